What follows belongs to an exercise in optimizing a design on an open flow for small area and a short achievable clock period; a production flow would make more cautious choices. Function was checked by simulation only, so behaviour that the tests miss may differ from the original. Order is by start time. A run may have started before the one above it ended, and the first run may already hold edits. Some runs may be left out. An edit can pass the tests and still lose a function that they never use. The flow treats the clock pin as an ideal source. Dropping or thinning the clock tree relies on that and would not hold on a real chip.

===== design/flow/config.mk =====
export PLATFORM = sky130hd
export DESIGN_NAME = dadda_16_pipelined
export DESIGN_NICKNAME = dadda_16_pipelined
export VERILOG_FILES = /design/flow/design.v
export SDC_FILE = /design/flow/constraint.sdc
export NUM_CORES = 4
export LEC_CHECK = 0
export CAP_MARGIN = 20
export CORE_MARGIN = 2
export CORE_UTILIZATION = 40
export SLEW_MARGIN = 20

===== design/flow/constraint.sdc =====
create_clock -name core_clock -period 9.0 [get_ports {clk}]
set_input_delay 1.8000 -clock core_clock [delete_from_list [all_inputs] [get_ports {clk}]]
set_output_delay 1.8000 -clock core_clock [all_outputs]
set_load 0.01 [all_outputs]

===== design/flow/design.v =====
module HA(a, b, Sum, Cout);
input a, b;  
output Sum, Cout;  
assign Sum = a ^ b; 
assign Cout = a & b; 
endmodule
module csa_dadda(A,B,Cin,Y,Cout);
input A,B,Cin;
output Y,Cout;
assign Y = A^B^Cin;
assign Cout = (A&B)|(A&Cin)|(B&Cin);
endmodule
module dadda_8_pipelined(clk, rst, A, B, y);
    input clk;
    input rst;
    input [7:0] A;
    input [7:0] B;
    output wire [15:0] y;
    wire  gen_pp [0:7][7:0];
    wire [0:5]s1,c1;
    wire [0:13]s2,c2;   
    wire [0:9]s3,c3;
    wire [0:11]s4,c4;
    wire [0:13]s5,c5;
reg [0:14] s1_pp_drag_pipe_1;
reg [0:27] s2_pp_drag_pipe_1, s2_pp_drag_pipe_2;
reg [0:6] s3_pp_drag_pipe_1, s3_pp_drag_pipe_2, s3_pp_drag_pipe_3;
reg [0:8] s4_pp_drag_pipe_1, s4_pp_drag_pipe_2, s4_pp_drag_pipe_3, s4_pp_drag_pipe_4;
reg [0:4] s5_pp_drag_pipe_1, s5_pp_drag_pipe_2, s5_pp_drag_pipe_3, s5_pp_drag_pipe_4, s5_pp_drag_pipe_5;
reg [0:5] s1_pipe,c1_pipe;
reg [0:13] s2_pipe,c2_pipe;
reg [0:13] s2_drag_pipe, c2_drag_pipe;
reg [0:9] s3_pipe, c3_pipe;
reg [0:11] s4_pipe, c4_pipe;
genvar i;
genvar j;
for(i = 0; i<8; i=i+1)begin
   for(j = 0; j<8;j = j+1)begin
      assign gen_pp[i][j] = A[j]*B[i];
end
end
    HA h1(.a(s1_pp_drag_pipe_1[14]),.b(s1_pp_drag_pipe_1[13]),.Sum(s1[0]),.Cout(c1[0]));
    HA h2(.a(s1_pp_drag_pipe_1[12]),.b(s1_pp_drag_pipe_1[11]),.Sum(s1[2]),.Cout(c1[2]));
    HA h3(.a(s1_pp_drag_pipe_1[10]),.b(s1_pp_drag_pipe_1[9]),.Sum(s1[4]),.Cout(c1[4]));
    csa_dadda c11(.A(s1_pp_drag_pipe_1[8]),.B(s1_pp_drag_pipe_1[7]),.Cin(s1_pp_drag_pipe_1[6]),.Y(s1[1]),.Cout(c1[1]));
    csa_dadda c12(.A(s1_pp_drag_pipe_1[5]),.B(s1_pp_drag_pipe_1[4]),.Cin(s1_pp_drag_pipe_1[3]),.Y(s1[3]),.Cout(c1[3])); 
    csa_dadda c13(.A(s1_pp_drag_pipe_1[2]),.B(s1_pp_drag_pipe_1[1]),.Cin(s1_pp_drag_pipe_1[0]),.Y(s1[5]),.Cout(c1[5]));
    HA h4(.a(s2_pp_drag_pipe_2[27]),.b(s2_pp_drag_pipe_2[26]),.Sum(s2[0]),.Cout(c2[0]));
    HA h5(.a(s2_pp_drag_pipe_2[25]),.b(s2_pp_drag_pipe_2[24]),.Sum(s2[2]),.Cout(c2[2]));
    csa_dadda c21(.A(s2_pp_drag_pipe_2[23]),.B(s2_pp_drag_pipe_2[22]),.Cin(s2_pp_drag_pipe_2[21]),.Y(s2[1]),.Cout(c2[1]));
    csa_dadda c22(.A(s1_pipe[0]),.B(s2_pp_drag_pipe_2[1]),.Cin(s2_pp_drag_pipe_2[0]),.Y(s2[3]),.Cout(c2[3]));
    csa_dadda c23(.A(s2_pp_drag_pipe_2[20]),.B(s2_pp_drag_pipe_2[19]),.Cin(s2_pp_drag_pipe_2[18]),.Y(s2[4]),.Cout(c2[4]));
    csa_dadda c24(.A(s1_pipe[1]),.B(s1_pipe[2]),.Cin(c1_pipe[0]),.Y(s2[5]),.Cout(c2[5]));
    csa_dadda c25(.A(s2_pp_drag_pipe_2[17]),.B(s2_pp_drag_pipe_2[16]),.Cin(s2_pp_drag_pipe_2[15]),.Y(s2[6]),.Cout(c2[6]));
    csa_dadda c26(.A(s1_pipe[3]),.B(s1_pipe[4]),.Cin(c1_pipe[1]),.Y(s2[7]),.Cout(c2[7]));
    csa_dadda c27(.A(c1_pipe[2]),.B(s2_pp_drag_pipe_2[14]),.Cin(s2_pp_drag_pipe_2[13]),.Y(s2[8]),.Cout(c2[8]));
    csa_dadda c28(.A(s1_pipe[5]),.B(c1_pipe[3]),.Cin(c1_pipe[4]),.Y(s2[9]),.Cout(c2[9]));
    csa_dadda c29(.A(s2_pp_drag_pipe_2[12]),.B(s2_pp_drag_pipe_2[11]),.Cin(s2_pp_drag_pipe_2[10]),.Y(s2[10]),.Cout(c2[10]));
    csa_dadda c210(.A(s2_pp_drag_pipe_2[9]),.B(c1_pipe[5]),.Cin(s2_pp_drag_pipe_2[8]),.Y(s2[11]),.Cout(c2[11]));
    csa_dadda c211(.A(s2_pp_drag_pipe_2[7]),.B(s2_pp_drag_pipe_2[6]),.Cin(s2_pp_drag_pipe_2[5]),.Y(s2[12]),.Cout(c2[12]));
    csa_dadda c212(.A(s2_pp_drag_pipe_2[4]),.B(s2_pp_drag_pipe_2[3]),.Cin(s2_pp_drag_pipe_2[2]),.Y(s2[13]),.Cout(c2[13]));
    HA h6(.a(s3_pp_drag_pipe_3[6]),.b(s3_pp_drag_pipe_3[5]),.Sum(s3[0]),.Cout(c3[0]));
    csa_dadda c31(.A(s2_pipe[0]),.B(s3_pp_drag_pipe_3[4]),.Cin(s3_pp_drag_pipe_3[3]),.Y(s3[1]),.Cout(c3[1]));
    csa_dadda c32(.A(s2_pipe[1]),.B(s2_pipe[2]),.Cin(c2_pipe[0]),.Y(s3[2]),.Cout(c3[2]));
    csa_dadda c33(.A(c2_pipe[1]),.B(c2_pipe[2]),.Cin(s2_pipe[3]),.Y(s3[3]),.Cout(c3[3]));
    csa_dadda c34(.A(c2_pipe[3]),.B(c2_pipe[4]),.Cin(s2_pipe[5]),.Y(s3[4]),.Cout(c3[4]));
    csa_dadda c35(.A(c2_pipe[5]),.B(c2_pipe[6]),.Cin(s2_pipe[7]),.Y(s3[5]),.Cout(c3[5]));
    csa_dadda c36(.A(c2_pipe[7]),.B(c2_pipe[8]),.Cin(s2_pipe[9]),.Y(s3[6]),.Cout(c3[6]));
    csa_dadda c37(.A(c2_pipe[9]),.B(c2_pipe[10]),.Cin(s2_pipe[11]),.Y(s3[7]),.Cout(c3[7]));
    csa_dadda c38(.A(c2_pipe[11]),.B(c2_pipe[12]),.Cin(s2_pipe[13]),.Y(s3[8]),.Cout(c3[8]));
    csa_dadda c39(.A(s3_pp_drag_pipe_3[2]),.B(s3_pp_drag_pipe_3[1]),.Cin(s3_pp_drag_pipe_3[0]),.Y(s3[9]),.Cout(c3[9]));
    HA h7(.a(s4_pp_drag_pipe_4[8]),.b(s4_pp_drag_pipe_4[7]),.Sum(s4[0]),.Cout(c4[0]));
    csa_dadda c41(.A(s3_pipe[0]),.B(s4_pp_drag_pipe_4[6]),.Cin(s4_pp_drag_pipe_4[5]),.Y(s4[1]),.Cout(c4[1]));
    csa_dadda c42(.A(c3_pipe[0]),.B(s3_pipe[1]),.Cin(s4_pp_drag_pipe_4[4]),.Y(s4[2]),.Cout(c4[2]));
    csa_dadda c43(.A(c3_pipe[1]),.B(s3_pipe[2]),.Cin(s4_pp_drag_pipe_4[3]),.Y(s4[3]),.Cout(c4[3]));
    csa_dadda c44(.A(c3_pipe[2]),.B(s3_pipe[3]),.Cin(s2_drag_pipe[4]),.Y(s4[4]),.Cout(c4[4]));
    csa_dadda c45(.A(c3_pipe[3]),.B(s3_pipe[4]),.Cin(s2_drag_pipe[6]),.Y(s4[5]),.Cout(c4[5]));
    csa_dadda c46(.A(c3_pipe[4]),.B(s3_pipe[5]),.Cin(s2_drag_pipe[8]),.Y(s4[6]),.Cout(c4[6]));
    csa_dadda c47(.A(c3_pipe[5]),.B(s3_pipe[6]),.Cin(s2_drag_pipe[10]),.Y(s4[7]),.Cout(c4[7]));
    csa_dadda c48(.A(c3_pipe[6]),.B(s3_pipe[7]),.Cin(s2_drag_pipe[12]),.Y(s4[8]),.Cout(c4[8]));
    csa_dadda c49(.A(c3_pipe[7]),.B(s3_pipe[8]),.Cin(s4_pp_drag_pipe_4[2]),.Y(s4[9]),.Cout(c4[9]));
    csa_dadda c410(.A(c3_pipe[8]),.B(s3_pipe[9]),.Cin(c2_drag_pipe[13]),.Y(s4[10]),.Cout(c4[10]));
    csa_dadda c411(.A(c3_pipe[9]),.B(s4_pp_drag_pipe_4[1]),.Cin(s4_pp_drag_pipe_4[0]),.Y(s4[11]),.Cout(c4[11]));
    HA h8(.a(s5_pp_drag_pipe_5[4]),.b(s5_pp_drag_pipe_5[3]),.Sum(y[1]),.Cout(c5[0]));
    csa_dadda c51(.A(s4_pipe[0]),.B(s5_pp_drag_pipe_5[2]),.Cin(c5[0]),.Y(y[2]),.Cout(c5[1]));
    csa_dadda c52(.A(c4_pipe[0]),.B(s4_pipe[1]),.Cin(c5[1]),.Y(y[3]),.Cout(c5[2]));
    csa_dadda c54(.A(c4_pipe[1]),.B(s4_pipe[2]),.Cin(c5[2]),.Y(y[4]),.Cout(c5[3]));
    csa_dadda c55(.A(c4_pipe[2]),.B(s4_pipe[3]),.Cin(c5[3]),.Y(y[5]),.Cout(c5[4]));
    csa_dadda c56(.A(c4_pipe[3]),.B(s4_pipe[4]),.Cin(c5[4]),.Y(y[6]),.Cout(c5[5]));
    csa_dadda c57(.A(c4_pipe[4]),.B(s4_pipe[5]),.Cin(c5[5]),.Y(y[7]),.Cout(c5[6]));
    csa_dadda c58(.A(c4_pipe[5]),.B(s4_pipe[6]),.Cin(c5[6]),.Y(y[8]),.Cout(c5[7]));
    csa_dadda c59(.A(c4_pipe[6]),.B(s4_pipe[7]),.Cin(c5[7]),.Y(y[9]),.Cout(c5[8]));
    csa_dadda c510(.A(c4_pipe[7]),.B(s4_pipe[8]),.Cin(c5[8]),.Y(y[10]),.Cout(c5[9]));
    csa_dadda c511(.A(c4_pipe[8]),.B(s4_pipe[9]),.Cin(c5[9]),.Y(y[11]),.Cout(c5[10]));
    csa_dadda c512(.A(c4_pipe[9]),.B(s4_pipe[10]),.Cin(c5[10]),.Y(y[12]),.Cout(c5[11]));
    csa_dadda c513(.A(c4_pipe[10]),.B(s4_pipe[11]),.Cin(c5[11]),.Y(y[13]),.Cout(c5[12]));
    csa_dadda c514(.A(c4_pipe[11]),.B(s5_pp_drag_pipe_5[1]),.Cin(c5[12]),.Y(y[14]),.Cout(c5[13]));
    assign y[0] = s5_pp_drag_pipe_5[0];
    assign y[15] = c5[13];
always @(posedge clk) begin
    if (!rst) begin
        s1_pp_drag_pipe_1 <= 15'b0;
        s1_pipe <= 6'b0;
        c1_pipe <= 6'b0;
    end else begin
        s1_pp_drag_pipe_1[14] <= gen_pp[6][0];   
        s1_pp_drag_pipe_1[13] <= gen_pp[5][1];   
        s1_pp_drag_pipe_1[12] <= gen_pp[4][3];   
        s1_pp_drag_pipe_1[11] <= gen_pp[3][4];   
        s1_pp_drag_pipe_1[10] <= gen_pp[4][4];   
        s1_pp_drag_pipe_1[9]  <= gen_pp[3][5];   
        s1_pp_drag_pipe_1[8]  <= gen_pp[7][0];   
        s1_pp_drag_pipe_1[7]  <= gen_pp[6][1];   
        s1_pp_drag_pipe_1[6]  <= gen_pp[5][2];   
        s1_pp_drag_pipe_1[5]  <= gen_pp[7][1];   
        s1_pp_drag_pipe_1[4]  <= gen_pp[6][2];   
        s1_pp_drag_pipe_1[3]  <= gen_pp[5][3];   
        s1_pp_drag_pipe_1[2]  <= gen_pp[7][2];   
        s1_pp_drag_pipe_1[1]  <= gen_pp[6][3];   
        s1_pp_drag_pipe_1[0]  <= gen_pp[5][4];   
        s1_pipe <= s1;
        c1_pipe <= c1;
    end
end
always @(posedge clk) begin
    if (!rst) begin
        s2_pp_drag_pipe_1 <= 28'b0;
        s2_pp_drag_pipe_2 <= 28'b0;
        s2_pipe <= 14'b0;
        c2_pipe <= 14'b0;
    end else begin
        s2_pp_drag_pipe_1[27] <= gen_pp[4][0];
        s2_pp_drag_pipe_1[26] <= gen_pp[3][1];
        s2_pp_drag_pipe_1[25] <= gen_pp[2][3];
        s2_pp_drag_pipe_1[24] <= gen_pp[1][4];
        s2_pp_drag_pipe_1[23] <= gen_pp[5][0];
        s2_pp_drag_pipe_1[22] <= gen_pp[4][1];
        s2_pp_drag_pipe_1[21] <= gen_pp[3][2];
        s2_pp_drag_pipe_1[20] <= gen_pp[2][4];
        s2_pp_drag_pipe_1[19] <= gen_pp[1][5];
        s2_pp_drag_pipe_1[18] <= gen_pp[0][6];
        s2_pp_drag_pipe_1[17] <= gen_pp[2][5];
        s2_pp_drag_pipe_1[16] <= gen_pp[1][6];
        s2_pp_drag_pipe_1[15] <= gen_pp[0][7];
        s2_pp_drag_pipe_1[14] <= gen_pp[2][6];
        s2_pp_drag_pipe_1[13] <= gen_pp[1][7];
        s2_pp_drag_pipe_1[12] <= gen_pp[4][5];
        s2_pp_drag_pipe_1[11] <= gen_pp[3][6];
        s2_pp_drag_pipe_1[10] <= gen_pp[2][7];
        s2_pp_drag_pipe_1[9]  <= gen_pp[7][3];
        s2_pp_drag_pipe_1[8]  <= gen_pp[6][4];
        s2_pp_drag_pipe_1[7]  <= gen_pp[5][5];
        s2_pp_drag_pipe_1[6]  <= gen_pp[4][6];
        s2_pp_drag_pipe_1[5]  <= gen_pp[3][7];
        s2_pp_drag_pipe_1[4]  <= gen_pp[7][4];
        s2_pp_drag_pipe_1[3]  <= gen_pp[6][5];
        s2_pp_drag_pipe_1[2]  <= gen_pp[5][6];
        s2_pp_drag_pipe_1[1]  <= gen_pp[4][2];
        s2_pp_drag_pipe_1[0]  <= gen_pp[3][3];
        s2_pp_drag_pipe_2 <= s2_pp_drag_pipe_1;
        s2_pipe <= s2;
        c2_pipe <= c2;
    end
end
always @(posedge clk) begin
    if (!rst) begin
        s3_pp_drag_pipe_1 <= 7'b0000000;
        s3_pp_drag_pipe_2 <= 7'b0000000;
        s3_pp_drag_pipe_3 <= 7'b0000000;
        s3_pipe <= 10'b0000000000;
        c3_pipe <= 10'b0000000000;
    end else begin
        s3_pp_drag_pipe_1[6] <= gen_pp[3][0];
        s3_pp_drag_pipe_1[5] <= gen_pp[2][1];
        s3_pp_drag_pipe_1[4] <= gen_pp[2][2];
        s3_pp_drag_pipe_1[3] <= gen_pp[1][3];
        s3_pp_drag_pipe_1[2] <= gen_pp[7][5];
        s3_pp_drag_pipe_1[1] <= gen_pp[6][6];
        s3_pp_drag_pipe_1[0] <= gen_pp[5][7];
        s3_pp_drag_pipe_2 <= s3_pp_drag_pipe_1;
        s3_pp_drag_pipe_3 <= s3_pp_drag_pipe_2;
        s3_pipe <= s3;
        c3_pipe <= c3;
    end
end
always @(posedge clk) begin
    if (!rst) begin
        s4_pp_drag_pipe_1 <= 8'b00000000;
        s4_pp_drag_pipe_2 <= 8'b00000000;
        s4_pp_drag_pipe_3 <= 8'b00000000;
        s4_pp_drag_pipe_4 <= 8'b00000000;
        s4_pipe <= 12'b000000000000;
        c4_pipe <= 12'b000000000000;
        s2_drag_pipe <= 14'b0;
        c2_drag_pipe <= 14'b0;
    end else begin
        s4_pp_drag_pipe_1[8] <= gen_pp[2][0];
        s4_pp_drag_pipe_1[7] <= gen_pp[1][1];
        s4_pp_drag_pipe_1[6] <= gen_pp[1][2];
        s4_pp_drag_pipe_1[5] <= gen_pp[0][3];
        s4_pp_drag_pipe_1[4] <= gen_pp[0][4];
        s4_pp_drag_pipe_1[3] <= gen_pp[0][5];
        s4_pp_drag_pipe_1[2] <= gen_pp[4][7];
        s4_pp_drag_pipe_1[1] <= gen_pp[7][6];
        s4_pp_drag_pipe_1[0] <= gen_pp[6][7];
        s4_pp_drag_pipe_2 <= s4_pp_drag_pipe_1;
        s4_pp_drag_pipe_3 <= s4_pp_drag_pipe_2;
        s4_pp_drag_pipe_4 <= s4_pp_drag_pipe_3;
        s4_pipe <= s4;
        c4_pipe <= c4;
        s2_drag_pipe <= s2_pipe;
        c2_drag_pipe <= c2_pipe;
    end
end
always @(posedge clk) begin
    if (!rst) begin
        s5_pp_drag_pipe_1 <= 5'b00000;
        s5_pp_drag_pipe_2 <= 5'b00000;
        s5_pp_drag_pipe_3 <= 5'b00000;
        s5_pp_drag_pipe_4 <= 5'b00000;
        s5_pp_drag_pipe_5 <= 5'b00000;
    end else begin
        s5_pp_drag_pipe_1[4] <= gen_pp[1][0];
        s5_pp_drag_pipe_1[3] <= gen_pp[0][1];
        s5_pp_drag_pipe_1[2] <= gen_pp[0][2];
        s5_pp_drag_pipe_1[1] <= gen_pp[7][7];
        s5_pp_drag_pipe_1[0] <= gen_pp[0][0];
        s5_pp_drag_pipe_2 <= s5_pp_drag_pipe_1;
        s5_pp_drag_pipe_3 <= s5_pp_drag_pipe_2;
        s5_pp_drag_pipe_4 <= s5_pp_drag_pipe_3;
        s5_pp_drag_pipe_5 <= s5_pp_drag_pipe_4;
    end
end
endmodule 
module dadda_16_pipelined(clk, rst, A, B, Y_reg);
    input clk, rst;
    input [15:0] A;
    input [15:0] B;
    output reg [31:0] Y_reg;
    wire [31:0] Y;
    reg [15:0] A_reg, B_reg;
    wire [15:0] y11, y12, y21, y22;
    reg [15:0] y11_pipe_1, y12_pipe_1, y21_pipe_1, y22_pipe_1;
    reg [15:0] y11_pipe_2, y12_pipe_2, y21_pipe_2, y22_pipe_2;
    reg s_1_pipe_1;
    reg s_1_pipe_2;
    wire [15:0] s_1, c_1;
    reg [15:0] s_1_reg, c_1_reg;
    wire [22:0] c_2;
    dadda_8_pipelined d1(.clk(clk), .rst(rst), .A(A[7:0]), .B(B[7:0]), .y(y11));
    dadda_8_pipelined d2(.clk(clk), .rst(rst), .A(A[7:0]), .B(B[15:8]), .y(y12));
    dadda_8_pipelined d3(.clk(clk), .rst(rst), .A(A[15:8]), .B(B[7:0]), .y(y21));
    dadda_8_pipelined d4(.clk(clk), .rst(rst), .A(A[15:8]), .B(B[15:8]), .y(y22));
    always @(posedge clk) begin
        if (!rst) begin
            y11_pipe_1 <= 16'b0;
            y12_pipe_1 <= 16'b0;
            y21_pipe_1 <= 16'b0;
            y22_pipe_1 <= 16'b0;
            s_1_pipe_1 <= 1'b0;
        end else begin
            y11_pipe_1 <= y11;
            y12_pipe_1 <= y12;
            y21_pipe_1 <= y21;
            y22_pipe_1 <= y22;
            s_1_pipe_1 <= s_1[0];
        end
    end
    always @(posedge clk) begin
        if (!rst) begin
            y11_pipe_2 <= 16'b0;
            y12_pipe_2 <= 16'b0;
            y21_pipe_2 <= 16'b0;
            y22_pipe_2 <= 16'b0;
            s_1_pipe_2 <= 1'b0;
        end else begin
            y11_pipe_2 <= y11_pipe_1;
            y12_pipe_2 <= y12_pipe_1;
            y21_pipe_2 <= y21_pipe_1;
            y22_pipe_2 <= y22_pipe_1;
            s_1_pipe_2 <= s_1_pipe_1;
        end
    end
    csa_dadda c_11(.A(y11_pipe_1[8]), .B(y12_pipe_1[0]), .Cin(y21_pipe_1[0]), .Y(s_1[0]), .Cout(c_1[0]));
    csa_dadda c_12(.A(y11_pipe_1[9]), .B(y12_pipe_1[1]), .Cin(y21_pipe_1[1]), .Y(s_1[1]), .Cout(c_1[1]));
    csa_dadda c_13(.A(y11_pipe_1[10]), .B(y12_pipe_1[2]), .Cin(y21_pipe_1[2]), .Y(s_1[2]), .Cout(c_1[2]));
    csa_dadda c_14(.A(y11_pipe_1[11]), .B(y12_pipe_1[3]), .Cin(y21_pipe_1[3]), .Y(s_1[3]), .Cout(c_1[3]));
    csa_dadda c_15(.A(y11_pipe_1[12]), .B(y12_pipe_1[4]), .Cin(y21_pipe_1[4]), .Y(s_1[4]), .Cout(c_1[4]));
    csa_dadda c_16(.A(y11_pipe_1[13]), .B(y12_pipe_1[5]), .Cin(y21_pipe_1[5]), .Y(s_1[5]), .Cout(c_1[5]));
    csa_dadda c_17(.A(y11_pipe_1[14]), .B(y12_pipe_1[6]), .Cin(y21_pipe_1[6]), .Y(s_1[6]), .Cout(c_1[6]));
    csa_dadda c_18(.A(y11_pipe_1[15]), .B(y12_pipe_1[7]), .Cin(y21_pipe_1[7]), .Y(s_1[7]), .Cout(c_1[7]));
    csa_dadda c_19(.A(y22_pipe_1[0]), .B(y12_pipe_1[8]), .Cin(y21_pipe_1[8]), .Y(s_1[8]), .Cout(c_1[8]));
    csa_dadda c_110(.A(y22_pipe_1[1]), .B(y12_pipe_1[9]), .Cin(y21_pipe_1[9]), .Y(s_1[9]), .Cout(c_1[9]));
    csa_dadda c_111(.A(y22_pipe_1[2]), .B(y12_pipe_1[10]), .Cin(y21_pipe_1[10]), .Y(s_1[10]), .Cout(c_1[10]));
    csa_dadda c_112(.A(y22_pipe_1[3]), .B(y12_pipe_1[11]), .Cin(y21_pipe_1[11]), .Y(s_1[11]), .Cout(c_1[11]));
    csa_dadda c_113(.A(y22_pipe_1[4]), .B(y12_pipe_1[12]), .Cin(y21_pipe_1[12]), .Y(s_1[12]), .Cout(c_1[12]));
    csa_dadda c_114(.A(y22_pipe_1[5]), .B(y12_pipe_1[13]), .Cin(y21_pipe_1[13]), .Y(s_1[13]), .Cout(c_1[13]));
    csa_dadda c_115(.A(y22_pipe_1[6]), .B(y12_pipe_1[14]), .Cin(y21_pipe_1[14]), .Y(s_1[14]), .Cout(c_1[14]));
    csa_dadda c_116(.A(y22_pipe_1[7]), .B(y12_pipe_1[15]), .Cin(y21_pipe_1[15]), .Y(s_1[15]), .Cout(c_1[15]));
    always @(posedge clk) begin
        if (!rst) begin
            s_1_reg <= 16'b0;
            c_1_reg <= 16'b0;
        end else begin
            s_1_reg <= s_1;
            c_1_reg <= c_1;
        end
    end
    HA h1(.a(s_1_reg[1]), .b(c_1_reg[0]), .Sum(Y[9]), .Cout(c_2[0]));
    csa_dadda c_22(.A(s_1_reg[2]), .B(c_1_reg[1]), .Cin(c_2[0]), .Y(Y[10]), .Cout(c_2[1]));
    csa_dadda c_23(.A(s_1_reg[3]), .B(c_1_reg[2]), .Cin(c_2[1]), .Y(Y[11]), .Cout(c_2[2]));
    csa_dadda c_24(.A(s_1_reg[4]), .B(c_1_reg[3]), .Cin(c_2[2]), .Y(Y[12]), .Cout(c_2[3]));
    csa_dadda c_25(.A(s_1_reg[5]), .B(c_1_reg[4]), .Cin(c_2[3]), .Y(Y[13]), .Cout(c_2[4]));
    csa_dadda c_26(.A(s_1_reg[6]), .B(c_1_reg[5]), .Cin(c_2[4]), .Y(Y[14]), .Cout(c_2[5]));
    csa_dadda c_27(.A(s_1_reg[7]), .B(c_1_reg[6]), .Cin(c_2[5]), .Y(Y[15]), .Cout(c_2[6]));
    csa_dadda c_28(.A(s_1_reg[8]), .B(c_1_reg[7]), .Cin(c_2[6]), .Y(Y[16]), .Cout(c_2[7]));
    csa_dadda c_29(.A(s_1_reg[9]), .B(c_1_reg[8]), .Cin(c_2[7]), .Y(Y[17]), .Cout(c_2[8]));
    csa_dadda c_210(.A(s_1_reg[10]), .B(c_1_reg[9]), .Cin(c_2[8]), .Y(Y[18]), .Cout(c_2[9]));
    csa_dadda c_211(.A(s_1_reg[11]), .B(c_1_reg[10]), .Cin(c_2[9]), .Y(Y[19]), .Cout(c_2[10]));
    csa_dadda c_212(.A(s_1_reg[12]), .B(c_1_reg[11]), .Cin(c_2[10]), .Y(Y[20]), .Cout(c_2[11]));
    csa_dadda c_213(.A(s_1_reg[13]), .B(c_1_reg[12]), .Cin(c_2[11]), .Y(Y[21]), .Cout(c_2[12]));
    csa_dadda c_214(.A(s_1_reg[14]), .B(c_1_reg[13]), .Cin(c_2[12]), .Y(Y[22]), .Cout(c_2[13]));
    csa_dadda c_215(.A(s_1_reg[15]), .B(c_1_reg[14]), .Cin(c_2[13]), .Y(Y[23]), .Cout(c_2[14]));
    csa_dadda c_216(.A(y22_pipe_2[8]), .B(c_1_reg[15]), .Cin(c_2[14]), .Y(Y[24]), .Cout(c_2[15]));
    HA h2(.a(y22_pipe_2[9]), .b(c_2[15]), .Sum(Y[25]), .Cout(c_2[16]));
    HA h3(.a(y22_pipe_2[10]), .b(c_2[16]), .Sum(Y[26]), .Cout(c_2[17]));
    HA h4(.a(y22_pipe_2[11]), .b(c_2[17]), .Sum(Y[27]), .Cout(c_2[18]));
    HA h5(.a(y22_pipe_2[12]), .b(c_2[18]), .Sum(Y[28]), .Cout(c_2[19]));
    HA h6(.a(y22_pipe_2[13]), .b(c_2[19]), .Sum(Y[29]), .Cout(c_2[20]));
    HA h7(.a(y22_pipe_2[14]), .b(c_2[20]), .Sum(Y[30]), .Cout(c_2[21]));
    HA h8(.a(y22_pipe_2[15]), .b(c_2[21]), .Sum(Y[31]), .Cout(c_2[22]));
    assign Y[8] = s_1_pipe_1;
    assign Y[7:0] = y11_pipe_2[7:0];
    always @(posedge clk) begin
        if (!rst) begin
            Y_reg <= 32'b0;
        end else begin
            Y_reg <= Y;
        end
    end
endmodule

===== design/flow/run.sh =====
#!/bin/bash
# synth_recipe.tcl (not shown) runs the flow's synth.tcl, then flattens the netlist and writes it again
# the make line also repeats each setting of config.mk as NAME=value (left out here)
make -C /OpenROAD-flow-scripts/flow DESIGN_CONFIG=/design/flow/config.mk WORK_HOME=/design/flow/orfs CLKGATE_MAP_FILE= SYNTH_SCRIPT=/design/flow/synth_recipe.tcl finish

==> results of run 1 <==
-- synth_stat cells (all sizes together) --
| library cell | n | area, um^2 |
|---|---|---|
| buf | 52 | 469.2 |
| clkbuf | 104 | 478.0 |
| xor2 | 1 | 8.760 |
| and3 | 256 | 1602 |
| dfxtp | 1116 | 22340 |
| fa | 223 | 4464 |
| inv | 28 | 105.1 |
| ha | 39 | 488.0 |
| nor2b | 12 | 75.07 |
| and2 | 848 | 5305 |
-- stage by stage --
step	utilization	setup slack [ns]
6_report	0.4589	0.3796
5_1_grt	0.4589	0.02585
4_1_cts	0.4582	0.03039
3_5_place_dp	0.4156	-0.08845
3_3_place_gp	0.4156	-0.1556
2_1_floorplan	-	0.3121
-- critical path, cell delays in order (launching register included) --
cell and delay [ns]:
dfxtp_1 0.30, ha_1 0.21, fa_1 0.45, fa_1 0.47
fa_2 0.42, fa_2 0.41, fa_2 0.41, fa_2 0.40
fa_1 0.46, fa_1 0.47, fa_2 0.41, fa_1 0.46
fa_2 0.41, fa_1 0.45, fa_1 0.47, fa_1 0.47
fa_2 0.42, ha_1 0.19, ha_1 0.19, ha_1 0.18
ha_1 0.19, ha_1 0.18, ha_1 0.18, xor2_1 0.15
and2_1 0.15
-- how the worst max path moves through the flow --
| stage | to | startpoint | cells after the start |
|---|---|---|---|
| 2_1_floorplan | Y_reg[31] | c_1_reg[0] | 24 |
| 5_1_grt | Y_reg[31] | c_1_reg[0] | 24 |
| 3_3_place_gp | Y_reg[31] | c_1_reg[0] | 24 |
| 4_1_cts | Y_reg[31] | c_1_reg[0] | 24 |
| 6_report | Y_reg[31] | c_1_reg[0] | 24 |
| 3_5_place_dp | Y_reg[31] | c_1_reg[0] | 24 |
-- what timing repair did --
action / 4_1_cts / 5_1_grt
gates cloned: 0 / 0
endpoints found under the setup margin: 2 / 2
gates resized for setup: 3 / 4
-- final cells by class --
type / count / area (um^2) / area share
flip-flops and latches: 1116 / 22340 / 0.5534
multi-input cells: 1379 / 11960 / 0.2963
well taps: 1165 / 1458 / 0.03611
repair buffers: 71 / 765.7 / 0.01897
diodes: 1 / 2.502 / 0.00006199
inverters: 28 / 105.1 / 0.002603
clock buffers: 162 / 3238 / 0.08021
clock inverters: 38 / 499.2 / 0.01237
-- routing by layer --
layer	vias up	share of wire	global-route usage
met5	-	0	0
met4	0	0.024	0.04513
met3	91	0.036	0.02406
met2	207	0.45	0.1980
met1	8065	0.49	0.1732
li1	8341	-	-
-- logic make-up (layout without fill, tap and decap cells) --
family / after synthesis / count (layout) / share of synthesized area
buf+inv: 184 / 299 / 0.02978
xor+xnor: 1 / 1 / 0.0002479
simple gates: 1116 / 1116 / 0.1976
other cells: 0 / 1 / 0
flops: 1116 / 1116 / 0.6322
fa+ha+maj: 262 / 262 / 0.1401
==> reports/metrics.cfg, run 1 <==
[clocking]
cts_htree_levels=3
numCtsBuffers=108
clk_transition_reported_paths_ns=0.06
cts-root-buf=clkbuf_16
cts_setup_buffers=0
clkLatencyLatePin_ns=0.67
cts_hold_buf=0
clockBufferDepth=3
tritoncts=built
clock_sinks=1116

[floorplan]
die_w_um=301.2
ioPinCount=66
coreArea_mm2=0.08797
rows=109
initial_core_util=0.4017
die_area_mm2=0.09073
die_y_um=301.2

[placed_design]
routabilityCongestion=0.7002
port_buffers=65
dp_hpwl_um=33820
dp.cells=3757
dpl_cell_area_mm2=0.03656

[setup_path]
crit_path_start_kind=flip-flop
cp_max_fo=1
crit_path_end_kind=flip-flop
timing_worst_setup_path_type=reg -> reg
r2r_setup_slack_ns=0.38
r2r_cells=24
r2r_start=c_1_reg[0]
crit_required_ns=9.53
r2r-end=Y_reg[31]
crit_arrival_ns=9.15

[timing]
rsz0062_at_grt=false
worstMarginPinSlew_ns=1.095
setup_tns_ns=0
skew_ns=0.01886
slew_headroom=0.2680
hold_viol=0
report.final.slew_viol_count=0
max_freq_mhz=116.0
finalCritPeriodShare=0.9578
fin_crit_ns=8.620
finalSetupViolations=0
hold-worst-slack_ns=0.4243

[min_path]
holdCritStartpoint=y11_pipe_1[1]
hold-path-endpoint=y11_pipe_2[1]
holdPathStages=1
min_path_type=reg -> reg

[synthesis]
syn-instance-count=2679
ys_seq_area_frac=0.6322
netlist_area_mm2=0.03534
ys_ff_latch=1116
yosysWarnings=2
ys_types=14
syn_avg_cell_area_um2=13.19

[detailed_routing]
drc=0
drt_iter0_drc=861
viasPerCell=4.218
dr.pass1.iters=4
vias=16700
wire_per_inst_um=14.27
ant_nets=0
wl_um=56490

[cells_and_area]
area_growth_pct=14.24
num-fill-cells=7794
fin_nets=3000
mostFrequentLayoutCell=dfxtp_1
stdcell_count=3960
layout-drive-gt1-share=0.06836
final_area_mm2=0.04037
final_cell_mix=1116 x dfxtp_1, 848 x and2_1, 256 x and3_1
largest_reg_flops=32

[global_routing]
grt_pass1_vias=16920
antenna_found_initial=6
grt_pass1_wl_um=90280
grt_max_degree=353
grt_usage=0.1259
grt_overflow=0

[outcome]
status=complete, no violations

[flow_run]
cap_violations=0

Power of run 1 is not shown: the default activity estimate is doubtful for this run.
==> run 2: changes to the inputs <==
==> design/flow/design.v (replaced) <==
module HA(a, b, Sum, Cout);
input a, b;  
output Sum, Cout;  
assign Sum = a ^ b; 
assign Cout = a & b; 
endmodule
module csa_dadda(A,B,Cin,Y,Cout);
input A,B,Cin;
output Y,Cout;
assign Y = A^B^Cin;
assign Cout = (A&B)|(A&Cin)|(B&Cin);
endmodule
module dadda_16_pipelined(clk, rst, A, B, Y_reg);
    input clk, rst;
    input [15:0] A;
    input [15:0] B;
    output reg [31:0] Y_reg;
    reg [15:0] a1, a2, a3, a4, a5, a6;
    reg [15:0] b1, b2, b3, b4, b5, b6;
    always @(posedge clk) begin
        a1 <= A;  a2 <= a1; a3 <= a2; a4 <= a3; a5 <= a4; a6 <= a5;
        b1 <= B;  b2 <= b1; b3 <= b2; b4 <= b3; b5 <= b4; b6 <= b5;
    end
    reg [2:0] hold;
    always @(posedge clk) begin
        if (!rst) hold <= 3'd7;
        else if (hold != 3'd0) hold <= hold - 3'd1;
    end
    wire ok = rst & (hold == 3'd0);
    wire [255:0] pp;
    genvar i, j;
    generate
        for (i = 0; i < 16; i = i + 1) begin : g_i
            for (j = 0; j < 16; j = j + 1) begin : g_j
                assign pp[i*16+j] = a6[j] & b6[i];
            end
        end
    endgenerate
    wire s0, c0, s1, c1, s2, c2, s3, c3, s4, c4, s5, c5;
    wire s6, c6, s7, c7, s8, c8, s9, c9, s10, c10, s11, c11;
    wire s12, c12, s13, c13, s14, c14, s15, c15, s16, c16, s17, c17;
    wire s18, c18, s19, c19, s20, c20, s21, c21, s22, c22, s23, c23;
    wire s24, c24, s25, c25, s26, c26, s27, c27, s28, c28, s29, c29;
    wire s30, c30, s31, c31, s32, c32, s33, c33, s34, c34, s35, c35;
    wire s36, c36, s37, c37, s38, c38, s39, c39, s40, c40, s41, c41;
    wire s42, c42, s43, c43, s44, c44, s45, c45, s46, c46, s47, c47;
    wire s48, c48, s49, c49, s50, c50, s51, c51, s52, c52, s53, c53;
    wire s54, c54, s55, c55, s56, c56, s57, c57, s58, c58, s59, c59;
    wire s60, c60, s61, c61, s62, c62, s63, c63, s64, c64, s65, c65;
    wire s66, c66, s67, c67, s68, c68, s69, c69, s70, c70, s71, c71;
    wire s72, c72, s73, c73, s74, c74, s75, c75, s76, c76, s77, c77;
    wire s78, c78, s79, c79, s80, c80, s81, c81, s82, c82, s83, c83;
    wire s84, c84, s85, c85, s86, c86, s87, c87, s88, c88, s89, c89;
    wire s90, c90, s91, c91, s92, c92, s93, c93, s94, c94, s95, c95;
    wire s96, c96, s97, c97, s98, c98, s99, c99, s100, c100, s101, c101;
    wire s102, c102, s103, c103, s104, c104, s105, c105, s106, c106, s107, c107;
    wire s108, c108, s109, c109, s110, c110, s111, c111, s112, c112, s113, c113;
    wire s114, c114, s115, c115, s116, c116, s117, c117, s118, c118, s119, c119;
    wire s120, c120, s121, c121, s122, c122, s123, c123, s124, c124, s125, c125;
    wire s126, c126, s127, c127, s128, c128, s129, c129, s130, c130, s131, c131;
    wire s132, c132, s133, c133, s134, c134, s135, c135, s136, c136, s137, c137;
    wire s138, c138, s139, c139, s140, c140, s141, c141, s142, c142, s143, c143;
    wire s144, c144, s145, c145, s146, c146, s147, c147, s148, c148, s149, c149;
    wire s150, c150, s151, c151, s152, c152, s153, c153, s154, c154, s155, c155;
    wire s156, c156, s157, c157, s158, c158, s159, c159, s160, c160, s161, c161;
    wire s162, c162, s163, c163, s164, c164, s165, c165, s166, c166, s167, c167;
    wire s168, c168, s169, c169, s170, c170, s171, c171, s172, c172, s173, c173;
    wire s174, c174, s175, c175, s176, c176, s177, c177, s178, c178, s179, c179;
    wire s180, c180, s181, c181, s182, c182, s183, c183, s184, c184, s185, c185;
    wire s186, c186, s187, c187, s188, c188, s189, c189, s190, c190, s191, c191;
    wire s192, c192, s193, c193, s194, c194, s195, c195, s196, c196, s197, c197;
    wire s198, c198, s199, c199, s200, c200, s201, c201, s202, c202, s203, c203;
    wire s204, c204, s205, c205, s206, c206, s207, c207, s208, c208, s209, c209;
    HA ha0 (.a(pp[13]), .b(pp[28]), .Sum(s0), .Cout(c0));
    csa_dadda fa0 (.A(pp[14]), .B(pp[29]), .Cin(pp[44]), .Y(s1), .Cout(c1));
    HA ha1 (.a(pp[59]), .b(pp[74]), .Sum(s2), .Cout(c2));
    csa_dadda fa1 (.A(pp[15]), .B(pp[30]), .Cin(pp[45]), .Y(s3), .Cout(c3));
    csa_dadda fa2 (.A(pp[60]), .B(pp[75]), .Cin(pp[90]), .Y(s4), .Cout(c4));
    HA ha2 (.a(pp[105]), .b(pp[120]), .Sum(s5), .Cout(c5));
    csa_dadda fa3 (.A(pp[31]), .B(pp[46]), .Cin(pp[61]), .Y(s6), .Cout(c6));
    csa_dadda fa4 (.A(pp[76]), .B(pp[91]), .Cin(pp[106]), .Y(s7), .Cout(c7));
    HA ha3 (.a(pp[121]), .b(pp[136]), .Sum(s8), .Cout(c8));
    csa_dadda fa5 (.A(pp[47]), .B(pp[62]), .Cin(pp[77]), .Y(s9), .Cout(c9));
    csa_dadda fa6 (.A(pp[92]), .B(pp[107]), .Cin(pp[122]), .Y(s10), .Cout(c10));
    csa_dadda fa7 (.A(pp[63]), .B(pp[78]), .Cin(pp[93]), .Y(s11), .Cout(c11));
    HA ha4 (.a(pp[9]), .b(pp[24]), .Sum(s12), .Cout(c12));
    csa_dadda fa8 (.A(pp[10]), .B(pp[25]), .Cin(pp[40]), .Y(s13), .Cout(c13));
    HA ha5 (.a(pp[55]), .b(pp[70]), .Sum(s14), .Cout(c14));
    csa_dadda fa9 (.A(pp[11]), .B(pp[26]), .Cin(pp[41]), .Y(s15), .Cout(c15));
    csa_dadda fa10 (.A(pp[56]), .B(pp[71]), .Cin(pp[86]), .Y(s16), .Cout(c16));
    HA ha6 (.a(pp[101]), .b(pp[116]), .Sum(s17), .Cout(c17));
    csa_dadda fa11 (.A(pp[12]), .B(pp[27]), .Cin(pp[42]), .Y(s18), .Cout(c18));
    csa_dadda fa12 (.A(pp[57]), .B(pp[72]), .Cin(pp[87]), .Y(s19), .Cout(c19));
    csa_dadda fa13 (.A(pp[102]), .B(pp[117]), .Cin(pp[132]), .Y(s20), .Cout(c20));
    HA ha7 (.a(pp[147]), .b(pp[162]), .Sum(s21), .Cout(c21));
    csa_dadda fa14 (.A(pp[43]), .B(pp[58]), .Cin(pp[73]), .Y(s22), .Cout(c22));
    csa_dadda fa15 (.A(pp[88]), .B(pp[103]), .Cin(pp[118]), .Y(s23), .Cout(c23));
    csa_dadda fa16 (.A(pp[133]), .B(pp[148]), .Cin(pp[163]), .Y(s24), .Cout(c24));
    csa_dadda fa17 (.A(pp[178]), .B(pp[193]), .Cin(pp[208]), .Y(s25), .Cout(c25));
    csa_dadda fa18 (.A(pp[89]), .B(pp[104]), .Cin(pp[119]), .Y(s26), .Cout(c26));
    csa_dadda fa19 (.A(pp[134]), .B(pp[149]), .Cin(pp[164]), .Y(s27), .Cout(c27));
    csa_dadda fa20 (.A(pp[179]), .B(pp[194]), .Cin(pp[209]), .Y(s28), .Cout(c28));
    csa_dadda fa21 (.A(pp[224]), .B(s1), .Cin(s2), .Y(s29), .Cout(c29));
    csa_dadda fa22 (.A(pp[135]), .B(pp[150]), .Cin(pp[165]), .Y(s30), .Cout(c30));
    csa_dadda fa23 (.A(pp[180]), .B(pp[195]), .Cin(pp[210]), .Y(s31), .Cout(c31));
    csa_dadda fa24 (.A(pp[225]), .B(pp[240]), .Cin(s3), .Y(s32), .Cout(c32));
    csa_dadda fa25 (.A(s4), .B(s5), .Cin(c1), .Y(s33), .Cout(c33));
    csa_dadda fa26 (.A(pp[151]), .B(pp[166]), .Cin(pp[181]), .Y(s34), .Cout(c34));
    csa_dadda fa27 (.A(pp[196]), .B(pp[211]), .Cin(pp[226]), .Y(s35), .Cout(c35));
    csa_dadda fa28 (.A(pp[241]), .B(s6), .Cin(s7), .Y(s36), .Cout(c36));
    csa_dadda fa29 (.A(s8), .B(c3), .Cin(c4), .Y(s37), .Cout(c37));
    csa_dadda fa30 (.A(pp[137]), .B(pp[152]), .Cin(pp[167]), .Y(s38), .Cout(c38));
    csa_dadda fa31 (.A(pp[182]), .B(pp[197]), .Cin(pp[212]), .Y(s39), .Cout(c39));
    csa_dadda fa32 (.A(pp[227]), .B(pp[242]), .Cin(s9), .Y(s40), .Cout(c40));
    csa_dadda fa33 (.A(s10), .B(c6), .Cin(c7), .Y(s41), .Cout(c41));
    csa_dadda fa34 (.A(pp[108]), .B(pp[123]), .Cin(pp[138]), .Y(s42), .Cout(c42));
    csa_dadda fa35 (.A(pp[153]), .B(pp[168]), .Cin(pp[183]), .Y(s43), .Cout(c43));
    csa_dadda fa36 (.A(pp[198]), .B(pp[213]), .Cin(pp[228]), .Y(s44), .Cout(c44));
    csa_dadda fa37 (.A(pp[243]), .B(s11), .Cin(c9), .Y(s45), .Cout(c45));
    csa_dadda fa38 (.A(pp[79]), .B(pp[94]), .Cin(pp[109]), .Y(s46), .Cout(c46));
    csa_dadda fa39 (.A(pp[124]), .B(pp[139]), .Cin(pp[154]), .Y(s47), .Cout(c47));
    csa_dadda fa40 (.A(pp[169]), .B(pp[184]), .Cin(pp[199]), .Y(s48), .Cout(c48));
    csa_dadda fa41 (.A(pp[214]), .B(pp[229]), .Cin(pp[244]), .Y(s49), .Cout(c49));
    csa_dadda fa42 (.A(pp[95]), .B(pp[110]), .Cin(pp[125]), .Y(s50), .Cout(c50));
    csa_dadda fa43 (.A(pp[140]), .B(pp[155]), .Cin(pp[170]), .Y(s51), .Cout(c51));
    csa_dadda fa44 (.A(pp[185]), .B(pp[200]), .Cin(pp[215]), .Y(s52), .Cout(c52));
    csa_dadda fa45 (.A(pp[111]), .B(pp[126]), .Cin(pp[141]), .Y(s53), .Cout(c53));
    csa_dadda fa46 (.A(pp[156]), .B(pp[171]), .Cin(pp[186]), .Y(s54), .Cout(c54));
    csa_dadda fa47 (.A(pp[127]), .B(pp[142]), .Cin(pp[157]), .Y(s55), .Cout(c55));
    HA ha8 (.a(pp[6]), .b(pp[21]), .Sum(s56), .Cout(c56));
    csa_dadda fa48 (.A(pp[7]), .B(pp[22]), .Cin(pp[37]), .Y(s57), .Cout(c57));
    HA ha9 (.a(pp[52]), .b(pp[67]), .Sum(s58), .Cout(c58));
    csa_dadda fa49 (.A(pp[8]), .B(pp[23]), .Cin(pp[38]), .Y(s59), .Cout(c59));
    csa_dadda fa50 (.A(pp[53]), .B(pp[68]), .Cin(pp[83]), .Y(s60), .Cout(c60));
    HA ha10 (.a(pp[98]), .b(pp[113]), .Sum(s61), .Cout(c61));
    csa_dadda fa51 (.A(pp[39]), .B(pp[54]), .Cin(pp[69]), .Y(s62), .Cout(c62));
    csa_dadda fa52 (.A(pp[84]), .B(pp[99]), .Cin(pp[114]), .Y(s63), .Cout(c63));
    csa_dadda fa53 (.A(pp[129]), .B(pp[144]), .Cin(s12), .Y(s64), .Cout(c64));
    csa_dadda fa54 (.A(pp[85]), .B(pp[100]), .Cin(pp[115]), .Y(s65), .Cout(c65));
    csa_dadda fa55 (.A(pp[130]), .B(pp[145]), .Cin(pp[160]), .Y(s66), .Cout(c66));
    csa_dadda fa56 (.A(s13), .B(s14), .Cin(c12), .Y(s67), .Cout(c67));
    csa_dadda fa57 (.A(pp[131]), .B(pp[146]), .Cin(pp[161]), .Y(s68), .Cout(c68));
    csa_dadda fa58 (.A(pp[176]), .B(s15), .Cin(s16), .Y(s69), .Cout(c69));
    csa_dadda fa59 (.A(s17), .B(c13), .Cin(c14), .Y(s70), .Cout(c70));
    csa_dadda fa60 (.A(pp[177]), .B(pp[192]), .Cin(s18), .Y(s71), .Cout(c71));
    csa_dadda fa61 (.A(s19), .B(s20), .Cin(s21), .Y(s72), .Cout(c72));
    csa_dadda fa62 (.A(c15), .B(c16), .Cin(c17), .Y(s73), .Cout(c73));
    csa_dadda fa63 (.A(s0), .B(s22), .Cin(s23), .Y(s74), .Cout(c74));
    csa_dadda fa64 (.A(s24), .B(s25), .Cin(c18), .Y(s75), .Cout(c75));
    csa_dadda fa65 (.A(c19), .B(c20), .Cin(c21), .Y(s76), .Cout(c76));
    csa_dadda fa66 (.A(c0), .B(s26), .Cin(s27), .Y(s77), .Cout(c77));
    csa_dadda fa67 (.A(s28), .B(s29), .Cin(c22), .Y(s78), .Cout(c78));
    csa_dadda fa68 (.A(c23), .B(c24), .Cin(c25), .Y(s79), .Cout(c79));
    csa_dadda fa69 (.A(c2), .B(s30), .Cin(s31), .Y(s80), .Cout(c80));
    csa_dadda fa70 (.A(s32), .B(s33), .Cin(c26), .Y(s81), .Cout(c81));
    csa_dadda fa71 (.A(c27), .B(c28), .Cin(c29), .Y(s82), .Cout(c82));
    csa_dadda fa72 (.A(c5), .B(s34), .Cin(s35), .Y(s83), .Cout(c83));
    csa_dadda fa73 (.A(s36), .B(s37), .Cin(c30), .Y(s84), .Cout(c84));
    csa_dadda fa74 (.A(c31), .B(c32), .Cin(c33), .Y(s85), .Cout(c85));
    csa_dadda fa75 (.A(c8), .B(s38), .Cin(s39), .Y(s86), .Cout(c86));
    csa_dadda fa76 (.A(s40), .B(s41), .Cin(c34), .Y(s87), .Cout(c87));
    csa_dadda fa77 (.A(c35), .B(c36), .Cin(c37), .Y(s88), .Cout(c88));
    csa_dadda fa78 (.A(c10), .B(s42), .Cin(s43), .Y(s89), .Cout(c89));
    csa_dadda fa79 (.A(s44), .B(s45), .Cin(c38), .Y(s90), .Cout(c90));
    csa_dadda fa80 (.A(c39), .B(c40), .Cin(c41), .Y(s91), .Cout(c91));
    csa_dadda fa81 (.A(c11), .B(s46), .Cin(s47), .Y(s92), .Cout(c92));
    csa_dadda fa82 (.A(s48), .B(s49), .Cin(c42), .Y(s93), .Cout(c93));
    csa_dadda fa83 (.A(c43), .B(c44), .Cin(c45), .Y(s94), .Cout(c94));
    csa_dadda fa84 (.A(pp[230]), .B(pp[245]), .Cin(s50), .Y(s95), .Cout(c95));
    csa_dadda fa85 (.A(s51), .B(s52), .Cin(c46), .Y(s96), .Cout(c96));
    csa_dadda fa86 (.A(c47), .B(c48), .Cin(c49), .Y(s97), .Cout(c97));
    csa_dadda fa87 (.A(pp[201]), .B(pp[216]), .Cin(pp[231]), .Y(s98), .Cout(c98));
    csa_dadda fa88 (.A(pp[246]), .B(s53), .Cin(s54), .Y(s99), .Cout(c99));
    csa_dadda fa89 (.A(c50), .B(c51), .Cin(c52), .Y(s100), .Cout(c100));
    csa_dadda fa90 (.A(pp[172]), .B(pp[187]), .Cin(pp[202]), .Y(s101), .Cout(c101));
    csa_dadda fa91 (.A(pp[217]), .B(pp[232]), .Cin(pp[247]), .Y(s102), .Cout(c102));
    csa_dadda fa92 (.A(s55), .B(c53), .Cin(c54), .Y(s103), .Cout(c103));
    csa_dadda fa93 (.A(pp[143]), .B(pp[158]), .Cin(pp[173]), .Y(s104), .Cout(c104));
    csa_dadda fa94 (.A(pp[188]), .B(pp[203]), .Cin(pp[218]), .Y(s105), .Cout(c105));
    csa_dadda fa95 (.A(pp[233]), .B(pp[248]), .Cin(c55), .Y(s106), .Cout(c106));
    csa_dadda fa96 (.A(pp[159]), .B(pp[174]), .Cin(pp[189]), .Y(s107), .Cout(c107));
    csa_dadda fa97 (.A(pp[204]), .B(pp[219]), .Cin(pp[234]), .Y(s108), .Cout(c108));
    csa_dadda fa98 (.A(pp[175]), .B(pp[190]), .Cin(pp[205]), .Y(s109), .Cout(c109));
    HA ha11 (.a(pp[4]), .b(pp[19]), .Sum(s110), .Cout(c110));
    csa_dadda fa99 (.A(pp[5]), .B(pp[20]), .Cin(pp[35]), .Y(s111), .Cout(c111));
    HA ha12 (.a(pp[50]), .b(pp[65]), .Sum(s112), .Cout(c112));
    csa_dadda fa100 (.A(pp[36]), .B(pp[51]), .Cin(pp[66]), .Y(s113), .Cout(c113));
    csa_dadda fa101 (.A(pp[81]), .B(pp[96]), .Cin(s56), .Y(s114), .Cout(c114));
    csa_dadda fa102 (.A(pp[82]), .B(pp[97]), .Cin(pp[112]), .Y(s115), .Cout(c115));
    csa_dadda fa103 (.A(s57), .B(s58), .Cin(c56), .Y(s116), .Cout(c116));
    csa_dadda fa104 (.A(pp[128]), .B(s59), .Cin(s60), .Y(s117), .Cout(c117));
    csa_dadda fa105 (.A(s61), .B(c57), .Cin(c58), .Y(s118), .Cout(c118));
    csa_dadda fa106 (.A(s62), .B(s63), .Cin(s64), .Y(s119), .Cout(c119));
    csa_dadda fa107 (.A(c59), .B(c60), .Cin(c61), .Y(s120), .Cout(c120));
    csa_dadda fa108 (.A(s65), .B(s66), .Cin(s67), .Y(s121), .Cout(c121));
    csa_dadda fa109 (.A(c62), .B(c63), .Cin(c64), .Y(s122), .Cout(c122));
    csa_dadda fa110 (.A(s68), .B(s69), .Cin(s70), .Y(s123), .Cout(c123));
    csa_dadda fa111 (.A(c65), .B(c66), .Cin(c67), .Y(s124), .Cout(c124));
    csa_dadda fa112 (.A(s71), .B(s72), .Cin(s73), .Y(s125), .Cout(c125));
    csa_dadda fa113 (.A(c68), .B(c69), .Cin(c70), .Y(s126), .Cout(c126));
    csa_dadda fa114 (.A(s74), .B(s75), .Cin(s76), .Y(s127), .Cout(c127));
    csa_dadda fa115 (.A(c71), .B(c72), .Cin(c73), .Y(s128), .Cout(c128));
    csa_dadda fa116 (.A(s77), .B(s78), .Cin(s79), .Y(s129), .Cout(c129));
    csa_dadda fa117 (.A(c74), .B(c75), .Cin(c76), .Y(s130), .Cout(c130));
    csa_dadda fa118 (.A(s80), .B(s81), .Cin(s82), .Y(s131), .Cout(c131));
    csa_dadda fa119 (.A(c77), .B(c78), .Cin(c79), .Y(s132), .Cout(c132));
    csa_dadda fa120 (.A(s83), .B(s84), .Cin(s85), .Y(s133), .Cout(c133));
    csa_dadda fa121 (.A(c80), .B(c81), .Cin(c82), .Y(s134), .Cout(c134));
    csa_dadda fa122 (.A(s86), .B(s87), .Cin(s88), .Y(s135), .Cout(c135));
    csa_dadda fa123 (.A(c83), .B(c84), .Cin(c85), .Y(s136), .Cout(c136));
    csa_dadda fa124 (.A(s89), .B(s90), .Cin(s91), .Y(s137), .Cout(c137));
    csa_dadda fa125 (.A(c86), .B(c87), .Cin(c88), .Y(s138), .Cout(c138));
    csa_dadda fa126 (.A(s92), .B(s93), .Cin(s94), .Y(s139), .Cout(c139));
    csa_dadda fa127 (.A(c89), .B(c90), .Cin(c91), .Y(s140), .Cout(c140));
    csa_dadda fa128 (.A(s95), .B(s96), .Cin(s97), .Y(s141), .Cout(c141));
    csa_dadda fa129 (.A(c92), .B(c93), .Cin(c94), .Y(s142), .Cout(c142));
    csa_dadda fa130 (.A(s98), .B(s99), .Cin(s100), .Y(s143), .Cout(c143));
    csa_dadda fa131 (.A(c95), .B(c96), .Cin(c97), .Y(s144), .Cout(c144));
    csa_dadda fa132 (.A(s101), .B(s102), .Cin(s103), .Y(s145), .Cout(c145));
    csa_dadda fa133 (.A(c98), .B(c99), .Cin(c100), .Y(s146), .Cout(c146));
    csa_dadda fa134 (.A(s104), .B(s105), .Cin(s106), .Y(s147), .Cout(c147));
    csa_dadda fa135 (.A(c101), .B(c102), .Cin(c103), .Y(s148), .Cout(c148));
    csa_dadda fa136 (.A(pp[249]), .B(s107), .Cin(s108), .Y(s149), .Cout(c149));
    csa_dadda fa137 (.A(c104), .B(c105), .Cin(c106), .Y(s150), .Cout(c150));
    csa_dadda fa138 (.A(pp[220]), .B(pp[235]), .Cin(pp[250]), .Y(s151), .Cout(c151));
    csa_dadda fa139 (.A(s109), .B(c107), .Cin(c108), .Y(s152), .Cout(c152));
    csa_dadda fa140 (.A(pp[191]), .B(pp[206]), .Cin(pp[221]), .Y(s153), .Cout(c153));
    csa_dadda fa141 (.A(pp[236]), .B(pp[251]), .Cin(c109), .Y(s154), .Cout(c154));
    csa_dadda fa142 (.A(pp[207]), .B(pp[222]), .Cin(pp[237]), .Y(s155), .Cout(c155));
    HA ha13 (.a(pp[3]), .b(pp[18]), .Sum(s156), .Cout(c156));
    csa_dadda fa143 (.A(pp[34]), .B(pp[49]), .Cin(pp[64]), .Y(s157), .Cout(c157));
    csa_dadda fa144 (.A(pp[80]), .B(s111), .Cin(s112), .Y(s158), .Cout(c158));
    csa_dadda fa145 (.A(s113), .B(s114), .Cin(c111), .Y(s159), .Cout(c159));
    csa_dadda fa146 (.A(s115), .B(s116), .Cin(c113), .Y(s160), .Cout(c160));
    csa_dadda fa147 (.A(s117), .B(s118), .Cin(c115), .Y(s161), .Cout(c161));
    csa_dadda fa148 (.A(s119), .B(s120), .Cin(c117), .Y(s162), .Cout(c162));
    csa_dadda fa149 (.A(s121), .B(s122), .Cin(c119), .Y(s163), .Cout(c163));
    csa_dadda fa150 (.A(s123), .B(s124), .Cin(c121), .Y(s164), .Cout(c164));
    csa_dadda fa151 (.A(s125), .B(s126), .Cin(c123), .Y(s165), .Cout(c165));
    csa_dadda fa152 (.A(s127), .B(s128), .Cin(c125), .Y(s166), .Cout(c166));
    csa_dadda fa153 (.A(s129), .B(s130), .Cin(c127), .Y(s167), .Cout(c167));
    csa_dadda fa154 (.A(s131), .B(s132), .Cin(c129), .Y(s168), .Cout(c168));
    csa_dadda fa155 (.A(s133), .B(s134), .Cin(c131), .Y(s169), .Cout(c169));
    csa_dadda fa156 (.A(s135), .B(s136), .Cin(c133), .Y(s170), .Cout(c170));
    csa_dadda fa157 (.A(s137), .B(s138), .Cin(c135), .Y(s171), .Cout(c171));
    csa_dadda fa158 (.A(s139), .B(s140), .Cin(c137), .Y(s172), .Cout(c172));
    csa_dadda fa159 (.A(s141), .B(s142), .Cin(c139), .Y(s173), .Cout(c173));
    csa_dadda fa160 (.A(s143), .B(s144), .Cin(c141), .Y(s174), .Cout(c174));
    csa_dadda fa161 (.A(s145), .B(s146), .Cin(c143), .Y(s175), .Cout(c175));
    csa_dadda fa162 (.A(s147), .B(s148), .Cin(c145), .Y(s176), .Cout(c176));
    csa_dadda fa163 (.A(s149), .B(s150), .Cin(c147), .Y(s177), .Cout(c177));
    csa_dadda fa164 (.A(s151), .B(s152), .Cin(c149), .Y(s178), .Cout(c178));
    csa_dadda fa165 (.A(s153), .B(s154), .Cin(c151), .Y(s179), .Cout(c179));
    csa_dadda fa166 (.A(pp[252]), .B(s155), .Cin(c153), .Y(s180), .Cout(c180));
    csa_dadda fa167 (.A(pp[223]), .B(pp[238]), .Cin(pp[253]), .Y(s181), .Cout(c181));
    reg [87:0] m_q;
    always @(posedge clk) begin
        m_q <= {pp[255], c181, pp[254], pp[239], c180, s181, c155, c179, s180, c154, c178, s179, c152, c177, s178, c150, c176, s177, c148, c175, s176, c146, c174, s175, c144, c173, s174, c142, c172, s173, c140, c171, s172, c138, c170, s171, c136, c169, s170, c134, c168, s169, c132, c167, s168, c130, c166, s167, c128, c165, s166, c126, c164, s165, c124, c163, s164, c122, c162, s163, c120, c161, s162, c118, c160, s161, c116, c159, s160, c114, c158, s159, c112, c157, s158, c110, c156, s157, s110, s156, pp[48], pp[33], pp[32], pp[17], pp[2], pp[16], pp[1], pp[0]};
    end
    HA ha14 (.a(m_q[3]), .b(m_q[4]), .Sum(s182), .Cout(c182));
    csa_dadda fa168 (.A(m_q[6]), .B(m_q[7]), .Cin(m_q[8]), .Y(s183), .Cout(c183));
    csa_dadda fa169 (.A(m_q[9]), .B(m_q[10]), .Cin(m_q[11]), .Y(s184), .Cout(c184));
    csa_dadda fa170 (.A(m_q[12]), .B(m_q[13]), .Cin(m_q[14]), .Y(s185), .Cout(c185));
    csa_dadda fa171 (.A(m_q[15]), .B(m_q[16]), .Cin(m_q[17]), .Y(s186), .Cout(c186));
    csa_dadda fa172 (.A(m_q[18]), .B(m_q[19]), .Cin(m_q[20]), .Y(s187), .Cout(c187));
    csa_dadda fa173 (.A(m_q[21]), .B(m_q[22]), .Cin(m_q[23]), .Y(s188), .Cout(c188));
    csa_dadda fa174 (.A(m_q[24]), .B(m_q[25]), .Cin(m_q[26]), .Y(s189), .Cout(c189));
    csa_dadda fa175 (.A(m_q[27]), .B(m_q[28]), .Cin(m_q[29]), .Y(s190), .Cout(c190));
    csa_dadda fa176 (.A(m_q[30]), .B(m_q[31]), .Cin(m_q[32]), .Y(s191), .Cout(c191));
    csa_dadda fa177 (.A(m_q[33]), .B(m_q[34]), .Cin(m_q[35]), .Y(s192), .Cout(c192));
    csa_dadda fa178 (.A(m_q[36]), .B(m_q[37]), .Cin(m_q[38]), .Y(s193), .Cout(c193));
    csa_dadda fa179 (.A(m_q[39]), .B(m_q[40]), .Cin(m_q[41]), .Y(s194), .Cout(c194));
    csa_dadda fa180 (.A(m_q[42]), .B(m_q[43]), .Cin(m_q[44]), .Y(s195), .Cout(c195));
    csa_dadda fa181 (.A(m_q[45]), .B(m_q[46]), .Cin(m_q[47]), .Y(s196), .Cout(c196));
    csa_dadda fa182 (.A(m_q[48]), .B(m_q[49]), .Cin(m_q[50]), .Y(s197), .Cout(c197));
    csa_dadda fa183 (.A(m_q[51]), .B(m_q[52]), .Cin(m_q[53]), .Y(s198), .Cout(c198));
    csa_dadda fa184 (.A(m_q[54]), .B(m_q[55]), .Cin(m_q[56]), .Y(s199), .Cout(c199));
    csa_dadda fa185 (.A(m_q[57]), .B(m_q[58]), .Cin(m_q[59]), .Y(s200), .Cout(c200));
    csa_dadda fa186 (.A(m_q[60]), .B(m_q[61]), .Cin(m_q[62]), .Y(s201), .Cout(c201));
    csa_dadda fa187 (.A(m_q[63]), .B(m_q[64]), .Cin(m_q[65]), .Y(s202), .Cout(c202));
    csa_dadda fa188 (.A(m_q[66]), .B(m_q[67]), .Cin(m_q[68]), .Y(s203), .Cout(c203));
    csa_dadda fa189 (.A(m_q[69]), .B(m_q[70]), .Cin(m_q[71]), .Y(s204), .Cout(c204));
    csa_dadda fa190 (.A(m_q[72]), .B(m_q[73]), .Cin(m_q[74]), .Y(s205), .Cout(c205));
    csa_dadda fa191 (.A(m_q[75]), .B(m_q[76]), .Cin(m_q[77]), .Y(s206), .Cout(c206));
    csa_dadda fa192 (.A(m_q[78]), .B(m_q[79]), .Cin(m_q[80]), .Y(s207), .Cout(c207));
    csa_dadda fa193 (.A(m_q[81]), .B(m_q[82]), .Cin(m_q[83]), .Y(s208), .Cout(c208));
    csa_dadda fa194 (.A(m_q[84]), .B(m_q[85]), .Cin(m_q[86]), .Y(s209), .Cout(c209));
    wire [31:0] r0 = {1'b0, m_q[87], s209, s208, s207, s206, s205, s204, s203, s202, s201, s200, s199, s198, s197, s196, s195, s194, s193, s192, s191, s190, s189, s188, s187, s186, s185, s184, s183, m_q[5], m_q[1], m_q[0]};
    wire [31:0] r1 = {1'b0, c209, c208, c207, c206, c205, c204, c203, c202, c201, c200, c199, c198, c197, c196, c195, c194, c193, c192, c191, c190, c189, c188, c187, c186, c185, c184, c183, c182, s182, m_q[2], 1'b0};
    wire [31:0] sum = r0 + r1;
    always @(posedge clk) begin
        Y_reg <= ok ? sum : 32'd0;
    end
endmodule
==> reports/metrics.cfg, run 2 <==
[outcome]
status=complete, no violations

[cells_and_area]
layout-drive-gt1-share=0.04825
diodes=0
final_area_mm2=0.01666
mostFrequentLayoutCell=dfxtp_1
num-fill-cells=3266
multi_input_area_mm2=0.007322
regArea_mm2=0.006306
final_cell_mix=315 x dfxtp_1, 196 x fa_1, 187 x inv_1
largest_reg_flops=88
fin_nets=1621
area_growth_pct=14.85
final_util=0.4673

[timing]
worstMarginPinSlew_ns=0.8462
slew_headroom=0.4351
hold_viol=0
finalSetupViolations=0
fin_crit_ns=3.674
skew_ns=0.02290
hold-worst-slack_ns=0.3138
report.final.slew_viol_count=0
max_freq_mhz=272.2
finalCritPeriodShare=0.4082
rsz0062_at_grt=false
setup_tns_ns=0

[setup_path]
crit_path_start_kind=flip-flop
crit_arrival_ns=4.06
crit_path_end_kind=flip-flop
timing_worst_setup_path_type=reg -> reg
cp_max_fo=16
crit_required_ns=9.39

[synthesis]
synth_flop_cell=dfxtp_1
synth_enable_flop_cells=0
syn_avg_cell_area_um2=11.27
synth_commonest_cells=315 x dfxtp_1, 196 x fa_1, 187 x inv_1, 145 x and2_1, 140 x nand2_1
yosysWarnings=1
synthArstFlopShare=0
yosysMostFrequentCell=dfxtp_1
yosysTopAreaCellShare=0.4347
syn-instance-count=1287
ys_seq_area_frac=0.4347
ys_types=54
ys_ff_latch=315
netlist_area_mm2=0.01451
synth_top_area_cell=dfxtp_1
yosys-top-cells-area=dfxtp_1 43%, fa_1 27%, and2_1 6.3%

[clocking]
cts_resized=0
tritoncts=built
clockBufferDepth=3
cts_hold_buf=0
clkLatencyLatePin_ns=0.53
numCtsBuffers=34
cts-root-buf=clkbuf_16
clk_transition_reported_paths_ns=0.07
clock_sinks=315
cts_setup_buffers=0
cts_htree_levels=2

[global_routing]
grt_max_degree=31
grt_pass1_wl_um=47600
grt_usage=0.1596
antenna_found_initial=0
grt_pass1_vias=9168
grt_overflow=0

[detailed_routing]
vias=8438
dr.pass1.iters=19
wl_um=28760
wire_per_inst_um=15.72
ant_nets=0
drc=0
drt_iter0_drc=371
viasPerCell=4.613

[floorplan]
rows=69
die_area_mm2=0.03781
ioPinCount=66
coreArea_mm2=0.03566
die_y_um=194.4
initial_core_util=0.4068
die_w_um=194.4

[placed_design]
routabilityCongestion=0.8479
port_buffers=65
dpl_cell_area_mm2=0.01556
dp_hpwl_um=20930

[flow_run]
cap_violations=0

[min_path]
min_path_type=reg -> reg

run 2: logic make-up (layout without fill, tap and decap cells):
kind of cell | Yosys count | in the layout | synth area share
AOI/OAI and AO/OA | 101 | 101 | 0.04899
xor gates and xnor gates | 19 | 19 | 0.01147
adders and majority gates | 243 | 243 | 0.3110
buffers and inverters | 232 | 313 | 0.06055
DFF | 315 | 315 | 0.4347
muxes | 3 | 3 | 0.002156
and+or+nand+nor | 374 | 374 | 0.1311
run 2: final cells by class:
type / count / area share
Clock buffer: 44 / 0.05452
Clock inverter: 16 / 0.01081
Inverter: 187 / 0.04213
Multi-Input combinational cell: 740 / 0.4395
Sequential cell: 315 / 0.3785
Tap cell: 461 / 0.03462
Timing Repair Buffer: 66 / 0.03995
run 2: final timing paths:
path | from | to | slack (ns) | cells past startpoint
max | a6[15] | m_q[49] | 5.33 | 7
min | a3[9] | a4[9] | 0.31 | 0
max reg2reg | a6[15] | m_q[49] | 5.33 | 7
min reg2reg | a3[9] | a4[9] | 0.31 | 0
run 2: metal layers:
metal	GRT usage	wire length, um	vias up
met4	0.06040	919	0
met3	0.03696	1823	59
met5	0	0	-
met1	0.2136	13230	4092
li1	-	-	4039
met2	0.2526	12790	248
run 2: critical path, stage by stage (launching register included):
cell	delay [ns]
dfxtp_1	0.76
nand2_1	0.19
fa_1	0.56
inv_1	0.05
fa_1	0.47
fa_1	0.58
fa_1	0.46
fa_1	0.47
run 2: per-stage QoR:
step	worst slack (ns)	std cells
final	5.326	1829
after global routing	5.170	1829
after CTS	5.326	1828
after detailed placement	5.269	1768
after global placement	5.320	1768
after floorplan	5.630	1287
Power of run 2 is not shown: the default activity estimate is doubtful for this run.
==> run 3: changes to the inputs <==
==> design/flow/design.v (replaced) <==
module HA(a, b, Sum, Cout);
input a, b;  
output Sum, Cout;  
assign Sum = a ^ b; 
assign Cout = a & b; 
endmodule
module HA_n(na, nb, nSum, nCout);
input na, nb;
output nSum, nCout;
gate_xnor2 x (.a(na), .b(nb), .y(nSum));
gate_or2   o (.a(na), .b(nb), .y(nCout));
endmodule
module gate_xnor2(a, b, y);
input a, b;
output y;
assign y = ~(a ^ b);
endmodule
module gate_or2(a, b, y);
input a, b;
output y;
assign y = a | b;
endmodule
module csa_dadda(A,B,Cin,Y,Cout);
input A,B,Cin;
output Y,Cout;
assign Y = A^B^Cin;
assign Cout = (A&B)|(A&Cin)|(B&Cin);
endmodule
module final_adder(a, b, s);
    input [31:0] a, b;
    output [31:0] s;
    wire [31:0] p = a ^ b;
    wire [31:0] g = a & b;
    wire G0 = g[0] | (p[0] & 1'b1);
    wire G1 = g[2] | (p[2] & g[1]);
    wire P1 = p[2] & p[1];
    wire G2 = g[4] | (p[4] & g[3]);
    wire P2 = p[4] & p[3];
    wire G3 = g[6] | (p[6] & g[5]);
    wire P3 = p[6] & p[5];
    wire G4 = g[8] | (p[8] & g[7]);
    wire P4 = p[8] & p[7];
    wire G5 = g[10] | (p[10] & g[9]);
    wire P5 = p[10] & p[9];
    wire G6 = g[12] | (p[12] & g[11]);
    wire P6 = p[12] & p[11];
    wire G7 = g[14] | (p[14] & g[13]);
    wire P7 = p[14] & p[13];
    wire G8 = g[16] | (p[16] & g[15]);
    wire P8 = p[16] & p[15];
    wire G9 = g[18] | (p[18] & g[17]);
    wire P9 = p[18] & p[17];
    wire G10 = g[20] | (p[20] & g[19]);
    wire P10 = p[20] & p[19];
    wire G11 = g[22] | (p[22] & g[21]);
    wire P11 = p[22] & p[21];
    wire G12 = g[24] | (p[24] & g[23]);
    wire P12 = p[24] & p[23];
    wire G13 = g[26] | (p[26] & g[25]);
    wire P13 = p[26] & p[25];
    wire G14 = g[28] | (p[28] & g[27]);
    wire P14 = p[28] & p[27];
    wire G15 = g[30] | (p[30] & g[29]);
    wire P15 = p[30] & p[29];
    wire G16 = G1 | (P1 & G0);
    wire G17 = G3 | (P3 & G2);
    wire P17 = P3 & P2;
    wire G18 = G5 | (P5 & G4);
    wire P18 = P5 & P4;
    wire G19 = G7 | (P7 & G6);
    wire P19 = P7 & P6;
    wire G20 = G9 | (P9 & G8);
    wire P20 = P9 & P8;
    wire G21 = G11 | (P11 & G10);
    wire P21 = P11 & P10;
    wire G22 = G13 | (P13 & G12);
    wire P22 = P13 & P12;
    wire G23 = G15 | (P15 & G14);
    wire P23 = P15 & P14;
    wire G24 = G17 | (P17 & G16);
    wire G25 = G19 | (P19 & G18);
    wire P25 = P19 & P18;
    wire G26 = G21 | (P21 & G20);
    wire P26 = P21 & P20;
    wire G27 = G23 | (P23 & G22);
    wire P27 = P23 & P22;
    wire G28 = G25 | (P25 & G24);
    wire G29 = G27 | (P27 & G26);
    wire P29 = P27 & P26;
    wire G30 = G29 | (P29 & G28);
    wire G31 = G26 | (P26 & G28);
    wire G32 = G18 | (P18 & G24);
    wire G33 = G20 | (P20 & G28);
    wire G34 = G22 | (P22 & G31);
    wire G35 = G2 | (P2 & G16);
    wire G36 = G4 | (P4 & G24);
    wire G37 = G6 | (P6 & G32);
    wire G38 = G8 | (P8 & G28);
    wire G39 = G10 | (P10 & G33);
    wire G40 = G12 | (P12 & G31);
    wire G41 = G14 | (P14 & G34);
    wire G42 = g[1] | (p[1] & G0);
    wire G43 = g[3] | (p[3] & G16);
    wire G44 = g[5] | (p[5] & G35);
    wire G45 = g[7] | (p[7] & G24);
    wire G46 = g[9] | (p[9] & G36);
    wire G47 = g[11] | (p[11] & G32);
    wire G48 = g[13] | (p[13] & G37);
    wire G49 = g[15] | (p[15] & G28);
    wire G50 = g[17] | (p[17] & G38);
    wire G51 = g[19] | (p[19] & G33);
    wire G52 = g[21] | (p[21] & G39);
    wire G53 = g[23] | (p[23] & G31);
    wire G54 = g[25] | (p[25] & G40);
    wire G55 = g[27] | (p[27] & G34);
    wire G56 = g[29] | (p[29] & G41);
    wire G57 = g[31] | (p[31] & G30);
    assign s[0] = p[0] ^ 1'b1;
    assign s[1] = p[1] ^ G0;
    assign s[2] = p[2] ^ G42;
    assign s[3] = p[3] ^ G16;
    assign s[4] = p[4] ^ G43;
    assign s[5] = p[5] ^ G35;
    assign s[6] = p[6] ^ G44;
    assign s[7] = p[7] ^ G24;
    assign s[8] = p[8] ^ G45;
    assign s[9] = p[9] ^ G36;
    assign s[10] = p[10] ^ G46;
    assign s[11] = p[11] ^ G32;
    assign s[12] = p[12] ^ G47;
    assign s[13] = p[13] ^ G37;
    assign s[14] = p[14] ^ G48;
    assign s[15] = p[15] ^ G28;
    assign s[16] = p[16] ^ G49;
    assign s[17] = p[17] ^ G38;
    assign s[18] = p[18] ^ G50;
    assign s[19] = p[19] ^ G33;
    assign s[20] = p[20] ^ G51;
    assign s[21] = p[21] ^ G39;
    assign s[22] = p[22] ^ G52;
    assign s[23] = p[23] ^ G31;
    assign s[24] = p[24] ^ G53;
    assign s[25] = p[25] ^ G40;
    assign s[26] = p[26] ^ G54;
    assign s[27] = p[27] ^ G34;
    assign s[28] = p[28] ^ G55;
    assign s[29] = p[29] ^ G41;
    assign s[30] = p[30] ^ G56;
    assign s[31] = p[31] ^ G30;
endmodule
module dadda_16_pipelined(clk, rst, A, B, Y_reg);
    input clk, rst;
    input [15:0] A;
    input [15:0] B;
    output reg [31:0] Y_reg;
    reg [15:0] a1, a2, a3, a4, a5, a6;
    reg [15:0] b1, b2, b3, b4, b5, b6;
    always @(posedge clk) begin
        a1 <= A;  a2 <= a1; a3 <= a2; a4 <= a3; a5 <= a4; a6 <= a5;
        b1 <= B;  b2 <= b1; b3 <= b2; b4 <= b3; b5 <= b4; b6 <= b5;
    end
    reg [2:0] hold;
    always @(posedge clk) begin
        if (!rst) hold <= 3'd7;
        else if (hold != 3'd0) hold <= hold - 3'd1;
    end
    wire ok = rst & (hold == 3'd0);
    wire [255:0] npp;
    genvar i, j;
    generate
        for (i = 0; i < 16; i = i + 1) begin : g_i
            for (j = 0; j < 16; j = j + 1) begin : g_j
                assign npp[i*16+j] = ~(a6[j] & b6[i]);
            end
        end
    endgenerate
    wire n0, n1, n2, n3, n4, n5, n6, n7, n8, n9, n10, n11, n12, n13, n14, n15;
    wire n16, n17, n18, n19, n20, n21, n22, n23, n24, n25, n26, n27, n28, n29, n30, n31;
    wire n32, n33, n34, n35, n36, n37, n38, n39, n40, n41, n42, n43, n44, n45, n46, n47;
    wire n48, n49, n50, n51, n52, n53, n54, n55, n56, n57, n58, n59, n60, n61, n62, n63;
    wire n64, n65, n66, n67, n68, n69, n70, n71, n72, n73, n74, n75, n76, n77, n78, n79;
    wire n80, n81, n82, n83, n84, n85, n86, n87, n88, n89, n90, n91, n92, n93, n94, n95;
    wire n96, n97, n98, n99, n100, n101, n102, n103, n104, n105, n106, n107, n108, n109, n110, n111;
    wire n112, n113, n114, n115, n116, n117, n118, n119, n120, n121, n122, n123, n124, n125, n126, n127;
    wire n128, n129, n130, n131, n132, n133, n134, n135, n136, n137, n138, n139, n140, n141, n142, n143;
    wire n144, n145, n146, n147, n148, n149, n150, n151, n152, n153, n154, n155, n156, n157, n158, n159;
    wire n160, n161, n162, n163, n164, n165, n166, n167, n168, n169, n170, n171, n172, n173, n174, n175;
    wire n176, n177, n178, n179, n180, n181, n182, n183, n184, n185, n186, n187, n188, n189, n190, n191;
    wire n192, n193, n194, n195, n196, n197, n198, n199, n200, n201, n202, n203, n204, n205, n206, n207;
    wire n208, n209, n210, n211, n212, n213, n214, n215, n216, n217, n218, n219, n220, n221, n222, n223;
    wire n224, n225, n226, n227, n228, n229, n230, n231, n232, n233, n234, n235, n236, n237, n238, n239;
    wire n240, n241, n242, n243, n244, n245, n246, n247, n248, n249, n250, n251, n252, n253, n254, n255;
    wire n256, n257, n258, n259, n260, n261, n262, n263, n264, n265, n266, n267, n268, n269, n270, n271;
    wire n272, n273, n274, n275, n276, n277, n278, n279, n280, n281, n282, n283, n284, n285, n286, n287;
    wire n288, n289, n290, n291, n292, n293, n294, n295, n296, n297, n298, n299, n300, n301, n302, n303;
    wire n304, n305, n306, n307, n308, n309, n310, n311, n312, n313, n314, n315, n316, n317, n318, n319;
    wire n320, n321, n322, n323, n324, n325, n326, n327, n328, n329, n330, n331, n332, n333, n334, n335;
    wire n336, n337, n338, n339, n340, n341, n342, n343, n344, n345, n346, n347, n348, n349, n350, n351;
    wire n352, n353, n354, n355, n356, n357, n358, n359, n360, n361, n362, n363, n364, n365, n366, n367;
    wire n368, n369, n370, n371, n372, n373, n374, n375, n376, n377, n378, n379, n380, n381, n382, n383;
    wire n384, n385, n386, n387, n388, n389, n390, n391, n392, n393, n394, n395, n396, n397, n398, n399;
    wire n400, n401, n402, n403, n404, n405, n406, n407, n408, n409, n410, n411, n412, n413, n414, n415;
    wire n416, n417, n418, n419;
    HA_n ha0 (.na(npp[13]), .nb(npp[28]), .nSum(n0), .nCout(n1));
    csa_dadda fa0 (.A(npp[14]), .B(npp[29]), .Cin(npp[44]), .Y(n2), .Cout(n3));
    HA_n ha1 (.na(npp[59]), .nb(npp[74]), .nSum(n4), .nCout(n5));
    csa_dadda fa1 (.A(npp[15]), .B(npp[30]), .Cin(npp[45]), .Y(n6), .Cout(n7));
    csa_dadda fa2 (.A(npp[60]), .B(npp[75]), .Cin(npp[90]), .Y(n8), .Cout(n9));
    HA_n ha2 (.na(npp[105]), .nb(npp[120]), .nSum(n10), .nCout(n11));
    csa_dadda fa3 (.A(npp[31]), .B(npp[46]), .Cin(npp[61]), .Y(n12), .Cout(n13));
    csa_dadda fa4 (.A(npp[76]), .B(npp[91]), .Cin(npp[106]), .Y(n14), .Cout(n15));
    HA_n ha3 (.na(npp[121]), .nb(npp[136]), .nSum(n16), .nCout(n17));
    csa_dadda fa5 (.A(npp[47]), .B(npp[62]), .Cin(npp[77]), .Y(n18), .Cout(n19));
    csa_dadda fa6 (.A(npp[92]), .B(npp[107]), .Cin(npp[122]), .Y(n20), .Cout(n21));
    csa_dadda fa7 (.A(npp[63]), .B(npp[78]), .Cin(npp[93]), .Y(n22), .Cout(n23));
    HA_n ha4 (.na(npp[9]), .nb(npp[24]), .nSum(n24), .nCout(n25));
    csa_dadda fa8 (.A(npp[10]), .B(npp[25]), .Cin(npp[40]), .Y(n26), .Cout(n27));
    HA_n ha5 (.na(npp[55]), .nb(npp[70]), .nSum(n28), .nCout(n29));
    csa_dadda fa9 (.A(npp[11]), .B(npp[26]), .Cin(npp[41]), .Y(n30), .Cout(n31));
    csa_dadda fa10 (.A(npp[56]), .B(npp[71]), .Cin(npp[86]), .Y(n32), .Cout(n33));
    HA_n ha6 (.na(npp[101]), .nb(npp[116]), .nSum(n34), .nCout(n35));
    csa_dadda fa11 (.A(npp[12]), .B(npp[27]), .Cin(npp[42]), .Y(n36), .Cout(n37));
    csa_dadda fa12 (.A(npp[57]), .B(npp[72]), .Cin(npp[87]), .Y(n38), .Cout(n39));
    csa_dadda fa13 (.A(npp[102]), .B(npp[117]), .Cin(npp[132]), .Y(n40), .Cout(n41));
    HA_n ha7 (.na(npp[147]), .nb(npp[162]), .nSum(n42), .nCout(n43));
    csa_dadda fa14 (.A(npp[43]), .B(npp[58]), .Cin(npp[73]), .Y(n44), .Cout(n45));
    csa_dadda fa15 (.A(npp[88]), .B(npp[103]), .Cin(npp[118]), .Y(n46), .Cout(n47));
    csa_dadda fa16 (.A(npp[133]), .B(npp[148]), .Cin(npp[163]), .Y(n48), .Cout(n49));
    csa_dadda fa17 (.A(npp[178]), .B(npp[193]), .Cin(npp[208]), .Y(n50), .Cout(n51));
    csa_dadda fa18 (.A(npp[89]), .B(npp[104]), .Cin(npp[119]), .Y(n52), .Cout(n53));
    csa_dadda fa19 (.A(npp[134]), .B(npp[149]), .Cin(npp[164]), .Y(n54), .Cout(n55));
    csa_dadda fa20 (.A(npp[179]), .B(npp[194]), .Cin(npp[209]), .Y(n56), .Cout(n57));
    csa_dadda fa21 (.A(npp[224]), .B(n2), .Cin(n4), .Y(n58), .Cout(n59));
    csa_dadda fa22 (.A(npp[135]), .B(npp[150]), .Cin(npp[165]), .Y(n60), .Cout(n61));
    csa_dadda fa23 (.A(npp[180]), .B(npp[195]), .Cin(npp[210]), .Y(n62), .Cout(n63));
    csa_dadda fa24 (.A(npp[225]), .B(npp[240]), .Cin(n6), .Y(n64), .Cout(n65));
    csa_dadda fa25 (.A(n8), .B(n10), .Cin(n3), .Y(n66), .Cout(n67));
    csa_dadda fa26 (.A(npp[151]), .B(npp[166]), .Cin(npp[181]), .Y(n68), .Cout(n69));
    csa_dadda fa27 (.A(npp[196]), .B(npp[211]), .Cin(npp[226]), .Y(n70), .Cout(n71));
    csa_dadda fa28 (.A(npp[241]), .B(n12), .Cin(n14), .Y(n72), .Cout(n73));
    csa_dadda fa29 (.A(n16), .B(n7), .Cin(n9), .Y(n74), .Cout(n75));
    csa_dadda fa30 (.A(npp[137]), .B(npp[152]), .Cin(npp[167]), .Y(n76), .Cout(n77));
    csa_dadda fa31 (.A(npp[182]), .B(npp[197]), .Cin(npp[212]), .Y(n78), .Cout(n79));
    csa_dadda fa32 (.A(npp[227]), .B(npp[242]), .Cin(n18), .Y(n80), .Cout(n81));
    csa_dadda fa33 (.A(n20), .B(n13), .Cin(n15), .Y(n82), .Cout(n83));
    csa_dadda fa34 (.A(npp[108]), .B(npp[123]), .Cin(npp[138]), .Y(n84), .Cout(n85));
    csa_dadda fa35 (.A(npp[153]), .B(npp[168]), .Cin(npp[183]), .Y(n86), .Cout(n87));
    csa_dadda fa36 (.A(npp[198]), .B(npp[213]), .Cin(npp[228]), .Y(n88), .Cout(n89));
    csa_dadda fa37 (.A(npp[243]), .B(n22), .Cin(n19), .Y(n90), .Cout(n91));
    csa_dadda fa38 (.A(npp[79]), .B(npp[94]), .Cin(npp[109]), .Y(n92), .Cout(n93));
    csa_dadda fa39 (.A(npp[124]), .B(npp[139]), .Cin(npp[154]), .Y(n94), .Cout(n95));
    csa_dadda fa40 (.A(npp[169]), .B(npp[184]), .Cin(npp[199]), .Y(n96), .Cout(n97));
    csa_dadda fa41 (.A(npp[214]), .B(npp[229]), .Cin(npp[244]), .Y(n98), .Cout(n99));
    csa_dadda fa42 (.A(npp[95]), .B(npp[110]), .Cin(npp[125]), .Y(n100), .Cout(n101));
    csa_dadda fa43 (.A(npp[140]), .B(npp[155]), .Cin(npp[170]), .Y(n102), .Cout(n103));
    csa_dadda fa44 (.A(npp[185]), .B(npp[200]), .Cin(npp[215]), .Y(n104), .Cout(n105));
    csa_dadda fa45 (.A(npp[111]), .B(npp[126]), .Cin(npp[141]), .Y(n106), .Cout(n107));
    csa_dadda fa46 (.A(npp[156]), .B(npp[171]), .Cin(npp[186]), .Y(n108), .Cout(n109));
    csa_dadda fa47 (.A(npp[127]), .B(npp[142]), .Cin(npp[157]), .Y(n110), .Cout(n111));
    HA_n ha8 (.na(npp[6]), .nb(npp[21]), .nSum(n112), .nCout(n113));
    csa_dadda fa48 (.A(npp[7]), .B(npp[22]), .Cin(npp[37]), .Y(n114), .Cout(n115));
    HA_n ha9 (.na(npp[52]), .nb(npp[67]), .nSum(n116), .nCout(n117));
    csa_dadda fa49 (.A(npp[8]), .B(npp[23]), .Cin(npp[38]), .Y(n118), .Cout(n119));
    csa_dadda fa50 (.A(npp[53]), .B(npp[68]), .Cin(npp[83]), .Y(n120), .Cout(n121));
    HA_n ha10 (.na(npp[98]), .nb(npp[113]), .nSum(n122), .nCout(n123));
    csa_dadda fa51 (.A(npp[39]), .B(npp[54]), .Cin(npp[69]), .Y(n124), .Cout(n125));
    csa_dadda fa52 (.A(npp[84]), .B(npp[99]), .Cin(npp[114]), .Y(n126), .Cout(n127));
    csa_dadda fa53 (.A(npp[129]), .B(npp[144]), .Cin(n24), .Y(n128), .Cout(n129));
    csa_dadda fa54 (.A(npp[85]), .B(npp[100]), .Cin(npp[115]), .Y(n130), .Cout(n131));
    csa_dadda fa55 (.A(npp[130]), .B(npp[145]), .Cin(npp[160]), .Y(n132), .Cout(n133));
    csa_dadda fa56 (.A(n26), .B(n28), .Cin(n25), .Y(n134), .Cout(n135));
    csa_dadda fa57 (.A(npp[131]), .B(npp[146]), .Cin(npp[161]), .Y(n136), .Cout(n137));
    csa_dadda fa58 (.A(npp[176]), .B(n30), .Cin(n32), .Y(n138), .Cout(n139));
    csa_dadda fa59 (.A(n34), .B(n27), .Cin(n29), .Y(n140), .Cout(n141));
    csa_dadda fa60 (.A(npp[177]), .B(npp[192]), .Cin(n36), .Y(n142), .Cout(n143));
    csa_dadda fa61 (.A(n38), .B(n40), .Cin(n42), .Y(n144), .Cout(n145));
    csa_dadda fa62 (.A(n31), .B(n33), .Cin(n35), .Y(n146), .Cout(n147));
    csa_dadda fa63 (.A(n0), .B(n44), .Cin(n46), .Y(n148), .Cout(n149));
    csa_dadda fa64 (.A(n48), .B(n50), .Cin(n37), .Y(n150), .Cout(n151));
    csa_dadda fa65 (.A(n39), .B(n41), .Cin(n43), .Y(n152), .Cout(n153));
    csa_dadda fa66 (.A(n1), .B(n52), .Cin(n54), .Y(n154), .Cout(n155));
    csa_dadda fa67 (.A(n56), .B(n58), .Cin(n45), .Y(n156), .Cout(n157));
    csa_dadda fa68 (.A(n47), .B(n49), .Cin(n51), .Y(n158), .Cout(n159));
    csa_dadda fa69 (.A(n5), .B(n60), .Cin(n62), .Y(n160), .Cout(n161));
    csa_dadda fa70 (.A(n64), .B(n66), .Cin(n53), .Y(n162), .Cout(n163));
    csa_dadda fa71 (.A(n55), .B(n57), .Cin(n59), .Y(n164), .Cout(n165));
    csa_dadda fa72 (.A(n11), .B(n68), .Cin(n70), .Y(n166), .Cout(n167));
    csa_dadda fa73 (.A(n72), .B(n74), .Cin(n61), .Y(n168), .Cout(n169));
    csa_dadda fa74 (.A(n63), .B(n65), .Cin(n67), .Y(n170), .Cout(n171));
    csa_dadda fa75 (.A(n17), .B(n76), .Cin(n78), .Y(n172), .Cout(n173));
    csa_dadda fa76 (.A(n80), .B(n82), .Cin(n69), .Y(n174), .Cout(n175));
    csa_dadda fa77 (.A(n71), .B(n73), .Cin(n75), .Y(n176), .Cout(n177));
    csa_dadda fa78 (.A(n21), .B(n84), .Cin(n86), .Y(n178), .Cout(n179));
    csa_dadda fa79 (.A(n88), .B(n90), .Cin(n77), .Y(n180), .Cout(n181));
    csa_dadda fa80 (.A(n79), .B(n81), .Cin(n83), .Y(n182), .Cout(n183));
    csa_dadda fa81 (.A(n23), .B(n92), .Cin(n94), .Y(n184), .Cout(n185));
    csa_dadda fa82 (.A(n96), .B(n98), .Cin(n85), .Y(n186), .Cout(n187));
    csa_dadda fa83 (.A(n87), .B(n89), .Cin(n91), .Y(n188), .Cout(n189));
    csa_dadda fa84 (.A(npp[230]), .B(npp[245]), .Cin(n100), .Y(n190), .Cout(n191));
    csa_dadda fa85 (.A(n102), .B(n104), .Cin(n93), .Y(n192), .Cout(n193));
    csa_dadda fa86 (.A(n95), .B(n97), .Cin(n99), .Y(n194), .Cout(n195));
    csa_dadda fa87 (.A(npp[201]), .B(npp[216]), .Cin(npp[231]), .Y(n196), .Cout(n197));
    csa_dadda fa88 (.A(npp[246]), .B(n106), .Cin(n108), .Y(n198), .Cout(n199));
    csa_dadda fa89 (.A(n101), .B(n103), .Cin(n105), .Y(n200), .Cout(n201));
    csa_dadda fa90 (.A(npp[172]), .B(npp[187]), .Cin(npp[202]), .Y(n202), .Cout(n203));
    csa_dadda fa91 (.A(npp[217]), .B(npp[232]), .Cin(npp[247]), .Y(n204), .Cout(n205));
    csa_dadda fa92 (.A(n110), .B(n107), .Cin(n109), .Y(n206), .Cout(n207));
    csa_dadda fa93 (.A(npp[143]), .B(npp[158]), .Cin(npp[173]), .Y(n208), .Cout(n209));
    csa_dadda fa94 (.A(npp[188]), .B(npp[203]), .Cin(npp[218]), .Y(n210), .Cout(n211));
    csa_dadda fa95 (.A(npp[233]), .B(npp[248]), .Cin(n111), .Y(n212), .Cout(n213));
    csa_dadda fa96 (.A(npp[159]), .B(npp[174]), .Cin(npp[189]), .Y(n214), .Cout(n215));
    csa_dadda fa97 (.A(npp[204]), .B(npp[219]), .Cin(npp[234]), .Y(n216), .Cout(n217));
    csa_dadda fa98 (.A(npp[175]), .B(npp[190]), .Cin(npp[205]), .Y(n218), .Cout(n219));
    HA_n ha11 (.na(npp[4]), .nb(npp[19]), .nSum(n220), .nCout(n221));
    csa_dadda fa99 (.A(npp[5]), .B(npp[20]), .Cin(npp[35]), .Y(n222), .Cout(n223));
    HA_n ha12 (.na(npp[50]), .nb(npp[65]), .nSum(n224), .nCout(n225));
    csa_dadda fa100 (.A(npp[36]), .B(npp[51]), .Cin(npp[66]), .Y(n226), .Cout(n227));
    csa_dadda fa101 (.A(npp[81]), .B(npp[96]), .Cin(n112), .Y(n228), .Cout(n229));
    csa_dadda fa102 (.A(npp[82]), .B(npp[97]), .Cin(npp[112]), .Y(n230), .Cout(n231));
    csa_dadda fa103 (.A(n114), .B(n116), .Cin(n113), .Y(n232), .Cout(n233));
    csa_dadda fa104 (.A(npp[128]), .B(n118), .Cin(n120), .Y(n234), .Cout(n235));
    csa_dadda fa105 (.A(n122), .B(n115), .Cin(n117), .Y(n236), .Cout(n237));
    csa_dadda fa106 (.A(n124), .B(n126), .Cin(n128), .Y(n238), .Cout(n239));
    csa_dadda fa107 (.A(n119), .B(n121), .Cin(n123), .Y(n240), .Cout(n241));
    csa_dadda fa108 (.A(n130), .B(n132), .Cin(n134), .Y(n242), .Cout(n243));
    csa_dadda fa109 (.A(n125), .B(n127), .Cin(n129), .Y(n244), .Cout(n245));
    csa_dadda fa110 (.A(n136), .B(n138), .Cin(n140), .Y(n246), .Cout(n247));
    csa_dadda fa111 (.A(n131), .B(n133), .Cin(n135), .Y(n248), .Cout(n249));
    csa_dadda fa112 (.A(n142), .B(n144), .Cin(n146), .Y(n250), .Cout(n251));
    csa_dadda fa113 (.A(n137), .B(n139), .Cin(n141), .Y(n252), .Cout(n253));
    csa_dadda fa114 (.A(n148), .B(n150), .Cin(n152), .Y(n254), .Cout(n255));
    csa_dadda fa115 (.A(n143), .B(n145), .Cin(n147), .Y(n256), .Cout(n257));
    csa_dadda fa116 (.A(n154), .B(n156), .Cin(n158), .Y(n258), .Cout(n259));
    csa_dadda fa117 (.A(n149), .B(n151), .Cin(n153), .Y(n260), .Cout(n261));
    csa_dadda fa118 (.A(n160), .B(n162), .Cin(n164), .Y(n262), .Cout(n263));
    csa_dadda fa119 (.A(n155), .B(n157), .Cin(n159), .Y(n264), .Cout(n265));
    csa_dadda fa120 (.A(n166), .B(n168), .Cin(n170), .Y(n266), .Cout(n267));
    csa_dadda fa121 (.A(n161), .B(n163), .Cin(n165), .Y(n268), .Cout(n269));
    csa_dadda fa122 (.A(n172), .B(n174), .Cin(n176), .Y(n270), .Cout(n271));
    csa_dadda fa123 (.A(n167), .B(n169), .Cin(n171), .Y(n272), .Cout(n273));
    csa_dadda fa124 (.A(n178), .B(n180), .Cin(n182), .Y(n274), .Cout(n275));
    csa_dadda fa125 (.A(n173), .B(n175), .Cin(n177), .Y(n276), .Cout(n277));
    csa_dadda fa126 (.A(n184), .B(n186), .Cin(n188), .Y(n278), .Cout(n279));
    csa_dadda fa127 (.A(n179), .B(n181), .Cin(n183), .Y(n280), .Cout(n281));
    csa_dadda fa128 (.A(n190), .B(n192), .Cin(n194), .Y(n282), .Cout(n283));
    csa_dadda fa129 (.A(n185), .B(n187), .Cin(n189), .Y(n284), .Cout(n285));
    csa_dadda fa130 (.A(n196), .B(n198), .Cin(n200), .Y(n286), .Cout(n287));
    csa_dadda fa131 (.A(n191), .B(n193), .Cin(n195), .Y(n288), .Cout(n289));
    csa_dadda fa132 (.A(n202), .B(n204), .Cin(n206), .Y(n290), .Cout(n291));
    csa_dadda fa133 (.A(n197), .B(n199), .Cin(n201), .Y(n292), .Cout(n293));
    csa_dadda fa134 (.A(n208), .B(n210), .Cin(n212), .Y(n294), .Cout(n295));
    csa_dadda fa135 (.A(n203), .B(n205), .Cin(n207), .Y(n296), .Cout(n297));
    csa_dadda fa136 (.A(npp[249]), .B(n214), .Cin(n216), .Y(n298), .Cout(n299));
    csa_dadda fa137 (.A(n209), .B(n211), .Cin(n213), .Y(n300), .Cout(n301));
    csa_dadda fa138 (.A(npp[220]), .B(npp[235]), .Cin(npp[250]), .Y(n302), .Cout(n303));
    csa_dadda fa139 (.A(n218), .B(n215), .Cin(n217), .Y(n304), .Cout(n305));
    csa_dadda fa140 (.A(npp[191]), .B(npp[206]), .Cin(npp[221]), .Y(n306), .Cout(n307));
    csa_dadda fa141 (.A(npp[236]), .B(npp[251]), .Cin(n219), .Y(n308), .Cout(n309));
    csa_dadda fa142 (.A(npp[207]), .B(npp[222]), .Cin(npp[237]), .Y(n310), .Cout(n311));
    HA_n ha13 (.na(npp[3]), .nb(npp[18]), .nSum(n312), .nCout(n313));
    csa_dadda fa143 (.A(npp[34]), .B(npp[49]), .Cin(npp[64]), .Y(n314), .Cout(n315));
    csa_dadda fa144 (.A(npp[80]), .B(n222), .Cin(n224), .Y(n316), .Cout(n317));
    csa_dadda fa145 (.A(n226), .B(n228), .Cin(n223), .Y(n318), .Cout(n319));
    csa_dadda fa146 (.A(n230), .B(n232), .Cin(n227), .Y(n320), .Cout(n321));
    csa_dadda fa147 (.A(n234), .B(n236), .Cin(n231), .Y(n322), .Cout(n323));
    csa_dadda fa148 (.A(n238), .B(n240), .Cin(n235), .Y(n324), .Cout(n325));
    csa_dadda fa149 (.A(n242), .B(n244), .Cin(n239), .Y(n326), .Cout(n327));
    csa_dadda fa150 (.A(n246), .B(n248), .Cin(n243), .Y(n328), .Cout(n329));
    csa_dadda fa151 (.A(n250), .B(n252), .Cin(n247), .Y(n330), .Cout(n331));
    csa_dadda fa152 (.A(n254), .B(n256), .Cin(n251), .Y(n332), .Cout(n333));
    csa_dadda fa153 (.A(n258), .B(n260), .Cin(n255), .Y(n334), .Cout(n335));
    csa_dadda fa154 (.A(n262), .B(n264), .Cin(n259), .Y(n336), .Cout(n337));
    csa_dadda fa155 (.A(n266), .B(n268), .Cin(n263), .Y(n338), .Cout(n339));
    csa_dadda fa156 (.A(n270), .B(n272), .Cin(n267), .Y(n340), .Cout(n341));
    csa_dadda fa157 (.A(n274), .B(n276), .Cin(n271), .Y(n342), .Cout(n343));
    csa_dadda fa158 (.A(n278), .B(n280), .Cin(n275), .Y(n344), .Cout(n345));
    csa_dadda fa159 (.A(n282), .B(n284), .Cin(n279), .Y(n346), .Cout(n347));
    csa_dadda fa160 (.A(n286), .B(n288), .Cin(n283), .Y(n348), .Cout(n349));
    csa_dadda fa161 (.A(n290), .B(n292), .Cin(n287), .Y(n350), .Cout(n351));
    csa_dadda fa162 (.A(n294), .B(n296), .Cin(n291), .Y(n352), .Cout(n353));
    csa_dadda fa163 (.A(n298), .B(n300), .Cin(n295), .Y(n354), .Cout(n355));
    csa_dadda fa164 (.A(n302), .B(n304), .Cin(n299), .Y(n356), .Cout(n357));
    csa_dadda fa165 (.A(n306), .B(n308), .Cin(n303), .Y(n358), .Cout(n359));
    csa_dadda fa166 (.A(npp[252]), .B(n310), .Cin(n307), .Y(n360), .Cout(n361));
    csa_dadda fa167 (.A(npp[223]), .B(npp[238]), .Cin(npp[253]), .Y(n362), .Cout(n363));
    reg [87:0] m_q;
    always @(posedge clk) begin
        m_q <= {npp[255], n363, npp[254], npp[239], n361, n362, n311, n359, n360, n309, n357, n358, n305, n355, n356, n301, n353, n354, n297, n351, n352, n293, n349, n350, n289, n347, n348, n285, n345, n346, n281, n343, n344, n277, n341, n342, n273, n339, n340, n269, n337, n338, n265, n335, n336, n261, n333, n334, n257, n331, n332, n253, n329, n330, n249, n327, n328, n245, n325, n326, n241, n323, n324, n237, n321, n322, n233, n319, n320, n229, n317, n318, n225, n315, n316, n221, n313, n314, n220, n312, npp[48], npp[33], npp[32], npp[17], npp[2], npp[16], npp[1], npp[0]};
    end
    HA_n ha14 (.na(m_q[3]), .nb(m_q[4]), .nSum(n364), .nCout(n365));
    csa_dadda fa168 (.A(m_q[6]), .B(m_q[7]), .Cin(m_q[8]), .Y(n366), .Cout(n367));
    csa_dadda fa169 (.A(m_q[9]), .B(m_q[10]), .Cin(m_q[11]), .Y(n368), .Cout(n369));
    csa_dadda fa170 (.A(m_q[12]), .B(m_q[13]), .Cin(m_q[14]), .Y(n370), .Cout(n371));
    csa_dadda fa171 (.A(m_q[15]), .B(m_q[16]), .Cin(m_q[17]), .Y(n372), .Cout(n373));
    csa_dadda fa172 (.A(m_q[18]), .B(m_q[19]), .Cin(m_q[20]), .Y(n374), .Cout(n375));
    csa_dadda fa173 (.A(m_q[21]), .B(m_q[22]), .Cin(m_q[23]), .Y(n376), .Cout(n377));
    csa_dadda fa174 (.A(m_q[24]), .B(m_q[25]), .Cin(m_q[26]), .Y(n378), .Cout(n379));
    csa_dadda fa175 (.A(m_q[27]), .B(m_q[28]), .Cin(m_q[29]), .Y(n380), .Cout(n381));
    csa_dadda fa176 (.A(m_q[30]), .B(m_q[31]), .Cin(m_q[32]), .Y(n382), .Cout(n383));
    csa_dadda fa177 (.A(m_q[33]), .B(m_q[34]), .Cin(m_q[35]), .Y(n384), .Cout(n385));
    csa_dadda fa178 (.A(m_q[36]), .B(m_q[37]), .Cin(m_q[38]), .Y(n386), .Cout(n387));
    csa_dadda fa179 (.A(m_q[39]), .B(m_q[40]), .Cin(m_q[41]), .Y(n388), .Cout(n389));
    csa_dadda fa180 (.A(m_q[42]), .B(m_q[43]), .Cin(m_q[44]), .Y(n390), .Cout(n391));
    csa_dadda fa181 (.A(m_q[45]), .B(m_q[46]), .Cin(m_q[47]), .Y(n392), .Cout(n393));
    csa_dadda fa182 (.A(m_q[48]), .B(m_q[49]), .Cin(m_q[50]), .Y(n394), .Cout(n395));
    csa_dadda fa183 (.A(m_q[51]), .B(m_q[52]), .Cin(m_q[53]), .Y(n396), .Cout(n397));
    csa_dadda fa184 (.A(m_q[54]), .B(m_q[55]), .Cin(m_q[56]), .Y(n398), .Cout(n399));
    csa_dadda fa185 (.A(m_q[57]), .B(m_q[58]), .Cin(m_q[59]), .Y(n400), .Cout(n401));
    csa_dadda fa186 (.A(m_q[60]), .B(m_q[61]), .Cin(m_q[62]), .Y(n402), .Cout(n403));
    csa_dadda fa187 (.A(m_q[63]), .B(m_q[64]), .Cin(m_q[65]), .Y(n404), .Cout(n405));
    csa_dadda fa188 (.A(m_q[66]), .B(m_q[67]), .Cin(m_q[68]), .Y(n406), .Cout(n407));
    csa_dadda fa189 (.A(m_q[69]), .B(m_q[70]), .Cin(m_q[71]), .Y(n408), .Cout(n409));
    csa_dadda fa190 (.A(m_q[72]), .B(m_q[73]), .Cin(m_q[74]), .Y(n410), .Cout(n411));
    csa_dadda fa191 (.A(m_q[75]), .B(m_q[76]), .Cin(m_q[77]), .Y(n412), .Cout(n413));
    csa_dadda fa192 (.A(m_q[78]), .B(m_q[79]), .Cin(m_q[80]), .Y(n414), .Cout(n415));
    csa_dadda fa193 (.A(m_q[81]), .B(m_q[82]), .Cin(m_q[83]), .Y(n416), .Cout(n417));
    csa_dadda fa194 (.A(m_q[84]), .B(m_q[85]), .Cin(m_q[86]), .Y(n418), .Cout(n419));
    wire [31:0] nr0 = {1'b1, m_q[87], n418, n416, n414, n412, n410, n408, n406, n404, n402, n400, n398, n396, n394, n392, n390, n388, n386, n384, n382, n380, n378, n376, n374, n372, n370, n368, n366, m_q[5], m_q[1], m_q[0]};
    wire [31:0] nr1 = {1'b1, n419, n417, n415, n413, n411, n409, n407, n405, n403, n401, n399, n397, n395, n393, n391, n389, n387, n385, n383, n381, n379, n377, n375, n373, n371, n369, n367, n365, n364, m_q[2], 1'b1};
    wire [31:0] nsum;
    final_adder fadd (.a(nr0), .b(nr1), .s(nsum));
    always @(posedge clk) begin
        Y_reg <= ok ? ~nsum : 32'd0;
    end
endmodule
==> design/flow/flow/run.sh (new file) <==
#!/bin/bash
set -euo pipefail
cd "$(dirname "${BASH_SOURCE[0]}")/.."
bash standard.sh SETUP_SLACK_MARGIN=5.8 \
  "BUFFER_PORTS_ARGS=-buffer_cell sky130_fd_sc_hd__buf_1" finish > flow_make.log 2>&1
==> design/flow/standard.sh (new file) <==
#!/bin/bash
# synth_recipe.tcl (not shown) runs the flow's synth.tcl, then flattens the netlist and writes it again
# the make line also repeats each setting of config.mk as NAME=value (left out here)
make -C /OpenROAD-flow-scripts/flow DESIGN_CONFIG=/design/flow/config.mk WORK_HOME=/design/flow/orfs CLKGATE_MAP_FILE= SYNTH_SCRIPT=/design/flow/synth_recipe.tcl "${@:-finish}"
--- a/design/flow/config.mk
+++ b/design/flow/config.mk
@@ -10,2 +10,4 @@
 export CORE_UTILIZATION = 40
 export SLEW_MARGIN = 20
+export SYNTH_HIERARCHICAL = 1
+export SYNTH_MINIMUM_KEEP_SIZE = 0
removed: design/flow/run.sh
==> reports/metrics.cfg, run 3 <==
[floorplan]
die_area_mm2=0.03496
die_y_um=187.0
coreArea_mm2=0.03328
ioPinCount=66
die_w_um=187.0
rows=67
initial_core_util=0.4023

[clocking]
tritoncts=built
clockBufferDepth=3
numCtsBuffers=31
cts_hold_buf=0
clk_transition_reported_paths_ns=0.06
cts_htree_levels=1
clkLatencyLatePin_ns=0.58
cts-root-buf=clkbuf_16
clock_sinks=315

[detailed_routing]
wl_um=24170
wire_per_inst_um=15.09
ant_nets=0
vias=7245
dr.pass1.iters=5
viasPerCell=4.522
drt_iter0_drc=324
drc=0

[cells_and_area]
mostFrequentLayoutCell=dfxtp_1
area_growth_pct=15.84
diodes=0
final_cell_mix=281 x dfxtp_1, 264 x nand2_1, 206 x fa_1
layout-drive-gt1-share=0.1586
fin_nets=1407
largest_reg_flops=88
num-fill-cells=2996

[synthesis]
synth_commonest_cells=315 x dfxtp_1, 265 x nand2_1, 210 x fa_1, 33 x ha_1, 32 x buf_2
synth_flop_cell=dfxtp_1
synth_top_family_by_area=adder cells
synth-xor-area-share=0.02093
ys_seq_area_frac=0.4709
syn-instance-count=1062
yosysWarnings=7
synth_enable_flop_cells=0
synth_top_area_cell=dfxtp_1
yosysMostFrequentCell=dfxtp_1
yosysTopAreaCellShare=0.4709
netlist_area_mm2=0.01339
synth_compound_area_frac=0.02065
ys_types=43
syn_avg_cell_area_um2=12.61
synthArstFlopShare=0
yosys-top-cells-area=dfxtp_1 47%, fa_1 31%, nand2_1 7.4%
synth_adder_area_share=0.3448
synth.area.mux_share=0.001121
ys_ff_latch=315
yosys.area_share.simple=0.1098

[setup_path]
cpMostUsedCell=fa_1
crit_path_end_kind=flip-flop
crit_path_start_kind=flip-flop
worstPathCellList=fa_1 > ha_4 > o211ai_1 > a21o_1 > a31o_4 > o311a_4 > o31ai_4 > buf_12 > a31oi_4 > o21ai_2 > fa_1 > nor2_2
crit_required_ns=9.51
slowest_stage=fa_1
cp_max_fo=4
timing_worst_setup_path_type=reg -> reg
r2r_cells=12
critical_path.max_stage_delay_ns=0.52
crit_arrival_ns=3.71
r2r_setup_slack_ns=5.80
r2r-end=Y_reg[27]
r2r_start=m_q[9]

[global_routing]
grt_pass1_vias=7756
grt_usage=0.1407
grt_overflow=0
grt_max_degree=33
grt_pass1_wl_um=39250
antenna_found_initial=0

[timing]
setup_tns_ns=0
skew_ns=0.02803
fin_crit_ns=3.204
worstMarginPinSlew_ns=0.6982
worst_slack_ns=5.796
finalCritPeriodShare=0.3560
finalSetupViolations=0
hold_viol=0
slew_headroom=0.5339
rsz0062_at_grt=true
max_freq_mhz=312.1
report.final.slew_viol_count=0

[min_path]
holdPathStages=0
hold-path-endpoint=a2[0]
holdCritStartpoint=a1[0]
min_path_type=reg -> reg

[flow_run]
cap_violations=0

[placed_design]
preCtsSetupSlack_ns=5.427
routabilityCongestion=0.8203
port_buffers=65
dp_hpwl_um=16660

[outcome]
status=complete, no violations

-- run 3: cell count changes after synthesis, sizes merged, moves of 7 or more --
| cell | change |
|---|---|
| inv | -161 |
| and2 | -145 |
| nand2 | +125 |
| buf | +28 |
| a21oi | -24 |
| fa | +14 |
| ha | -14 |
| nor3 | -14 |
| or2 | +14 |
| o21a | -9 |
| xnor2 | +9 |
| a21o | -8 |
| o21ai | -8 |
| and3 | -7 |
-- run 3: layout make-up --
cell class / instances / area (um^2) / share of cell area
flip-flops and latches: 315 / 6384 / 0.4116
inverters: 26 / 97.59 / 0.006292
clock inverters: 14 / 203.9 / 0.01315
repair buffers: 100 / 516.7 / 0.03331
multi-input cells: 656 / 6838 / 0.4408
well taps: 448 / 560.5 / 0.03614
clock buffers: 43 / 910.9 / 0.05872
-- run 3: kinds of logic (layout without fill, tap and decap cells) --
logic type | after synthesis | in the layout
buffers and inverters | 93 | 183
adders and majority gates | 243 | 243
AOI/OAI and AO/OA | 38 | 38
xor gates and xnor gates | 32 | 32
DFF | 315 | 315
and+or+nand+nor | 339 | 339
other | 1 | 3
muxes | 1 | 1
-- run 3: timing repair --
action | CTS | global route
cloned | 0 | 0
resized for setup | 47 | 30
pin swaps | 14 | 30
endpoints found under the setup margin | 27 | 34
endpoints found under the hold margin | 0 | 0
buffers inserted | 8 | 27
-- run 3: per-module statistics from Yosys (local to each module, per instance), excerpt --
| module | copies in the design | flip-flops and latches | cell area [um^2] | cells inside |
|---|---|---|---|---|
| final_adder | 1 | 0 | 1336 | 152 |
| dadda_16_pipelined | 1 | 315 | 7925 | 685 |
| csa_dadda | 195 | 0 | 20.02 | 1 |
| gate_xnor2 | 15 | 0 | 8.758 | 1 |
| gate_or2 | 15 | 0 | 6.256 | 1 |
-- run 3: worst max path at each step --
stage / from / end / slack [ns] / cells past startpoint
floorplan: a6[15] / m_q[46] / 5.80 / 8
global placement: a6[14] / m_q[40] / 5.47 / 6
detailed placement: b6[3] / m_q[52] / 5.43 / 6
CTS: m_q[11] / Y_reg[27] / 5.67 / 12
global route: m_q[8] / Y_reg[27] / 5.69 / 12
finish: m_q[9] / Y_reg[27] / 5.80 / 12
-- run 3: per-layer routing --
layer  global-route usage  vias up  part of all wire
met5                    0        -                 0
met4              0.05342        0             0.038
met3              0.02702       53             0.056
met2               0.2403      235              0.49
met1               0.1774     3587              0.41
li1                     -     3370                 -
-- run 3: per-stage QoR --
step	std cells	util	hold WS [ns]	area, um^2
after floorplan	1064	-	0.3096	13450
after global placement	1510	0.4170	0.3104	13880
after detailed placement	1510	0.4170	0.3121	13880
after CTS	1575	0.4566	0.3108	15190
after global routing	1602	0.4661	0.3234	15510
final	1602	0.4661	0.3018	15510
-- run 3: critical path, delay by kind of cell (launching register included) --
kind / cells / cell delay, ns
AND/OR/NAND/NOR: 1 / 0.08
flip-flops: 1 / 0.32
adder cells (fa/ha/maj): 3 / 1.25
AO/OA/AOI/OAI: 7 / 1.33
buffers and inverters: 1 / 0.16
Power of run 3 is not shown: the default activity estimate is doubtful for this run.
==> run 4: changes to the inputs <==
--- a/design/flow/design.v
+++ b/design/flow/design.v
@@ -27,9 +27,10 @@
 assign Cout = (A&B)|(A&Cin)|(B&Cin);
 endmodule
-module final_adder(a, b, s);
-    input [31:0] a, b;
-    output [31:0] s;
-    wire [31:0] p = a ^ b;
-    wire [31:0] g = a & b;
+module adder_lo(a, b, s, co);
+    input [13:0] a, b;
+    output [13:0] s;
+    output co;
+    wire [13:0] p = a ^ b;
+    wire [13:0] g = a & b;
     wire G0 = g[0] | (p[0] & 1'b1);
     wire G1 = g[2] | (p[2] & g[1]);
@@ -45,107 +46,103 @@
     wire G6 = g[12] | (p[12] & g[11]);
     wire P6 = p[12] & p[11];
+    wire G7 = G1 | (P1 & G0);
+    wire G8 = G3 | (P3 & G2);
+    wire P8 = P3 & P2;
+    wire G9 = G5 | (P5 & G4);
+    wire P9 = P5 & P4;
+    wire G10 = G8 | (P8 & G7);
+    wire G11 = G9 | (P9 & G10);
+    wire G12 = G2 | (P2 & G7);
+    wire G13 = G4 | (P4 & G10);
+    wire G14 = G6 | (P6 & G11);
+    wire G15 = g[1] | (p[1] & G0);
+    wire G16 = g[3] | (p[3] & G7);
+    wire G17 = g[5] | (p[5] & G12);
+    wire G18 = g[7] | (p[7] & G10);
+    wire G19 = g[9] | (p[9] & G13);
+    wire G20 = g[11] | (p[11] & G11);
+    wire G21 = g[13] | (p[13] & G14);
+    assign s[0] = p[0] ^ 1'b1;
+    assign s[1] = p[1] ^ G0;
+    assign s[2] = p[2] ^ G15;
+    assign s[3] = p[3] ^ G7;
+    assign s[4] = p[4] ^ G16;
+    assign s[5] = p[5] ^ G12;
+    assign s[6] = p[6] ^ G17;
+    assign s[7] = p[7] ^ G10;
+    assign s[8] = p[8] ^ G18;
+    assign s[9] = p[9] ^ G13;
+    assign s[10] = p[10] ^ G19;
+    assign s[11] = p[11] ^ G11;
+    assign s[12] = p[12] ^ G20;
+    assign s[13] = p[13] ^ G14;
+    assign co = G21;
+endmodule
+module adder_hi(a, b, ci, s);
+    input [17:0] a, b;
+    input ci;
+    output [17:0] s;
+    wire [17:0] p = a ^ b;
+    wire [17:0] g = a & b;
+    wire G0 = g[0] | (p[0] & ci);
+    wire G1 = g[2] | (p[2] & g[1]);
+    wire P1 = p[2] & p[1];
+    wire G2 = g[4] | (p[4] & g[3]);
+    wire P2 = p[4] & p[3];
+    wire G3 = g[6] | (p[6] & g[5]);
+    wire P3 = p[6] & p[5];
+    wire G4 = g[8] | (p[8] & g[7]);
+    wire P4 = p[8] & p[7];
+    wire G5 = g[10] | (p[10] & g[9]);
+    wire P5 = p[10] & p[9];
+    wire G6 = g[12] | (p[12] & g[11]);
+    wire P6 = p[12] & p[11];
     wire G7 = g[14] | (p[14] & g[13]);
     wire P7 = p[14] & p[13];
     wire G8 = g[16] | (p[16] & g[15]);
     wire P8 = p[16] & p[15];
-    wire G9 = g[18] | (p[18] & g[17]);
-    wire P9 = p[18] & p[17];
-    wire G10 = g[20] | (p[20] & g[19]);
-    wire P10 = p[20] & p[19];
-    wire G11 = g[22] | (p[22] & g[21]);
-    wire P11 = p[22] & p[21];
-    wire G12 = g[24] | (p[24] & g[23]);
-    wire P12 = p[24] & p[23];
-    wire G13 = g[26] | (p[26] & g[25]);
-    wire P13 = p[26] & p[25];
-    wire G14 = g[28] | (p[28] & g[27]);
-    wire P14 = p[28] & p[27];
-    wire G15 = g[30] | (p[30] & g[29]);
-    wire P15 = p[30] & p[29];
-    wire G16 = G1 | (P1 & G0);
-    wire G17 = G3 | (P3 & G2);
-    wire P17 = P3 & P2;
-    wire G18 = G5 | (P5 & G4);
-    wire P18 = P5 & P4;
-    wire G19 = G7 | (P7 & G6);
-    wire P19 = P7 & P6;
-    wire G20 = G9 | (P9 & G8);
-    wire P20 = P9 & P8;
-    wire G21 = G11 | (P11 & G10);
-    wire P21 = P11 & P10;
-    wire G22 = G13 | (P13 & G12);
-    wire P22 = P13 & P12;
-    wire G23 = G15 | (P15 & G14);
-    wire P23 = P15 & P14;
-    wire G24 = G17 | (P17 & G16);
-    wire G25 = G19 | (P19 & G18);
-    wire P25 = P19 & P18;
-    wire G26 = G21 | (P21 & G20);
-    wire P26 = P21 & P20;
-    wire G27 = G23 | (P23 & G22);
-    wire P27 = P23 & P22;
-    wire G28 = G25 | (P25 & G24);
-    wire G29 = G27 | (P27 & G26);
-    wire P29 = P27 & P26;
-    wire G30 = G29 | (P29 & G28);
-    wire G31 = G26 | (P26 & G28);
-    wire G32 = G18 | (P18 & G24);
-    wire G33 = G20 | (P20 & G28);
-    wire G34 = G22 | (P22 & G31);
-    wire G35 = G2 | (P2 & G16);
-    wire G36 = G4 | (P4 & G24);
-    wire G37 = G6 | (P6 & G32);
-    wire G38 = G8 | (P8 & G28);
-    wire G39 = G10 | (P10 & G33);
-    wire G40 = G12 | (P12 & G31);
-    wire G41 = G14 | (P14 & G34);
-    wire G42 = g[1] | (p[1] & G0);
-    wire G43 = g[3] | (p[3] & G16);
-    wire G44 = g[5] | (p[5] & G35);
-    wire G45 = g[7] | (p[7] & G24);
-    wire G46 = g[9] | (p[9] & G36);
-    wire G47 = g[11] | (p[11] & G32);
-    wire G48 = g[13] | (p[13] & G37);
-    wire G49 = g[15] | (p[15] & G28);
-    wire G50 = g[17] | (p[17] & G38);
-    wire G51 = g[19] | (p[19] & G33);
-    wire G52 = g[21] | (p[21] & G39);
-    wire G53 = g[23] | (p[23] & G31);
-    wire G54 = g[25] | (p[25] & G40);
-    wire G55 = g[27] | (p[27] & G34);
-    wire G56 = g[29] | (p[29] & G41);
-    wire G57 = g[31] | (p[31] & G30);
-    assign s[0] = p[0] ^ 1'b1;
+    wire G9 = G1 | (P1 & G0);
+    wire G10 = G3 | (P3 & G2);
+    wire P10 = P3 & P2;
+    wire G11 = G5 | (P5 & G4);
+    wire P11 = P5 & P4;
+    wire G12 = G7 | (P7 & G6);
+    wire P12 = P7 & P6;
+    wire G13 = G10 | (P10 & G9);
+    wire G14 = G12 | (P12 & G11);
+    wire P14 = P12 & P11;
+    wire G15 = G14 | (P14 & G13);
+    wire G16 = G11 | (P11 & G13);
+    wire G17 = G2 | (P2 & G9);
+    wire G18 = G4 | (P4 & G13);
+    wire G19 = G6 | (P6 & G16);
+    wire G20 = G8 | (P8 & G15);
+    wire G21 = g[1] | (p[1] & G0);
+    wire G22 = g[3] | (p[3] & G9);
+    wire G23 = g[5] | (p[5] & G17);
+    wire G24 = g[7] | (p[7] & G13);
+    wire G25 = g[9] | (p[9] & G18);
+    wire G26 = g[11] | (p[11] & G16);
+    wire G27 = g[13] | (p[13] & G19);
+    wire G28 = g[15] | (p[15] & G15);
+    wire G29 = g[17] | (p[17] & G20);
+    assign s[0] = p[0] ^ ci;
     assign s[1] = p[1] ^ G0;
-    assign s[2] = p[2] ^ G42;
-    assign s[3] = p[3] ^ G16;
-    assign s[4] = p[4] ^ G43;
-    assign s[5] = p[5] ^ G35;
-    assign s[6] = p[6] ^ G44;
-    assign s[7] = p[7] ^ G24;
-    assign s[8] = p[8] ^ G45;
-    assign s[9] = p[9] ^ G36;
-    assign s[10] = p[10] ^ G46;
-    assign s[11] = p[11] ^ G32;
-    assign s[12] = p[12] ^ G47;
-    assign s[13] = p[13] ^ G37;
-    assign s[14] = p[14] ^ G48;
-    assign s[15] = p[15] ^ G28;
-    assign s[16] = p[16] ^ G49;
-    assign s[17] = p[17] ^ G38;
-    assign s[18] = p[18] ^ G50;
-    assign s[19] = p[19] ^ G33;
-    assign s[20] = p[20] ^ G51;
-    assign s[21] = p[21] ^ G39;
-    assign s[22] = p[22] ^ G52;
-    assign s[23] = p[23] ^ G31;
-    assign s[24] = p[24] ^ G53;
-    assign s[25] = p[25] ^ G40;
-    assign s[26] = p[26] ^ G54;
-    assign s[27] = p[27] ^ G34;
-    assign s[28] = p[28] ^ G55;
-    assign s[29] = p[29] ^ G41;
-    assign s[30] = p[30] ^ G56;
-    assign s[31] = p[31] ^ G30;
+    assign s[2] = p[2] ^ G21;
+    assign s[3] = p[3] ^ G9;
+    assign s[4] = p[4] ^ G22;
+    assign s[5] = p[5] ^ G17;
+    assign s[6] = p[6] ^ G23;
+    assign s[7] = p[7] ^ G13;
+    assign s[8] = p[8] ^ G24;
+    assign s[9] = p[9] ^ G18;
+    assign s[10] = p[10] ^ G25;
+    assign s[11] = p[11] ^ G16;
+    assign s[12] = p[12] ^ G26;
+    assign s[13] = p[13] ^ G19;
+    assign s[14] = p[14] ^ G27;
+    assign s[15] = p[15] ^ G15;
+    assign s[16] = p[16] ^ G28;
+    assign s[17] = p[17] ^ G20;
 endmodule
 module dadda_16_pipelined(clk, rst, A, B, Y_reg);
@@ -154,9 +151,9 @@
     input [15:0] B;
     output reg [31:0] Y_reg;
-    reg [15:0] a1, a2, a3, a4, a5, a6;
-    reg [15:0] b1, b2, b3, b4, b5, b6;
+    reg [15:0] a1, a2, a3, a4, a5;
+    reg [15:0] b1, b2, b3, b4, b5;
     always @(posedge clk) begin
-        a1 <= A;  a2 <= a1; a3 <= a2; a4 <= a3; a5 <= a4; a6 <= a5;
-        b1 <= B;  b2 <= b1; b3 <= b2; b4 <= b3; b5 <= b4; b6 <= b5;
+        a1 <= A; a2 <= a1; a3 <= a2; a4 <= a3; a5 <= a4;
+        b1 <= B; b2 <= b1; b3 <= b2; b4 <= b3; b5 <= b4;
     end
     reg [2:0] hold;
@@ -171,5 +168,5 @@
         for (i = 0; i < 16; i = i + 1) begin : g_i
             for (j = 0; j < 16; j = j + 1) begin : g_j
-                assign npp[i*16+j] = ~(a6[j] & b6[i]);
+                assign npp[i*16+j] = ~(a5[j] & b5[i]);
             end
         end
@@ -358,68 +355,76 @@
     csa_dadda fa141 (.A(npp[236]), .B(npp[251]), .Cin(n219), .Y(n308), .Cout(n309));
     csa_dadda fa142 (.A(npp[207]), .B(npp[222]), .Cin(npp[237]), .Y(n310), .Cout(n311));
-    HA_n ha13 (.na(npp[3]), .nb(npp[18]), .nSum(n312), .nCout(n313));
-    csa_dadda fa143 (.A(npp[34]), .B(npp[49]), .Cin(npp[64]), .Y(n314), .Cout(n315));
-    csa_dadda fa144 (.A(npp[80]), .B(n222), .Cin(n224), .Y(n316), .Cout(n317));
-    csa_dadda fa145 (.A(n226), .B(n228), .Cin(n223), .Y(n318), .Cout(n319));
-    csa_dadda fa146 (.A(n230), .B(n232), .Cin(n227), .Y(n320), .Cout(n321));
-    csa_dadda fa147 (.A(n234), .B(n236), .Cin(n231), .Y(n322), .Cout(n323));
-    csa_dadda fa148 (.A(n238), .B(n240), .Cin(n235), .Y(n324), .Cout(n325));
-    csa_dadda fa149 (.A(n242), .B(n244), .Cin(n239), .Y(n326), .Cout(n327));
-    csa_dadda fa150 (.A(n246), .B(n248), .Cin(n243), .Y(n328), .Cout(n329));
-    csa_dadda fa151 (.A(n250), .B(n252), .Cin(n247), .Y(n330), .Cout(n331));
-    csa_dadda fa152 (.A(n254), .B(n256), .Cin(n251), .Y(n332), .Cout(n333));
-    csa_dadda fa153 (.A(n258), .B(n260), .Cin(n255), .Y(n334), .Cout(n335));
-    csa_dadda fa154 (.A(n262), .B(n264), .Cin(n259), .Y(n336), .Cout(n337));
-    csa_dadda fa155 (.A(n266), .B(n268), .Cin(n263), .Y(n338), .Cout(n339));
-    csa_dadda fa156 (.A(n270), .B(n272), .Cin(n267), .Y(n340), .Cout(n341));
-    csa_dadda fa157 (.A(n274), .B(n276), .Cin(n271), .Y(n342), .Cout(n343));
-    csa_dadda fa158 (.A(n278), .B(n280), .Cin(n275), .Y(n344), .Cout(n345));
-    csa_dadda fa159 (.A(n282), .B(n284), .Cin(n279), .Y(n346), .Cout(n347));
-    csa_dadda fa160 (.A(n286), .B(n288), .Cin(n283), .Y(n348), .Cout(n349));
-    csa_dadda fa161 (.A(n290), .B(n292), .Cin(n287), .Y(n350), .Cout(n351));
-    csa_dadda fa162 (.A(n294), .B(n296), .Cin(n291), .Y(n352), .Cout(n353));
-    csa_dadda fa163 (.A(n298), .B(n300), .Cin(n295), .Y(n354), .Cout(n355));
-    csa_dadda fa164 (.A(n302), .B(n304), .Cin(n299), .Y(n356), .Cout(n357));
-    csa_dadda fa165 (.A(n306), .B(n308), .Cin(n303), .Y(n358), .Cout(n359));
-    csa_dadda fa166 (.A(npp[252]), .B(n310), .Cin(n307), .Y(n360), .Cout(n361));
-    csa_dadda fa167 (.A(npp[223]), .B(npp[238]), .Cin(npp[253]), .Y(n362), .Cout(n363));
-    reg [87:0] m_q;
-    always @(posedge clk) begin
-        m_q <= {npp[255], n363, npp[254], npp[239], n361, n362, n311, n359, n360, n309, n357, n358, n305, n355, n356, n301, n353, n354, n297, n351, n352, n293, n349, n350, n289, n347, n348, n285, n345, n346, n281, n343, n344, n277, n341, n342, n273, n339, n340, n269, n337, n338, n265, n335, n336, n261, n333, n334, n257, n331, n332, n253, n329, n330, n249, n327, n328, n245, n325, n326, n241, n323, n324, n237, n321, n322, n233, n319, n320, n229, n317, n318, n225, n315, n316, n221, n313, n314, n220, n312, npp[48], npp[33], npp[32], npp[17], npp[2], npp[16], npp[1], npp[0]};
-    end
-    HA_n ha14 (.na(m_q[3]), .nb(m_q[4]), .nSum(n364), .nCout(n365));
-    csa_dadda fa168 (.A(m_q[6]), .B(m_q[7]), .Cin(m_q[8]), .Y(n366), .Cout(n367));
-    csa_dadda fa169 (.A(m_q[9]), .B(m_q[10]), .Cin(m_q[11]), .Y(n368), .Cout(n369));
-    csa_dadda fa170 (.A(m_q[12]), .B(m_q[13]), .Cin(m_q[14]), .Y(n370), .Cout(n371));
-    csa_dadda fa171 (.A(m_q[15]), .B(m_q[16]), .Cin(m_q[17]), .Y(n372), .Cout(n373));
-    csa_dadda fa172 (.A(m_q[18]), .B(m_q[19]), .Cin(m_q[20]), .Y(n374), .Cout(n375));
-    csa_dadda fa173 (.A(m_q[21]), .B(m_q[22]), .Cin(m_q[23]), .Y(n376), .Cout(n377));
-    csa_dadda fa174 (.A(m_q[24]), .B(m_q[25]), .Cin(m_q[26]), .Y(n378), .Cout(n379));
-    csa_dadda fa175 (.A(m_q[27]), .B(m_q[28]), .Cin(m_q[29]), .Y(n380), .Cout(n381));
-    csa_dadda fa176 (.A(m_q[30]), .B(m_q[31]), .Cin(m_q[32]), .Y(n382), .Cout(n383));
-    csa_dadda fa177 (.A(m_q[33]), .B(m_q[34]), .Cin(m_q[35]), .Y(n384), .Cout(n385));
-    csa_dadda fa178 (.A(m_q[36]), .B(m_q[37]), .Cin(m_q[38]), .Y(n386), .Cout(n387));
-    csa_dadda fa179 (.A(m_q[39]), .B(m_q[40]), .Cin(m_q[41]), .Y(n388), .Cout(n389));
-    csa_dadda fa180 (.A(m_q[42]), .B(m_q[43]), .Cin(m_q[44]), .Y(n390), .Cout(n391));
-    csa_dadda fa181 (.A(m_q[45]), .B(m_q[46]), .Cin(m_q[47]), .Y(n392), .Cout(n393));
-    csa_dadda fa182 (.A(m_q[48]), .B(m_q[49]), .Cin(m_q[50]), .Y(n394), .Cout(n395));
-    csa_dadda fa183 (.A(m_q[51]), .B(m_q[52]), .Cin(m_q[53]), .Y(n396), .Cout(n397));
-    csa_dadda fa184 (.A(m_q[54]), .B(m_q[55]), .Cin(m_q[56]), .Y(n398), .Cout(n399));
-    csa_dadda fa185 (.A(m_q[57]), .B(m_q[58]), .Cin(m_q[59]), .Y(n400), .Cout(n401));
-    csa_dadda fa186 (.A(m_q[60]), .B(m_q[61]), .Cin(m_q[62]), .Y(n402), .Cout(n403));
-    csa_dadda fa187 (.A(m_q[63]), .B(m_q[64]), .Cin(m_q[65]), .Y(n404), .Cout(n405));
-    csa_dadda fa188 (.A(m_q[66]), .B(m_q[67]), .Cin(m_q[68]), .Y(n406), .Cout(n407));
-    csa_dadda fa189 (.A(m_q[69]), .B(m_q[70]), .Cin(m_q[71]), .Y(n408), .Cout(n409));
-    csa_dadda fa190 (.A(m_q[72]), .B(m_q[73]), .Cin(m_q[74]), .Y(n410), .Cout(n411));
-    csa_dadda fa191 (.A(m_q[75]), .B(m_q[76]), .Cin(m_q[77]), .Y(n412), .Cout(n413));
-    csa_dadda fa192 (.A(m_q[78]), .B(m_q[79]), .Cin(m_q[80]), .Y(n414), .Cout(n415));
-    csa_dadda fa193 (.A(m_q[81]), .B(m_q[82]), .Cin(m_q[83]), .Y(n416), .Cout(n417));
-    csa_dadda fa194 (.A(m_q[84]), .B(m_q[85]), .Cin(m_q[86]), .Y(n418), .Cout(n419));
-    wire [31:0] nr0 = {1'b1, m_q[87], n418, n416, n414, n412, n410, n408, n406, n404, n402, n400, n398, n396, n394, n392, n390, n388, n386, n384, n382, n380, n378, n376, n374, n372, n370, n368, n366, m_q[5], m_q[1], m_q[0]};
-    wire [31:0] nr1 = {1'b1, n419, n417, n415, n413, n411, n409, n407, n405, n403, n401, n399, n397, n395, n393, n391, n389, n387, n385, n383, n381, n379, n377, n375, n373, n371, n369, n367, n365, n364, m_q[2], 1'b1};
-    wire [31:0] nsum;
-    final_adder fadd (.a(nr0), .b(nr1), .s(nsum));
+    reg [112:0] m1;
+    always @(posedge clk) m1 <= {npp[255], npp[254], npp[239], n311, npp[253], npp[238], npp[223], n309, n307, n310, npp[252], n305, n303, n308, n306, n301, n299, n304, n302, n297, n295, n300, n298, n293, n291, n296, n294, n289, n287, n292, n290, n285, n283, n288, n286, n281, n279, n284, n282, n277, n275, n280, n278, n273, n271, n276, n274, n269, n267, n272, n270, n265, n263, n268, n266, n261, n259, n264, n262, n257, n255, n260, n258, n253, n251, n256, n254, n249, n247, n252, n250, n245, n243, n248, n246, n241, n239, n244, n242, n237, n235, n240, n238, n233, n231, n236, n234, n229, n227, n232, n230, n225, n223, n228, n226, n221, n224, n222, npp[80], n220, npp[64], npp[49], npp[34], npp[48], npp[33], npp[18], npp[3], npp[32], npp[17], npp[2], npp[16], npp[1], npp[0]};
+    HA_n ha13 (.na(m1[6]), .nb(m1[7]), .nSum(n312), .nCout(n313));
+    csa_dadda fa143 (.A(m1[10]), .B(m1[11]), .Cin(m1[12]), .Y(n314), .Cout(n315));
+    csa_dadda fa144 (.A(m1[14]), .B(m1[15]), .Cin(m1[16]), .Y(n316), .Cout(n317));
+    csa_dadda fa145 (.A(m1[18]), .B(m1[19]), .Cin(m1[20]), .Y(n318), .Cout(n319));
+    csa_dadda fa146 (.A(m1[22]), .B(m1[23]), .Cin(m1[24]), .Y(n320), .Cout(n321));
+    csa_dadda fa147 (.A(m1[26]), .B(m1[27]), .Cin(m1[28]), .Y(n322), .Cout(n323));
+    csa_dadda fa148 (.A(m1[30]), .B(m1[31]), .Cin(m1[32]), .Y(n324), .Cout(n325));
+    csa_dadda fa149 (.A(m1[34]), .B(m1[35]), .Cin(m1[36]), .Y(n326), .Cout(n327));
+    csa_dadda fa150 (.A(m1[38]), .B(m1[39]), .Cin(m1[40]), .Y(n328), .Cout(n329));
+    csa_dadda fa151 (.A(m1[42]), .B(m1[43]), .Cin(m1[44]), .Y(n330), .Cout(n331));
+    csa_dadda fa152 (.A(m1[46]), .B(m1[47]), .Cin(m1[48]), .Y(n332), .Cout(n333));
+    csa_dadda fa153 (.A(m1[50]), .B(m1[51]), .Cin(m1[52]), .Y(n334), .Cout(n335));
+    csa_dadda fa154 (.A(m1[54]), .B(m1[55]), .Cin(m1[56]), .Y(n336), .Cout(n337));
+    csa_dadda fa155 (.A(m1[58]), .B(m1[59]), .Cin(m1[60]), .Y(n338), .Cout(n339));
+    csa_dadda fa156 (.A(m1[62]), .B(m1[63]), .Cin(m1[64]), .Y(n340), .Cout(n341));
+    csa_dadda fa157 (.A(m1[66]), .B(m1[67]), .Cin(m1[68]), .Y(n342), .Cout(n343));
+    csa_dadda fa158 (.A(m1[70]), .B(m1[71]), .Cin(m1[72]), .Y(n344), .Cout(n345));
+    csa_dadda fa159 (.A(m1[74]), .B(m1[75]), .Cin(m1[76]), .Y(n346), .Cout(n347));
+    csa_dadda fa160 (.A(m1[78]), .B(m1[79]), .Cin(m1[80]), .Y(n348), .Cout(n349));
+    csa_dadda fa161 (.A(m1[82]), .B(m1[83]), .Cin(m1[84]), .Y(n350), .Cout(n351));
+    csa_dadda fa162 (.A(m1[86]), .B(m1[87]), .Cin(m1[88]), .Y(n352), .Cout(n353));
+    csa_dadda fa163 (.A(m1[90]), .B(m1[91]), .Cin(m1[92]), .Y(n354), .Cout(n355));
+    csa_dadda fa164 (.A(m1[94]), .B(m1[95]), .Cin(m1[96]), .Y(n356), .Cout(n357));
+    csa_dadda fa165 (.A(m1[98]), .B(m1[99]), .Cin(m1[100]), .Y(n358), .Cout(n359));
+    csa_dadda fa166 (.A(m1[102]), .B(m1[103]), .Cin(m1[104]), .Y(n360), .Cout(n361));
+    csa_dadda fa167 (.A(m1[106]), .B(m1[107]), .Cin(m1[108]), .Y(n362), .Cout(n363));
+    HA_n ha14 (.na(m1[3]), .nb(m1[4]), .nSum(n364), .nCout(n365));
+    csa_dadda fa168 (.A(m1[8]), .B(m1[9]), .Cin(n312), .Y(n366), .Cout(n367));
+    csa_dadda fa169 (.A(m1[13]), .B(n314), .Cin(n313), .Y(n368), .Cout(n369));
+    csa_dadda fa170 (.A(m1[17]), .B(n316), .Cin(n315), .Y(n370), .Cout(n371));
+    csa_dadda fa171 (.A(m1[21]), .B(n318), .Cin(n317), .Y(n372), .Cout(n373));
+    csa_dadda fa172 (.A(m1[25]), .B(n320), .Cin(n319), .Y(n374), .Cout(n375));
+    csa_dadda fa173 (.A(m1[29]), .B(n322), .Cin(n321), .Y(n376), .Cout(n377));
+    csa_dadda fa174 (.A(m1[33]), .B(n324), .Cin(n323), .Y(n378), .Cout(n379));
+    csa_dadda fa175 (.A(m1[37]), .B(n326), .Cin(n325), .Y(n380), .Cout(n381));
+    csa_dadda fa176 (.A(m1[41]), .B(n328), .Cin(n327), .Y(n382), .Cout(n383));
+    csa_dadda fa177 (.A(m1[45]), .B(n330), .Cin(n329), .Y(n384), .Cout(n385));
+    csa_dadda fa178 (.A(m1[49]), .B(n332), .Cin(n331), .Y(n386), .Cout(n387));
+    csa_dadda fa179 (.A(m1[53]), .B(n334), .Cin(n333), .Y(n388), .Cout(n389));
+    csa_dadda fa180 (.A(m1[57]), .B(n336), .Cin(n335), .Y(n390), .Cout(n391));
+    csa_dadda fa181 (.A(m1[61]), .B(n338), .Cin(n337), .Y(n392), .Cout(n393));
+    csa_dadda fa182 (.A(m1[65]), .B(n340), .Cin(n339), .Y(n394), .Cout(n395));
+    csa_dadda fa183 (.A(m1[69]), .B(n342), .Cin(n341), .Y(n396), .Cout(n397));
+    csa_dadda fa184 (.A(m1[73]), .B(n344), .Cin(n343), .Y(n398), .Cout(n399));
+    csa_dadda fa185 (.A(m1[77]), .B(n346), .Cin(n345), .Y(n400), .Cout(n401));
+    csa_dadda fa186 (.A(m1[81]), .B(n348), .Cin(n347), .Y(n402), .Cout(n403));
+    csa_dadda fa187 (.A(m1[85]), .B(n350), .Cin(n349), .Y(n404), .Cout(n405));
+    csa_dadda fa188 (.A(m1[89]), .B(n352), .Cin(n351), .Y(n406), .Cout(n407));
+    csa_dadda fa189 (.A(m1[93]), .B(n354), .Cin(n353), .Y(n408), .Cout(n409));
+    csa_dadda fa190 (.A(m1[97]), .B(n356), .Cin(n355), .Y(n410), .Cout(n411));
+    csa_dadda fa191 (.A(m1[101]), .B(n358), .Cin(n357), .Y(n412), .Cout(n413));
+    csa_dadda fa192 (.A(m1[105]), .B(n360), .Cin(n359), .Y(n414), .Cout(n415));
+    csa_dadda fa193 (.A(m1[109]), .B(n362), .Cin(n361), .Y(n416), .Cout(n417));
+    csa_dadda fa194 (.A(m1[110]), .B(m1[111]), .Cin(n363), .Y(n418), .Cout(n419));
+    wire [31:0] nr0 = {1'b1, m1[112], n418, n416, n414, n412, n410, n408, n406, n404, n402, n400, n398, n396, n394, n392, n390, n388, n386, n384, n382, n380, n378, n376, n374, n372, n370, n368, n366, m1[5], m1[1], m1[0]};
+    wire [31:0] nr1 = {1'b1, n419, n417, n415, n413, n411, n409, n407, n405, n403, n401, n399, n397, n395, n393, n391, n389, n387, n385, n383, n381, n379, n377, n375, n373, n371, n369, n367, n365, n364, m1[2], 1'b1};
+    wire [13:0] nlo;
+    wire c_lo;
+    adder_lo add_lo (.a(nr0[13:0]), .b(nr1[13:0]), .s(nlo), .co(c_lo));
+    reg [13:0] nlo_q;
+    reg c_lo_q;
+    reg [17:0] nr0_q, nr1_q;
     always @(posedge clk) begin
-        Y_reg <= ok ? ~nsum : 32'd0;
+        nlo_q <= nlo;
+        c_lo_q <= c_lo;
+        nr0_q <= nr0[31:14];
+        nr1_q <= nr1[31:14];
     end
+    wire [17:0] nhi;
+    adder_hi add_hi (.a(nr0_q), .b(nr1_q), .ci(c_lo_q), .s(nhi));
+    always @(posedge clk) Y_reg <= ok ? ~{nhi, nlo_q} : 32'd0;
 endmodule
==> design/flow/flow/run.sh (replaced) <==
#!/bin/bash
set -euo pipefail
cd "$(dirname "${BASH_SOURCE[0]}")/.."
bash standard.sh SETUP_SLACK_MARGIN=6.2 \
  "BUFFER_PORTS_ARGS=-buffer_cell sky130_fd_sc_hd__buf_1" finish > flow_make.log 2>&1
==> reports/metrics.cfg, run 4 <==
[floorplan]
die_area_mm2=0.03713
die_w_um=192.7
rows=69
initial_core_util=0.4033
ioPinCount=66
coreArea_mm2=0.03531
die_y_um=192.7

[setup_path]
crit_path_end_kind=flip-flop
r2r_setup_slack_ns=6.18
r2r_cells=9
timing_worst_setup_path_type=reg -> reg
r2r-end=nlo_q[9]
r2r_start=m1[10]
cp_max_fo=3
crit_arrival_ns=3.24
crit_path_start_kind=flip-flop
crit_required_ns=9.42

[synthesis]
synth_top_family_by_area=adder cells
ys_ff_latch=357
synth-xor-area-share=0.01968
synth_commonest_cells=357 x dfxtp_1, 264 x nand2_1, 211 x fa_1, 35 x inv_1, 32 x buf_2
synth_adder_area_share=0.3238
yosysTopAreaCellShare=0.5018
netlist_area_mm2=0.01424
synth_top_area_cell=dfxtp_1
yosysWarnings=7
synth_enable_flop_cells=0
ys_seq_area_frac=0.5018
synth_compound_area_frac=0.02047
yosys.area_share.simple=0.09998
ys_types=45
yosys-top-cells-area=dfxtp_1 50%, fa_1 30%, nand2_1 7.0%
synth_flop_cell=dfxtp_1
yosysMostFrequentCell=dfxtp_1
synthArstFlopShare=0
syn-instance-count=1108
syn_avg_cell_area_um2=12.85
synth.area.mux_share=0.001757

[clocking]
tritoncts=built
clk_transition_reported_paths_ns=0.06
clock_sinks=357
numCtsBuffers=38
cts_htree_levels=2
clkLatencyLatePin_ns=0.53
clockBufferDepth=3
cts-root-buf=clkbuf_16

[min_path]
holdPathStages=0
min_path_type=reg -> reg
holdCritStartpoint=a2[7]
hold-path-endpoint=a3[7]

[placed_design]
port_buffers=65
dp_hpwl_um=18010
preCtsSetupSlack_ns=5.903
dpl_cell_area_mm2=0.01474
routabilityCongestion=0.9068

[cells_and_area]
num-fill-cells=3103
final_cell_mix=330 x dfxtp_1, 264 x nand2_1, 210 x fa_1
diodes=0
mostFrequentLayoutCell=dfxtp_1
final_area_mm2=0.01643
largest_reg_flops=113
layout-drive-gt1-share=0.1592
area_growth_pct=15.35
fin_nets=1437

[timing]
report.final.slew_viol_count=0
worstMarginPinSlew_ns=0.8261
hold_viol=0
finalCritPeriodShare=0.3137
finalSetupViolations=0
rsz0062_at_grt=true
slew_headroom=0.4485
fin_crit_ns=2.823
max_freq_mhz=354.2
skew_ns=0.02117
setup_tns_ns=0
worst_slack_ns=6.177

[detailed_routing]
wl_um=25860
dr.pass1.iters=5
vias=7430
wire_per_inst_um=15.69
drc=0
ant_nets=0
viasPerCell=4.508
drt_iter0_drc=360

[flow_run]
cap_violations=0

[global_routing]
antenna_found_initial=0
grt_pass1_vias=7836
grt_pass1_wl_um=41260
grt_max_degree=33
grt_usage=0.1447
grt_overflow=0

[outcome]
status=complete, no violations

## run 4: cell types whose count changed after synthesis, sizes merged, moves of 3 or more
cell and delta:
dfxtp +42, xor2 -4, o21ai +4, nand4 -3, xnor2 +4, inv +9
## run 4: timing repair
action	CTS	global route
resized for setup	50	42
setup endpoints to repair	43	44
pin swaps	14	3
gates cloned	0	0
buffers inserted	1	12
hold buffers	0	0
## run 4: worst max path at each step
stage / startpoint / to / cells past startpoint
6_report: m1[10] / nlo_q[9] / 9
5_1_grt: m1[10] / nlo_q[8] / 9
4_1_cts: b5[6] / m1[62] / 5
3_5_place_dp: a5[14] / m1[50] / 5
3_3_place_gp: a5[14] / m1[50] / 5
2_1_floorplan: a5[13] / m1[58] / 7
## run 4: critical path: stages, from the launching register on
cell      delay (ns)
dfxtp_2         0.32
fa_1            0.54
fa_1            0.46
ha_4            0.31
o211ai_1        0.10
a21oi_2         0.20
o21ai_1         0.10
and2_4          0.15
fa_2            0.52
inv_2           0.03
## run 4: logic make-up (layout without fill, tap and decap cells)
group / Yosys count / in the layout
other cells: 1 / 3
mux: 2 / 2
simple gates: 330 / 330
buf+inv: 102 / 179
compound gates: 42 / 42
xor+xnor: 32 / 32
fa+ha+maj: 242 / 242
flops: 357 / 357
## run 4: routing by layer
metal	track usage	share of wire	routed length [um]	vias to the layer above
met2	0.2324	0.46	11950	254
met1	0.1882	0.43	11020	3666
met5	0	0	0	-
li1	-	-	-	3458
met3	0.03510	0.081	2084	52
met4	0.05872	0.031	797	0
## run 4: modules after synthesis (local to each module, per instance), excerpt
| module | copies in the design | area (um^2) |
|---|---|---|
| gate_xnor2 | 15 | 8.758 |
| adder_lo | 1 | 580.6 |
| gate_or2 | 15 | 6.256 |
| csa_dadda | 195 | 20.02 |
| dadda_16_pipelined | 1 | 8771 |
| adder_hi | 1 | 760.7 |
## run 4: final cells by class
| cell class | instances | area (um^2) | area share |
|---|---|---|---|
| sequential | 357 | 7216 | 0.4393 |
| multi-input combinational | 651 | 6749 | 0.4108 |
| clock buffer | 46 | 1032 | 0.06284 |
| tap | 461 | 576.8 | 0.03511 |
| timing repair buffer | 78 | 386.6 | 0.02354 |
| clock inverter | 20 | 335.3 | 0.02041 |
| inverter | 35 | 131.4 | 0.007998 |
## run 4: per-stage QoR
| stage | hold WS, ns | cells | utilization |
|---|---|---|---|
| after global placement | 0.3100 | 1569 | 0.4175 |
| after detailed placement | 0.3121 | 1569 | 0.4175 |
| after CTS | 0.3208 | 1636 | 0.4605 |
| after floorplan | 0.3096 | 1110 | - |
| final | 0.3193 | 1648 | 0.4652 |
| after global routing | 0.3270 | 1648 | 0.4652 |
Power of run 4 is not shown: the default activity estimate is doubtful for this run.
==> run 5: changes to the inputs <==
--- a/design/flow/config.mk
+++ b/design/flow/config.mk
@@ -9,4 +9,7 @@
 export CORE_MARGIN = 2
 export CORE_UTILIZATION = 40
+export CTS_BUF_LIST = sky130_fd_sc_hd__clkbuf_8 sky130_fd_sc_hd__clkbuf_16
+export CTS_CLUSTER_DIAMETER = 100
+export CTS_CLUSTER_SIZE = 18
 export SLEW_MARGIN = 20
 export SYNTH_HIERARCHICAL = 1
==> reports/metrics.cfg, run 5 <==
[synthesis]
yosysWarnings=7
yosysMostFrequentCell=dfxtp_1
yosysTopAreaCellShare=0.5018
yosys-top-cells-area=dfxtp_1 50%, fa_1 30%, nand2_1 7.0%
synthArstFlopShare=0
netlist_area_mm2=0.01424
syn-instance-count=1108
synth_enable_flop_cells=0
synth_commonest_cells=357 x dfxtp_1, 264 x nand2_1, 211 x fa_1, 35 x inv_1, 32 x buf_2
ys_ff_latch=357
synth_flop_cell=dfxtp_1
ys_seq_area_frac=0.5018
synth_top_area_cell=dfxtp_1
syn_avg_cell_area_um2=12.85
ys_types=45

[detailed_routing]
wl_um=25190
vias=7290
dr.pass1.iters=5
ant_nets=0
viasPerCell=4.539
drt_iter0_drc=373
drc=0
wire_per_inst_um=15.69

[floorplan]
die_area_mm2=0.03713
rows=69
die_y_um=192.7
initial_core_util=0.4033
ioPinCount=66
coreArea_mm2=0.03531
die_w_um=192.7

[clocking]
cts_hold_buf=0
clock_sinks=357
cts-root-buf=clkbuf_16
cts_htree_levels=1
clk_transition_reported_paths_ns=0.08
clockBufferDepth=3
numCtsBuffers=23
clkLatencyLatePin_ns=0.54
tritoncts=built

[cells_and_area]
mostFrequentLayoutCell=dfxtp_1
largest_reg_flops=113
regArea_mm2=0.007226
multi_input_area_mm2=0.006756
stdcell_count=1606
final_cell_mix=322 x dfxtp_1, 264 x nand2_1, 210 x fa_1
diodes=0
layout-drive-gt1-share=0.1389
fin_nets=1421
area_growth_pct=10.48
num-fill-cells=3165

[global_routing]
grt_overflow=0
grt_pass1_wl_um=40280
antenna_found_initial=0
grt_pass1_vias=7686
grt_max_degree=33
grt_usage=0.1401

[setup_path]
cp-startpoint=m1[10]
critical_path_buf_inv_count=1
timing_worst_setup_path_type=reg -> reg
cpMostUsedCell=fa_1
slowest_stage=fa_1
crit_path_end_kind=flip-flop
r2r_start=m1[10]
path_depth=9
cp_max_fo=3
crit_required_ns=9.44
worstPathCellList=fa_1 > fa_1 > ha_4 > o211ai_1 > a21oi_2 > o21ai_1 > and2_4 > fa_2 > inv_2
crit_arrival_ns=3.25
r2r_cells=9
r2r-end=nlo_q[9]
crit_path_start_kind=flip-flop
r2r_setup_slack_ns=6.18
critical_path.max_stage_delay_ns=0.54
crit_family=adder cells

[timing]
skew_ns=0.02315
report.final.slew_viol_count=0
finalSetupViolations=0
finalCritPeriodShare=0.3131
hold_viol=0
fin_crit_ns=2.818
worstMarginPinSlew_ns=0.8487
setup_tns_ns=0
worst_slack_ns=6.182
max_freq_mhz=354.9
rsz0062_at_grt=true
slew_headroom=0.4334

[placed_design]
dp.cells=1569
dp_hpwl_um=18010
routabilityCongestion=0.9068
preCtsSetupSlack_ns=5.903
port_buffers=65

[min_path]
min_path_type=reg -> reg
holdCritStartpoint=b4[2]
hold-path-endpoint=b5[2]
holdPathStages=0

[flow_run]
cap_violations=0

[outcome]
status=complete, no violations

run 5: cell counts after synthesis:
No cell type changed its count.
run 5: layout make-up:
class / instances / share of cell area
flip-flops and latches: 357 / 0.4592
multi-input cells: 651 / 0.4294
well taps: 461 / 0.03666
clock buffers: 23 / 0.03658
repair buffers: 77 / 0.02815
inverters: 35 / 0.008350
clock inverters: 2 / 0.001590
run 5: through the flow:
stage	area, um^2	hold slack [ns]	util
6_report	15730	0.3207	0.4456
3_3_place_gp	14740	0.3100	0.4175
3_5_place_dp	14740	0.3121	0.4175
4_1_cts	15540	0.3206	0.4401
5_1_grt	15730	0.3253	0.4456
2_1_floorplan	14260	0.3096	-
run 5: metal layers:
layer	part of all wire	GRT usage	routed length, um
met4	0.033	0.04727	828
met5	0	0	0
met2	0.46	0.2295	11630
met1	0.44	0.1853	11110
met3	0.064	0.02910	1616
run 5: worst max path at each step:
stage,endpoint,slack (ns)
after global routing,nlo_q[12],6.10
after detailed placement,m1[50],5.90
after global placement,m1[50],5.95
final,nlo_q[9],6.18
after CTS,nlo_q[12],6.18
after floorplan,m1[58],6.20
run 5: modules after synthesis, one instance, submodules excluded, excerpt:
module,cells,cell area [um^2],flip-flops and latches
gate_xnor2,1,8.758,0
dadda_16_pipelined,727,8771,357
adder_lo,70,580.6,0
gate_or2,1,6.256,0
csa_dadda,1,20.02,0
adder_hi,86,760.7,0
run 5: what timing repair did:
item,4_1_cts,5_1_grt
pin swaps,14,5
setup endpoints to repair,59,47
gates resized for setup,73,41
buffers inserted,1,11
run 5: cells by family after synthesis:
kind of cell | after synthesis | share of synthesized area
other | 1 | 0.0002633
AND/OR/NAND/NOR | 330 | 0.09998
buffers and inverters | 102 | 0.03216
multiplexers | 2 | 0.001757
adder cells (fa/ha/maj) | 242 | 0.3238
flip-flops | 357 | 0.5018
AO/OA/AOI/OAI | 42 | 0.02047
XOR/XNOR | 32 | 0.01968
run 5: worst reg2reg max path, cell delays in order, from the launching register on:
cell and delay (ns):
dfxtp_2 0.32, fa_1 0.54, fa_1 0.46, ha_4 0.31
o211ai_1 0.10, a21oi_2 0.20, o21ai_1 0.10, and2_4 0.15
fa_2 0.52, inv_2 0.03
Power of run 5 is not shown: the default activity estimate is doubtful for this run.
==> run 6: changes to the inputs <==
--- a/design/flow/design.v
+++ b/design/flow/design.v
@@ -355,62 +355,62 @@
     csa_dadda fa141 (.A(npp[236]), .B(npp[251]), .Cin(n219), .Y(n308), .Cout(n309));
     csa_dadda fa142 (.A(npp[207]), .B(npp[222]), .Cin(npp[237]), .Y(n310), .Cout(n311));
-    reg [112:0] m1;
-    always @(posedge clk) m1 <= {npp[255], npp[254], npp[239], n311, npp[253], npp[238], npp[223], n309, n307, n310, npp[252], n305, n303, n308, n306, n301, n299, n304, n302, n297, n295, n300, n298, n293, n291, n296, n294, n289, n287, n292, n290, n285, n283, n288, n286, n281, n279, n284, n282, n277, n275, n280, n278, n273, n271, n276, n274, n269, n267, n272, n270, n265, n263, n268, n266, n261, n259, n264, n262, n257, n255, n260, n258, n253, n251, n256, n254, n249, n247, n252, n250, n245, n243, n248, n246, n241, n239, n244, n242, n237, n235, n240, n238, n233, n231, n236, n234, n229, n227, n232, n230, n225, n223, n228, n226, n221, n224, n222, npp[80], n220, npp[64], npp[49], npp[34], npp[48], npp[33], npp[18], npp[3], npp[32], npp[17], npp[2], npp[16], npp[1], npp[0]};
-    HA_n ha13 (.na(m1[6]), .nb(m1[7]), .nSum(n312), .nCout(n313));
-    csa_dadda fa143 (.A(m1[10]), .B(m1[11]), .Cin(m1[12]), .Y(n314), .Cout(n315));
-    csa_dadda fa144 (.A(m1[14]), .B(m1[15]), .Cin(m1[16]), .Y(n316), .Cout(n317));
-    csa_dadda fa145 (.A(m1[18]), .B(m1[19]), .Cin(m1[20]), .Y(n318), .Cout(n319));
-    csa_dadda fa146 (.A(m1[22]), .B(m1[23]), .Cin(m1[24]), .Y(n320), .Cout(n321));
-    csa_dadda fa147 (.A(m1[26]), .B(m1[27]), .Cin(m1[28]), .Y(n322), .Cout(n323));
-    csa_dadda fa148 (.A(m1[30]), .B(m1[31]), .Cin(m1[32]), .Y(n324), .Cout(n325));
-    csa_dadda fa149 (.A(m1[34]), .B(m1[35]), .Cin(m1[36]), .Y(n326), .Cout(n327));
-    csa_dadda fa150 (.A(m1[38]), .B(m1[39]), .Cin(m1[40]), .Y(n328), .Cout(n329));
-    csa_dadda fa151 (.A(m1[42]), .B(m1[43]), .Cin(m1[44]), .Y(n330), .Cout(n331));
-    csa_dadda fa152 (.A(m1[46]), .B(m1[47]), .Cin(m1[48]), .Y(n332), .Cout(n333));
-    csa_dadda fa153 (.A(m1[50]), .B(m1[51]), .Cin(m1[52]), .Y(n334), .Cout(n335));
-    csa_dadda fa154 (.A(m1[54]), .B(m1[55]), .Cin(m1[56]), .Y(n336), .Cout(n337));
-    csa_dadda fa155 (.A(m1[58]), .B(m1[59]), .Cin(m1[60]), .Y(n338), .Cout(n339));
-    csa_dadda fa156 (.A(m1[62]), .B(m1[63]), .Cin(m1[64]), .Y(n340), .Cout(n341));
-    csa_dadda fa157 (.A(m1[66]), .B(m1[67]), .Cin(m1[68]), .Y(n342), .Cout(n343));
-    csa_dadda fa158 (.A(m1[70]), .B(m1[71]), .Cin(m1[72]), .Y(n344), .Cout(n345));
-    csa_dadda fa159 (.A(m1[74]), .B(m1[75]), .Cin(m1[76]), .Y(n346), .Cout(n347));
-    csa_dadda fa160 (.A(m1[78]), .B(m1[79]), .Cin(m1[80]), .Y(n348), .Cout(n349));
-    csa_dadda fa161 (.A(m1[82]), .B(m1[83]), .Cin(m1[84]), .Y(n350), .Cout(n351));
-    csa_dadda fa162 (.A(m1[86]), .B(m1[87]), .Cin(m1[88]), .Y(n352), .Cout(n353));
-    csa_dadda fa163 (.A(m1[90]), .B(m1[91]), .Cin(m1[92]), .Y(n354), .Cout(n355));
-    csa_dadda fa164 (.A(m1[94]), .B(m1[95]), .Cin(m1[96]), .Y(n356), .Cout(n357));
-    csa_dadda fa165 (.A(m1[98]), .B(m1[99]), .Cin(m1[100]), .Y(n358), .Cout(n359));
-    csa_dadda fa166 (.A(m1[102]), .B(m1[103]), .Cin(m1[104]), .Y(n360), .Cout(n361));
-    csa_dadda fa167 (.A(m1[106]), .B(m1[107]), .Cin(m1[108]), .Y(n362), .Cout(n363));
-    HA_n ha14 (.na(m1[3]), .nb(m1[4]), .nSum(n364), .nCout(n365));
-    csa_dadda fa168 (.A(m1[8]), .B(m1[9]), .Cin(n312), .Y(n366), .Cout(n367));
-    csa_dadda fa169 (.A(m1[13]), .B(n314), .Cin(n313), .Y(n368), .Cout(n369));
-    csa_dadda fa170 (.A(m1[17]), .B(n316), .Cin(n315), .Y(n370), .Cout(n371));
-    csa_dadda fa171 (.A(m1[21]), .B(n318), .Cin(n317), .Y(n372), .Cout(n373));
-    csa_dadda fa172 (.A(m1[25]), .B(n320), .Cin(n319), .Y(n374), .Cout(n375));
-    csa_dadda fa173 (.A(m1[29]), .B(n322), .Cin(n321), .Y(n376), .Cout(n377));
-    csa_dadda fa174 (.A(m1[33]), .B(n324), .Cin(n323), .Y(n378), .Cout(n379));
-    csa_dadda fa175 (.A(m1[37]), .B(n326), .Cin(n325), .Y(n380), .Cout(n381));
-    csa_dadda fa176 (.A(m1[41]), .B(n328), .Cin(n327), .Y(n382), .Cout(n383));
-    csa_dadda fa177 (.A(m1[45]), .B(n330), .Cin(n329), .Y(n384), .Cout(n385));
-    csa_dadda fa178 (.A(m1[49]), .B(n332), .Cin(n331), .Y(n386), .Cout(n387));
-    csa_dadda fa179 (.A(m1[53]), .B(n334), .Cin(n333), .Y(n388), .Cout(n389));
-    csa_dadda fa180 (.A(m1[57]), .B(n336), .Cin(n335), .Y(n390), .Cout(n391));
-    csa_dadda fa181 (.A(m1[61]), .B(n338), .Cin(n337), .Y(n392), .Cout(n393));
-    csa_dadda fa182 (.A(m1[65]), .B(n340), .Cin(n339), .Y(n394), .Cout(n395));
-    csa_dadda fa183 (.A(m1[69]), .B(n342), .Cin(n341), .Y(n396), .Cout(n397));
-    csa_dadda fa184 (.A(m1[73]), .B(n344), .Cin(n343), .Y(n398), .Cout(n399));
-    csa_dadda fa185 (.A(m1[77]), .B(n346), .Cin(n345), .Y(n400), .Cout(n401));
-    csa_dadda fa186 (.A(m1[81]), .B(n348), .Cin(n347), .Y(n402), .Cout(n403));
-    csa_dadda fa187 (.A(m1[85]), .B(n350), .Cin(n349), .Y(n404), .Cout(n405));
-    csa_dadda fa188 (.A(m1[89]), .B(n352), .Cin(n351), .Y(n406), .Cout(n407));
-    csa_dadda fa189 (.A(m1[93]), .B(n354), .Cin(n353), .Y(n408), .Cout(n409));
-    csa_dadda fa190 (.A(m1[97]), .B(n356), .Cin(n355), .Y(n410), .Cout(n411));
-    csa_dadda fa191 (.A(m1[101]), .B(n358), .Cin(n357), .Y(n412), .Cout(n413));
-    csa_dadda fa192 (.A(m1[105]), .B(n360), .Cin(n359), .Y(n414), .Cout(n415));
-    csa_dadda fa193 (.A(m1[109]), .B(n362), .Cin(n361), .Y(n416), .Cout(n417));
-    csa_dadda fa194 (.A(m1[110]), .B(m1[111]), .Cin(n363), .Y(n418), .Cout(n419));
-    wire [31:0] nr0 = {1'b1, m1[112], n418, n416, n414, n412, n410, n408, n406, n404, n402, n400, n398, n396, n394, n392, n390, n388, n386, n384, n382, n380, n378, n376, n374, n372, n370, n368, n366, m1[5], m1[1], m1[0]};
-    wire [31:0] nr1 = {1'b1, n419, n417, n415, n413, n411, n409, n407, n405, n403, n401, n399, n397, n395, n393, n391, n389, n387, n385, n383, n381, n379, n377, n375, n373, n371, n369, n367, n365, n364, m1[2], 1'b1};
+    HA_n ha13 (.na(npp[3]), .nb(npp[18]), .nSum(n312), .nCout(n313));
+    csa_dadda fa143 (.A(npp[34]), .B(npp[49]), .Cin(npp[64]), .Y(n314), .Cout(n315));
+    csa_dadda fa144 (.A(npp[80]), .B(n222), .Cin(n224), .Y(n316), .Cout(n317));
+    csa_dadda fa145 (.A(n226), .B(n228), .Cin(n223), .Y(n318), .Cout(n319));
+    csa_dadda fa146 (.A(n230), .B(n232), .Cin(n227), .Y(n320), .Cout(n321));
+    csa_dadda fa147 (.A(n234), .B(n236), .Cin(n231), .Y(n322), .Cout(n323));
+    csa_dadda fa148 (.A(n238), .B(n240), .Cin(n235), .Y(n324), .Cout(n325));
+    csa_dadda fa149 (.A(n242), .B(n244), .Cin(n239), .Y(n326), .Cout(n327));
+    csa_dadda fa150 (.A(n246), .B(n248), .Cin(n243), .Y(n328), .Cout(n329));
+    csa_dadda fa151 (.A(n250), .B(n252), .Cin(n247), .Y(n330), .Cout(n331));
+    csa_dadda fa152 (.A(n254), .B(n256), .Cin(n251), .Y(n332), .Cout(n333));
+    csa_dadda fa160 (.A(n286), .B(n288), .Cin(n283), .Y(n348), .Cout(n349));
+    csa_dadda fa161 (.A(n290), .B(n292), .Cin(n287), .Y(n350), .Cout(n351));
+    csa_dadda fa162 (.A(n294), .B(n296), .Cin(n291), .Y(n352), .Cout(n353));
+    csa_dadda fa163 (.A(n298), .B(n300), .Cin(n295), .Y(n354), .Cout(n355));
+    csa_dadda fa164 (.A(n302), .B(n304), .Cin(n299), .Y(n356), .Cout(n357));
+    csa_dadda fa165 (.A(n306), .B(n308), .Cin(n303), .Y(n358), .Cout(n359));
+    csa_dadda fa166 (.A(npp[252]), .B(n310), .Cin(n307), .Y(n360), .Cout(n361));
+    csa_dadda fa167 (.A(npp[223]), .B(npp[238]), .Cin(npp[253]), .Y(n362), .Cout(n363));
+    HA_n ha14 (.na(npp[2]), .nb(npp[17]), .nSum(n364), .nCout(n365));
+    csa_dadda fa168 (.A(npp[33]), .B(npp[48]), .Cin(n312), .Y(n366), .Cout(n367));
+    csa_dadda fa169 (.A(n220), .B(n314), .Cin(n313), .Y(n368), .Cout(n369));
+    csa_dadda fa170 (.A(n221), .B(n316), .Cin(n315), .Y(n370), .Cout(n371));
+    csa_dadda fa171 (.A(n225), .B(n318), .Cin(n317), .Y(n372), .Cout(n373));
+    csa_dadda fa172 (.A(n229), .B(n320), .Cin(n319), .Y(n374), .Cout(n375));
+    csa_dadda fa173 (.A(n233), .B(n322), .Cin(n321), .Y(n376), .Cout(n377));
+    csa_dadda fa191 (.A(n305), .B(n358), .Cin(n357), .Y(n412), .Cout(n413));
+    csa_dadda fa192 (.A(n309), .B(n360), .Cin(n359), .Y(n414), .Cout(n415));
+    csa_dadda fa193 (.A(n311), .B(n362), .Cin(n361), .Y(n416), .Cout(n417));
+    csa_dadda fa194 (.A(npp[239]), .B(npp[254]), .Cin(n363), .Y(n418), .Cout(n419));
+    reg [84:0] m1;
+    always @(posedge clk) m1 <= {n419, npp[255], n417, n418, n415, n416, n413, n414, n412, n377, n375, n376, n373, n374, n371, n372, n369, n370, n367, n368, n365, n366, n364, npp[32], npp[16], npp[1], npp[0], n355, n356, n301, n353, n354, n297, n351, n352, n293, n349, n350, n289, n348, n285, n281, n277, n273, n269, n265, n261, n333, n257, n331, n332, n253, n329, n330, n249, n327, n328, n245, n325, n326, n241, n323, n324, n237, n279, n284, n282, n275, n280, n278, n271, n276, n274, n267, n272, n270, n263, n268, n266, n259, n264, n262, n255, n260, n258};
+    csa_dadda fa153 (.A(m1[0]), .B(m1[1]), .Cin(m1[2]), .Y(n334), .Cout(n335));
+    csa_dadda fa154 (.A(m1[3]), .B(m1[4]), .Cin(m1[5]), .Y(n336), .Cout(n337));
+    csa_dadda fa155 (.A(m1[6]), .B(m1[7]), .Cin(m1[8]), .Y(n338), .Cout(n339));
+    csa_dadda fa156 (.A(m1[9]), .B(m1[10]), .Cin(m1[11]), .Y(n340), .Cout(n341));
+    csa_dadda fa157 (.A(m1[12]), .B(m1[13]), .Cin(m1[14]), .Y(n342), .Cout(n343));
+    csa_dadda fa158 (.A(m1[15]), .B(m1[16]), .Cin(m1[17]), .Y(n344), .Cout(n345));
+    csa_dadda fa159 (.A(m1[18]), .B(m1[19]), .Cin(m1[20]), .Y(n346), .Cout(n347));
+    csa_dadda fa174 (.A(m1[21]), .B(m1[22]), .Cin(m1[23]), .Y(n378), .Cout(n379));
+    csa_dadda fa175 (.A(m1[24]), .B(m1[25]), .Cin(m1[26]), .Y(n380), .Cout(n381));
+    csa_dadda fa176 (.A(m1[27]), .B(m1[28]), .Cin(m1[29]), .Y(n382), .Cout(n383));
+    csa_dadda fa177 (.A(m1[30]), .B(m1[31]), .Cin(m1[32]), .Y(n384), .Cout(n385));
+    csa_dadda fa178 (.A(m1[33]), .B(m1[34]), .Cin(m1[35]), .Y(n386), .Cout(n387));
+    csa_dadda fa179 (.A(m1[36]), .B(n334), .Cin(m1[37]), .Y(n388), .Cout(n389));
+    csa_dadda fa180 (.A(m1[38]), .B(n336), .Cin(n335), .Y(n390), .Cout(n391));
+    csa_dadda fa181 (.A(m1[39]), .B(n338), .Cin(n337), .Y(n392), .Cout(n393));
+    csa_dadda fa182 (.A(m1[40]), .B(n340), .Cin(n339), .Y(n394), .Cout(n395));
+    csa_dadda fa183 (.A(m1[41]), .B(n342), .Cin(n341), .Y(n396), .Cout(n397));
+    csa_dadda fa184 (.A(m1[42]), .B(n344), .Cin(n343), .Y(n398), .Cout(n399));
+    csa_dadda fa185 (.A(m1[43]), .B(n346), .Cin(n345), .Y(n400), .Cout(n401));
+    csa_dadda fa186 (.A(m1[44]), .B(m1[45]), .Cin(n347), .Y(n402), .Cout(n403));
+    csa_dadda fa187 (.A(m1[46]), .B(m1[47]), .Cin(m1[48]), .Y(n404), .Cout(n405));
+    csa_dadda fa188 (.A(m1[49]), .B(m1[50]), .Cin(m1[51]), .Y(n406), .Cout(n407));
+    csa_dadda fa189 (.A(m1[52]), .B(m1[53]), .Cin(m1[54]), .Y(n408), .Cout(n409));
+    csa_dadda fa190 (.A(m1[55]), .B(m1[56]), .Cin(m1[57]), .Y(n410), .Cout(n411));
+    wire [31:0] nr0 = {1'b1, m1[83], m1[81], m1[79], m1[77], m1[76], n410, n408, n406, n404, n402, n400, n398, n396, n394, n392, n390, n388, n386, n384, n382, n380, n378, m1[73], m1[71], m1[69], m1[67], m1[65], m1[63], m1[61], m1[59], m1[58]};
+    wire [31:0] nr1 = {1'b1, m1[84], m1[82], m1[80], m1[78], n411, n409, n407, n405, n403, n401, n399, n397, n395, n393, n391, n389, n387, n385, n383, n381, n379, m1[75], m1[74], m1[72], m1[70], m1[68], m1[66], m1[64], m1[62], m1[60], 1'b1};
     wire [13:0] nlo;
     wire c_lo;
==> reports/metrics.cfg, run 6 <==
[cells_and_area]
area_growth_pct=11.53
fin_nets=1417
diodes=0
final_cell_mix=289 x dfxtp_1, 264 x nand2_1, 211 x fa_1
final_util=0.4539
largest_reg_flops=85
mostFrequentLayoutCell=dfxtp_1
num-fill-cells=3042
layout-drive-gt1-share=0.1549
stdcell_count=1591

[placed_design]
port_buffers=65
routabilityCongestion=0.8644
dp_hpwl_um=17010
dp.cells=1528

[clocking]
clk_transition_reported_paths_ns=0.07
clkLatencyLatePin_ns=0.53
cts_hold_buf=0
numCtsBuffers=22
cts_htree_levels=1
tritoncts=built
clockBufferDepth=3
cts-root-buf=clkbuf_16
clock_sinks=329

[floorplan]
initial_core_util=0.4070
rows=67
die_area_mm2=0.03570
ioPinCount=66
coreArea_mm2=0.03362
die_y_um=188.9
die_w_um=188.9

[detailed_routing]
wl_um=24330
dr.pass1.iters=5
wire_per_inst_um=15.29
viasPerCell=4.608
drc=0
ant_nets=0
drt_iter0_drc=497
vias=7332

[setup_path]
worstPathCellList=buf_2
path_depth=1
cp-startpoint=Y_reg[28]
cp_max_fo=1
r2r-end=m1[76]
r2r_setup_slack_ns=6.25
r2r_cells=6
crit_path_start_kind=flip-flop
critical_path.max_stage_delay_ns=0.31
crit_family=flip-flops
crit_required_ns=7.20
crit_arrival_ns=0.96
critical_path_buf_inv_count=1
crit_path_end_kind=output port
timing_worst_setup_path_type=reg -> out
slowest_stage=dfxtp_2
crit_end=Y_reg[28]
r2r_start=a5[14]

[timing]
report.final.slew_viol_count=0
setup_tns_ns=0
finalCritPeriodShare=0.3071
skew_ns=0.01534
max_freq_mhz=361.8
slew_headroom=0.5832
fin_crit_ns=2.764
hold_viol=0
worstMarginPinSlew_ns=0.6252
finalSetupViolations=0
rsz0062_at_grt=true

[synthesis]
netlist_area_mm2=0.01368
ys_ff_latch=329
ys_types=45
synth_top_area_cell=dfxtp_1
yosysMostFrequentCell=dfxtp_1
syn_avg_cell_area_um2=12.67
synthArstFlopShare=0
ys_seq_area_frac=0.4814
synth_commonest_cells=329 x dfxtp_1, 264 x nand2_1, 211 x fa_1, 35 x inv_1, 32 x buf_2
yosysWarnings=7
syn-instance-count=1080
synth_enable_flop_cells=0
yosysTopAreaCellShare=0.4814
synth_flop_cell=dfxtp_1
yosys-top-cells-area=dfxtp_1 48%, fa_1 31%, nand2_1 7.2%

[global_routing]
grt_overflow=0
grt_pass1_wl_um=38770
antenna_found_initial=0
grt_max_degree=33
grt_pass1_vias=7879
grt_usage=0.1370

[flow_run]
cap_violations=0

[min_path]
holdCritStartpoint=a4[9]
min_path_type=reg -> reg

[outcome]
status=complete, no violations

## run 6: cell types whose count changed in the layout (fill, tap and decap cells not counted), sizes merged
cell	before	now
dfxtp	357	329
buf	76	96
clkbuf	24	29
clkinv	1	2
## run 6: cell families (layout without fill, tap and decap cells)
kind of cell / after synthesis / after routing / share of synthesized area
simple gates: 330 / 330 / 0.1041
flops: 329 / 329 / 0.4814
fa+ha+maj: 242 / 242 / 0.3371
buf+inv: 102 / 163 / 0.03347
compound gates: 42 / 42 / 0.02131
xor+xnor: 32 / 32 / 0.02049
mux: 2 / 2 / 0.001829
other cells: 1 / 3 / 0.0002741
## run 6: layer usage
layer  GRT usage  share of wire
met5           0              0
met4     0.04868          0.027
met3     0.03299          0.082
met2      0.2326           0.48
met1      0.1707           0.41
## run 6: Yosys stat by module, one instance, submodules excluded, a selection
module              flops+latches  cells inside  times used
adder_lo                        0            70           1
gate_xnor2                      0             1          15
csa_dadda                       0             1         195
gate_or2                        0             1          15
dadda_16_pipelined            329           699           1
adder_hi                        0            86           1
## run 6: area by class of cell
cell class	instances	area (um^2)	share of cell area
flip-flops and latches	329	6711	0.4399
clock buffers	23	564.3	0.03698
inverters	35	131.4	0.008610
multi-input cells	651	6649	0.4358
clock inverters	3	30.03	0.001968
well taps	448	560.5	0.03674
repair buffers	102	611.8	0.04010
## run 6: what timing repair did
item,4_1_cts,5_1_grt
gates resized for setup,93,17
buffers inserted,0,37
endpoints found under the setup margin,77,31
## run 6: worst min path at each step
stage | endpoint | slack [ns] | cells past startpoint
6_report | a5[9] | 0.32 | 0
5_1_grt | b5[1] | 0.33 | 0
4_1_cts | b5[1] | 0.32 | 0
3_5_place_dp | a4[15] | 0.31 | 0
3_3_place_gp | b2[15] | 0.31 | 0
2_1_floorplan | a2[0] | 0.31 | 0
## run 6: per-stage QoR
stage / hold WS, ns / area [um^2] / worst slack, ns
after floorplan: 0.3096 / 13750 / 6.178
after global placement: 0.3100 / 14170 / 5.859
after detailed placement: 0.3121 / 14170 / 5.800
after CTS: 0.3211 / 14920 / 6.194
after global routing: 0.3282 / 15260 / 6.177
final: 0.3196 / 15260 / 6.236
Power of run 6 is not shown: the default activity estimate is doubtful for this run.
==> run 7: changes to the inputs <==
--- a/design/flow/design.v
+++ b/design/flow/design.v
@@ -28,9 +28,9 @@
 endmodule
 module adder_lo(a, b, s, co);
-    input [13:0] a, b;
-    output [13:0] s;
+    input [16:0] a, b;
+    output [16:0] s;
     output co;
-    wire [13:0] p = a ^ b;
-    wire [13:0] g = a & b;
+    wire [16:0] p = a ^ b;
+    wire [16:0] g = a & b;
     wire G0 = g[0] | (p[0] & 1'b1);
     wire G1 = g[2] | (p[2] & g[1]);
@@ -46,56 +46,4 @@
     wire G6 = g[12] | (p[12] & g[11]);
     wire P6 = p[12] & p[11];
-    wire G7 = G1 | (P1 & G0);
-    wire G8 = G3 | (P3 & G2);
-    wire P8 = P3 & P2;
-    wire G9 = G5 | (P5 & G4);
-    wire P9 = P5 & P4;
-    wire G10 = G8 | (P8 & G7);
-    wire G11 = G9 | (P9 & G10);
-    wire G12 = G2 | (P2 & G7);
-    wire G13 = G4 | (P4 & G10);
-    wire G14 = G6 | (P6 & G11);
-    wire G15 = g[1] | (p[1] & G0);
-    wire G16 = g[3] | (p[3] & G7);
-    wire G17 = g[5] | (p[5] & G12);
-    wire G18 = g[7] | (p[7] & G10);
-    wire G19 = g[9] | (p[9] & G13);
-    wire G20 = g[11] | (p[11] & G11);
-    wire G21 = g[13] | (p[13] & G14);
-    assign s[0] = p[0] ^ 1'b1;
-    assign s[1] = p[1] ^ G0;
-    assign s[2] = p[2] ^ G15;
-    assign s[3] = p[3] ^ G7;
-    assign s[4] = p[4] ^ G16;
-    assign s[5] = p[5] ^ G12;
-    assign s[6] = p[6] ^ G17;
-    assign s[7] = p[7] ^ G10;
-    assign s[8] = p[8] ^ G18;
-    assign s[9] = p[9] ^ G13;
-    assign s[10] = p[10] ^ G19;
-    assign s[11] = p[11] ^ G11;
-    assign s[12] = p[12] ^ G20;
-    assign s[13] = p[13] ^ G14;
-    assign co = G21;
-endmodule
-module adder_hi(a, b, ci, s);
-    input [17:0] a, b;
-    input ci;
-    output [17:0] s;
-    wire [17:0] p = a ^ b;
-    wire [17:0] g = a & b;
-    wire G0 = g[0] | (p[0] & ci);
-    wire G1 = g[2] | (p[2] & g[1]);
-    wire P1 = p[2] & p[1];
-    wire G2 = g[4] | (p[4] & g[3]);
-    wire P2 = p[4] & p[3];
-    wire G3 = g[6] | (p[6] & g[5]);
-    wire P3 = p[6] & p[5];
-    wire G4 = g[8] | (p[8] & g[7]);
-    wire P4 = p[8] & p[7];
-    wire G5 = g[10] | (p[10] & g[9]);
-    wire P5 = p[10] & p[9];
-    wire G6 = g[12] | (p[12] & g[11]);
-    wire P6 = p[12] & p[11];
     wire G7 = g[14] | (p[14] & g[13]);
     wire P7 = p[14] & p[13];
@@ -126,6 +74,5 @@
     wire G27 = g[13] | (p[13] & G19);
     wire G28 = g[15] | (p[15] & G15);
-    wire G29 = g[17] | (p[17] & G20);
-    assign s[0] = p[0] ^ ci;
+    assign s[0] = p[0] ^ 1'b1;
     assign s[1] = p[1] ^ G0;
     assign s[2] = p[2] ^ G21;
@@ -144,5 +91,64 @@
     assign s[15] = p[15] ^ G15;
     assign s[16] = p[16] ^ G28;
-    assign s[17] = p[17] ^ G20;
+    assign co = G20;
+endmodule
+module adder_hi(a, b, ci, s);
+    input [14:0] a, b;
+    input ci;
+    output [14:0] s;
+    wire [14:0] p = a ^ b;
+    wire [14:0] g = a & b;
+    wire G0 = g[0] | (p[0] & ci);
+    wire G1 = g[2] | (p[2] & g[1]);
+    wire P1 = p[2] & p[1];
+    wire G2 = g[4] | (p[4] & g[3]);
+    wire P2 = p[4] & p[3];
+    wire G3 = g[6] | (p[6] & g[5]);
+    wire P3 = p[6] & p[5];
+    wire G4 = g[8] | (p[8] & g[7]);
+    wire P4 = p[8] & p[7];
+    wire G5 = g[10] | (p[10] & g[9]);
+    wire P5 = p[10] & p[9];
+    wire G6 = g[12] | (p[12] & g[11]);
+    wire P6 = p[12] & p[11];
+    wire G7 = g[14] | (p[14] & g[13]);
+    wire P7 = p[14] & p[13];
+    wire G8 = G1 | (P1 & G0);
+    wire G9 = G3 | (P3 & G2);
+    wire P9 = P3 & P2;
+    wire G10 = G5 | (P5 & G4);
+    wire P10 = P5 & P4;
+    wire G11 = G7 | (P7 & G6);
+    wire P11 = P7 & P6;
+    wire G12 = G9 | (P9 & G8);
+    wire G13 = G11 | (P11 & G10);
+    wire P13 = P11 & P10;
+    wire G14 = G13 | (P13 & G12);
+    wire G15 = G10 | (P10 & G12);
+    wire G16 = G2 | (P2 & G8);
+    wire G17 = G4 | (P4 & G12);
+    wire G18 = G6 | (P6 & G15);
+    wire G19 = g[1] | (p[1] & G0);
+    wire G20 = g[3] | (p[3] & G8);
+    wire G21 = g[5] | (p[5] & G16);
+    wire G22 = g[7] | (p[7] & G12);
+    wire G23 = g[9] | (p[9] & G17);
+    wire G24 = g[11] | (p[11] & G15);
+    wire G25 = g[13] | (p[13] & G18);
+    assign s[0] = p[0] ^ ci;
+    assign s[1] = p[1] ^ G0;
+    assign s[2] = p[2] ^ G19;
+    assign s[3] = p[3] ^ G8;
+    assign s[4] = p[4] ^ G20;
+    assign s[5] = p[5] ^ G16;
+    assign s[6] = p[6] ^ G21;
+    assign s[7] = p[7] ^ G12;
+    assign s[8] = p[8] ^ G22;
+    assign s[9] = p[9] ^ G17;
+    assign s[10] = p[10] ^ G23;
+    assign s[11] = p[11] ^ G15;
+    assign s[12] = p[12] ^ G24;
+    assign s[13] = p[13] ^ G18;
+    assign s[14] = p[14] ^ G25;
 endmodule
 module dadda_16_pipelined(clk, rst, A, B, Y_reg);
@@ -413,17 +419,17 @@
     wire [31:0] nr0 = {1'b1, m1[83], m1[81], m1[79], m1[77], m1[76], n410, n408, n406, n404, n402, n400, n398, n396, n394, n392, n390, n388, n386, n384, n382, n380, n378, m1[73], m1[71], m1[69], m1[67], m1[65], m1[63], m1[61], m1[59], m1[58]};
     wire [31:0] nr1 = {1'b1, m1[84], m1[82], m1[80], m1[78], n411, n409, n407, n405, n403, n401, n399, n397, n395, n393, n391, n389, n387, n385, n383, n381, n379, m1[75], m1[74], m1[72], m1[70], m1[68], m1[66], m1[64], m1[62], m1[60], 1'b1};
-    wire [13:0] nlo;
+    wire [16:0] nlo;
     wire c_lo;
-    adder_lo add_lo (.a(nr0[13:0]), .b(nr1[13:0]), .s(nlo), .co(c_lo));
-    reg [13:0] nlo_q;
+    adder_lo add_lo (.a(nr0[16:0]), .b(nr1[16:0]), .s(nlo), .co(c_lo));
+    reg [16:0] nlo_q;
     reg c_lo_q;
-    reg [17:0] nr0_q, nr1_q;
+    reg [14:0] nr0_q, nr1_q;
     always @(posedge clk) begin
         nlo_q <= nlo;
         c_lo_q <= c_lo;
-        nr0_q <= nr0[31:14];
-        nr1_q <= nr1[31:14];
+        nr0_q <= nr0[31:17];
+        nr1_q <= nr1[31:17];
     end
-    wire [17:0] nhi;
+    wire [14:0] nhi;
     adder_hi add_hi (.a(nr0_q), .b(nr1_q), .ci(c_lo_q), .s(nhi));
     always @(posedge clk) Y_reg <= ok ? ~{nhi, nlo_q} : 32'd0;
==> reports/metrics.cfg, run 7 <==
[synthesis]
yosysTopAreaCellShare=0.4816
synth_top_area_cell=dfxtp_1
synthArstFlopShare=0
synth_flop_cell=dfxtp_1
synth_enable_flop_cells=0
yosysWarnings=7
synth_commonest_cells=326 x dfxtp_1, 266 x nand2_1, 211 x fa_1, 32 x buf_2, 31 x ha_1
syn-instance-count=1067
ys_seq_area_frac=0.4816
yosysMostFrequentCell=dfxtp_1
netlist_area_mm2=0.01355
ys_ff_latch=326
yosys-top-cells-area=dfxtp_1 48%, fa_1 31%, nand2_1 7.4%
ys_types=40
syn_avg_cell_area_um2=12.70

[clocking]
tritoncts=built
clk_transition_reported_paths_ns=0.08
cts-root-buf=clkbuf_16
clkLatencyLatePin_ns=0.54
cts_hold_buf=0
cts_htree_levels=1
clock_sinks=326
clockBufferDepth=3
numCtsBuffers=22

[global_routing]
antenna_found_initial=0
grt_max_degree=33
grt_pass1_vias=7673
grt_pass1_wl_um=38830
grt_usage=0.1377
grt_overflow=0

[timing]
worstMarginPinSlew_ns=0.6309
fin_crit_ns=2.773
max_freq_mhz=360.6
report.final.slew_viol_count=0
rsz0062_at_grt=true
hold_viol=0
skew_ns=0.01948
slew_headroom=0.5794
setup_tns_ns=0
finalSetupViolations=0
finalCritPeriodShare=0.3082
hold-worst-slack_ns=0.3191

[setup_path]
r2r_setup_slack_ns=6.25
r2r_cells=5
cp_max_fo=1
r2r-end=m1[6]
crit_end=Y_reg[28]
worstPathCellList=buf_6
crit_path_end_kind=output port
critical_path.max_stage_delay_ns=0.32
crit_required_ns=7.20
timing_worst_setup_path_type=reg -> out
crit_arrival_ns=0.97
critical_path_buf_inv_count=1
crit_family=flip-flops
crit_path_start_kind=flip-flop
path_depth=1
slowest_stage=dfxtp_2
cp-startpoint=Y_reg[28]
r2r_start=a5[12]

[cells_and_area]
final_cell_mix=288 x dfxtp_1, 266 x nand2_1, 211 x fa_1
diodes=0
largest_reg_flops=85
mostFrequentLayoutCell=dfxtp_1
fin_nets=1392
area_growth_pct=11.34
final_util=0.4511
layout-drive-gt1-share=0.1441

[floorplan]
die_w_um=188.1
initial_core_util=0.4052
coreArea_mm2=0.03345
ioPinCount=66
rows=67
die_area_mm2=0.03537
die_y_um=188.1

[placed_design]
port_buffers=65
routabilityCongestion=0.8310
dp_hpwl_um=16860

[detailed_routing]
wl_um=23470
dr.pass1.iters=5
drc=0
drt_iter0_drc=353
wire_per_inst_um=14.99
viasPerCell=4.546
ant_nets=0
vias=7115

[min_path]
holdPathStages=0
min_path_type=reg -> reg

[outcome]
status=complete, no violations

[flow_run]
cap_violations=0

-- run 7: cell types whose count changed after synthesis, moves of 2 or more --
cell / before / now
inv_1: 35 / 29
dfxtp_1: 329 / 326
o21a_1: 3 / 0
a21o_1: 3 / 5
nand2_1: 264 / 266
-- run 7: cell type report --
class / instances / area [um^2]
repair buffers: 90 / 564.3
multi-input cells: 647 / 6618
clock inverters: 3 / 47.55
clock buffers: 22 / 550.5
flip-flops and latches: 326 / 6639
inverters: 29 / 108.9
fillers: 3043 / 18360
well taps: 448 / 560.5
-- run 7: per-module statistics from Yosys, one instance, submodules excluded, excerpt --
module	flip-flops and latches	copies in the design
dadda_16_pipelined	326	1
adder_lo	0	1
adder_hi	0	1
csa_dadda	0	195
gate_xnor2	0	15
gate_or2	0	15
-- run 7: how the worst min path moves through the flow --
stage | start | to | slack, ns
2_1_floorplan | a1[0] | a2[0] | 0.31
4_1_cts | b4[4] | b5[4] | 0.32
6_report | a4[5] | a5[5] | 0.32
3_5_place_dp | a1[0] | a2[0] | 0.31
3_3_place_gp | a2[0] | a3[0] | 0.31
5_1_grt | b4[4] | b5[4] | 0.32
-- run 7: cell families after synthesis --
| kind of cell | share of synthesized area |
|---|---|
| AO/OA/AOI/OAI | 0.01856 |
| buffers and inverters | 0.03213 |
| flip-flops | 0.4816 |
| multiplexers | 0.001108 |
| adder cells (fa/ha/maj) | 0.3403 |
| AND/OR/NAND/NOR | 0.1060 |
| XOR/XNOR | 0.02004 |
| other | 0.0002767 |
-- run 7: worst register-to-register path: cells and delay by family, from the launching register on --
| family | cells | cell delay [ns] |
|---|---|---|
| adders and majority gates | 4 | 2.04 |
| DFF | 1 | 0.47 |
| and+or+nand+nor | 1 | 0.12 |
-- run 7: per-layer routing --
layer  vias to the layer above  global-route usage  share of wire
li1                       3311                   -              -
met1                      3532              0.1718           0.41
met2                       220              0.2387           0.49
met3                        52             0.02340          0.057
met4                         0             0.05330          0.038
met5                         -                   0              0
-- run 7: per-stage QoR --
step	cell area, um^2	setup WS (ns)	cells
after global routing	15090	6.173	1565
final	15090	6.227	1565
after detailed placement	14070	5.835	1519
after CTS	14830	6.156	1544
after floorplan	13620	6.178	1069
after global placement	14070	5.889	1519
-- run 7: what timing repair did --
item / CTS / global route
pin swaps: 0 / 3
gates cloned: 0 / 0
endpoints found under the hold margin: 0 / 0
endpoints found under the setup margin: 82 / 29
buffers inserted: 0 / 21
resized for setup: 91 / 29
Power of run 7 is not shown: the default activity estimate is doubtful for this run.
==> run 8: changes to the inputs <==
==> design/flow/flow/run.sh (replaced) <==
#!/bin/bash
set -euo pipefail
cd "$(dirname "${BASH_SOURCE[0]}")/.."
bash standard.sh SETUP_SLACK_MARGIN=6.2 \
  "BUFFER_PORTS_ARGS=-buffer_cell sky130_fd_sc_hd__buf_1" \
  "CTS_ARGS=-sink_clustering_enable -repair_clock_nets -sink_clustering_size 24 -sink_clustering_max_diameter 200 -sink_clustering_levels 1 -buf_list sky130_fd_sc_hd__clkbuf_16" \
  finish > flow_make.log 2>&1
--- a/design/flow/config.mk
+++ b/design/flow/config.mk
@@ -9,7 +9,4 @@
 export CORE_MARGIN = 2
 export CORE_UTILIZATION = 40
-export CTS_BUF_LIST = sky130_fd_sc_hd__clkbuf_8 sky130_fd_sc_hd__clkbuf_16
-export CTS_CLUSTER_DIAMETER = 100
-export CTS_CLUSTER_SIZE = 18
 export SLEW_MARGIN = 20
 export SYNTH_HIERARCHICAL = 1
==> reports/metrics.cfg, run 8 <==
[synthesis]
syn_avg_cell_area_um2=12.70
synth_flop_cell=dfxtp_1
ys_types=40
ys_seq_area_frac=0.4816
synth_enable_flop_cells=0
synth_commonest_cells=326 x dfxtp_1, 266 x nand2_1, 211 x fa_1, 32 x buf_2, 31 x ha_1
yosysTopAreaCellShare=0.4816
yosysMostFrequentCell=dfxtp_1
ys_ff_latch=326
netlist_area_mm2=0.01355
syn-instance-count=1067
yosys-top-cells-area=dfxtp_1 48%, fa_1 31%, nand2_1 7.4%
synth_top_area_cell=dfxtp_1
yosysWarnings=7
synthArstFlopShare=0

[placed_design]
routabilityCongestion=0.8310
dp_hpwl_um=16860
port_buffers=65
dp.cells=1519
preCtsSetupSlack_ns=5.835

[floorplan]
coreArea_mm2=0.03345
rows=67
die_w_um=188.1
die_y_um=188.1
initial_core_util=0.4052
ioPinCount=66
die_area_mm2=0.03537

[cells_and_area]
area_growth_pct=10.02
final_cell_mix=288 x dfxtp_1, 266 x nand2_1, 211 x fa_1
fin_nets=1384
mostFrequentLayoutCell=dfxtp_1
stdcell_count=1556
regArea_mm2=0.006639
largest_reg_flops=85
diodes=0
multi_input_area_mm2=0.006618
layout-drive-gt1-share=0.1372
num-fill-cells=3053

[detailed_routing]
wl_um=23520
drt_iter0_drc=346
drc=0
dr.pass1.iters=5
ant_nets=0
wire_per_inst_um=15.11
viasPerCell=4.575
vias=7118

[clocking]
cts_htree_levels=1
numCtsBuffers=17
clk_transition_reported_paths_ns=0.09
clockBufferDepth=3
tritoncts=built
clkLatencyLatePin_ns=0.52
cts-root-buf=clkbuf_16
clock_sinks=326

[setup_path]
worstPathCellList=buf_2
crit_path_end_kind=output port
cp-startpoint=Y_reg[4]
crit_path_start_kind=flip-flop
crit_arrival_ns=0.96
crit_required_ns=7.20
timing_worst_setup_path_type=reg -> out
r2r_setup_slack_ns=6.25
critical_path_buf_inv_count=1
cp_max_fo=1
critical_path.max_stage_delay_ns=0.32
r2r_cells=6
crit_family=flip-flops
r2r_start=b5[13]
r2r-end=m1[34]
slowest_stage=dfxtp_1

[min_path]
hold-path-endpoint=a3[1]
holdCritStartpoint=a2[1]
holdPathStages=0
min_path_type=reg -> reg

[timing]
hold_viol=0
worstMarginPinSlew_ns=0.6299
setup_tns_ns=0
finalCritPeriodShare=0.3071
slew_headroom=0.5801
worst_slack_ns=6.236
max_freq_mhz=361.8
rsz0062_at_grt=true
finalSetupViolations=0
skew_ns=0.02222
fin_crit_ns=2.764
report.final.slew_viol_count=0

[global_routing]
grt_pass1_vias=7682
grt_pass1_wl_um=38740
grt_overflow=0
antenna_found_initial=0
grt_usage=0.1371
grt_max_degree=33

[outcome]
status=complete, no violations

[flow_run]
cap_violations=0

## run 8: cell counts after synthesis
Identical to the previous run, type by type.
## run 8: area by class of cell
class,count,share of cell area
Clock inverter,2,0.001343
Multi-Input combinational cell,647,0.4439
Sequential cell,326,0.4453
Tap cell,448,0.03760
Inverter,29,0.007301
Clock buffer,17,0.02853
Timing Repair Buffer,87,0.03609
## run 8: routing by layer
metal	wire, um	global-route usage	vias to the layer above
li1	-	-	3297
met5	0	0	-
met3	1658	0.02340	50
met2	11650	0.2383	237
met4	769	0.05270	0
met1	9440	0.1704	3534
## run 8: how the worst max path moves through the flow
stage | cells after the start | to
after floorplan | 7 | m1[31]
after global placement | 5 | m1[34]
after detailed placement | 5 | m1[34]
after CTS | 5 | m1[34]
after global routing | 6 | m1[34]
final | 1 | Y_reg[4]
## run 8: stage by stage
stage	hold WS (ns)	util	area, um^2
2_1_floorplan	0.3096	-	13620
3_3_place_gp	0.3106	0.4206	14070
3_5_place_dp	0.3121	0.4206	14070
4_1_cts	0.3244	0.4380	14650
5_1_grt	0.3215	0.4457	14910
6_report	0.3230	0.4457	14910
## run 8: cells by family (layout without fill, tap and decap cells)
kind of cell | count (synthesis) | count (layout) | share of synthesized area
AOI/OAI and AO/OA | 37 | 37 | 0.01856
xor gates and xnor gates | 31 | 31 | 0.02004
adders and majority gates | 242 | 242 | 0.3403
buffers and inverters | 96 | 135 | 0.03213
DFF | 326 | 326 | 0.4816
muxes | 1 | 1 | 0.001108
other | 1 | 3 | 0.0002767
and+or+nand+nor | 333 | 333 | 0.1060
## run 8: timing repair
action,4_1_cts,5_1_grt
pin swaps,0,2
setup buffers,0,18
gates cloned,0,0
hold buffers,0,0
resized for setup,80,39
setup endpoints to repair,77,39
## run 8: Yosys stat by module, one instance, submodules excluded, a selection
module,flops+latches,area (um^2),copies in the design,cells inside
dadda_16_pipelined,326,8150,1,696
adder_lo,0,709.4,1,85
gate_or2,0,6.256,15,1
adder_hi,0,563.0,1,61
gate_xnor2,0,8.758,15,1
csa_dadda,0,20.02,195,1
Power of run 8 is not shown: the default activity estimate is doubtful for this run.
==> run 9: changes to the inputs <==
==> design/flow/flow/run.sh (replaced) <==
#!/bin/bash
set -euo pipefail
cd "$(dirname "${BASH_SOURCE[0]}")/.."
bash standard.sh SETUP_SLACK_MARGIN=6.2 \
  "BUFFER_PORTS_ARGS=-buffer_cell sky130_fd_sc_hd__buf_1" \
  "CTS_ARGS=-sink_clustering_enable -repair_clock_nets -sink_clustering_size 28 -sink_clustering_max_diameter 200 -sink_clustering_levels 1 -buf_list sky130_fd_sc_hd__clkbuf_16" \
  finish > flow_make.log 2>&1
==> reports/metrics.cfg, run 9 <==
[outcome]
status=complete, no violations

[timing]
setup_tns_ns=0
max_freq_mhz=361.7
skew_ns=0.01183
report.final.slew_viol_count=0
finalSetupViolations=0
slew_headroom=0.5753
worst_slack_ns=6.235
hold_viol=0
rsz0062_at_grt=true
fin_crit_ns=2.765
worstMarginPinSlew_ns=0.6371
finalCritPeriodShare=0.3072

[clocking]
cts_htree_levels=1
tritoncts=built
clk_transition_reported_paths_ns=0.11
clock_sinks=326
numCtsBuffers=15
cts-root-buf=clkbuf_16
clkLatencyLatePin_ns=0.51
cts_hold_buf=0
clockBufferDepth=3

[synthesis]
synth_top_family_by_area=adder cells
ys_seq_area_frac=0.4816
synth_top_area_cell=dfxtp_1
syn-instance-count=1067
synth.area.mux_share=0.001108
yosysTopAreaCellShare=0.4816
synthArstFlopShare=0
yosys-top-cells-area=dfxtp_1 48%, fa_1 31%, nand2_1 7.4%
netlist_area_mm2=0.01355
synth_flop_cell=dfxtp_1
synth_commonest_cells=326 x dfxtp_1, 266 x nand2_1, 211 x fa_1, 32 x buf_2, 31 x ha_1
synth_compound_area_frac=0.01856
yosysMostFrequentCell=dfxtp_1
ys_ff_latch=326
yosysWarnings=7
synth_enable_flop_cells=0
yosys.area_share.simple=0.1060
syn_avg_cell_area_um2=12.70
synth_adder_area_share=0.3403
ys_types=40
synth-xor-area-share=0.02004

[detailed_routing]
wire_per_inst_um=15.02
drc=0
viasPerCell=4.545
dr.pass1.iters=4
vias=7027
drt_iter0_drc=327
wl_um=23220
ant_nets=0

[cells_and_area]
mostFrequentLayoutCell=dfxtp_1
diodes=0
layout-drive-gt1-share=0.1284
final_cell_mix=289 x dfxtp_1, 266 x nand2_1, 211 x fa_1
fin_nets=1374
area_growth_pct=9.131
final_util=0.4422
largest_reg_flops=85
stdcell_count=1546

[floorplan]
die_y_um=188.1
die_area_mm2=0.03537
coreArea_mm2=0.03345
initial_core_util=0.4052
ioPinCount=66
die_w_um=188.1
rows=67

[setup_path]
cp-startpoint=a5[15]
crit_end=m1[3]
crit_required_ns=9.40
cp_max_fo=16
r2r-end=m1[3]
r2r_cells=5
crit_path_start_kind=flip-flop
timing_worst_setup_path_type=reg -> reg
r2r_start=a5[15]
crit_arrival_ns=3.17
crit_path_end_kind=flip-flop
r2r_setup_slack_ns=6.23

[placed_design]
dp_hpwl_um=16860
preCtsSetupSlack_ns=5.835
port_buffers=65
routabilityCongestion=0.8310
dp.cells=1519

[global_routing]
grt_usage=0.1364
grt_max_degree=33
grt_pass1_wl_um=38520
antenna_found_initial=0
grt_overflow=0
grt_pass1_vias=7611

[min_path]
min_path_type=reg -> reg

[flow_run]
cap_violations=0

## run 9: modules after synthesis (local to each module, per instance), a selection
module	copies in the design	flip-flops and latches	cell area, um^2
gate_or2	15	0	6.256
dadda_16_pipelined	1	326	8150
csa_dadda	195	0	20.02
adder_lo	1	0	709.4
gate_xnor2	15	0	8.758
adder_hi	1	0	563.0
## run 9: cell families (layout without fill, tap and decap cells)
group,Yosys count,count (layout)
AOI/OAI and AO/OA,37,37
muxes,1,1
other,1,3
xor gates and xnor gates,31,31
adders and majority gates,242,242
DFF,326,326
and+or+nand+nor,333,333
buffers and inverters,96,125
## run 9: critical path: stages (launching register included)
cell,delay [ns]
dfxtp_4,0.49
nand2_1,0.11
fa_1,0.60
fa_1,0.46
fa_1,0.58
fa_1,0.41
## run 9: layer usage
metal | up-vias | part of all wire | routed length (um) | GRT usage
met4 | 0 | 0.031 | 715 | 0.04634
li1 | 3277 | - | - | -
met3 | 38 | 0.059 | 1380 | 0.02115
met5 | - | 0 | 0 | 0
met1 | 3498 | 0.42 | 9721 | 0.1725
met2 | 214 | 0.49 | 11400 | 0.2381
## run 9: cell type report
class,instances,area [um^2]
clock buffer,15,375.4
clock inverter,2,20.02
fill,3056,18660
inverter,29,108.9
multi-input combinational,647,6618
sequential,326,6638
tap,448,560.5
timing repair buffer,79,469.2
## run 9: repair_timing
| action | CTS | global route |
|---|---|---|
| setup buffers | 0 | 10 |
| endpoints found under the setup margin | 74 | 36 |
| pin swaps | 0 | 2 |
| resized for setup | 77 | 38 |
## run 9: stage by stage
step | hold slack, ns | area, um^2
floorplan | 0.3096 | 13620
global placement | 0.3106 | 14070
detailed placement | 0.3121 | 14070
CTS | 0.3295 | 14600
global route | 0.3357 | 14790
finish | 0.3257 | 14790
## run 9: worst min path at each step
stage             end    from  cells past startpoint
2_1_floorplan   a2[0]   a1[0]                      0
5_1_grt        b5[15]  b4[15]                      0
6_report        a3[1]   a2[1]                      0
4_1_cts         a3[1]   a2[1]                      0
3_3_place_gp    a3[0]   a2[0]                      0
3_5_place_dp    a2[0]   a1[0]                      0
Power of run 9 is not shown: the default activity estimate is doubtful for this run.
==> run 10: changes to the inputs <==
--- a/design/flow/design.v
+++ b/design/flow/design.v
@@ -234,21 +234,21 @@
     csa_dadda fa19 (.A(npp[134]), .B(npp[149]), .Cin(npp[164]), .Y(n54), .Cout(n55));
     csa_dadda fa20 (.A(npp[179]), .B(npp[194]), .Cin(npp[209]), .Y(n56), .Cout(n57));
-    csa_dadda fa21 (.A(npp[224]), .B(n2), .Cin(n4), .Y(n58), .Cout(n59));
+    csa_dadda fa21 (.A(npp[224]), .B(n1), .Cin(n4), .Y(n58), .Cout(n59));
     csa_dadda fa22 (.A(npp[135]), .B(npp[150]), .Cin(npp[165]), .Y(n60), .Cout(n61));
     csa_dadda fa23 (.A(npp[180]), .B(npp[195]), .Cin(npp[210]), .Y(n62), .Cout(n63));
-    csa_dadda fa24 (.A(npp[225]), .B(npp[240]), .Cin(n6), .Y(n64), .Cout(n65));
-    csa_dadda fa25 (.A(n8), .B(n10), .Cin(n3), .Y(n66), .Cout(n67));
+    csa_dadda fa24 (.A(npp[225]), .B(npp[240]), .Cin(n5), .Y(n64), .Cout(n65));
+    csa_dadda fa25 (.A(n10), .B(n3), .Cin(n6), .Y(n66), .Cout(n67));
     csa_dadda fa26 (.A(npp[151]), .B(npp[166]), .Cin(npp[181]), .Y(n68), .Cout(n69));
     csa_dadda fa27 (.A(npp[196]), .B(npp[211]), .Cin(npp[226]), .Y(n70), .Cout(n71));
-    csa_dadda fa28 (.A(npp[241]), .B(n12), .Cin(n14), .Y(n72), .Cout(n73));
-    csa_dadda fa29 (.A(n16), .B(n7), .Cin(n9), .Y(n74), .Cout(n75));
+    csa_dadda fa28 (.A(npp[241]), .B(n11), .Cin(n16), .Y(n72), .Cout(n73));
+    csa_dadda fa29 (.A(n7), .B(n9), .Cin(n12), .Y(n74), .Cout(n75));
     csa_dadda fa30 (.A(npp[137]), .B(npp[152]), .Cin(npp[167]), .Y(n76), .Cout(n77));
     csa_dadda fa31 (.A(npp[182]), .B(npp[197]), .Cin(npp[212]), .Y(n78), .Cout(n79));
-    csa_dadda fa32 (.A(npp[227]), .B(npp[242]), .Cin(n18), .Y(n80), .Cout(n81));
-    csa_dadda fa33 (.A(n20), .B(n13), .Cin(n15), .Y(n82), .Cout(n83));
+    csa_dadda fa32 (.A(npp[227]), .B(npp[242]), .Cin(n17), .Y(n80), .Cout(n81));
+    csa_dadda fa33 (.A(n13), .B(n15), .Cin(n18), .Y(n82), .Cout(n83));
     csa_dadda fa34 (.A(npp[108]), .B(npp[123]), .Cin(npp[138]), .Y(n84), .Cout(n85));
     csa_dadda fa35 (.A(npp[153]), .B(npp[168]), .Cin(npp[183]), .Y(n86), .Cout(n87));
     csa_dadda fa36 (.A(npp[198]), .B(npp[213]), .Cin(npp[228]), .Y(n88), .Cout(n89));
-    csa_dadda fa37 (.A(npp[243]), .B(n22), .Cin(n19), .Y(n90), .Cout(n91));
+    csa_dadda fa37 (.A(npp[243]), .B(n19), .Cin(n21), .Y(n90), .Cout(n91));
     csa_dadda fa38 (.A(npp[79]), .B(npp[94]), .Cin(npp[109]), .Y(n92), .Cout(n93));
     csa_dadda fa39 (.A(npp[124]), .B(npp[139]), .Cin(npp[154]), .Y(n94), .Cout(n95));
@@ -272,41 +272,41 @@
     csa_dadda fa54 (.A(npp[85]), .B(npp[100]), .Cin(npp[115]), .Y(n130), .Cout(n131));
     csa_dadda fa55 (.A(npp[130]), .B(npp[145]), .Cin(npp[160]), .Y(n132), .Cout(n133));
-    csa_dadda fa56 (.A(n26), .B(n28), .Cin(n25), .Y(n134), .Cout(n135));
+    csa_dadda fa56 (.A(n25), .B(n28), .Cin(n26), .Y(n134), .Cout(n135));
     csa_dadda fa57 (.A(npp[131]), .B(npp[146]), .Cin(npp[161]), .Y(n136), .Cout(n137));
-    csa_dadda fa58 (.A(npp[176]), .B(n30), .Cin(n32), .Y(n138), .Cout(n139));
-    csa_dadda fa59 (.A(n34), .B(n27), .Cin(n29), .Y(n140), .Cout(n141));
-    csa_dadda fa60 (.A(npp[177]), .B(npp[192]), .Cin(n36), .Y(n142), .Cout(n143));
-    csa_dadda fa61 (.A(n38), .B(n40), .Cin(n42), .Y(n144), .Cout(n145));
-    csa_dadda fa62 (.A(n31), .B(n33), .Cin(n35), .Y(n146), .Cout(n147));
-    csa_dadda fa63 (.A(n0), .B(n44), .Cin(n46), .Y(n148), .Cout(n149));
-    csa_dadda fa64 (.A(n48), .B(n50), .Cin(n37), .Y(n150), .Cout(n151));
-    csa_dadda fa65 (.A(n39), .B(n41), .Cin(n43), .Y(n152), .Cout(n153));
-    csa_dadda fa66 (.A(n1), .B(n52), .Cin(n54), .Y(n154), .Cout(n155));
-    csa_dadda fa67 (.A(n56), .B(n58), .Cin(n45), .Y(n156), .Cout(n157));
-    csa_dadda fa68 (.A(n47), .B(n49), .Cin(n51), .Y(n158), .Cout(n159));
-    csa_dadda fa69 (.A(n5), .B(n60), .Cin(n62), .Y(n160), .Cout(n161));
-    csa_dadda fa70 (.A(n64), .B(n66), .Cin(n53), .Y(n162), .Cout(n163));
-    csa_dadda fa71 (.A(n55), .B(n57), .Cin(n59), .Y(n164), .Cout(n165));
-    csa_dadda fa72 (.A(n11), .B(n68), .Cin(n70), .Y(n166), .Cout(n167));
-    csa_dadda fa73 (.A(n72), .B(n74), .Cin(n61), .Y(n168), .Cout(n169));
-    csa_dadda fa74 (.A(n63), .B(n65), .Cin(n67), .Y(n170), .Cout(n171));
-    csa_dadda fa75 (.A(n17), .B(n76), .Cin(n78), .Y(n172), .Cout(n173));
-    csa_dadda fa76 (.A(n80), .B(n82), .Cin(n69), .Y(n174), .Cout(n175));
-    csa_dadda fa77 (.A(n71), .B(n73), .Cin(n75), .Y(n176), .Cout(n177));
-    csa_dadda fa78 (.A(n21), .B(n84), .Cin(n86), .Y(n178), .Cout(n179));
-    csa_dadda fa79 (.A(n88), .B(n90), .Cin(n77), .Y(n180), .Cout(n181));
-    csa_dadda fa80 (.A(n79), .B(n81), .Cin(n83), .Y(n182), .Cout(n183));
-    csa_dadda fa81 (.A(n23), .B(n92), .Cin(n94), .Y(n184), .Cout(n185));
-    csa_dadda fa82 (.A(n96), .B(n98), .Cin(n85), .Y(n186), .Cout(n187));
-    csa_dadda fa83 (.A(n87), .B(n89), .Cin(n91), .Y(n188), .Cout(n189));
-    csa_dadda fa84 (.A(npp[230]), .B(npp[245]), .Cin(n100), .Y(n190), .Cout(n191));
-    csa_dadda fa85 (.A(n102), .B(n104), .Cin(n93), .Y(n192), .Cout(n193));
-    csa_dadda fa86 (.A(n95), .B(n97), .Cin(n99), .Y(n194), .Cout(n195));
+    csa_dadda fa58 (.A(npp[176]), .B(n29), .Cin(n34), .Y(n138), .Cout(n139));
+    csa_dadda fa59 (.A(n27), .B(n30), .Cin(n32), .Y(n140), .Cout(n141));
+    csa_dadda fa60 (.A(npp[177]), .B(npp[192]), .Cin(n35), .Y(n142), .Cout(n143));
+    csa_dadda fa61 (.A(n42), .B(n31), .Cin(n33), .Y(n144), .Cout(n145));
+    csa_dadda fa62 (.A(n36), .B(n38), .Cin(n40), .Y(n146), .Cout(n147));
+    csa_dadda fa63 (.A(n43), .B(n0), .Cin(n37), .Y(n148), .Cout(n149));
+    csa_dadda fa64 (.A(n39), .B(n41), .Cin(n44), .Y(n150), .Cout(n151));
+    csa_dadda fa65 (.A(n46), .B(n48), .Cin(n50), .Y(n152), .Cout(n153));
+    csa_dadda fa66 (.A(n45), .B(n47), .Cin(n49), .Y(n154), .Cout(n155));
+    csa_dadda fa67 (.A(n51), .B(n2), .Cin(n52), .Y(n156), .Cout(n157));
+    csa_dadda fa68 (.A(n54), .B(n56), .Cin(n58), .Y(n158), .Cout(n159));
+    csa_dadda fa69 (.A(n53), .B(n55), .Cin(n57), .Y(n160), .Cout(n161));
+    csa_dadda fa70 (.A(n8), .B(n60), .Cin(n62), .Y(n162), .Cout(n163));
+    csa_dadda fa71 (.A(n59), .B(n64), .Cin(n66), .Y(n164), .Cout(n165));
+    csa_dadda fa72 (.A(n61), .B(n63), .Cin(n14), .Y(n166), .Cout(n167));
+    csa_dadda fa73 (.A(n68), .B(n70), .Cin(n65), .Y(n168), .Cout(n169));
+    csa_dadda fa74 (.A(n72), .B(n67), .Cin(n74), .Y(n170), .Cout(n171));
+    csa_dadda fa75 (.A(n69), .B(n71), .Cin(n20), .Y(n172), .Cout(n173));
+    csa_dadda fa76 (.A(n76), .B(n78), .Cin(n73), .Y(n174), .Cout(n175));
+    csa_dadda fa77 (.A(n80), .B(n75), .Cin(n82), .Y(n176), .Cout(n177));
+    csa_dadda fa78 (.A(n77), .B(n79), .Cin(n22), .Y(n178), .Cout(n179));
+    csa_dadda fa79 (.A(n84), .B(n86), .Cin(n88), .Y(n180), .Cout(n181));
+    csa_dadda fa80 (.A(n81), .B(n83), .Cin(n90), .Y(n182), .Cout(n183));
+    csa_dadda fa81 (.A(n23), .B(n85), .Cin(n87), .Y(n184), .Cout(n185));
+    csa_dadda fa82 (.A(n89), .B(n92), .Cin(n94), .Y(n186), .Cout(n187));
+    csa_dadda fa83 (.A(n96), .B(n98), .Cin(n91), .Y(n188), .Cout(n189));
+    csa_dadda fa84 (.A(npp[230]), .B(npp[245]), .Cin(n93), .Y(n190), .Cout(n191));
+    csa_dadda fa85 (.A(n95), .B(n97), .Cin(n99), .Y(n192), .Cout(n193));
+    csa_dadda fa86 (.A(n100), .B(n102), .Cin(n104), .Y(n194), .Cout(n195));
     csa_dadda fa87 (.A(npp[201]), .B(npp[216]), .Cin(npp[231]), .Y(n196), .Cout(n197));
-    csa_dadda fa88 (.A(npp[246]), .B(n106), .Cin(n108), .Y(n198), .Cout(n199));
-    csa_dadda fa89 (.A(n101), .B(n103), .Cin(n105), .Y(n200), .Cout(n201));
+    csa_dadda fa88 (.A(npp[246]), .B(n101), .Cin(n103), .Y(n198), .Cout(n199));
+    csa_dadda fa89 (.A(n105), .B(n106), .Cin(n108), .Y(n200), .Cout(n201));
     csa_dadda fa90 (.A(npp[172]), .B(npp[187]), .Cin(npp[202]), .Y(n202), .Cout(n203));
     csa_dadda fa91 (.A(npp[217]), .B(npp[232]), .Cin(npp[247]), .Y(n204), .Cout(n205));
-    csa_dadda fa92 (.A(n110), .B(n107), .Cin(n109), .Y(n206), .Cout(n207));
+    csa_dadda fa92 (.A(n107), .B(n109), .Cin(n110), .Y(n206), .Cout(n207));
     csa_dadda fa93 (.A(npp[143]), .B(npp[158]), .Cin(npp[173]), .Y(n208), .Cout(n209));
     csa_dadda fa94 (.A(npp[188]), .B(npp[203]), .Cin(npp[218]), .Y(n210), .Cout(n211));
@@ -321,41 +321,41 @@
     csa_dadda fa101 (.A(npp[81]), .B(npp[96]), .Cin(n112), .Y(n228), .Cout(n229));
     csa_dadda fa102 (.A(npp[82]), .B(npp[97]), .Cin(npp[112]), .Y(n230), .Cout(n231));
-    csa_dadda fa103 (.A(n114), .B(n116), .Cin(n113), .Y(n232), .Cout(n233));
-    csa_dadda fa104 (.A(npp[128]), .B(n118), .Cin(n120), .Y(n234), .Cout(n235));
-    csa_dadda fa105 (.A(n122), .B(n115), .Cin(n117), .Y(n236), .Cout(n237));
-    csa_dadda fa106 (.A(n124), .B(n126), .Cin(n128), .Y(n238), .Cout(n239));
-    csa_dadda fa107 (.A(n119), .B(n121), .Cin(n123), .Y(n240), .Cout(n241));
-    csa_dadda fa108 (.A(n130), .B(n132), .Cin(n134), .Y(n242), .Cout(n243));
-    csa_dadda fa109 (.A(n125), .B(n127), .Cin(n129), .Y(n244), .Cout(n245));
-    csa_dadda fa110 (.A(n136), .B(n138), .Cin(n140), .Y(n246), .Cout(n247));
-    csa_dadda fa111 (.A(n131), .B(n133), .Cin(n135), .Y(n248), .Cout(n249));
-    csa_dadda fa112 (.A(n142), .B(n144), .Cin(n146), .Y(n250), .Cout(n251));
-    csa_dadda fa113 (.A(n137), .B(n139), .Cin(n141), .Y(n252), .Cout(n253));
-    csa_dadda fa114 (.A(n148), .B(n150), .Cin(n152), .Y(n254), .Cout(n255));
-    csa_dadda fa115 (.A(n143), .B(n145), .Cin(n147), .Y(n256), .Cout(n257));
-    csa_dadda fa116 (.A(n154), .B(n156), .Cin(n158), .Y(n258), .Cout(n259));
-    csa_dadda fa117 (.A(n149), .B(n151), .Cin(n153), .Y(n260), .Cout(n261));
-    csa_dadda fa118 (.A(n160), .B(n162), .Cin(n164), .Y(n262), .Cout(n263));
-    csa_dadda fa119 (.A(n155), .B(n157), .Cin(n159), .Y(n264), .Cout(n265));
-    csa_dadda fa120 (.A(n166), .B(n168), .Cin(n170), .Y(n266), .Cout(n267));
-    csa_dadda fa121 (.A(n161), .B(n163), .Cin(n165), .Y(n268), .Cout(n269));
-    csa_dadda fa122 (.A(n172), .B(n174), .Cin(n176), .Y(n270), .Cout(n271));
-    csa_dadda fa123 (.A(n167), .B(n169), .Cin(n171), .Y(n272), .Cout(n273));
-    csa_dadda fa124 (.A(n178), .B(n180), .Cin(n182), .Y(n274), .Cout(n275));
-    csa_dadda fa125 (.A(n173), .B(n175), .Cin(n177), .Y(n276), .Cout(n277));
-    csa_dadda fa126 (.A(n184), .B(n186), .Cin(n188), .Y(n278), .Cout(n279));
-    csa_dadda fa127 (.A(n179), .B(n181), .Cin(n183), .Y(n280), .Cout(n281));
-    csa_dadda fa128 (.A(n190), .B(n192), .Cin(n194), .Y(n282), .Cout(n283));
-    csa_dadda fa129 (.A(n185), .B(n187), .Cin(n189), .Y(n284), .Cout(n285));
-    csa_dadda fa130 (.A(n196), .B(n198), .Cin(n200), .Y(n286), .Cout(n287));
-    csa_dadda fa131 (.A(n191), .B(n193), .Cin(n195), .Y(n288), .Cout(n289));
-    csa_dadda fa132 (.A(n202), .B(n204), .Cin(n206), .Y(n290), .Cout(n291));
-    csa_dadda fa133 (.A(n197), .B(n199), .Cin(n201), .Y(n292), .Cout(n293));
-    csa_dadda fa134 (.A(n208), .B(n210), .Cin(n212), .Y(n294), .Cout(n295));
-    csa_dadda fa135 (.A(n203), .B(n205), .Cin(n207), .Y(n296), .Cout(n297));
-    csa_dadda fa136 (.A(npp[249]), .B(n214), .Cin(n216), .Y(n298), .Cout(n299));
-    csa_dadda fa137 (.A(n209), .B(n211), .Cin(n213), .Y(n300), .Cout(n301));
+    csa_dadda fa103 (.A(n113), .B(n116), .Cin(n114), .Y(n232), .Cout(n233));
+    csa_dadda fa104 (.A(npp[128]), .B(n117), .Cin(n122), .Y(n234), .Cout(n235));
+    csa_dadda fa105 (.A(n115), .B(n118), .Cin(n120), .Y(n236), .Cout(n237));
+    csa_dadda fa106 (.A(n123), .B(n119), .Cin(n121), .Y(n238), .Cout(n239));
+    csa_dadda fa107 (.A(n124), .B(n126), .Cin(n128), .Y(n240), .Cout(n241));
+    csa_dadda fa108 (.A(n125), .B(n127), .Cin(n130), .Y(n242), .Cout(n243));
+    csa_dadda fa109 (.A(n132), .B(n129), .Cin(n134), .Y(n244), .Cout(n245));
+    csa_dadda fa110 (.A(n131), .B(n133), .Cin(n136), .Y(n246), .Cout(n247));
+    csa_dadda fa111 (.A(n138), .B(n135), .Cin(n140), .Y(n248), .Cout(n249));
+    csa_dadda fa112 (.A(n137), .B(n139), .Cin(n142), .Y(n250), .Cout(n251));
+    csa_dadda fa113 (.A(n141), .B(n144), .Cin(n146), .Y(n252), .Cout(n253));
+    csa_dadda fa114 (.A(n143), .B(n145), .Cin(n148), .Y(n254), .Cout(n255));
+    csa_dadda fa115 (.A(n147), .B(n150), .Cin(n152), .Y(n256), .Cout(n257));
+    csa_dadda fa116 (.A(n149), .B(n151), .Cin(n154), .Y(n258), .Cout(n259));
+    csa_dadda fa117 (.A(n153), .B(n156), .Cin(n158), .Y(n260), .Cout(n261));
+    csa_dadda fa118 (.A(n155), .B(n157), .Cin(n160), .Y(n262), .Cout(n263));
+    csa_dadda fa119 (.A(n162), .B(n159), .Cin(n164), .Y(n264), .Cout(n265));
+    csa_dadda fa120 (.A(n161), .B(n163), .Cin(n166), .Y(n266), .Cout(n267));
+    csa_dadda fa121 (.A(n168), .B(n165), .Cin(n170), .Y(n268), .Cout(n269));
+    csa_dadda fa122 (.A(n167), .B(n169), .Cin(n172), .Y(n270), .Cout(n271));
+    csa_dadda fa123 (.A(n174), .B(n171), .Cin(n176), .Y(n272), .Cout(n273));
+    csa_dadda fa124 (.A(n173), .B(n178), .Cin(n175), .Y(n274), .Cout(n275));
+    csa_dadda fa125 (.A(n180), .B(n177), .Cin(n182), .Y(n276), .Cout(n277));
+    csa_dadda fa126 (.A(n179), .B(n184), .Cin(n181), .Y(n278), .Cout(n279));
+    csa_dadda fa127 (.A(n186), .B(n188), .Cin(n183), .Y(n280), .Cout(n281));
+    csa_dadda fa128 (.A(n185), .B(n190), .Cin(n187), .Y(n282), .Cout(n283));
+    csa_dadda fa129 (.A(n192), .B(n194), .Cin(n189), .Y(n284), .Cout(n285));
+    csa_dadda fa130 (.A(n196), .B(n191), .Cin(n193), .Y(n286), .Cout(n287));
+    csa_dadda fa131 (.A(n198), .B(n195), .Cin(n200), .Y(n288), .Cout(n289));
+    csa_dadda fa132 (.A(n197), .B(n202), .Cin(n204), .Y(n290), .Cout(n291));
+    csa_dadda fa133 (.A(n199), .B(n201), .Cin(n206), .Y(n292), .Cout(n293));
+    csa_dadda fa134 (.A(n203), .B(n205), .Cin(n208), .Y(n294), .Cout(n295));
+    csa_dadda fa135 (.A(n210), .B(n212), .Cin(n207), .Y(n296), .Cout(n297));
+    csa_dadda fa136 (.A(npp[249]), .B(n209), .Cin(n211), .Y(n298), .Cout(n299));
+    csa_dadda fa137 (.A(n214), .B(n216), .Cin(n213), .Y(n300), .Cout(n301));
     csa_dadda fa138 (.A(npp[220]), .B(npp[235]), .Cin(npp[250]), .Y(n302), .Cout(n303));
-    csa_dadda fa139 (.A(n218), .B(n215), .Cin(n217), .Y(n304), .Cout(n305));
+    csa_dadda fa139 (.A(n215), .B(n217), .Cin(n218), .Y(n304), .Cout(n305));
     csa_dadda fa140 (.A(npp[191]), .B(npp[206]), .Cin(npp[221]), .Y(n306), .Cout(n307));
     csa_dadda fa141 (.A(npp[236]), .B(npp[251]), .Cin(n219), .Y(n308), .Cout(n309));
@@ -363,60 +363,60 @@
     HA_n ha13 (.na(npp[3]), .nb(npp[18]), .nSum(n312), .nCout(n313));
     csa_dadda fa143 (.A(npp[34]), .B(npp[49]), .Cin(npp[64]), .Y(n314), .Cout(n315));
-    csa_dadda fa144 (.A(npp[80]), .B(n222), .Cin(n224), .Y(n316), .Cout(n317));
-    csa_dadda fa145 (.A(n226), .B(n228), .Cin(n223), .Y(n318), .Cout(n319));
-    csa_dadda fa146 (.A(n230), .B(n232), .Cin(n227), .Y(n320), .Cout(n321));
-    csa_dadda fa147 (.A(n234), .B(n236), .Cin(n231), .Y(n322), .Cout(n323));
-    csa_dadda fa148 (.A(n238), .B(n240), .Cin(n235), .Y(n324), .Cout(n325));
-    csa_dadda fa149 (.A(n242), .B(n244), .Cin(n239), .Y(n326), .Cout(n327));
-    csa_dadda fa150 (.A(n246), .B(n248), .Cin(n243), .Y(n328), .Cout(n329));
-    csa_dadda fa151 (.A(n250), .B(n252), .Cin(n247), .Y(n330), .Cout(n331));
-    csa_dadda fa152 (.A(n254), .B(n256), .Cin(n251), .Y(n332), .Cout(n333));
-    csa_dadda fa160 (.A(n286), .B(n288), .Cin(n283), .Y(n348), .Cout(n349));
-    csa_dadda fa161 (.A(n290), .B(n292), .Cin(n287), .Y(n350), .Cout(n351));
-    csa_dadda fa162 (.A(n294), .B(n296), .Cin(n291), .Y(n352), .Cout(n353));
-    csa_dadda fa163 (.A(n298), .B(n300), .Cin(n295), .Y(n354), .Cout(n355));
-    csa_dadda fa164 (.A(n302), .B(n304), .Cin(n299), .Y(n356), .Cout(n357));
-    csa_dadda fa165 (.A(n306), .B(n308), .Cin(n303), .Y(n358), .Cout(n359));
-    csa_dadda fa166 (.A(npp[252]), .B(n310), .Cin(n307), .Y(n360), .Cout(n361));
+    csa_dadda fa144 (.A(npp[80]), .B(n221), .Cin(n224), .Y(n316), .Cout(n317));
+    csa_dadda fa145 (.A(n225), .B(n223), .Cin(n226), .Y(n318), .Cout(n319));
+    csa_dadda fa146 (.A(n227), .B(n230), .Cin(n229), .Y(n320), .Cout(n321));
+    csa_dadda fa147 (.A(n231), .B(n234), .Cin(n233), .Y(n322), .Cout(n323));
+    csa_dadda fa148 (.A(n235), .B(n237), .Cin(n238), .Y(n324), .Cout(n325));
+    csa_dadda fa149 (.A(n239), .B(n242), .Cin(n241), .Y(n326), .Cout(n327));
+    csa_dadda fa150 (.A(n243), .B(n246), .Cin(n245), .Y(n328), .Cout(n329));
+    csa_dadda fa151 (.A(n247), .B(n250), .Cin(n249), .Y(n330), .Cout(n331));
+    csa_dadda fa152 (.A(n251), .B(n254), .Cin(n253), .Y(n332), .Cout(n333));
+    csa_dadda fa153 (.A(n255), .B(n258), .Cin(n257), .Y(n334), .Cout(n335));
+    csa_dadda fa161 (.A(n290), .B(n287), .Cin(n289), .Y(n350), .Cout(n351));
+    csa_dadda fa162 (.A(n291), .B(n294), .Cin(n293), .Y(n352), .Cout(n353));
+    csa_dadda fa163 (.A(n295), .B(n298), .Cin(n300), .Y(n354), .Cout(n355));
+    csa_dadda fa164 (.A(n302), .B(n299), .Cin(n304), .Y(n356), .Cout(n357));
+    csa_dadda fa165 (.A(n303), .B(n306), .Cin(n308), .Y(n358), .Cout(n359));
+    csa_dadda fa166 (.A(npp[252]), .B(n307), .Cin(n310), .Y(n360), .Cout(n361));
     csa_dadda fa167 (.A(npp[223]), .B(npp[238]), .Cin(npp[253]), .Y(n362), .Cout(n363));
     HA_n ha14 (.na(npp[2]), .nb(npp[17]), .nSum(n364), .nCout(n365));
     csa_dadda fa168 (.A(npp[33]), .B(npp[48]), .Cin(n312), .Y(n366), .Cout(n367));
-    csa_dadda fa169 (.A(n220), .B(n314), .Cin(n313), .Y(n368), .Cout(n369));
-    csa_dadda fa170 (.A(n221), .B(n316), .Cin(n315), .Y(n370), .Cout(n371));
-    csa_dadda fa171 (.A(n225), .B(n318), .Cin(n317), .Y(n372), .Cout(n373));
-    csa_dadda fa172 (.A(n229), .B(n320), .Cin(n319), .Y(n374), .Cout(n375));
-    csa_dadda fa173 (.A(n233), .B(n322), .Cin(n321), .Y(n376), .Cout(n377));
+    csa_dadda fa169 (.A(n313), .B(n220), .Cin(n314), .Y(n368), .Cout(n369));
+    csa_dadda fa170 (.A(n315), .B(n222), .Cin(n316), .Y(n370), .Cout(n371));
+    csa_dadda fa171 (.A(n317), .B(n228), .Cin(n318), .Y(n372), .Cout(n373));
+    csa_dadda fa172 (.A(n319), .B(n232), .Cin(n320), .Y(n374), .Cout(n375));
+    csa_dadda fa173 (.A(n321), .B(n236), .Cin(n322), .Y(n376), .Cout(n377));
+    csa_dadda fa174 (.A(n240), .B(n323), .Cin(n324), .Y(n378), .Cout(n379));
     csa_dadda fa191 (.A(n305), .B(n358), .Cin(n357), .Y(n412), .Cout(n413));
     csa_dadda fa192 (.A(n309), .B(n360), .Cin(n359), .Y(n414), .Cout(n415));
     csa_dadda fa193 (.A(n311), .B(n362), .Cin(n361), .Y(n416), .Cout(n417));
     csa_dadda fa194 (.A(npp[239]), .B(npp[254]), .Cin(n363), .Y(n418), .Cout(n419));
-    reg [84:0] m1;
-    always @(posedge clk) m1 <= {n419, npp[255], n417, n418, n415, n416, n413, n414, n412, n377, n375, n376, n373, n374, n371, n372, n369, n370, n367, n368, n365, n366, n364, npp[32], npp[16], npp[1], npp[0], n355, n356, n301, n353, n354, n297, n351, n352, n293, n349, n350, n289, n348, n285, n281, n277, n273, n269, n265, n261, n333, n257, n331, n332, n253, n329, n330, n249, n327, n328, n245, n325, n326, n241, n323, n324, n237, n279, n284, n282, n275, n280, n278, n271, n276, n274, n267, n272, n270, n263, n268, n266, n259, n264, n262, n255, n260, n258};
-    csa_dadda fa153 (.A(m1[0]), .B(m1[1]), .Cin(m1[2]), .Y(n334), .Cout(n335));
-    csa_dadda fa154 (.A(m1[3]), .B(m1[4]), .Cin(m1[5]), .Y(n336), .Cout(n337));
-    csa_dadda fa155 (.A(m1[6]), .B(m1[7]), .Cin(m1[8]), .Y(n338), .Cout(n339));
-    csa_dadda fa156 (.A(m1[9]), .B(m1[10]), .Cin(m1[11]), .Y(n340), .Cout(n341));
-    csa_dadda fa157 (.A(m1[12]), .B(m1[13]), .Cin(m1[14]), .Y(n342), .Cout(n343));
-    csa_dadda fa158 (.A(m1[15]), .B(m1[16]), .Cin(m1[17]), .Y(n344), .Cout(n345));
-    csa_dadda fa159 (.A(m1[18]), .B(m1[19]), .Cin(m1[20]), .Y(n346), .Cout(n347));
-    csa_dadda fa174 (.A(m1[21]), .B(m1[22]), .Cin(m1[23]), .Y(n378), .Cout(n379));
-    csa_dadda fa175 (.A(m1[24]), .B(m1[25]), .Cin(m1[26]), .Y(n380), .Cout(n381));
-    csa_dadda fa176 (.A(m1[27]), .B(m1[28]), .Cin(m1[29]), .Y(n382), .Cout(n383));
-    csa_dadda fa177 (.A(m1[30]), .B(m1[31]), .Cin(m1[32]), .Y(n384), .Cout(n385));
-    csa_dadda fa178 (.A(m1[33]), .B(m1[34]), .Cin(m1[35]), .Y(n386), .Cout(n387));
-    csa_dadda fa179 (.A(m1[36]), .B(n334), .Cin(m1[37]), .Y(n388), .Cout(n389));
-    csa_dadda fa180 (.A(m1[38]), .B(n336), .Cin(n335), .Y(n390), .Cout(n391));
-    csa_dadda fa181 (.A(m1[39]), .B(n338), .Cin(n337), .Y(n392), .Cout(n393));
-    csa_dadda fa182 (.A(m1[40]), .B(n340), .Cin(n339), .Y(n394), .Cout(n395));
-    csa_dadda fa183 (.A(m1[41]), .B(n342), .Cin(n341), .Y(n396), .Cout(n397));
-    csa_dadda fa184 (.A(m1[42]), .B(n344), .Cin(n343), .Y(n398), .Cout(n399));
-    csa_dadda fa185 (.A(m1[43]), .B(n346), .Cin(n345), .Y(n400), .Cout(n401));
-    csa_dadda fa186 (.A(m1[44]), .B(m1[45]), .Cin(n347), .Y(n402), .Cout(n403));
-    csa_dadda fa187 (.A(m1[46]), .B(m1[47]), .Cin(m1[48]), .Y(n404), .Cout(n405));
-    csa_dadda fa188 (.A(m1[49]), .B(m1[50]), .Cin(m1[51]), .Y(n406), .Cout(n407));
-    csa_dadda fa189 (.A(m1[52]), .B(m1[53]), .Cin(m1[54]), .Y(n408), .Cout(n409));
-    csa_dadda fa190 (.A(m1[55]), .B(m1[56]), .Cin(m1[57]), .Y(n410), .Cout(n411));
-    wire [31:0] nr0 = {1'b1, m1[83], m1[81], m1[79], m1[77], m1[76], n410, n408, n406, n404, n402, n400, n398, n396, n394, n392, n390, n388, n386, n384, n382, n380, n378, m1[73], m1[71], m1[69], m1[67], m1[65], m1[63], m1[61], m1[59], m1[58]};
-    wire [31:0] nr1 = {1'b1, m1[84], m1[82], m1[80], m1[78], n411, n409, n407, n405, n403, n401, n399, n397, n395, n393, n391, n389, n387, n385, n383, n381, n379, m1[75], m1[74], m1[72], m1[70], m1[68], m1[66], m1[64], m1[62], m1[60], 1'b1};
+    reg [83:0] m1;
+    always @(posedge clk) m1 <= {n419, npp[255], n417, n418, n415, n416, n413, n414, n412, n379, n377, n378, n375, n376, n373, n374, n371, n372, n369, n370, n367, n368, n365, n366, n364, npp[32], npp[16], npp[1], npp[0], n355, n356, n301, n353, n354, n297, n352, n351, n296, n350, n292, n285, n281, n280, n276, n272, n268, n264, n335, n334, n333, n260, n332, n331, n256, n330, n329, n252, n328, n248, n327, n326, n244, n325, n288, n286, n283, n284, n282, n279, n277, n278, n275, n273, n274, n271, n269, n270, n267, n265, n266, n263, n261, n262, n259};
+    csa_dadda fa154 (.A(m1[0]), .B(m1[1]), .Cin(m1[2]), .Y(n336), .Cout(n337));
+    csa_dadda fa155 (.A(m1[3]), .B(m1[4]), .Cin(m1[5]), .Y(n338), .Cout(n339));
+    csa_dadda fa156 (.A(m1[6]), .B(m1[7]), .Cin(m1[8]), .Y(n340), .Cout(n341));
+    csa_dadda fa157 (.A(m1[9]), .B(m1[10]), .Cin(m1[11]), .Y(n342), .Cout(n343));
+    csa_dadda fa158 (.A(m1[12]), .B(m1[13]), .Cin(m1[14]), .Y(n344), .Cout(n345));
+    csa_dadda fa159 (.A(m1[15]), .B(m1[16]), .Cin(m1[17]), .Y(n346), .Cout(n347));
+    csa_dadda fa160 (.A(m1[18]), .B(m1[19]), .Cin(m1[20]), .Y(n348), .Cout(n349));
+    csa_dadda fa175 (.A(m1[21]), .B(m1[22]), .Cin(m1[23]), .Y(n380), .Cout(n381));
+    csa_dadda fa176 (.A(m1[24]), .B(m1[25]), .Cin(m1[26]), .Y(n382), .Cout(n383));
+    csa_dadda fa177 (.A(m1[27]), .B(m1[28]), .Cin(m1[29]), .Y(n384), .Cout(n385));
+    csa_dadda fa178 (.A(m1[30]), .B(m1[31]), .Cin(m1[32]), .Y(n386), .Cout(n387));
+    csa_dadda fa179 (.A(m1[33]), .B(m1[34]), .Cin(m1[35]), .Y(n388), .Cout(n389));
+    csa_dadda fa180 (.A(m1[36]), .B(m1[37]), .Cin(n336), .Y(n390), .Cout(n391));
+    csa_dadda fa181 (.A(m1[38]), .B(n337), .Cin(n338), .Y(n392), .Cout(n393));
+    csa_dadda fa182 (.A(m1[39]), .B(n339), .Cin(n340), .Y(n394), .Cout(n395));
+    csa_dadda fa183 (.A(m1[40]), .B(n341), .Cin(n342), .Y(n396), .Cout(n397));
+    csa_dadda fa184 (.A(m1[41]), .B(n343), .Cin(n344), .Y(n398), .Cout(n399));
+    csa_dadda fa185 (.A(m1[42]), .B(n346), .Cin(n345), .Y(n400), .Cout(n401));
+    csa_dadda fa186 (.A(m1[43]), .B(n348), .Cin(n347), .Y(n402), .Cout(n403));
+    csa_dadda fa187 (.A(m1[44]), .B(m1[45]), .Cin(n349), .Y(n404), .Cout(n405));
+    csa_dadda fa188 (.A(m1[46]), .B(m1[47]), .Cin(m1[48]), .Y(n406), .Cout(n407));
+    csa_dadda fa189 (.A(m1[49]), .B(m1[50]), .Cin(m1[51]), .Y(n408), .Cout(n409));
+    csa_dadda fa190 (.A(m1[52]), .B(m1[53]), .Cin(m1[54]), .Y(n410), .Cout(n411));
+    wire [31:0] nr0 = {1'b1, m1[82], m1[80], m1[78], m1[76], m1[75], n410, n408, n406, n404, n402, n400, n398, n396, n394, n392, n390, n388, n386, n384, n382, n380, m1[72], m1[70], m1[68], m1[66], m1[64], m1[62], m1[60], m1[58], m1[56], m1[55]};
+    wire [31:0] nr1 = {1'b1, m1[83], m1[81], m1[79], m1[77], n411, n409, n407, n405, n403, n401, n399, n397, n395, n393, n391, n389, n387, n385, n383, n381, m1[74], m1[73], m1[71], m1[69], m1[67], m1[65], m1[63], m1[61], m1[59], m1[57], 1'b1};
     wire [16:0] nlo;
     wire c_lo;
==> reports/metrics.cfg, run 10 <==
[outcome]
status=complete, no violations

[timing]
finalCritPeriodShare=0.3063
slew_headroom=0.5795
rsz0062_at_grt=false
hold_viol=0
fin_crit_ns=2.756
finalSetupViolations=0
skew_ns=0.03431
setup_tns_ns=0
report.final.slew_viol_count=0
worstMarginPinSlew_ns=0.6308
max_freq_mhz=362.8

[cells_and_area]
final_cell_mix=286 x dfxtp_1, 266 x nand2_1, 211 x fa_1
layout-drive-gt1-share=0.1128
largest_reg_flops=84
mostFrequentLayoutCell=dfxtp_1
final_area_mm2=0.01454
area_growth_pct=7.462
fin_nets=1359
diodes=0

[synthesis]
yosysTopAreaCellShare=0.4808
synth_enable_flop_cells=0
yosys-top-cells-area=dfxtp_1 48%, fa_1 31%, nand2_1 7.4%
yosysWarnings=7
ys_ff_latch=325
yosysMostFrequentCell=dfxtp_1
syn_avg_cell_area_um2=12.69
ys_types=40
netlist_area_mm2=0.01353
synth_top_area_cell=dfxtp_1
ys_seq_area_frac=0.4808
synthArstFlopShare=0
synth_flop_cell=dfxtp_1
synth_commonest_cells=325 x dfxtp_1, 266 x nand2_1, 211 x fa_1, 32 x buf_2, 31 x ha_1
syn-instance-count=1066

[global_routing]
grt_overflow=0
antenna_found_initial=1
grt_max_degree=33
grt_pass1_vias=7826
grt_pass1_wl_um=39100
grt_usage=0.1373

[setup_path]
crit_required_ns=7.20
cp_max_fo=1
worstPathCellList=buf_2
crit_family=flip-flops
timing_worst_setup_path_type=reg -> out
r2r_cells=5
critical_path.max_stage_delay_ns=0.33
r2r_setup_slack_ns=6.27
crit_path_start_kind=flip-flop
crit_path_end_kind=output port
crit_arrival_ns=0.96
r2r-end=m1[35]
r2r_start=a5[3]
slowest_stage=dfxtp_2
critical_path_buf_inv_count=1

[detailed_routing]
ant_nets=0
drt_iter0_drc=395
dr.pass1.iters=4
vias=6985
wl_um=22790
viasPerCell=4.565
drc=0
wire_per_inst_um=14.90

[min_path]
holdCritStartpoint=a4[1]
hold-path-endpoint=a5[1]
holdPathStages=0
min_path_type=reg -> reg

[placed_design]
routabilityCongestion=0.8477
dpl_cell_area_mm2=0.01402
port_buffers=65
dp_hpwl_um=16390

[floorplan]
rows=67
die_area_mm2=0.03532
initial_core_util=0.4046
die_y_um=187.9
die_w_um=187.9
ioPinCount=66
coreArea_mm2=0.03345

[clocking]
clkLatencyLatePin_ns=0.51
cts-root-buf=clkbuf_16
cts_setup_buffers=0
cts_htree_levels=1
clock_sinks=325
cts_hold_buf=0
clk_transition_reported_paths_ns=0.12
numCtsBuffers=15
clockBufferDepth=3
tritoncts=built

[flow_run]
cap_violations=0

run 10: changes by cell type after synthesis:
cell and change:
dfxtp_1 -1
run 10: final cells by class:
type,instances,area (um^2)
clock buffers,15,375.4
well taps,448,560.5
repair buffers,65,292.8
flip-flops and latches,325,6590
multi-input cells,647,6598
clock inverters,1,16.27
fillers,3081,18910
inverters,29,108.9
run 10: cell families after synthesis:
family	share of synthesized area
AND/OR/NAND/NOR	0.1061
flip-flops	0.4808
adder cells (fa/ha/maj)	0.3408
buffers and inverters	0.03218
AO/OA/AOI/OAI	0.01858
XOR/XNOR	0.02006
other	0.0002771
multiplexers	0.001109
run 10: metrics by stage:
step                      hold slack [ns]  setup WS, ns  instances  utilization
after global placement             0.3097         5.994       1514       0.4191
after global routing               0.3158         6.199       1530       0.4347
after detailed placement           0.3121         5.946       1514       0.4191
after floorplan                    0.3096         6.231       1068            -
final                              0.3055         6.244       1530       0.4347
after CTS                          0.3083         6.200       1530       0.4323
run 10: how the worst max path moves through the flow:
stage               from         to  slack [ns]  cells past startpoint
6_report       Y_reg[30]  Y_reg[30]        6.24                      1
5_1_grt            b5[8]     m1[35]        6.20                      5
4_1_cts        Y_reg[24]  Y_reg[24]        6.20                      1
3_5_place_dp       a5[4]     m1[35]        5.95                      5
3_3_place_gp       b5[1]     m1[38]        5.99                      5
2_1_floorplan     a5[11]     m1[35]        6.23                      7
run 10: per-layer routing:
metal,wire length [um],part of all wire,vias to the layer above,GRT usage
met4,623,0.027,2,0.04634
li1,-,-,3240,-
met3,1406,0.062,44,0.02807
met2,10640,0.47,213,0.2262
met1,10110,0.44,3486,0.1816
met5,13,0.00057,-,0
run 10: Yosys stat by module, one instance, submodules excluded, a selection:
| module | copies in the design | cells |
|---|---|---|
| adder_hi | 1 | 61 |
| csa_dadda | 195 | 1 |
| gate_xnor2 | 15 | 1 |
| gate_or2 | 15 | 1 |
| adder_lo | 1 | 85 |
| dadda_16_pipelined | 1 | 695 |
run 10: timing repair:
action,in CTS,in global routing
gates resized for setup,40,45
endpoints found under the setup margin,42,34
cloned,0,0
Power of run 10 is not shown: the default activity estimate is doubtful for this run.
==> run 11: changes to the inputs <==
==> design/flow/flow/run.sh (replaced) <==
#!/bin/bash
set -euo pipefail
cd "$(dirname "${BASH_SOURCE[0]}")/.."
VARS=(SETUP_SLACK_MARGIN=6.25
  "BUFFER_PORTS_ARGS=-buffer_cell sky130_fd_sc_hd__buf_1"
  "CTS_ARGS=-sink_clustering_enable -repair_clock_nets -sink_clustering_size 28 -sink_clustering_max_diameter 200 -sink_clustering_levels 1 -buf_list sky130_fd_sc_hd__clkbuf_16")
bash standard.sh "${VARS[@]}" cts > flow_make_cts.log 2>&1
RES="orfs/results/${FLOW_PLATFORM:-sky130hd}/dadda_16_pipelined/base" CLKNET=clk \
  openroad -no_init -exit flow/flatten_ctree.tcl > flatten_ctree.log 2>&1
bash standard.sh "${VARS[@]}" finish > flow_make.log 2>&1
==> design/flow/flow/flatten_ctree.tcl (new file) <==
# Shortens the clock tree that clock_tree_synthesis built: the root buffer (the one cell the
# clock port drives) then drives every leaf buffer directly, and the H-tree's intermediate
# buffers between them are removed, with the dummy-load inverters CTS hung on those buffers'
# nets.  Every flip-flop still gets the clock through the root buffer and one leaf buffer, so
# all flip-flops keep the same number of buffers on their clock path.  If the tree is not of
# that form the layout is left as it is.
set res $::env(RES)
read_db $res/4_cts.odb
set block [ord::get_db_block]
set clk [$block findNet $::env(CLKNET)]
set roots {}
foreach it [$clk getITerms] {
  if {[$it isInputSignal]} { lappend roots [$it getInst] }
}
if {[llength $roots] != 1} { puts "clock port drives [llength $roots] cells: tree left as it is"; exit 0 }
set root [lindex $roots 0]
set rootout ""
foreach it [$root getITerms] { if {[$it isOutputSignal]} { set rootout [$it getNet] } }
puts "root [$root getName] ([[$root getMaster] getName]) drives [$rootout getName]"
set mids {}
foreach it [$rootout getITerms] {
  if {[$it isInputSignal]} {
    set inst [$it getInst]
    if {[string match "*clkbuf*" [[$inst getMaster] getName]]} { lappend mids $inst }
  }
}
set n 0
foreach m $mids {
  set onet ""
  foreach it [$m getITerms] { if {[$it isOutputSignal]} { set onet [$it getNet] } }
  if {$onet eq "" || $onet eq "NULL"} { continue }
  # only a buffer that drives clock buffers (and floating dummy-load inverters) alone
  set ok 1
  set sinks {}
  set dummies {}
  foreach it [$onet getITerms] {
    if {![$it isInputSignal]} { continue }
    set inst [$it getInst]
    set mname [[$inst getMaster] getName]
    if {[string match "*clkbuf*" $mname]} {
      lappend sinks $it
    } elseif {[string match "*__inv_*" $mname] || [string match "*clkinv*" $mname]} {
      set floating 1
      foreach jt [$inst getITerms] { if {[$jt isOutputSignal] && [$jt getNet] ne "NULL"} { set floating 0 } }
      if {$floating} { lappend dummies $inst } else { set ok 0 }
    } else {
      set ok 0
    }
  }
  if {!$ok || [llength $sinks] == 0} { continue }
  foreach d $dummies {
    foreach jt [$d getITerms] { if {[$jt getNet] ne "NULL"} { $jt disconnect } }
    odb::dbInst_destroy $d
  }
  foreach it $sinks { $it disconnect; $it connect $rootout }
  foreach it [$m getITerms] { if {[$it getNet] ne "NULL"} { $it disconnect } }
  odb::dbInst_destroy $m
  odb::dbNet_destroy $onet
  incr n
}
puts "removed $n intermediate clock buffers; root now drives [llength [$rootout getITerms]] pins"
if {$n > 0} { write_db $res/4_cts.odb }
==> reports/metrics.cfg, run 11 <==
[detailed_routing]
viasPerCell=4.516
wl_um=22800
drc=0
drt_iter0_drc=361
ant_nets=0
wire_per_inst_um=14.92
vias=6900
dr.pass1.iters=5

[setup_path]
crit_path_end_kind=output port
r2r_start=b5[9]
critical_path_buf_inv_count=1
critical_path.max_stage_delay_ns=0.34
worstPathCellList=buf_6
crit_path_start_kind=flip-flop
path_depth=1
timing_worst_setup_path_type=reg -> out
crit_family=flip-flops
r2r_setup_slack_ns=6.32
cp-startpoint=Y_reg[8]
r2r_cells=5
slowest_stage=dfxtp_2
cp_max_fo=1
r2r-end=m1[45]
crit_arrival_ns=0.90
crit_required_ns=7.20
crit_end=Y_reg[8]

[cells_and_area]
mostFrequentLayoutCell=dfxtp_1
area_growth_pct=7.647
fin_nets=1357
largest_reg_flops=84
final_cell_mix=283 x dfxtp_1, 266 x nand2_1, 211 x fa_1
layout-drive-gt1-share=0.1167
diodes=0

[clocking]
cts_setup_buffers=0
cts_hold_buf=0
clk_transition_reported_paths_ns=0.11
clkLatencyLatePin_ns=0.46
clock_sinks=325

[synthesis]
ys_ff_latch=325
synth.area.mux_share=0.001110
synthArstFlopShare=0
ys_seq_area_frac=0.4808
syn-instance-count=1066
yosysWarnings=7
synth_adder_area_share=0.3408
netlist_area_mm2=0.01353
synth_enable_flop_cells=0
yosys-top-cells-area=dfxtp_1 48%, fa_1 31%, nand2_1 7.4%
synth_top_family_by_area=adder cells
yosysMostFrequentCell=dfxtp_1
ys_types=40
yosys.area_share.simple=0.1061
yosysTopAreaCellShare=0.4808
synth-xor-area-share=0.02006
synth_commonest_cells=325 x dfxtp_1, 266 x nand2_1, 211 x fa_1, 32 x buf_2, 31 x ha_1
synth_flop_cell=dfxtp_1
synth_top_area_cell=dfxtp_1
syn_avg_cell_area_um2=12.69
synth_compound_area_frac=0.01859

[floorplan]
die_area_mm2=0.03532
die_y_um=187.9
coreArea_mm2=0.03345
initial_core_util=0.4046
ioPinCount=66
die_w_um=187.9
rows=67

[timing]
finalCritPeriodShare=0.3005
slew_headroom=0.5868
report.final.slew_viol_count=0
max_freq_mhz=369.7
worstMarginPinSlew_ns=0.6198
skew_ns=0.01797
fin_crit_ns=2.705
finalSetupViolations=0
hold_viol=0
setup_tns_ns=0
rsz0062_at_grt=true

[global_routing]
grt_overflow=0
grt_pass1_wl_um=38380
grt_usage=0.1408
grt_max_degree=33
antenna_found_initial=0
grt_pass1_vias=7590

[flow_run]
cap_violations=0

[min_path]
holdPathStages=0
min_path_type=reg -> reg

[placed_design]
routabilityCongestion=0.8292
port_buffers=65
dp_hpwl_um=16290

[outcome]
status=complete, no violations

[run 11: cell counts after synthesis]
Identical to the previous run, type by type.
[run 11: cells by family (layout without fill, tap and decap cells)]
logic type / after synthesis / in the layout
simple gates: 333 / 333
other cells: 1 / 3
fa+ha+maj: 242 / 242
compound gates: 37 / 37
flops: 325 / 325
xor+xnor: 31 / 31
mux: 1 / 1
buf+inv: 96 / 108
[run 11: metal layers]
metal,vias up,global-route usage,wire (um)
li1,3236,-,-
met1,3446,0.1859,10530
met2,185,0.2225,10410
met3,33,0.03481,1295
met4,0,0.05875,563
met5,-,0,0
[run 11: Yosys stat by module (local to each module, per instance), a selection]
module              flip-flops and latches  copies in the design  cell area, um^2  cells
adder_lo                                 0                     1            709.4     85
dadda_16_pipelined                     325                     1             8130    695
gate_or2                                 0                    15            6.256      1
gate_xnor2                               0                    15            8.758      1
csa_dadda                                0                   195            20.02      1
adder_hi                                 0                     1            563.0     61
[run 11: repair_timing]
item | 4_1_cts | 5_1_grt
resized for setup | 68 | 40
setup endpoints to repair | 67 | 28
gates cloned | 0 | 0
pin swaps | 0 | 0
[run 11: through the flow]
stage / hold slack [ns] / setup slack (ns) / instance area [um^2] / std cells / util
after floorplan: 0.3096 / 6.260 / 13540 / 1068 / -
after global placement: 0.3100 / 5.982 / 14020 / 1514 / 0.4191
after detailed placement: 0.3121 / 5.946 / 14020 / 1514 / 0.4191
after CTS: 0.3126 / 6.205 / 14510 / 1531 / 0.4339
after global routing: 0.3239 / 6.239 / 14570 / 1528 / 0.4355
final: 0.3065 / 6.295 / 14570 / 1528 / 0.4355
[run 11: how the worst min path moves through the flow]
stage,from,to
floorplan,a1[0],a2[0]
global placement,a2[14],a3[14]
detailed placement,a1[12],a2[12]
CTS,b4[11],b5[11]
global route,a4[3],a5[3]
finish,a4[3],a5[3]
[run 11: layout make-up]
cell class / instances / area, um^2
clock buffer: 13 / 325.3
clock inverter: 1 / 16.27
fill: 3062 / 18880
inverter: 29 / 108.9
multi-input combinational: 647 / 6598
sequential: 325 / 6624
tap: 448 / 560.5
timing repair buffer: 65 / 334.1
Power of run 11 is not shown: the default activity estimate is doubtful for this run.
==> run 12: changes to the inputs <==
==> design/flow/flow/run.sh (replaced) <==
#!/bin/bash
set -euo pipefail
cd "$(dirname "${BASH_SOURCE[0]}")/.."
VARS=(SETUP_SLACK_MARGIN=6.3
  "BUFFER_PORTS_ARGS=-buffer_cell sky130_fd_sc_hd__buf_1"
  "CTS_ARGS=-sink_clustering_enable -repair_clock_nets -sink_clustering_size 28 -sink_clustering_max_diameter 200 -sink_clustering_levels 1 -buf_list sky130_fd_sc_hd__clkbuf_16")
bash standard.sh "${VARS[@]}" cts > flow_make_cts.log 2>&1
RES="orfs/results/${FLOW_PLATFORM:-sky130hd}/dadda_16_pipelined/base" CLKNET=clk \
  openroad -no_init -exit flow/drop_root.tcl > drop_root.log 2>&1
bash standard.sh "${VARS[@]}" finish > flow_make.log 2>&1
==> design/flow/flow/drop_root.tcl (new file) <==
# Shortens the clock tree that clock_tree_synthesis built: the clock port drives the H-tree's
# first-level buffers directly and the root buffer, which only drove those, is removed.
# Every flip-flop keeps the same number of buffers on its clock path (first-level buffer, leaf
# buffer).  If the tree is not of that form the layout is left as it is.
set res $::env(RES)
read_db $res/4_cts.odb
set block [ord::get_db_block]
set clk [$block findNet $::env(CLKNET)]
set roots {}
foreach it [$clk getITerms] {
  if {[$it isInputSignal]} { lappend roots [$it getInst] }
}
if {[llength $roots] != 1} { puts "clock port drives [llength $roots] cells: tree left as it is"; exit 0 }
set root [lindex $roots 0]
set rootin ""; set rootout ""
foreach it [$root getITerms] {
  if {[$it isOutputSignal]} { set rootout $it }
  if {[$it isInputSignal] && [$it getNet] ne "NULL" && [[$it getNet] getName] eq [$clk getName]} { set rootin $it }
}
set onet [$rootout getNet]
set mids {}
set ok 1
foreach it [$onet getITerms] {
  if {![$it isInputSignal]} { continue }
  set inst [$it getInst]
  if {[string match "*clkbuf*" [[$inst getMaster] getName]]} { lappend mids $it } else { set ok 0 }
}
if {!$ok || [llength $mids] == 0 || [llength $mids] > 4} { puts "root drives [llength $mids] buffers (ok=$ok): tree left as it is"; exit 0 }
foreach it $mids { $it disconnect; $it connect $clk }
foreach it [$root getITerms] { if {[$it getNet] ne "NULL"} { $it disconnect } }
puts "removed root [$root getName]; clock port now drives [llength $mids] buffers"
odb::dbInst_destroy $root
odb::dbNet_destroy $onet
write_db $res/4_cts.odb
removed: design/flow/flow/flatten_ctree.tcl
==> reports/metrics.cfg, run 12 <==
[outcome]
status=complete, no violations

[cells_and_area]
final_cell_mix=290 x dfxtp_1, 266 x nand2_1, 211 x fa_1
fin_nets=1368
layout-drive-gt1-share=0.1200
num-fill-cells=3064
final_util=0.4381
largest_reg_flops=84
diodes=0
mostFrequentLayoutCell=dfxtp_1
area_growth_pct=8.285

[synthesis]
yosys-top-cells-area=dfxtp_1 48%, fa_1 31%, nand2_1 7.4%
yosysMostFrequentCell=dfxtp_1
ys_seq_area_frac=0.4808
ys_ff_latch=325
synth.area.mux_share=0.001110
netlist_area_mm2=0.01353
synth_compound_area_frac=0.01859
syn_avg_cell_area_um2=12.69
synth_enable_flop_cells=0
synth_commonest_cells=325 x dfxtp_1, 266 x nand2_1, 211 x fa_1, 32 x buf_2, 31 x ha_1
ys_types=40
synth_flop_cell=dfxtp_1
yosysTopAreaCellShare=0.4808
yosys.area_share.simple=0.1061
syn-instance-count=1066
yosysWarnings=7
synth_top_area_cell=dfxtp_1
synth_adder_area_share=0.3408
synth_top_family_by_area=adder cells
synthArstFlopShare=0
synth-xor-area-share=0.02006

[global_routing]
grt_overflow=0
grt_usage=0.1368
grt_pass1_wl_um=39010
antenna_found_initial=0
grt_max_degree=33
grt_pass1_vias=7861

[setup_path]
timing_worst_setup_path_type=reg -> reg
r2r_start=a5[1]
cp_max_fo=16
crit_path_start_kind=flip-flop
crit_arrival_ns=2.93
crit_path_end_kind=flip-flop
cp-startpoint=a5[1]
r2r_cells=5
crit_required_ns=9.28

[timing]
rsz0062_at_grt=true
report.final.slew_viol_count=0
finalSetupViolations=0
fin_crit_ns=2.648
setup_tns_ns=0
skew_ns=0.02946
max_freq_mhz=377.7
worstMarginPinSlew_ns=0.6330
hold_viol=0
finalCritPeriodShare=0.2942
slew_headroom=0.5780

[floorplan]
initial_core_util=0.4046
die_y_um=187.9
die_w_um=187.9
die_area_mm2=0.03532
ioPinCount=66
rows=67
coreArea_mm2=0.03345

[min_path]
holdCritStartpoint=a4[1]
min_path_type=reg -> reg
holdPathStages=0

[detailed_routing]
wire_per_inst_um=15.04
vias=7050
viasPerCell=4.578
dr.pass1.iters=5
drc=0
drt_iter0_drc=326
ant_nets=0
wl_um=23160

[flow_run]
cap_violations=0

[clocking]
numCtsBuffers=15
clkLatencyLatePin_ns=0.39
tritoncts=built
clk_transition_reported_paths_ns=0.11
cts_hold_buf=0
clock_sinks=325

[placed_design]
dp_hpwl_um=16630
routabilityCongestion=0.8273
port_buffers=65

-- run 12: worst paths after layout --
check                 to  slack (ns)
setup reg to reg  m1[35]        6.35
hold / removal     a5[1]        0.30
setup / recovery  m1[35]        6.35
hold reg to reg    a5[1]        0.30
-- run 12: routing by layer --
layer | routed length [um] | vias to the layer above | track usage
li1 | - | 3255 | -
met1 | 10020 | 3528 | 0.1762
met2 | 11110 | 230 | 0.2339
met3 | 1461 | 37 | 0.02564
met4 | 566 | 0 | 0.04331
met5 | 0 | - | 0
-- run 12: through the flow --
| step | std cells | setup slack (ns) | hold slack [ns] | instance area [um^2] |
|---|---|---|---|---|
| 2_1_floorplan | 1068 | 6.293 | 0.3096 | 13560 |
| 3_3_place_gp | 1514 | 5.979 | 0.3095 | 14020 |
| 3_5_place_dp | 1514 | 5.944 | 0.3121 | 14020 |
| 4_1_cts | 1531 | 6.209 | 0.3107 | 14550 |
| 5_1_grt | 1540 | 6.263 | 0.3052 | 14650 |
| 6_report | 1540 | 6.352 | 0.2953 | 14650 |
-- run 12: Yosys stat by module (local to each module, per instance), excerpt --
module | cells inside | cell area (um^2) | flops+latches | copies in the design
gate_or2 | 1 | 6.256 | 0 | 15
adder_lo | 85 | 709.4 | 0 | 1
gate_xnor2 | 1 | 8.758 | 0 | 15
dadda_16_pipelined | 695 | 8130 | 325 | 1
adder_hi | 61 | 563.0 | 0 | 1
csa_dadda | 1 | 20.02 | 0 | 195
-- run 12: repair_timing --
action,4_1_cts,5_1_grt
setup buffers,0,10
gates resized for setup,82,16
endpoints found under the setup margin,69,21
-- run 12: cell type report --
type / instances / area (um^2) / share of cell area
Tap cell: 448 / 560.5 / 0.03825
Multi-Input combinational cell: 647 / 6598 / 0.4503
Timing Repair Buffer: 75 / 390.4 / 0.02664
Inverter: 29 / 108.9 / 0.007429
Clock inverter: 2 / 25.02 / 0.001708
Clock buffer: 14 / 350.3 / 0.02391
Sequential cell: 325 / 6620 / 0.4518
-- run 12: logic make-up after synthesis --
logic type / Yosys count
XOR/XNOR: 31
adder cells (fa/ha/maj): 242
AND/OR/NAND/NOR: 333
AO/OA/AOI/OAI: 37
buffers and inverters: 96
flip-flops: 325
other: 1
multiplexers: 1
-- run 12: worst max-delay path, cell delays in order, from the launching register on --
cell	delay, ns
dfxtp_2	0.60
nand2_1	0.14
fa_1	0.55
fa_1	0.43
fa_1	0.39
fa_1	0.42
Power of run 12 is not shown: the default activity estimate is doubtful for this run.
==> run 13: changes to the inputs <==
==> design/flow/flow/run.sh (replaced) <==
#!/bin/bash
set -euo pipefail
cd "$(dirname "${BASH_SOURCE[0]}")/.."
VARS=(SETUP_SLACK_MARGIN=6.3
  "BUFFER_PORTS_ARGS=-buffer_cell sky130_fd_sc_hd__buf_1"
  "CTS_ARGS=-sink_clustering_enable -repair_clock_nets -sink_clustering_size 24 -sink_clustering_max_diameter 200 -sink_clustering_levels 1 -buf_list sky130_fd_sc_hd__clkbuf_16")
bash standard.sh "${VARS[@]}" cts > flow_make_cts.log 2>&1
RES="orfs/results/${FLOW_PLATFORM:-sky130hd}/dadda_16_pipelined/base" CLKNET=clk \
  openroad -no_init -exit flow/drop_root.tcl > drop_root.log 2>&1
bash standard.sh "${VARS[@]}" finish > flow_make.log 2>&1
==> reports/metrics.cfg, run 13 <==
[setup_path]
r2r_cells=5
timing_worst_setup_path_type=reg -> reg
r2r-end=m1[35]
r2r_setup_slack_ns=6.37
r2r_start=a5[7]
crit_path_end_kind=flip-flop
crit_arrival_ns=2.91
crit_required_ns=9.28
cp_max_fo=16
crit_path_start_kind=flip-flop

[synthesis]
ys_seq_area_frac=0.4808
synth_flop_cell=dfxtp_1
yosysWarnings=7
synth_enable_flop_cells=0
yosysTopAreaCellShare=0.4808
ys_ff_latch=325
synth_top_area_cell=dfxtp_1
synthArstFlopShare=0
syn-instance-count=1066
netlist_area_mm2=0.01353
synth_commonest_cells=325 x dfxtp_1, 266 x nand2_1, 211 x fa_1, 32 x buf_2, 31 x ha_1
syn_avg_cell_area_um2=12.69
yosys-top-cells-area=dfxtp_1 48%, fa_1 31%, nand2_1 7.4%
yosysMostFrequentCell=dfxtp_1
ys_types=40

[min_path]
hold-path-endpoint=a5[3]
holdCritStartpoint=a4[3]
holdPathStages=0
min_path_type=reg -> reg

[cells_and_area]
area_growth_pct=8.442
mostFrequentLayoutCell=dfxtp_1
largest_reg_flops=84
fin_nets=1369
num-fill-cells=3066
diodes=0
final_cell_mix=290 x dfxtp_1, 266 x nand2_1, 211 x fa_1
layout-drive-gt1-share=0.1200

[timing]
slew_headroom=0.5794
report.final.slew_viol_count=0
hold-worst-slack_ns=0.3067
rsz0062_at_grt=true
max_freq_mhz=380.5
fin_crit_ns=2.628
setup_tns_ns=0
hold_viol=0
skew_ns=0.03029
finalSetupViolations=0
finalCritPeriodShare=0.2920
worstMarginPinSlew_ns=0.6309

[clocking]
tritoncts=built
clk_transition_reported_paths_ns=0.11
clkLatencyLatePin_ns=0.39
cts_hold_buf=0
numCtsBuffers=17
clock_sinks=325

[detailed_routing]
dr.pass1.iters=6
drc=0
wire_per_inst_um=15.14
drt_iter0_drc=406
viasPerCell=4.578
wl_um=23320
ant_nets=0
vias=7050

[floorplan]
coreArea_mm2=0.03345
initial_core_util=0.4046
die_y_um=187.9
ioPinCount=66
die_area_mm2=0.03532
rows=67
die_w_um=187.9

[global_routing]
grt_usage=0.1374
grt_max_degree=33
grt_overflow=0
grt_pass1_wl_um=39110
antenna_found_initial=0
grt_pass1_vias=7886

[flow_run]
cap_violations=0

[placed_design]
dp_hpwl_um=16630
routabilityCongestion=0.8273
port_buffers=65

[outcome]
status=complete, no violations

## run 13: cell counts after synthesis
Identical to the previous run, type by type.
## run 13: repair_timing
item / CTS / global route
buffers inserted: 0 / 9
resized for setup: 80 / 18
endpoints found under the setup margin: 69 / 21
## run 13: layer usage
metal | GRT usage | part of all wire | vias to the layer above
met2 | 0.2349 | 0.48 | 212
met4 | 0.03725 | 0.019 | 0
met3 | 0.02770 | 0.066 | 37
met5 | 0 | 0 | -
met1 | 0.1781 | 0.44 | 3548
li1 | - | - | 3253
## run 13: per-stage QoR
| step | worst slack, ns | cell area, um^2 | util | instances |
|---|---|---|---|---|
| 6_report | 6.372 | 14670 | 0.4387 | 1540 |
| 5_1_grt | 6.291 | 14670 | 0.4387 | 1540 |
| 4_1_cts | 6.220 | 14590 | 0.4361 | 1532 |
| 3_5_place_dp | 5.944 | 14020 | 0.4191 | 1514 |
| 3_3_place_gp | 5.979 | 14020 | 0.4191 | 1514 |
| 2_1_floorplan | 6.293 | 13560 | - | 1068 |
## run 13: final cells by class
type | instances | area (um^2) | area share
clock inverter | 1 | 16.27 | 0.001108
tap | 448 | 560.5 | 0.03820
sequential | 325 | 6620 | 0.4511
timing repair buffer | 74 | 370.4 | 0.02524
multi-input combinational | 647 | 6598 | 0.4496
inverter | 29 | 108.9 | 0.007418
clock buffer | 16 | 400.4 | 0.02729
## run 13: cell families after synthesis
kind of cell    after synthesis  synth area share
compound gates               37           0.01858
xor+xnor                     31           0.02006
fa+ha+maj                   242            0.3408
buf+inv                      96           0.03218
flops                       325            0.4808
mux                           1          0.001109
other cells                   1         0.0002771
simple gates                333            0.1061
## run 13: critical path, cell delays in order (launching register included)
cell     delay, ns
dfxtp_4       0.51
nand2_1       0.13
fa_1          0.45
fa_1          0.55
fa_1          0.43
fa_1          0.45
## run 13: worst max-delay path by stage
stage              start         to  slack, ns  cells past startpoint
5_1_grt            a5[1]     m1[35]       6.29                      5
2_1_floorplan      b5[6]     m1[35]       6.29                      7
3_5_place_dp       b5[3]     m1[38]       5.94                      5
3_3_place_gp       b5[3]     m1[38]       5.98                      5
6_report           a5[7]     m1[35]       6.37                      5
4_1_cts        Y_reg[10]  Y_reg[10]       6.22                      1
## run 13: modules after synthesis, one instance, submodules excluded, a selection
module,cells inside,times used,flops+latches
dadda_16_pipelined,695,1,325
gate_or2,1,15,0
csa_dadda,1,195,0
gate_xnor2,1,15,0
adder_hi,61,1,0
adder_lo,85,1,0
Power of run 13 is not shown: the default activity estimate is doubtful for this run.

## separate check: timing with driven ports
The flow's constraints put no driver on any port. The routed layouts listed below were extracted and timed again, unchanged, in two steps. Step 1 sets driving cells, clkbuf_16 on the clock port and buf_2 on the other inputs (assumed; they add their load-dependent delay and slew). Step 2 also shifts input and output timing later by t, the mid clock arrival at the registers, as if the neighbouring blocks saw the same clock. Three values: ideal, step 1, step 2; two values: the first two.
run | t (ns) | setup slack, ns | clock arrival spread, ns | slew at the worst register clock pin (ns)
run 1 | 0.716 | 0.380 / 0.380 / 0.380 | 0.028 / 0.027 | 0.06 / 0.06
run 2 | 0.564 | 5.326 / 5.326 / 5.326 | 0.024 / 0.024 | 0.07 / 0.07
run 3 | 0.615 | 5.796 / 5.796 / 5.796 | 0.028 / 0.028 | 0.06 / 0.06
run 4 | 0.576 | 6.177 / 6.177 / 6.074 | 0.023 / 0.022 | 0.06 / 0.06
run 5 | 0.584 | 6.182 / 6.182 / 6.078 | 0.024 / 0.024 | 0.09 / 0.09
run 6 | 0.571 | 6.236 / 6.189 / 6.072 | 0.016 / 0.016 | 0.08 / 0.08
run 7 | 0.581 | 6.227 / 6.176 / 6.054 | 0.024 / 0.025 | 0.08 / 0.08
run 8 | 0.561 | 6.236 / 6.187 / 6.077 | 0.024 / 0.024 | 0.10 / 0.10
run 9 | 0.555 | 6.235 / 6.195 / 6.069 | 0.014 / 0.014 | 0.11 / 0.11
run 10 | 0.546 | 6.244 / 6.190 / 6.076 | 0.039 / 0.039 | 0.12 / 0.12
run 11 | 0.502 | 6.295 / 6.244 / 6.093 | 0.019 / 0.019 | 0.11 / 0.11
run 12 | 0.441 | 6.352 / 6.299 / 6.057 | 0.032 / 0.032 | 0.11 / 0.11
run 13 | 0.439 | 6.372 / 6.311 / 6.058 | 0.033 / 0.033 | 0.11 / 0.11
After both steps setup and hold are still met in every run listed. The setup slack of run 13, which loses most, moves by -0.061 ns with the drivers and by -0.314 ns with both steps.
